What follows belongs to an exercise in optimizing a design on an open flow for small area and few clock cycles; a production flow would make more cautious choices. Where RTL was checked, it was by simulation tests only, not by an equivalence proof against the original. Runs are listed by start time; runs that overlapped did not see each other's results, and the first one shown may already differ from the original design. The series may have gaps, and a smaller design here may also do less where the tests do not look. For runs 3, 4 and 10, only the layout was checked, not whether the RTL still works. The clock cells of runs 16 to 23 come from the design's own scripts or RTL, not from TritonCTS. The clock port is modelled as an ideal driver, which makes a skipped or thinned clock tree look cheaper than it is; a real chip needs a root buffer or a tree.

File: flow/config.mk
export PLATFORM = sky130hd
export DESIGN_NAME = ad9958_master
export DESIGN_NICKNAME = ad9958_master
export VERILOG_FILES = /design/flow/design.v
export SDC_FILE = /design/flow/constraint.sdc
export NUM_CORES = 4
export LEC_CHECK = 0
export CAP_MARGIN = 20
export CORE_MARGIN = 2
export CORE_UTILIZATION = 40
export SLEW_MARGIN = 20
File: flow/constraint.sdc
create_clock -name core_clock -period 5.0 [get_ports {clock}]
set_input_delay 1.0000 -clock core_clock [delete_from_list [all_inputs] [get_ports {clock}]]
set_output_delay 1.0000 -clock core_clock [all_outputs]
set_load 0.01 [all_outputs]
File: flow/design.v
`timescale 1ns / 1ps
module ad9958_config_register(
							  output 	   vco_gain,
							  output [4:0] clock_multiplier,
							  output [1:0] dac_fscale_ch0,
							  output [1:0] dac_fscale_ch1
);
   assign vco_gain = 1'b1;
   assign clock_multiplier = 5'd10;
   assign dac_fscale_ch0 = 2'b01;
   assign dac_fscale_ch1 = 2'b01;
endmodule
`timescale 1ns / 1ps
module four_bit_spi(
					 input 			  clock,
					 input 			  reset_n,
					 input 			  trigger,
					 input 			  four_bit,
					 output reg 	  busy,
					 input [5:0] 	  bits_to_send,
					 input [63:0] 	  data_input,
					 output 		  cs,
					 output 		  sclk,
					 output reg [3:0] sdio
);
   parameter
	 STATE_IDLE = 0,
	 STATE_SEND = 1;
   reg [1:0] 						  state;
   reg [5:0] 						  bits_cntr;
   assign cs = 1'b0;
   reg 								  sclk_r;
   assign sclk = sclk_r;
   always @(posedge clock) begin
	  if(~reset_n) begin
		 state <= STATE_IDLE;
		 busy <= 0;
		 sclk_r <= 1'b1;
		 sdio <= 4'b0;
	  end else begin
		 case(state)
		   STATE_IDLE : begin
			  sclk_r <= 1'b1;
			  if(trigger & ~busy) begin
				 busy <= 1;
				 state <= STATE_SEND;
				 sclk_r <= 1'b0;
				 if(four_bit) begin
					sdio[0] <= data_input[bits_to_send-4];
					sdio[1] <= data_input[bits_to_send-3];
					sdio[2] <= data_input[bits_to_send-2];
					sdio[3] <= data_input[bits_to_send-1];
					bits_cntr <= bits_to_send - 4;
				 end else begin
					sdio[0] <= data_input[bits_to_send-1];
					sdio[1] <= 0;
					sdio[2] <= 0;
					sdio[3] <= 0;
					bits_cntr <= bits_to_send - 1;
				 end
			  end else begin
				 busy <= 0;
			  end
		   end
		   STATE_SEND : begin
			  busy <= 1;
			  if(~sclk_r) begin
				 sclk_r <= 1'b1;
			  end else if(bits_cntr == 0) begin
				 state <= STATE_IDLE;
			  end else begin
				 sclk_r <= 1'b0;
				 if(four_bit) begin
					sdio[0] <= data_input[bits_cntr-4];
					sdio[1] <= data_input[bits_cntr-3];
					sdio[2] <= data_input[bits_cntr-2];
					sdio[3] <= data_input[bits_cntr-1];
					bits_cntr <= bits_cntr - 4;
				 end else begin
					sdio[0] <= data_input[bits_cntr-1];
					sdio[1] <= 0;
					sdio[2] <= 0;
					sdio[3] <= 0;
					bits_cntr <= bits_cntr - 1;
				 end
			  end
		   end
		   default : begin
			  state <= STATE_IDLE;
		   end
		 endcase  
	  end  
   end  
endmodule  
`timescale 1ns / 1ps
module ad9958_core(
				   input 			 clock,
				   input 			 reset_n,
				   input [32-1:0] 	 ftw_ch0,
				   input [32-1:0] 	 ftw_ch1,
				   input [10-1:0] 	 asf_ch0,
				   input [10-1:0] 	 asf_ch1,
				   input 			 vco_gain,
				   input [4:0] 		 clock_multiplier,
				   input [1:0] 		 dac_fscale_ch0,
				   input [1:0] 		 dac_fscale_ch1,
				   input 			 busy,
				   output reg 		 trigger,
				   output reg 		 four_bit,
				   output reg [5:0]  bits_to_send,
				   output reg [63:0] data_input,
				   output reg 		 master_reset,
				   output reg 		 io_update
				   );
   parameter
	 MSB_FIRST = 0,
	 LSB_FIRST = 1;
   parameter
	 ASF_EN = 13'b1000000000000;
   parameter
	 CH0_ENABLE = 8'b01000000,
	 CH1_ENABLE = 8'b10000000;
   parameter
	 IO_MODE = 3'b110;
   parameter
	 STATE_MASTER_RESET = 0,
	 STATE_IO_UPDATE = 1,
	 STATE_INSTRUCTION_WRITE = 2,
	 STATE_CSR_CONFIG = 3,
	 STATE_FR1_CONFIG = 4,
	 STATE_FR2_CONFIG = 5,
	 STATE_CFR_CONFIG = 6,
	 STATE_FTW_CONFIG = 7,
	 STATE_ASF_CONFIG = 8,
	 STATE_WAIT = 9;
   parameter
	 NONE_SELECTED = 0,
	 CH0_SELECTED = 1,
	 CH1_SELECTED = 2,
	 BOTH_SELECTED = 3;
   parameter
	 TUNE_FREQ = 0,
	 TUNE_AMPL = 1;
   reg 								 init_done;
   reg [1:0] 						 channel_select;
   reg 								 io_mode_set;
   reg [3:0] 						 state;
   reg [3:0] 						 next_state;
   reg [7:0] 						 reg_address;
   reg [1:0] 						 tune_target;
   reg [32-1:0] 					 ftw_ch0_buf;
   reg [32-1:0] 					 ftw_ch1_buf;
   reg [32-1:0] 					 asf_ch0_buf;
   reg [32-1:0] 					 asf_ch1_buf;
   always @(posedge clock) begin
	  if(reset_n && state == STATE_IO_UPDATE) begin
		 ftw_ch0_buf <= ftw_ch0;
		 ftw_ch1_buf <= ftw_ch1;
		 asf_ch0_buf <= asf_ch0;
		 asf_ch1_buf <= asf_ch1;
	  end
   end
   always @(posedge clock) begin
	  if(~reset_n) begin
		 init_done <= 0;
		 master_reset <= 0;
		 io_update <= 0;
		 trigger <= 0;
		 state <= STATE_MASTER_RESET;
		 io_mode_set <= 0;
	  end else begin
		 case(state)
		   STATE_MASTER_RESET : begin
			  four_bit <= 0;
			  master_reset <= 0;
			  state <= STATE_INSTRUCTION_WRITE;
			  next_state <= STATE_CSR_CONFIG;
			  channel_select <= BOTH_SELECTED;
			  reg_address <= 8'h00;
			  tune_target <= TUNE_FREQ;
		   end
		   STATE_IO_UPDATE : begin
			  io_update <= 1;
			  state <= STATE_WAIT;
			  next_state <= STATE_INSTRUCTION_WRITE;
			  channel_select <= CH0_SELECTED;
		   end  
		   STATE_INSTRUCTION_WRITE : begin
			  state <= STATE_WAIT;
			  master_reset <= 0;
			  trigger <= 1;
			  data_input <= reg_address | 8'h00;
			  bits_to_send <= 8;
			  if(io_mode_set) begin
				 four_bit <= 1;
			  end else begin
				 four_bit <= 0;
			  end
			  case(reg_address)
				8'h00 : begin
				   next_state <= STATE_CSR_CONFIG;
				end
				8'h01 : begin
				   next_state <= STATE_FR1_CONFIG;
				end
				8'h02 : begin
				   next_state <= STATE_FR2_CONFIG;
				end
				8'h03 : begin
				   next_state <= STATE_CFR_CONFIG;
				end
				8'h04 : begin
				   next_state <= STATE_FTW_CONFIG;
				end
				8'h06 : begin
				   next_state <= STATE_ASF_CONFIG;
				end
				default : begin
				   next_state <= STATE_INSTRUCTION_WRITE;
				end
			  endcase  
		   end  
		   STATE_CSR_CONFIG : begin
			  state <= STATE_WAIT;
			  trigger <= 1;
			  bits_to_send <= 8;
			  case (channel_select)
				CH0_SELECTED : begin
					next_state <= STATE_INSTRUCTION_WRITE;
				   data_input <= CH0_ENABLE | MSB_FIRST | IO_MODE;
				   case(tune_target)
					 TUNE_FREQ : begin
						reg_address <= 8'h04;
					 end
					 TUNE_AMPL :begin
						reg_address <= 8'h06;
					 end
				   endcase
				end
				CH1_SELECTED : begin
					next_state <= STATE_INSTRUCTION_WRITE;
				   data_input <= CH1_ENABLE | MSB_FIRST | IO_MODE;
				   case(tune_target)
					 TUNE_FREQ : begin
						reg_address <= 8'h04;
					 end
					 TUNE_AMPL :begin
						reg_address <= 8'h06;
					 end
				   endcase
				end
				BOTH_SELECTED : begin
					next_state <= STATE_IO_UPDATE;
				   io_mode_set <= 1;
					data_input <= CH0_ENABLE | CH1_ENABLE | MSB_FIRST | IO_MODE;
				   reg_address <= 8'h01;
				end
				default : begin  
				   data_input <= MSB_FIRST | IO_MODE;
				   reg_address <= 8'h01;
				end
			  endcase  
		   end  
		   STATE_FR1_CONFIG : begin
			  state <= STATE_WAIT;
			  next_state <= STATE_IO_UPDATE;
			  reg_address <= 8'h03;
			  trigger <= 1;
			  bits_to_send <= 24;
			  data_input <= (vco_gain << 23) | (clock_multiplier << 18);
		   end
		   STATE_FR2_CONFIG : begin
			  state <= STATE_WAIT;
			  next_state <= STATE_IO_UPDATE;
			  reg_address <= 8'h00;
		   end
		   STATE_CFR_CONFIG : begin
			  state <= STATE_WAIT;
			  next_state <= STATE_IO_UPDATE;
			  init_done <= 1;
			  trigger <= 1;
			  bits_to_send <= 24;
			  data_input <= (dac_fscale_ch0 << 8);
			  reg_address <= 8'h00;
		   end  
		   STATE_FTW_CONFIG : begin
			  state <= STATE_WAIT;
			  next_state <= STATE_INSTRUCTION_WRITE;
			  trigger <= 1;
			  bits_to_send <= 32;
			  case(channel_select)
				CH0_SELECTED : begin
				   channel_select <= CH1_SELECTED;
				   data_input <= ftw_ch0_buf;
				   next_state <= STATE_INSTRUCTION_WRITE;
				   tune_target <= TUNE_FREQ;
				end
				CH1_SELECTED : begin
				   channel_select <= CH0_SELECTED;
				   data_input <= ftw_ch1_buf;
				   next_state <= STATE_IO_UPDATE;
				   tune_target <= TUNE_AMPL;
				end
				default : begin
				end
			  endcase  
			  reg_address <= 8'h00;
		   end  
		   STATE_ASF_CONFIG : begin
			  state <= STATE_WAIT;
			  trigger <= 1;
			  bits_to_send <= 16;
			  case (channel_select)
				CH0_SELECTED : begin
				   channel_select <= CH1_SELECTED;
				   next_state <= STATE_INSTRUCTION_WRITE;
				   data_input <= ASF_EN | asf_ch0_buf;
				   tune_target <= TUNE_AMPL;
				end
				CH1_SELECTED : begin
				   channel_select <= CH0_SELECTED;
				   next_state <= STATE_IO_UPDATE;
				   data_input <= ASF_EN | asf_ch1_buf;
				   tune_target <= TUNE_FREQ;
				end
				default : begin
				   channel_select <= CH0_SELECTED;
				end
			  endcase  
			  reg_address <= 8'h00;
		   end  
		   STATE_WAIT : begin
			  master_reset <= 0;
			  io_update <= 0;
			  trigger <= 0;
			  if(~ (busy | trigger)) begin
				 state <= next_state;
			  end
		   end
		   default : begin
		   end
		 endcase  
	  end  
   end  
endmodule  
`timescale 1ns / 1ps
module ad9958_master(
					 input 			  clock,
					 input 			  reset_n,
					 output 		  cs,
					 output 		  sclk,
					 output [3:0] 	  sdio,
					 output 		  master_reset,
					 output 		  io_update,
					 input [32-1:0] ftw_ch0,
					 input [32-1:0] ftw_ch1,
					 input [10-1:0] asf_ch0,
					 input [10-1:0] asf_ch1
);
   wire [5:0]			bits_to_send;			 
   wire					busy;					 
   wire [4:0]			clock_multiplier;		 
   wire [1:0]			dac_fscale_ch0;			 
   wire [1:0]			dac_fscale_ch1;			 
   wire [63:0]			data_input;				 
   wire					four_bit;				 
   wire					trigger;				 
   wire					vco_gain;				 
   ad9958_core ad9958_core_inst( 
								.trigger		(trigger),
								.four_bit		(four_bit),
								.bits_to_send	(bits_to_send[5:0]),
								.data_input		(data_input[63:0]),
								.master_reset	(master_reset),
								.io_update		(io_update),
								.clock			(clock),
								.reset_n		(reset_n),
								.ftw_ch0		(ftw_ch0[32-1:0]),
								.ftw_ch1		(ftw_ch1[32-1:0]),
								.asf_ch0		(asf_ch0[10-1:0]),
								.asf_ch1		(asf_ch1[10-1:0]),
								.vco_gain		(vco_gain),
								.clock_multiplier(clock_multiplier[4:0]),
								.dac_fscale_ch0	(dac_fscale_ch0[1:0]),
								.dac_fscale_ch1	(dac_fscale_ch1[1:0]),
								.busy			(busy));
   four_bit_spi spi_master( 
						   .busy				(busy),
						   .cs					(cs),
						   .sclk				(sclk),
						   .sdio				(sdio[3:0]),
						   .clock				(clock),
						   .reset_n				(reset_n),
						   .trigger				(trigger),
						   .four_bit			(four_bit),
						   .bits_to_send		(bits_to_send[5:0]),
						   .data_input			(data_input[63:0]));
   ad9958_config_register config_register( 
										  .vco_gain				(vco_gain),
										  .clock_multiplier		(clock_multiplier[4:0]),
										  .dac_fscale_ch0		(dac_fscale_ch0[1:0]),
										  .dac_fscale_ch1		(dac_fscale_ch1[1:0]));
endmodule
File: flow/run.sh
#!/bin/bash
# synth_recipe.tcl (not shown) runs the flow's synth.tcl, then flattens the netlist and writes it again
# the make line also repeats each setting of config.mk as NAME=value (left out here)
make -C /OpenROAD-flow-scripts/flow DESIGN_CONFIG=/design/flow/config.mk WORK_HOME=/design/flow/orfs CLKGATE_MAP_FILE= SYNTH_SCRIPT=/design/flow/synth_recipe.tcl finish
==> results.cfg, run 1 <==
[worst_setup_path]
r2r_cells = 8
start_kind = register
worstReg2RegEnd = spi_master.sdio[3]$_SDFFE_PN0P_
crit_end = spi_master.sdio[3]$_SDFFE_PN0P_
reg2reg_from = spi_master.bits_cntr[2]$_SDFFCE_PN1P_
crit_path_end_kind = register
reg2reg_slack_ps = 1830
cp_max_fo = 15
critPathKind = reg2reg
crit_path_start = spi_master.bits_cntr[2]$_SDFFCE_PN1P_
worst_ep_required_time_ps = 5290
crit_arrival_ps = 3460

[synthesis]
syn_inst = 648
muxShareOfSynthArea_pct = 13.8
synthArstFlopShare_pct = 0
synth_top_family_by_area = multiplexers
synth-seq-area-share_pct = 55.2
yosysWarnings = 2
synth-compound-area-share_pct = 12.1
synthAdderAreaFrac_pct = 2.06
syn_area_um2 = 7900
synth-simple-area-share_pct = 11.2
synth_cell_types = 70
syn_area_per_cell_um2 = 12.2
synth_top_flop_cell = edfxtp_1
synth_xor_area_share_pct = 1.77
ys_ff_latch = 150
synth-edff-count = 136

[cells_and_area]
final_common_cell = edfxtp_1
layout_common_cells = edfxtp_1 (136), clkdlybuf4s50_1 (91), nor2_1 (55)
final_layout_size_suffix_gt1_share_pct = 11.8
nets = 830
post-route-util_pct = 49.6
area_delta_synth_final_pct = 21.8
diodes = 0

[detailed_routing]
ant_nets = 0
avgRoutedWirePerCell_um = 18.7
viasPerCell = 5.56
drc = 0
dr_total_vias = 5615
first_pass_iters = 5
wirelength_um = 18900
drt_iter0_drc = 497

[clock_tree]
cts_buffers = 17
cts_resized = 0
h-tree-depth = 4
worstSkewPairLatency_ps = 420
cts.path.max_buffers = 2
clk_pin_slew_ps = 60
cts_tree = yes
post_cts_buffers = 0
cts_sinks = 150
ctsHoldBuffers = 0
root_buffer = clkbuf_16

[grt]
antenna_found_initial = 0
grt_pass1_vias = 5582
grt_pass1_wl_um = 30000
grt_max_degree = 47
gr-total-overflow = 0
grt_usage_pct = 18.9

[floorplan]
start_util_pct = 40.7
io_pins = 94
die-height_um = 145
die_w_um = 145
core_area_um2 = 19400
row_count = 51
dieArea_um2 = 20900

[sta]
rsz0062_at_grt = false
clock-skew-final_ps = 14.8
fin_crit_ps = 3170
maxSlewHeadroom_pct = 36.9
finalMaxSlewViolations = 0
tightest_slew_ps = 943
fmax_mhz = 316
setup_tns_ps = 0
finalSetupViolations = 0
finalHoldViolCount = 0
finalCritPeriodShare_pct = 63.4
timing.final.ws_setup_ps = 1830

[place]
pre_cts_slack_ps = 1410
place.gp.congestion = 0.924
port-buffer-count = 91
dpl.hpwl_um = 13800

[status]
status = finished clean

[min_path]
min_path_type = reg2reg

[job]
maxCapViolCount = 0
## critical path, cell delays in order, from the launching register on
cell,delay [ps]
edfxtp_1,940
inv_1,310
ha_1,300
a21boi_1,440
mux2_2,400
a22oi_1,150
a32oi_1,160
nor3_1,240
o41ai_2,90
## metrics by stage
step / area [um2] / hold slack, ps / instances
2_1_floorplan: 7920 / 450 / 649
3_3_place_gp: 9080 / 460 / 977
3_5_place_dp: 9080 / 444 / 977
4_1_cts: 9620 / 466 / 1009
5_1_grt: 9620 / 482 / 1009
6_report: 9620 / 465 / 1009
## area by class of cell
class                      count  area, um2
fill                        1753       9780
sequential                   150       4360
multi-input combinational    432       3250
timing repair buffer         107       1040
clock buffer                  17        425
tap                          265        332
clock inverter                15        116
inverter                      23       86.3
## sequential cells by signal, indices dropped and copies added (netlist names)
signal                           count
ad9958_core_inst.data_input         32
ad9958_core_inst.ftw_ch0_buf        32
ad9958_core_inst.ftw_ch1_buf        32
ad9958_core_inst.asf_ch0_buf        10
ad9958_core_inst.asf_ch1_buf        10
spi_master.bits_cntr                 6
ad9958_core_inst.next_state          4
ad9958_core_inst.state               4
spi_master.sdio                      4
ad9958_core_inst.bits_to_send        3
ad9958_core_inst.reg_address         3
ad9958_core_inst.channel_select      2
ad9958_core_inst.four_bit            1
ad9958_core_inst.io_mode_set         1
ad9958_core_inst.io_update           1
ad9958_core_inst.trigger             1
ad9958_core_inst.tune_target         1
spi_master.busy                      1
spi_master.sclk_r                    1
spi_master.state                     1
## worst min path at each step
| stage | startpoint | slack, ps | to | depth (start not counted) |
|---|---|---|---|---|
| 2_1_floorplan | ad9958_core_inst.io_mode_set$_SDFFE_PN0P_ | 450 | ad9958_core_inst.io_mode_set$_SDFFE_PN0P_ | 2 |
| 3_3_place_gp | spi_master.sdio[3]$_SDFFE_PN0P_ | 460 | spi_master.sdio[3]$_SDFFE_PN0P_ | 2 |
| 3_5_place_dp | spi_master.sdio[1]$_SDFFE_PN0P_ | 440 | spi_master.sdio[1]$_SDFFE_PN0P_ | 2 |
| 4_1_cts | spi_master.sdio[1]$_SDFFE_PN0P_ | 470 | spi_master.sdio[1]$_SDFFE_PN0P_ | 2 |
| 5_1_grt | spi_master.sdio[1]$_SDFFE_PN0P_ | 480 | spi_master.sdio[1]$_SDFFE_PN0P_ | 2 |
| 6_report | spi_master.sdio[1]$_SDFFE_PN0P_ | 470 | spi_master.sdio[1]$_SDFFE_PN0P_ | 2 |
## metal layers
layer | GRT usage [%] | vias to the layer above | part of all wire [%] | routed length, um
li1 | - | 2630 | - | -
met1 | 26.3 | 2714 | 45 | 8420
met2 | 29.0 | 238 | 47 | 8770
met3 | 4.57 | 33 | 7.1 | 1330
met4 | 6.44 | 0 | 1.8 | 336
met5 | 0 | - | 0 | 0
## logic make-up after synthesis
logic type      after synthesis
other cells                   1
simple gates                185
buf+inv                      67
mux                          79
flops                       150
compound gates              140
xor+xnor                     13
fa+ha+maj                    13
## synth_stat cells, drive strengths merged, types with 8 or more instances
cell | n | share of area, %
ha | 13 | 2.1
inv | 22 | 1.0
nor3 | 11 | 0.70
dfxtp | 14 | 3.5
nand2b | 8 | 0.63
nor2b | 11 | 0.87
nor2 | 57 | 2.8
o21ai | 28 | 1.8
a21oi | 28 | 1.8
nand2 | 55 | 2.6
a221oi | 11 | 1.2
mux4 | 22 | 6.5
edfxtp | 136 | 52
mux2i | 52 | 6.6
a21boi | 8 | 0.76
nand3 | 17 | 1.1
buf | 24 | 1.8
clkbuf | 20 | 0.95
o22ai | 12 | 0.95
Testbench counts, summed over its fixed seeds: cycles 20,244.
Power of run 1 is not shown: the default activity estimate is doubtful for this run.
==> inputs of run 2 (changes only) <==
==> flow/design.v (replaced) <==
`timescale 1ns / 1ps
module ad9958_master(
    input         clock,
    input         reset_n,
    output        cs,
    output        sclk,
    output [3:0]  sdio,
    output        master_reset,
    output        io_update,
    input  [31:0] ftw_ch0,
    input  [31:0] ftw_ch1,
    input  [9:0]  asf_ch0,
    input  [9:0]  asf_ch1
);
   assign cs = 1'b0;
   assign master_reset = 1'b0;
   reg        sclk_r;
   reg        iou_r;
   reg [3:0]  n;
   reg [1:0]  st;
   reg        ch;
   reg        amp;
   reg [63:0] buf_r;
   wire last     = &n;
   wire need_iou = (st != 2'd0) ? ~(st == 2'd1 & ch) : ch;
   wire to_iou   = sclk_r & ~iou_r & last & need_iou;
   wire load_amp = (st == 2'd0) & ~amp;
   always @(posedge clock) begin
      if (~reset_n) begin
         sclk_r <= 1'b1;
         iou_r  <= 1'b0;
         n      <= 4'd15;
         st     <= 2'd1;
         ch     <= 1'b1;
      end else begin
         iou_r <= to_iou;
         if (~sclk_r) begin
            sclk_r <= 1'b1;
         end else if (~to_iou) begin
            sclk_r <= 1'b0;
            if (last & (st != 2'd1 | ~ch)) begin
               case (st)
                 2'd1: begin st <= 2'd2; n <= 4'd8; end
                 2'd2: begin st <= 2'd3; n <= 4'd8; end
                 2'd3: begin st <= 2'd0; n <= 4'd2; ch <= 1'b0; amp <= 1'b0; end
                 default: begin
                    n  <= 4'd2;
                    ch <= ~ch;
                    if (ch) amp <= ~amp;
                 end
               endcase
            end else begin
               if (st == 2'd1) ch <= 1'b0;
               n <= (st == 2'd0 & amp & n == 4'd7) ? 4'd12 : n + 4'd1;
            end
         end
      end
   end
   always @(posedge clock) begin
      if (to_iou) begin
         buf_r[63:48] <= ftw_ch0[31:16];
         buf_r[31:16] <= ftw_ch1[31:16];
         if (load_amp) begin
            buf_r[47:32] <= {4'h1, 2'b00, asf_ch0};
            buf_r[15:0]  <= {4'h1, 2'b00, asf_ch1};
         end else begin
            buf_r[47:32] <= ftw_ch0[15:0];
            buf_r[15:0]  <= ftw_ch1[15:0];
         end
      end
   end
   wire [3:0] slot = {ch, n[2:0]};
   wire [3:0] data_nib = buf_r[{~slot, 2'b00} +: 4];
   reg [3:0] hdr_nib;
   always @(*) begin
      case (n[2:0])
        3'd4:    hdr_nib = ch ? 4'h8 : 4'h4;
        3'd5:    hdr_nib = 4'h6;
        3'd7:    hdr_nib = amp ? 4'h6 : 4'h4;
        default: hdr_nib = 4'h0;
      endcase
   end
   reg [3:0] sdio_c;
   always @(*) begin
      case (st)
        2'd1: sdio_c = {3'b000, (n == 4'd8) | (n == 4'd9) | (n == 4'd13) | (n == 4'd14)};
        2'd2: sdio_c = (n[2:0] == 3'd1) ? 4'h1 : (n[2:0] == 3'd2) ? 4'hA :
                       (n[2:0] == 3'd3) ? 4'h8 : 4'h0;
        2'd3: sdio_c = (n[2:0] == 3'd1) ? 4'h3 : (n[2:0] == 3'd5) ? 4'h1 : 4'h0;
        default: sdio_c = n[3] ? data_nib : hdr_nib;
      endcase
   end
   assign sclk = sclk_r;
   assign sdio = sdio_c;
   assign io_update = iou_r;
endmodule
==> results.cfg, run 2 <==
[worst_setup_path]
worst_ep_required_time_ps = 4000
critPathKind = reg2out
path_cells = buf_4, clkinv_1, ha_1, mux2_1, o21ai_0, a21oi_1, or3_1, clkdlybuf4s50_1
slowest_stage = clkdlybuf4s50_1
cp_num_cells = 8
critPathBufInv = 3
crit_family = buffers and inverters
start_kind = register
worstReg2RegEnd = buf_r[46]$_SDFFCE_PP0P_
crit_path_end_kind = output port
reg2reg_from = st[1]$_SDFFE_PN0P_
r2r_cells = 6
worst_path_largest_cell_delay_ps = 500
reg2reg_slack_ps = 2400
crit_arrival_ps = 2870
cp_max_fo = 16

[job]
maxCapViolCount = 0

[clock_tree]
cts_resized = 0
cts_sinks = 74
root_buffer = clkbuf_8
post_cts_buffers = 0
cts_tree = yes
h-tree-depth = 3
cts_buffers = 9
ctsHoldBuffers = 0
cts.path.max_buffers = 2
clk_pin_slew_ps = 70
worstSkewPairLatency_ps = 340

[synthesis]
synth-seq-area-share_pct = 58.3
synth_top_flop_cell = edfxtp_1
syn_area_per_cell_um2 = 14.5
syn_area_um2 = 3660
synth_top_area_share_pct = 53.3
synthArstFlopShare_pct = 0
synth_area_leader_cell = edfxtp_1
synth_area_leaders = edfxtp_1 (53%), mux4_2 (6.8%), mux2_2 (6.2%), dfxtp_1 (4.9%), ha_1 (4.1%)
synth_cell_types = 46
syn_inst = 252
yosysMostFrequentCell = edfxtp_1
synth_common_cells = edfxtp_1 (65), mux2_2 (20), nand2_1 (20)
ys_ff_latch = 74
synth-edff-count = 65
yosysWarnings = 1

[sta]
fmax_mhz = 258
finalHoldViolCount = 0
fin_crit_ps = 3870
tightest_slew_ps = 788
finalCritPeriodShare_pct = 77.4
setup_tns_ps = 0
rsz0062_at_grt = false
maxSlewHeadroom_pct = 47.5
finalMaxSlewViolations = 0
clock-skew-final_ps = 10.7
timing.final.ws_setup_ps = 1130
finalSetupViolations = 0

[floorplan]
core_area_um2 = 8810
die_w_um = 99.7
io_pins = 94
start_util_pct = 41.6
dieArea_um2 = 9930
die-height_um = 99.7
row_count = 34

[place]
place.gp.congestion = 0.857
dp.cells = 444
port-buffer-count = 91
dpl.hpwl_um = 5400
pre_cts_slack_ps = 1470

[cells_and_area]
final_common_cell = clkdlybuf4s50_1
final_layout_size_suffix_gt1_share_pct = 16.2
nets = 445
top_register = buf_r
largest_register_ffs = 64
fillers = 741
diodes = 0
top_regs = buf_r: 64 flops, n: 4 flops, st: 2 flops
area_delta_synth_final_pct = 32.6
final_cell_count_no_fill = 459
layout_common_cells = clkdlybuf4s50_1 (91), edfxtp_1 (65), nand2_1 (20), mux2_2 (20), nor2b_1 (16)

[detailed_routing]
first_pass_iters = 4
viasPerCell = 5.19
drt_iter0_drc = 92
wirelength_um = 7390
avgRoutedWirePerCell_um = 16.1
dr_total_vias = 2382
ant_nets = 0
drc = 0

[grt]
grt_max_degree = 65
antenna_found_initial = 0
grt_usage_pct = 16.5
gr-total-overflow = 0
grt_pass1_vias = 2511
grt_pass1_wl_um = 12500

[status]
status = finished clean

[min_path]
min_path_type = reg2reg
min_to = amp$_SDFFCE_PP0P_
hp-start = amp$_SDFFCE_PP0P_
hold_depth = 1
run 2: cell types whose count changed after synthesis, moves of 9 or more:
cell and delta:
o22ai_1 -12, a221oi_1 -10, o21ai_0 -18, mux2i_1 -47, a21oi_1 -19, clkbuf_1 -18
nand3_1 -11, edfxtp_1 -71, mux2_2 +16, nand2_1 -34, nor3_1 -9, nor2_1 -53
run 2: per-stage QoR:
step                      cell area [um2]  hold slack (ps)  utilization (%)
after detailed placement             4670              626             53.0
after global routing                 4850              687             55.1
after CTS                            4850              652             55.1
final                                4850              651             55.1
after floorplan                      3660              558                -
after global placement               4670              603             53.0
run 2: logic make-up (layout without fill, tap and decap cells):
logic type | Yosys count | count (layout) | share of synthesized area [%]
compound gates | 37 | 37 | 7.35
xor+xnor | 1 | 1 | 0.239
fa+ha+maj | 12 | 12 | 4.10
buf+inv | 27 | 125 | 3.83
flops | 74 | 74 | 58.3
mux | 41 | 41 | 17.5
other cells | 1 | 2 | 0.102
simple gates | 59 | 59 | 8.65
run 2: area by class of cell:
cell class	count	area (um2)	area share, %
Sequential cell	74	2130	43.9
Tap cell	108	135	2.78
Multi-Input combinational cell	152	1400	28.9
Clock buffer	10	128	2.63
Inverter	14	52.6	1.08
Clock inverter	5	56.3	1.16
Timing Repair Buffer	96	948	19.5
run 2: how the worst max path moves through the flow:
stage                  startpoint                 end  slack (ps)
3_3_place_gp    n[0]$_SDFFE_PN1P_             sdio[0]        1500
4_1_cts         n[0]$_SDFFE_PN1P_             sdio[0]        1090
3_5_place_dp    n[0]$_SDFFE_PN1P_             sdio[0]        1470
6_report        n[0]$_SDFFE_PN1P_             sdio[0]        1130
5_1_grt         n[0]$_SDFFE_PN1P_             sdio[0]         910
2_1_floorplan  st[1]$_SDFFE_PN0P_  buf_r[0]$_DFFE_PP_         560
run 2: metal layers:
layer	track usage [%]	vias to the layer above	part of all wire (%)
li1	-	1153	-
met1	21.6	1157	45
met2	26.6	65	48
met3	4.08	7	4.9
met4	6.43	0	1.4
met5	0	-	0
Testbench counts for the RTL of run 2, summed over its fixed seeds: cycles 12,162.
Power of run 2 is not shown: the default activity estimate is doubtful for this run.
==> inputs of run 3 (changes only) <==
--- a/flow/design.v
+++ b/flow/design.v
@@ -71,4 +71,23 @@
    end
-   wire [3:0] slot = {ch, n[2:0]};
-   wire [3:0] data_nib = buf_r[{~slot, 2'b00} +: 4];
+   reg [3:0] data_nib;
+   always @(*) begin
+      case ({ch, n[2:0]})
+        4'd0:  data_nib = buf_r[63:60];
+        4'd1:  data_nib = buf_r[59:56];
+        4'd2:  data_nib = buf_r[55:52];
+        4'd3:  data_nib = buf_r[51:48];
+        4'd4:  data_nib = buf_r[47:44];
+        4'd5:  data_nib = buf_r[43:40];
+        4'd6:  data_nib = buf_r[39:36];
+        4'd7:  data_nib = buf_r[35:32];
+        4'd8:  data_nib = buf_r[31:28];
+        4'd9:  data_nib = buf_r[27:24];
+        4'd10: data_nib = buf_r[23:20];
+        4'd11: data_nib = buf_r[19:16];
+        4'd12: data_nib = buf_r[15:12];
+        4'd13: data_nib = buf_r[11:8];
+        4'd14: data_nib = buf_r[7:4];
+        default: data_nib = buf_r[3:0];
+      endcase
+   end
    reg [3:0] hdr_nib;
==> flow/flow/run.sh (new file) <==
#!/bin/bash
# Standard layout, with plain buf_1 cells as the port buffers.
set -euo pipefail
bash standard.sh "BUFFER_PORTS_ARGS=-buffer_cell sky130_fd_sc_hd__buf_1" finish > flow_make.log 2>&1
==> flow/standard.sh (new file) <==
#!/bin/bash
# synth_recipe.tcl (not shown) runs the flow's synth.tcl, then flattens the netlist and writes it again
# the make line also repeats each setting of config.mk as NAME=value (left out here)
make -C /OpenROAD-flow-scripts/flow DESIGN_CONFIG=/design/flow/config.mk WORK_HOME=/design/flow/orfs CLKGATE_MAP_FILE= SYNTH_SCRIPT=/design/flow/synth_recipe.tcl "${@:-finish}"
removed: flow/run.sh
==> results.cfg, run 3 <==
[worst_setup_path]
crit_path_end_kind = output port
worst_path_largest_cell_delay_ps = 780
slowest_stage = ha_1
critPathKind = reg2out
path_cells = ha_1, a22o_1, a221oi_2, mux4_2, o2bb2ai_1, buf_1
start_kind = register
cp_max_fo = 23
worst_ep_required_time_ps = 4000
crit_arrival_ps = 2810

[clock_tree]
cts_buffers = 9
root_buffer = clkbuf_8
ctsHoldBuffers = 0
cts_sinks = 74
post_cts_buffers = 0
cts_tree = yes
cts.path.max_buffers = 2
h-tree-depth = 3
clk_pin_slew_ps = 80
cts_resized = 0
worstSkewPairLatency_ps = 350

[sta]
fmax_mhz = 263
maxSlewHeadroom_pct = 42.0
setup_tns_ps = 0
tightest_slew_ps = 870
fin_crit_ps = 3810
finalSetupViolations = 0
finalCritPeriodShare_pct = 76.1
finalHoldViolCount = 0
finalMaxSlewViolations = 0
rsz0062_at_grt = false
timing.final.ws_setup_ps = 1190
clock-skew-final_ps = 8.87

[synthesis]
syn_inst = 275
synth_area_leader_cell = edfxtp_1
synth_area_leaders = edfxtp_1 (53%), mux2_2 (7.0%), dfxtp_1 (4.9%), ha_1 (4.1%), nor2b_1 (2.2%)
synth-seq-area-share_pct = 58.0
ys_ff_latch = 74
syn_area_um2 = 3680
synth_top_area_share_pct = 53.1
yosysMostFrequentCell = edfxtp_1
syn_area_per_cell_um2 = 13.4
synth_top_flop_cell = edfxtp_1
synthArstFlopShare_pct = 0
synth_common_cells = edfxtp_1 (65), mux2_2 (23), nand2_1 (20)
synth_cell_types = 59
synth-edff-count = 65
yosysWarnings = 1

[detailed_routing]
dr_total_vias = 2518
avgRoutedWirePerCell_um = 16.1
viasPerCell = 5.29
drc = 0
wirelength_um = 7670
ant_nets = 0
first_pass_iters = 4
drt_iter0_drc = 183

[floorplan]
die_w_um = 99.9
die-height_um = 99.9
core_area_um2 = 8810
start_util_pct = 41.8
dieArea_um2 = 9980
io_pins = 94
row_count = 34

[cells_and_area]
top_register = buf_r
diodes = 0
area_delta_synth_final_pct = 15.3
final_cell_count_no_fill = 476
largest_register_ffs = 64
final_common_cell = buf_1
top_regs = buf_r: 64 flops, n: 4 flops, st: 2 flops
fillers = 798
layout_common_cells = buf_1 (91), edfxtp_1 (65), mux2_2 (23)
nets = 461
final_layout_size_suffix_gt1_share_pct = 15.8

[min_path]
min_path_type = reg2reg

[place]
pre_cts_slack_ps = 1600
place.gp.congestion = 0.825
dp.cells = 460
port-buffer-count = 91
dpl.hpwl_um = 5450

[grt]
grt_max_degree = 43
grt_pass1_vias = 2544
grt_pass1_wl_um = 12500
antenna_found_initial = 0
gr-total-overflow = 0
grt_usage_pct = 16.1

[status]
status = finished clean

[job]
maxCapViolCount = 0
## run 3: stage by stage
step           hold slack (ps)  cell area [um2]  util [%]
2_1_floorplan              520             3680         -
3_3_place_gp               534             4060      46.1
3_5_place_dp               546             4060      46.1
4_1_cts                    559             4240      48.2
5_1_grt                    571             4240      48.2
6_report                   556             4240      48.2
## run 3: final timing paths
| check | from | depth (start not counted) | slack (ps) | end |
|---|---|---|---|---|
| worst min register to register | sclk_r$_SDFF_PN1_ | 1 | 560 | iou_r$_SDFF_PN0_ |
| worst min-delay path | sclk_r$_SDFF_PN1_ | 1 | 560 | iou_r$_SDFF_PN0_ |
| worst max register to register | n[0]$_SDFFE_PN1P_ | 5 | 1840 | buf_r[58]$_DFFE_PP_ |
| worst max-delay path | n[0]$_SDFFE_PN1P_ | 6 | 1190 | sdio[2] |
## run 3: layer usage
metal  vias to the layer above  part of all wire, %  global-route usage [%]
li1                       1233                    -                       -
met1                      1178                   45                    22.6
met2                        96                   47                    24.5
met3                        11                  6.6                    3.90
met4                         0                  1.4                    5.90
met5                         -                    0                       0
## run 3: logic make-up (layout without fill, tap and decap cells)
family / count (synthesis) / count (layout) / synth area share (%)
flip-flops: 74 / 74 / 58.0
AO/OA/AOI/OAI: 69 / 69 / 15.1
AND/OR/NAND/NOR: 66 / 66 / 9.66
multiplexers: 28 / 28 / 8.88
buffers and inverters: 25 / 117 / 4.15
adder cells (fa/ha/maj): 12 / 12 / 4.08
other: 1 / 2 / 0.102
## run 3: worst max-delay path: cells and delay by family (launching register included)
family                   cells  cell delay [ps]
adder cells (fa/ha/maj)      1              780
buffers and inverters        1              180
multiplexers                 1              510
AO/OA/AOI/OAI                3              490
flip-flops                   1              480
## run 3: cell type report
| type | instances | area [um2] | area share, % |
|---|---|---|---|
| repair buffers | 94 | 364 | 8.59 |
| flip-flops and latches | 74 | 2130 | 50.3 |
| well taps | 108 | 135 | 3.19 |
| multi-input cells | 177 | 1400 | 33.0 |
| inverters | 7 | 26.3 | 0.620 |
| clock buffers | 9 | 124 | 2.92 |
| clock inverters | 7 | 58.8 | 1.39 |
Power of run 3 is not shown: the default activity estimate is doubtful for this run.
==> inputs of run 4 (changes only) <==
==> flow/flow/run.sh (replaced) <==
#!/bin/bash
# Standard layout, with plain buf_1 cells as the port buffers and no dummy clock loads.
set -euo pipefail
bash standard.sh "BUFFER_PORTS_ARGS=-buffer_cell sky130_fd_sc_hd__buf_1" \
  "CTS_ARGS=-sink_clustering_enable -repair_clock_nets -dont_use_dummy_load" \
  finish > flow_make.log 2>&1
==> results.cfg, run 4 <==
[min_path]
hp-start = sclk_r$_SDFF_PN1_
min_to = iou_r$_SDFF_PN0_
min_path_type = reg2reg
hold_depth = 1

[cells_and_area]
layout_common_cells = buf_1 (91), edfxtp_1 (65), mux2_2 (23)
largest_register_ffs = 64
final_common_cell = buf_1
fin_area_um2 = 4180
top_register = buf_r
fillers = 802
diodes = 0
multiInputGateArea_um2 = 1400
regArea_um2 = 2130
top_regs = buf_r: 64 flops, n: 4 flops, st: 2 flops
area_delta_synth_final_pct = 13.7
final_layout_size_suffix_gt1_share_pct = 14.1
nets = 461

[sta]
fin_crit_ps = 3760
finalCritPeriodShare_pct = 75.3
rsz0062_at_grt = false
tightest_slew_ps = 867
maxSlewHeadroom_pct = 42.2
setup_tns_ps = 0
finalSetupViolations = 0
finalMaxSlewViolations = 0
clock-skew-final_ps = 24.0
fmax_mhz = 266
finalHoldViolCount = 0

[floorplan]
dieArea_um2 = 9980
core_area_um2 = 8810
io_pins = 94
die-height_um = 99.9
row_count = 34
die_w_um = 99.9
start_util_pct = 41.8

[grt]
grt_use_met1_pct = 22.4
grt_pass1_wl_um = 12300
antenna_found_initial = 0
grtUsageMet2_pct = 24.1
top_usage_layer = met2
grt_max_degree = 43
grt_pass1_vias = 2533
grtUsageMet3_pct = 4.32
grt_usage_pct = 16.0
gr-total-overflow = 0

[worst_setup_path]
crit_arrival_ps = 2760
crit_path_end_kind = output port
critPathKind = reg2out
r2r_cells = 5
start_kind = register
critPathBufInv = 1
worst_ep_required_time_ps = 4000
path_cells = ha_1, a22o_1, a221oi_2, mux4_2, o2bb2ai_1, buf_1
worst_path_largest_cell_delay_ps = 780
cp_max_fo = 23
worstReg2RegEnd = buf_r[58]$_DFFE_PP_
reg2reg_slack_ps = 1860
crit_family = adder cells
reg2reg_from = n[0]$_SDFFE_PN1P_
slowest_stage = ha_1

[clock_tree]
worstSkewPairLatency_ps = 350
h-tree-depth = 3
post_cts_buffers = 0
cts_resized = 0
root_buffer = clkbuf_8
ctsHoldBuffers = 0
clk_pin_slew_ps = 60
cts_buffers = 9
cts_sinks = 74
cts.path.max_buffers = 2
cts_tree = yes

[synthesis]
synthArstFlopShare_pct = 0
synth_common_cells = edfxtp_1 (65), mux2_2 (23), nand2_1 (20)
yosysWarnings = 1
ys_ff_latch = 74
synth-simple-area-share_pct = 9.66
syn_inst = 275
syn_area_per_cell_um2 = 13.4
synth_top_family_by_area = compound AO/OA/AOI/OAI gates
synth_area_leader_cell = edfxtp_1
syn_area_um2 = 3680
synth_top_area_share_pct = 53.1
synth-seq-area-share_pct = 58.0
synth-compound-area-share_pct = 15.1
yosysMostFrequentCell = edfxtp_1
synth_cell_types = 59
synth-edff-count = 65
synth_xor_area_share_pct = 0
synth_top_flop_cell = edfxtp_1
synthAdderAreaFrac_pct = 4.08
synth_area_leaders = edfxtp_1 (53%), mux2_2 (7.0%), dfxtp_1 (4.9%), ha_1 (4.1%), nor2b_1 (2.2%)
muxShareOfSynthArea_pct = 8.88

[place]
post_dp_cell_area_um2 = 4060
port-buffer-count = 91
place.gp.congestion = 0.825
dpl.hpwl_um = 5450

[detailed_routing]
avgRoutedWirePerCell_um = 16.2
drc = 0
dr_total_vias = 2457
wirelength_um = 7590
first_pass_iters = 4
ant_nets = 0
viasPerCell = 5.24
drt_iter0_drc = 160

[status]
status = finished clean

[job]
maxCapViolCount = 0
==> run 4: cell counts after synthesis <==
No cell type changed its count.
==> run 4: area by class of cell <==
type                            instances  share of cell area [%]
Clock buffer                            9                    2.96
Multi-Input combinational cell        177                    33.5
Inverter                                7                   0.628
Sequential cell                        74                    51.0
Tap cell                              108                    3.23
Timing Repair Buffer                   94                    8.71
==> run 4: worst max path at each step <==
| stage | startpoint | to | cells past startpoint |
|---|---|---|---|
| after floorplan | n[0]$_SDFFE_PN1P_ | buf_r[0]$_DFFE_PP_ | 4 |
| after global placement | n[0]$_SDFFE_PN1P_ | sdio[2] | 6 |
| after detailed placement | n[0]$_SDFFE_PN1P_ | sdio[2] | 6 |
| after CTS | n[0]$_SDFFE_PN1P_ | sdio[2] | 6 |
| after global routing | n[0]$_SDFFE_PN1P_ | sdio[3] | 6 |
| final | n[0]$_SDFFE_PN1P_ | sdio[2] | 6 |
==> run 4: per-layer routing <==
| layer | part of all wire [%] | vias to the layer above |
|---|---|---|
| met5 | 0 | - |
| met4 | 1.0 | 0 |
| met3 | 4.7 | 8 |
| met2 | 47 | 68 |
| met1 | 47 | 1154 |
| li1 | - | 1227 |
==> run 4: through the flow <==
step           utilization [%]  setup slack [ps]  std cells  hold WS (ps)
6_report                  47.5              1240        469           552
3_3_place_gp              46.1              1700        460           534
5_1_grt                   47.5              1070        469           568
2_1_floorplan                -              1850        276           520
3_5_place_dp              46.1              1600        460           546
4_1_cts                   47.5              1220        469           556
==> run 4: cells by family after synthesis <==
| group | Yosys count |
|---|---|
| adder cells (fa/ha/maj) | 12 |
| multiplexers | 28 |
| AND/OR/NAND/NOR | 66 |
| other | 1 |
| flip-flops | 74 |
| buffers and inverters | 25 |
| AO/OA/AOI/OAI | 69 |
==> run 4: worst register-to-register path, cell delays in order, from the launching register on <==
cell and delay [ps]:
dfxtp_1 470, ha_1 750, nand3_4 180, nor4_1 250
and2_2 550, buf_4 550
Power of run 4 is not shown: the default activity estimate is doubtful for this run.
==> inputs of run 5 (changes only) <==
--- a/flow/design.v
+++ b/flow/design.v
@@ -1 +1,24 @@
+`timescale 1ns / 1ps
+module ad9958_buffer(
+    input         clock,
+    input         load,
+    input         load_amp,
+    input  [31:0] ftw_ch0,
+    input  [31:0] ftw_ch1,
+    input  [9:0]  asf_ch0,
+    input  [9:0]  asf_ch1,
+    input  [3:0]  slot,
+    output [3:0]  nibble
+);
+   reg [63:0] buf_r;
+   always @(posedge clock) begin
+      if (load) begin
+         buf_r[63:42] <= ftw_ch0[31:10];
+         buf_r[31:10] <= ftw_ch1[31:10];
+         buf_r[41:32] <= load_amp ? asf_ch0 : ftw_ch0[9:0];
+         buf_r[9:0]   <= load_amp ? asf_ch1 : ftw_ch1[9:0];
+      end
+   end
+   assign nibble = buf_r[{~slot, 2'b00} +: 4];
+endmodule
 `timescale 1ns / 1ps
@@ -22,3 +45,2 @@
    reg        amp;
-   reg [63:0] buf_r;
    wire last     = &n;
@@ -26,3 +48,2 @@
    wire to_iou   = sclk_r & ~iou_r & last & need_iou;
-   wire load_amp = (st == 2'd0) & ~amp;
    always @(posedge clock) begin
@@ -58,45 +79,7 @@
    end
-   always @(posedge clock) begin
-      if (to_iou) begin
-         buf_r[63:48] <= ftw_ch0[31:16];
-         buf_r[31:16] <= ftw_ch1[31:16];
-         if (load_amp) begin
-            buf_r[47:32] <= {4'h1, 2'b00, asf_ch0};
-            buf_r[15:0]  <= {4'h1, 2'b00, asf_ch1};
-         end else begin
-            buf_r[47:32] <= ftw_ch0[15:0];
-            buf_r[15:0]  <= ftw_ch1[15:0];
-         end
-      end
-   end
-   reg [3:0] data_nib;
-   always @(*) begin
-      case ({ch, n[2:0]})
-        4'd0:  data_nib = buf_r[63:60];
-        4'd1:  data_nib = buf_r[59:56];
-        4'd2:  data_nib = buf_r[55:52];
-        4'd3:  data_nib = buf_r[51:48];
-        4'd4:  data_nib = buf_r[47:44];
-        4'd5:  data_nib = buf_r[43:40];
-        4'd6:  data_nib = buf_r[39:36];
-        4'd7:  data_nib = buf_r[35:32];
-        4'd8:  data_nib = buf_r[31:28];
-        4'd9:  data_nib = buf_r[27:24];
-        4'd10: data_nib = buf_r[23:20];
-        4'd11: data_nib = buf_r[19:16];
-        4'd12: data_nib = buf_r[15:12];
-        4'd13: data_nib = buf_r[11:8];
-        4'd14: data_nib = buf_r[7:4];
-        default: data_nib = buf_r[3:0];
-      endcase
-   end
-   reg [3:0] hdr_nib;
-   always @(*) begin
-      case (n[2:0])
-        3'd4:    hdr_nib = ch ? 4'h8 : 4'h4;
-        3'd5:    hdr_nib = 4'h6;
-        3'd7:    hdr_nib = amp ? 4'h6 : 4'h4;
-        default: hdr_nib = 4'h0;
-      endcase
-   end
+   wire [3:0] data_nib;
+   ad9958_buffer data_buf(
+      .clock(clock), .load(to_iou), .load_amp((st == 2'd0) & ~amp),
+      .ftw_ch0(ftw_ch0), .ftw_ch1(ftw_ch1), .asf_ch0(asf_ch0), .asf_ch1(asf_ch1),
+      .slot({ch, n[2:0]}), .nibble(data_nib));
    reg [3:0] sdio_c;
@@ -108,3 +91,11 @@
         2'd3: sdio_c = (n[2:0] == 3'd1) ? 4'h3 : (n[2:0] == 3'd5) ? 4'h1 : 4'h0;
-        default: sdio_c = n[3] ? data_nib : hdr_nib;
+        default:
+          case (n)
+            4'd4:  sdio_c = ch ? 4'h8 : 4'h4;
+            4'd5:  sdio_c = 4'h6;
+            4'd7:  sdio_c = amp ? 4'h6 : 4'h4;
+            4'd12: sdio_c = amp ? 4'h1 : data_nib;
+            4'd13: sdio_c = amp ? {2'b00, data_nib[1:0]} : data_nib;
+            default: sdio_c = n[3] ? data_nib : 4'h0;
+          endcase
       endcase
==> flow/flow/run.sh (replaced) <==
#!/bin/bash
# Standard layout with three changes: synthesis maps logic with an
# area-oriented ABC script and without the adder step (flow/synth.tcl,
# flow/area.abc), the port
# buffers are plain buf_1 cells, and clock tree
# synthesis adds no dummy loads.
set -euo pipefail
here=$(pwd)
bash standard.sh "SYNTH_SCRIPT=$here/flow/synth.tcl" \
  "ADDER_MAP_FILE=" \
  "CTS_ARGS=-sink_clustering_enable -repair_clock_nets -dont_use_dummy_load" \
  "BUFFER_PORTS_ARGS=-buffer_cell sky130_fd_sc_hd__buf_1" \
  finish > flow_make.log 2>&1
==> flow/flow/area.abc (new file) <==
strash
dc2
dch -f
amap
==> flow/flow/synth.tcl (new file) <==
set ::area_abc_script [file join [file dirname [file normalize [info script]]] area.abc]
proc synth {args} { yosys synth -nofsm -noshare {*}$args }
proc abc {args} {
  set i [lsearch -exact $args -script]
  if { $i >= 0 } { lset args [expr { $i + 1 }] $::area_abc_script }
  puts "abc script: $::area_abc_script"
  yosys abc {*}$args
}
source $::env(SCRIPTS_DIR)/synth.tcl
# left out here: clear keep_hierarchy, flatten, clean up, hide names made inside functions, write 1_2_yosys.v
==> results.cfg, run 5 <==
[detailed_routing]
ant_nets = 0
first_pass_iters = 5
wl_met1_um = 3230
wl_met2_um = 3580
wirelength_um = 7480
drt_iter0_drc = 182
drc = 0
viasPerCell = 5.47
avgRoutedWirePerCell_um = 16.6
met3_length_um = 569
dr_total_vias = 2460
dr.max_layer_used = met4

[clock_tree]
cts_resized = 0
cts_buffers = 9
h-tree-depth = 3
cts.path.max_buffers = 2
clk_pin_slew_ps = 70
root_buffer = clkbuf_8
ctsHoldBuffers = 0
worstSkewPairLatency_ps = 340
cts_tree = yes
cts_sinks = 74
post_cts_buffers = 0

[place]
dpl.hpwl_um = 5510
place.gp.congestion = 0.855
pre_cts_slack_ps = 1450
port-buffer-count = 91

[worst_setup_path]
start_kind = register
cp_max_fo = 12
crit_arrival_ps = 2950
crit_path_end_kind = output port
critPathKind = reg2out
worst_ep_required_time_ps = 4000

[sta]
fmax_mhz = 253
clock-skew-final_ps = 20.1
finalCritPeriodShare_pct = 78.9
finalHoldViolCount = 0
setup_tns_ps = 0
timing.final.ws_setup_ps = 1050
finalSetupViolations = 0
maxSlewHeadroom_pct = 56.3
finalMaxSlewViolations = 0
rsz0062_at_grt = false
fin_crit_ps = 3950
timing.hold.ws_ps = 527
tightest_slew_ps = 654

[floorplan]
dieArea_um2 = 8540
die-height_um = 92.4
row_count = 32
start_util_pct = 40.9
die_w_um = 92.4
core_area_um2 = 7650
io_pins = 94

[synthesis]
synth_top_area_share_pct = 62.4
ys_ff_latch = 74
yosysMostFrequentCell = edfxtp_1
yosysWarnings = 2
syn_area_um2 = 3130
syn_inst = 242
synth_cell_types = 31
synth_area_leader_cell = edfxtp_1
synth_area_leaders = edfxtp_1 (62%), a22o_1 (5.9%), dfxtp_1 (5.8%), a222oi_1 (4.5%), nor2_1 (2.9%)
synth-seq-area-share_pct = 68.2
synth_common_cells = edfxtp_1 (65), nor2_1 (24), clkinv_1 (22)
synth_top_flop_cell = edfxtp_1
synthArstFlopShare_pct = 0
synth-edff-count = 65
syn_area_per_cell_um2 = 12.9

[grt]
grt_max_degree = 36
grt_usage_pct = 18.3
grt_pass1_vias = 2399
grt_pass1_wl_um = 11800
antenna_found_initial = 0
gr-total-overflow = 0

[cells_and_area]
top_regs = data_buf.buf_r: 64 flops, n: 4 flops, st: 2 flops
diodes = 0
final_layout_size_suffix_gt1_share_pct = 4.89
top_register = data_buf.buf_r
area_delta_synth_final_pct = 20.8
largest_register_ffs = 64
nets = 436
final_common_cell = buf_1
layout_common_cells = buf_1 (91), edfxtp_1 (65), nor2_1 (24)

[status]
status = finished clean

[job]
maxCapViolCount = 0

[min_path]
min_path_type = reg2reg
==> run 5: cell count changes in the layout (fill, tap and decap cells not counted), sizes merged, moves of 11 or more <==
cell,change
a222oi,+11
a22o,+17
clkinv,+22
ha,-12
mux2,-24
nor2,+17
nor2b,-11
==> run 5: path summary, 6_finish.rpt <==
kind                   endpoint               start  slack (ps)  depth (start not counted)
max reg2reg     ch$_SDFFE_PN1P_   n[0]$_SDFFE_PN1P_        2110                         14
min reg2reg  st[1]$_SDFFE_PN0P_  st[0]$_SDFFE_PN1P_         530                          2
min          st[1]$_SDFFE_PN0P_  st[0]$_SDFFE_PN1P_         530                          2
max                     sdio[2]   n[0]$_SDFFE_PN1P_        1050                          9
==> run 5: worst max-delay path: stages (launching register included) <==
cell and delay (ps):
dfxtp_1 400, clkinv_1 170, nor2_1 450, buf_4 290, a222oi_1 130, a32oi_1 290, o22ai_1 140, o2111a_1 250
nor3_1 300, buf_1 190
==> run 5: layout make-up <==
class,instances,area [um2]
clock buffer,9,124
fill,703,3870
inverter,22,82.6
multi-input combinational,145,917
sequential,74,2130
tap,102,128
timing repair buffer,98,394
==> run 5: cell families (layout without fill, tap and decap cells) <==
kind of cell / Yosys count / count (layout) / share of synthesized area [%]
AOI/OAI and AO/OA: 79 / 79 / 19.8
and+or+nand+nor: 64 / 64 / 8.80
other: 1 / 2 / 0.120
DFF: 74 / 74 / 68.2
buffers and inverters: 24 / 129 / 3.12
==> run 5: stage by stage <==
| stage | area [um2] | utilization, % | std cells |
|---|---|---|---|
| 2_1_floorplan | 3150 | - | 243 |
| 3_3_place_gp | 3650 | 47.8 | 441 |
| 3_5_place_dp | 3650 | 47.8 | 441 |
| 4_1_cts | 3780 | 49.4 | 450 |
| 5_1_grt | 3780 | 49.4 | 450 |
| 6_report | 3780 | 49.4 | 450 |
==> run 5: metal layers <==
metal	track usage, %	vias up
met1	24.1	1145
met2	29.3	116
li1	-	1192
met5	0	-
met3	3.91	7
met4	7.84	0
Testbench counts for the RTL of run 5, summed over its fixed seeds: cycles 12,162.
Power of run 5 is not shown: the default activity estimate is doubtful for this run.
==> inputs of run 6 (changes only) <==
--- a/flow/design.v
+++ b/flow/design.v
@@ -40,3 +40,2 @@
    reg        sclk_r;
-   reg        iou_r;
    reg [3:0]  n;
@@ -46,4 +45,6 @@
    wire last     = &n;
-   wire need_iou = (st != 2'd0) ? ~(st == 2'd1 & ch) : ch;
-   wire to_iou   = sclk_r & ~iou_r & last & need_iou;
+   wire need_iou = ch | st[1];
+   wire to_iou   = sclk_r & last & need_iou;
+   wire restart  = (n[3:1] == 3'd0) | (last & ~need_iou);
+   wire [3:0] start = (st == 2'd0) ? 4'd2 : 4'd8;
    always @(posedge clock) begin
@@ -51,27 +52,23 @@
          sclk_r <= 1'b1;
-         iou_r  <= 1'b0;
-         n      <= 4'd15;
+         n      <= 4'd1;
          st     <= 2'd1;
-         ch     <= 1'b1;
+         ch     <= 1'b0;
+      end else if (~sclk_r) begin
+         sclk_r <= 1'b1;
       end else begin
-         iou_r <= to_iou;
-         if (~sclk_r) begin
-            sclk_r <= 1'b1;
-         end else if (~to_iou) begin
-            sclk_r <= 1'b0;
-            if (last & (st != 2'd1 | ~ch)) begin
-               case (st)
-                 2'd1: begin st <= 2'd2; n <= 4'd8; end
-                 2'd2: begin st <= 2'd3; n <= 4'd8; end
-                 2'd3: begin st <= 2'd0; n <= 4'd2; ch <= 1'b0; amp <= 1'b0; end
-                 default: begin
-                    n  <= 4'd2;
-                    ch <= ~ch;
-                    if (ch) amp <= ~amp;
-                 end
-               endcase
-            end else begin
-               if (st == 2'd1) ch <= 1'b0;
-               n <= (st == 2'd0 & amp & n == 4'd7) ? 4'd12 : n + 4'd1;
-            end
+         sclk_r <= to_iou;
+         if (restart)
+            n <= start;
+         else if (st == 2'd0 & amp & n == 4'd7)
+            n <= 4'd12;
+         else
+            n <= n + 4'd1;
+         if (last) begin
+            ch <= ~ch;
+            if (st != 2'd0 & (st != 2'd1 | ch))
+               st <= st + 2'd1;
+            if (st == 2'd3)
+               amp <= 1'b0;
+            else if (ch)
+               amp <= ~amp;
          end
@@ -87,3 +84,3 @@
       case (st)
-        2'd1: sdio_c = {3'b000, (n == 4'd8) | (n == 4'd9) | (n == 4'd13) | (n == 4'd14)};
+        2'd1: sdio_c = {3'b000, ch & ((n == 4'd8) | (n == 4'd9) | (n == 4'd13) | (n == 4'd14))};
         2'd2: sdio_c = (n[2:0] == 3'd1) ? 4'h1 : (n[2:0] == 3'd2) ? 4'hA :
@@ -104,3 +101,3 @@
    assign sdio = sdio_c;
-   assign io_update = iou_r;
+   assign io_update = sclk_r & (n == 4'd0);
 endmodule
==> flow/flow/area.abc (replaced) <==
strash
dc2
dc2
dch -f
amap
==> results.cfg, run 6 <==
[worst_setup_path]
crit_path_end_kind = output port
critPathBufInv = 3
worst_path_largest_cell_delay_ps = 480
crit_arrival_ps = 2840
worst_ep_required_time_ps = 4000
reg2reg_slack_ps = 1840
crit_family = compound AO/OA/AOI/OAI gates
cp_max_fo = 12
slowest_stage = nor2_1
critPathKind = reg2out
path_cells = clkinv_1, nor2_1, buf_4, a222oi_1, a221oi_1, a31o_1, a31oi_1, o22ai_1, buf_1
start_kind = register

[grt]
gr-total-overflow = 0
grt_max_degree = 43
antenna_found_initial = 0
grt_pass1_wl_um = 12000
grt_usage_pct = 18.7
grt_pass1_vias = 2372

[synthesis]
ys_ff_latch = 73
syn_area_per_cell_um2 = 13.5
yosysMostFrequentCell = edfxtp_1
synth_area_leaders = edfxtp_1 (64%), o22a_1 (5.8%), dfxtp_1 (5.3%), a222oi_1 (3.6%), a21oi_1 (2.6%)
synth_common_cells = edfxtp_1 (65), nor2_1 (20), o22a_1 (20)
synthArstFlopShare_pct = 0
syn_area_um2 = 3030
synth-seq-area-share_pct = 69.7
syn_inst = 224
yosysWarnings = 2
synth-edff-count = 65
synth_cell_types = 28
synth_area_leader_cell = edfxtp_1
synth_top_area_share_pct = 64.4
synth_top_flop_cell = edfxtp_1

[clock_tree]
cts_tree = yes
clk_pin_slew_ps = 60
h-tree-depth = 3
root_buffer = clkbuf_8
post_cts_buffers = 0
worstSkewPairLatency_ps = 340
cts_sinks = 73
cts.path.max_buffers = 2
ctsHoldBuffers = 0
cts_resized = 0
cts_buffers = 9

[cells_and_area]
largest_register_ffs = 64
final_cell_count_no_fill = 428
area_delta_synth_final_pct = 21.3
nets = 417
top_regs = data_buf.buf_r: 64 flops, n: 4 flops, st: 2 flops
layout_common_cells = buf_1 (91), edfxtp_1 (65), nor2_1 (20), o22a_1 (20), a21oi_1 (15)
final_common_cell = buf_1
diodes = 0
top_register = data_buf.buf_r
final_layout_size_suffix_gt1_share_pct = 4.86
fillers = 675

[floorplan]
core_area_um2 = 7290
io_pins = 94
die-height_um = 91.1
dieArea_um2 = 8290
die_w_um = 91.1
row_count = 31
start_util_pct = 41.6

[sta]
finalHoldViolCount = 0
fmax_mhz = 261
finalSetupViolations = 0
setup_tns_ps = 0
clock-skew-final_ps = 17.6
finalCritPeriodShare_pct = 76.8
rsz0062_at_grt = false
maxSlewHeadroom_pct = 43.8
fin_crit_ps = 3840
tightest_slew_ps = 841
finalMaxSlewViolations = 0

[detailed_routing]
avgRoutedWirePerCell_um = 17.0
wirelength_um = 7290
met3_length_um = 547
dr_total_vias = 2377
viasPerCell = 5.55
dr.max_layer_used = met4
drc = 0
wl_met1_um = 3280
drt_iter0_drc = 169
first_pass_iters = 5
wl_met2_um = 3400
ant_nets = 0

[place]
dp.cells = 419
dpl.hpwl_um = 5150
port-buffer-count = 91
place.gp.congestion = 0.960

[job]
maxCapViolCount = 0

[min_path]
min_path_type = reg2reg

[status]
status = finished clean
-- run 6: metrics by stage --
step                      setup slack, ps  hold WS, ps  util, %  cell area [um2]
after floorplan                       954          510        -             3040
after global placement               1650          547     48.7             3550
after detailed placement             1570          583     48.7             3550
after CTS                            1180          591     50.4             3680
after global routing                  825          618     50.4             3680
final                                1160          595     50.4             3680
-- run 6: cells by family (layout without fill, tap and decap cells) --
| group | count (synthesis) | count (layout) | synth area share [%] |
|---|---|---|---|
| compound gates | 80 | 80 | 20.3 |
| buf+inv | 16 | 120 | 2.23 |
| flops | 73 | 73 | 69.7 |
| other cells | 1 | 2 | 0.124 |
| simple gates | 54 | 54 | 7.72 |
-- run 6: final timing paths --
path	start	end	cells after the start
min reg2reg	sclk_r$_SDFF_PN1_	n[0]$_SDFFE_PN1P_	1
max	n[1]$_SDFFE_PN0P_	sdio[1]	9
min	sclk_r$_SDFF_PN1_	n[0]$_SDFFE_PN1P_	1
max reg2reg	n[1]$_SDFFE_PN0P_	data_buf.buf_r[7]$_DFFE_PP_	7
-- run 6: layout make-up --
| type | instances | area (um2) | area share [%] |
|---|---|---|---|
| tap | 99 | 124 | 3.37 |
| timing repair buffer | 97 | 399 | 10.9 |
| sequential | 73 | 2110 | 57.4 |
| inverter | 14 | 52.6 | 1.43 |
| clock buffer | 9 | 124 | 3.37 |
| multi-input combinational | 136 | 867 | 23.6 |
-- run 6: routing by layer --
layer | track usage, % | vias up
met5 | 0 | -
met4 | 5.81 | 0
met3 | 5.64 | 6
met2 | 28.6 | 118
met1 | 25.8 | 1118
li1 | - | 1135
Testbench counts for the RTL of run 6, summed over its fixed seeds: cycles 12,162.
Power of run 6 is not shown: the default activity estimate is doubtful for this run.
==> inputs of run 7 (changes only) <==
--- a/flow/config.mk
+++ b/flow/config.mk
@@ -10,2 +10,3 @@
 export CORE_UTILIZATION = 40
+export CTS_BUF_LIST = sky130_fd_sc_hd__clkbuf_16
 export SLEW_MARGIN = 20
==> results.cfg, run 7 <==
[floorplan]
start_util_pct = 41.6
die-height_um = 91.1
io_pins = 94
die_w_um = 91.1
dieArea_um2 = 8290
row_count = 31
core_area_um2 = 7290

[worst_setup_path]
worst_path_largest_cell_delay_ps = 480
crit_arrival_ps = 2840
cp_max_fo = 12
crit_path_end_kind = output port
start_kind = register
worst_ep_required_time_ps = 4000
critPathKind = reg2out
slowest_stage = nor2_1
path_cells = clkinv_1, nor2_1, buf_4, a222oi_1, a221oi_1, a31o_1, a31oi_1, o22ai_1, buf_1

[clock_tree]
cts_sinks = 73
root_buffer = clkbuf_8
clk_pin_slew_ps = 60
ctsHoldBuffers = 0
h-tree-depth = 3
cts_resized = 0
worstSkewPairLatency_ps = 340
cts.path.max_buffers = 2
cts_tree = yes
post_cts_buffers = 0
cts_buffers = 9

[place]
post_dp_cell_area_um2 = 3550
dpl.hpwl_um = 5150
port-buffer-count = 91
place.gp.congestion = 0.960

[sta]
rsz0062_at_grt = false
tightest_slew_ps = 841
finalSetupViolations = 0
finalCritPeriodShare_pct = 76.8
fin_crit_ps = 3840
finalHoldViolCount = 0
clock-skew-final_ps = 17.6
finalMaxSlewViolations = 0
timing.hold.ws_ps = 595
fmax_mhz = 261
setup_tns_ps = 0
maxSlewHeadroom_pct = 43.8

[synthesis]
synth_cell_types = 28
synth-edff-count = 65
synth_common_cells = edfxtp_1 (65), nor2_1 (20), o22a_1 (20)
ys_ff_latch = 73
synthArstFlopShare_pct = 0
yosysWarnings = 2
synth_top_flop_cell = edfxtp_1
syn_area_um2 = 3030
yosysMostFrequentCell = edfxtp_1
syn_inst = 224
synth_area_leaders = edfxtp_1 (64%), o22a_1 (5.8%), dfxtp_1 (5.3%), a222oi_1 (3.6%), a21oi_1 (2.6%)
synth_top_area_share_pct = 64.4
synth_area_leader_cell = edfxtp_1
synth-seq-area-share_pct = 69.7
syn_area_per_cell_um2 = 13.5

[cells_and_area]
top_register = data_buf.buf_r
layout_common_cells = buf_1 (91), edfxtp_1 (65), nor2_1 (20), o22a_1 (20), a21oi_1 (15)
final_common_cell = buf_1
area_delta_synth_final_pct = 21.3
diodes = 0
nets = 417
fin_area_um2 = 3680
final_layout_size_suffix_gt1_share_pct = 4.86
top_regs = data_buf.buf_r: 64 flops, n: 4 flops, st: 2 flops
largest_register_ffs = 64

[grt]
gr-total-overflow = 0
grt_max_degree = 43
antenna_found_initial = 0
grt_pass1_wl_um = 12000
grt_pass1_vias = 2372
grt_usage_pct = 18.7

[detailed_routing]
dr_total_vias = 2377
ant_nets = 0
first_pass_iters = 5
wl_met1_um = 3280
wl_met2_um = 3400
wirelength_um = 7290
drt_iter0_drc = 169
met3_length_um = 547
avgRoutedWirePerCell_um = 17.0
viasPerCell = 5.55
dr.max_layer_used = met4
drc = 0

[min_path]
min_path_type = reg2reg

[status]
status = finished clean

[job]
maxCapViolCount = 0
run 7: cell counts in the layout (fill, tap and decap cells not counted):
No cell type changed its count.
run 7: per-stage QoR:
step                      setup slack [ps]  std cells  utilization (%)
after floorplan                        954        225                -
after global placement                1650        419             48.7
after detailed placement              1570        419             48.7
after CTS                             1180        428             50.4
after global routing                   825        428             50.4
final                                 1160        428             50.4
run 7: logic make-up (layout without fill, tap and decap cells):
kind of cell / after synthesis / in the layout / synth area share, %
buf+inv: 16 / 120 / 2.23
flops: 73 / 73 / 69.7
other cells: 1 / 2 / 0.124
compound gates: 80 / 80 / 20.3
simple gates: 54 / 54 / 7.72
run 7: final timing paths:
kind | slack (ps) | end | start | cells after the start
max reg2reg | 1840 | data_buf.buf_r[7]$_DFFE_PP_ | n[1]$_SDFFE_PN0P_ | 7
max | 1160 | sdio[1] | n[1]$_SDFFE_PN0P_ | 9
min reg2reg | 590 | n[0]$_SDFFE_PN1P_ | sclk_r$_SDFF_PN1_ | 1
min | 590 | n[0]$_SDFFE_PN1P_ | sclk_r$_SDFF_PN1_ | 1
run 7: routing by layer:
layer  GRT usage [%]  up-vias
li1                -     1135
met1            25.8     1118
met2            28.6      118
met3            5.64        6
met4            5.81        0
met5               0        -
run 7: worst max-delay path, delay by kind of cell, from the launching register on:
| kind | cells | cell delay [ps] |
|---|---|---|
| DFF | 1 | 450 |
| and+or+nand+nor | 1 | 480 |
| AOI/OAI and AO/OA | 5 | 880 |
| buffers and inverters | 3 | 700 |
run 7: area by class of cell:
class	instances	area (um2)
Clock buffer	9	124
Fill cell	675	3610
Inverter	14	52.6
Multi-Input combinational cell	136	867
Sequential cell	73	2110
Tap cell	99	124
Timing Repair Buffer	97	399
Power of run 7 is not shown: the default activity estimate is doubtful for this run.
==> inputs of run 8 (changes only) <==
--- a/flow/flow/run.sh
+++ b/flow/flow/run.sh
@@ -10,3 +10,3 @@
   "ADDER_MAP_FILE=" \
-  "CTS_ARGS=-sink_clustering_enable -repair_clock_nets -dont_use_dummy_load" \
+  "CTS_ARGS=-sink_clustering_enable -repair_clock_nets -dont_use_dummy_load -buf_list sky130_fd_sc_hd__clkbuf_16" \
   "BUFFER_PORTS_ARGS=-buffer_cell sky130_fd_sc_hd__buf_1" \
--- a/flow/config.mk
+++ b/flow/config.mk
@@ -10,3 +10,2 @@
 export CORE_UTILIZATION = 40
-export CTS_BUF_LIST = sky130_fd_sc_hd__clkbuf_16
 export SLEW_MARGIN = 20
==> results.cfg, run 8 <==
[status]
status = finished clean

[clock_tree]
cts_buffers = 9
post_cts_buffers = 0
worstSkewPairLatency_ps = 330
cts_sinks = 73
cts_resized = 0
clk_pin_slew_ps = 50
root_buffer = clkbuf_16
ctsHoldBuffers = 0
h-tree-depth = 3
cts_tree = yes
cts.path.max_buffers = 2

[worst_setup_path]
worst_ep_required_time_ps = 4000
path_cells = clkinv_1, nor2_1, buf_4, a222oi_1, a221oi_1, a31o_1, a31oi_1, o22ai_1, buf_1
crit_path_start = n[1]$_SDFFE_PN0P_
cp_num_cells = 9
reg2reg_from = n[1]$_SDFFE_PN0P_
crit_family = compound AO/OA/AOI/OAI gates
worst_path_largest_cell_delay_ps = 520
critPathBufInv = 3
start_kind = register
slowest_stage = nor2_1
r2r_cells = 7
worstReg2RegEnd = data_buf.buf_r[7]$_DFFE_PP_
reg2reg_slack_ps = 1780
crit_arrival_ps = 2910
crit_end = sdio[1]
crit_path_end_kind = output port
critPathKind = reg2out
cp_max_fo = 12

[cells_and_area]
final_layout_size_suffix_gt1_share_pct = 4.86
top_register = data_buf.buf_r
layout_common_cells = buf_1 (91), edfxtp_1 (65), nor2_1 (20), o22a_1 (20), a21oi_1 (15)
top_regs = data_buf.buf_r: 64 flops, n: 4 flops, st: 2 flops
diodes = 0
largest_register_ffs = 64
fillers = 666
final_common_cell = buf_1
area_delta_synth_final_pct = 24.7
nets = 417

[sta]
finalHoldViolCount = 0
setup_tns_ps = 0
finalCritPeriodShare_pct = 78.2
clock-skew-final_ps = 15.2
rsz0062_at_grt = false
finalSetupViolations = 0
fin_crit_ps = 3910
maxSlewHeadroom_pct = 43.8
tightest_slew_ps = 841
finalMaxSlewViolations = 0
fmax_mhz = 256

[detailed_routing]
avgRoutedWirePerCell_um = 17.3
wirelength_um = 7410
viasPerCell = 5.60
ant_nets = 0
dr_total_vias = 2395
first_pass_iters = 5
drt_iter0_drc = 201
drc = 0

[grt]
gr-total-overflow = 0
grt_max_degree = 43
grt_usage_pct = 19.0
antenna_found_initial = 0
grt_pass1_wl_um = 12100
grt_pass1_vias = 2368

[synthesis]
synthArstFlopShare_pct = 0
yosysWarnings = 2
synth_top_flop_cell = edfxtp_1
synth_cell_types = 28
ys_ff_latch = 73
syn_area_um2 = 3030
synth_common_cells = edfxtp_1 (65), nor2_1 (20), o22a_1 (20)
synth_top_area_share_pct = 64.4
synth_area_leader_cell = edfxtp_1
syn_inst = 224
synth_area_leaders = edfxtp_1 (64%), o22a_1 (5.8%), dfxtp_1 (5.3%), a222oi_1 (3.6%), a21oi_1 (2.6%)
synth-seq-area-share_pct = 69.7
synth-edff-count = 65
yosysMostFrequentCell = edfxtp_1
syn_area_per_cell_um2 = 13.5

[place]
port-buffer-count = 91
dpl.hpwl_um = 5150
place.gp.congestion = 0.960

[floorplan]
io_pins = 94
die_w_um = 91.1
dieArea_um2 = 8290
die-height_um = 91.1
start_util_pct = 41.6
core_area_um2 = 7290
row_count = 31

[job]
maxCapViolCount = 0

[min_path]
min_path_type = reg2reg
-- run 8: cell counts after synthesis --
Identical to the previous run, type by type.
-- run 8: layer usage --
| metal | GRT usage (%) | part of all wire [%] |
|---|---|---|
| met1 | 26.3 | 45 |
| met2 | 29.4 | 48 |
| met3 | 4.98 | 6.3 |
| met4 | 6.31 | 1.2 |
| met5 | 0 | 0 |
-- run 8: worst min path at each step --
stage | start | endpoint | depth (start not counted)
finish | sclk_r$_SDFF_PN1_ | n[0]$_SDFFE_PN1P_ | 1
detailed placement | st[0]$_SDFFE_PN1P_ | st[0]$_SDFFE_PN1P_ | 2
global route | sclk_r$_SDFF_PN1_ | n[0]$_SDFFE_PN1P_ | 1
global placement | st[0]$_SDFFE_PN1P_ | st[0]$_SDFFE_PN1P_ | 2
CTS | st[0]$_SDFFE_PN1P_ | st[0]$_SDFFE_PN1P_ | 2
floorplan | st[0]$_SDFFE_PN1P_ | st[0]$_SDFFE_PN1P_ | 2
-- run 8: kinds of logic after synthesis --
logic type | count (synthesis) | share of synthesized area (%)
compound gates | 80 | 20.3
flops | 73 | 69.7
simple gates | 54 | 7.72
buf+inv | 16 | 2.23
other cells | 1 | 0.124
-- run 8: metrics by stage --
stage | util [%] | hold slack [ps] | instance area, um2 | setup WS (ps) | std cells
3_3_place_gp | 48.7 | 547 | 3550 | 1650 | 419
5_1_grt | 51.8 | 616 | 3780 | 811 | 428
2_1_floorplan | - | 510 | 3040 | 954 | 225
6_report | 51.8 | 590 | 3780 | 1090 | 428
3_5_place_dp | 48.7 | 583 | 3550 | 1570 | 419
4_1_cts | 51.8 | 593 | 3780 | 1190 | 428
-- run 8: worst register-to-register path, cell delays in order, from the launching register on --
cell and delay [ps]:
dfxtp_1 450, clkinv_1 230, nor2_1 520, nand3_1 260, nor2_1 240, clkinv_1 190
a21oi_4 680, buf_12 320
-- run 8: layout make-up --
type / instances / area [um2] / area share, %
Sequential cell: 73 / 2110 / 55.9
Multi-Input combinational cell: 136 / 867 / 22.9
Timing Repair Buffer: 97 / 399 / 10.6
Clock buffer: 9 / 225 / 5.96
Tap cell: 99 / 124 / 3.28
Inverter: 14 / 52.6 / 1.39
Power of run 8 is not shown: the default activity estimate is doubtful for this run.
==> inputs of run 9 (changes only) <==
--- a/flow/flow/run.sh
+++ b/flow/flow/run.sh
@@ -10,3 +10,3 @@
   "ADDER_MAP_FILE=" \
-  "CTS_ARGS=-sink_clustering_enable -repair_clock_nets -dont_use_dummy_load -buf_list sky130_fd_sc_hd__clkbuf_16" \
+  "CTS_ARGS=-sink_clustering_enable -repair_clock_nets -dont_use_dummy_load -buf_list sky130_fd_sc_hd__clkbuf_8 -sink_clustering_size 40 -sink_clustering_max_diameter 200" \
   "BUFFER_PORTS_ARGS=-buffer_cell sky130_fd_sc_hd__buf_1" \
==> results.cfg, run 9 <==
[cells_and_area]
final_cell_count_no_fill = 428
layout_common_cells = buf_1 (91), edfxtp_1 (65), nor2_1 (20), o22a_1 (20), a21oi_1 (15)
fillers = 675
area_delta_synth_final_pct = 21.3
top_regs = data_buf.buf_r: 64 flops, n: 4 flops, st: 2 flops
diodes = 0
top_register = data_buf.buf_r
final_layout_size_suffix_gt1_share_pct = 4.86
nets = 417
fin_area_um2 = 3680
largest_register_ffs = 64
final_common_cell = buf_1

[grt]
grt_max_degree = 43
grt_usage_pct = 18.7
grt_pass1_vias = 2372
grt_pass1_wl_um = 12000
gr-total-overflow = 0
antenna_found_initial = 0

[synthesis]
syn_inst = 224
yosysMostFrequentCell = edfxtp_1
syn_area_um2 = 3030
synth-edff-count = 65
yosysWarnings = 2
synth-seq-area-share_pct = 69.7
synth_cell_types = 28
synth_area_leader_cell = edfxtp_1
synthArstFlopShare_pct = 0
syn_area_per_cell_um2 = 13.5
synth_area_leaders = edfxtp_1 (64%), o22a_1 (5.8%), dfxtp_1 (5.3%), a222oi_1 (3.6%), a21oi_1 (2.6%)
ys_ff_latch = 73
synth_common_cells = edfxtp_1 (65), nor2_1 (20), o22a_1 (20)
synth_top_area_share_pct = 64.4
synth_top_flop_cell = edfxtp_1

[worst_setup_path]
crit_path_end_kind = output port
worst_path_largest_cell_delay_ps = 480
critPathKind = reg2out
start_kind = register
worst_ep_required_time_ps = 4000
reg2reg_from = n[1]$_SDFFE_PN0P_
path_cells = clkinv_1, nor2_1, buf_4, a222oi_1, a221oi_1, a31o_1, a31oi_1, o22ai_1, buf_1
worstReg2RegEnd = data_buf.buf_r[7]$_DFFE_PP_
cp_max_fo = 12
crit_arrival_ps = 2840
slowest_stage = nor2_1
reg2reg_slack_ps = 1840
r2r_cells = 7

[clock_tree]
cts_resized = 0
cts_sinks = 73
post_cts_buffers = 0
cts_tree = yes
h-tree-depth = 3
ctsHoldBuffers = 0
cts.path.max_buffers = 2
clk_pin_slew_ps = 60
root_buffer = clkbuf_8
cts_buffers = 9
worstSkewPairLatency_ps = 340

[floorplan]
io_pins = 94
start_util_pct = 41.6
die-height_um = 91.1
dieArea_um2 = 8290
die_w_um = 91.1
core_area_um2 = 7290
row_count = 31

[min_path]
min_path_type = reg2reg
min_to = n[0]$_SDFFE_PN1P_
hold_depth = 1
hp-start = sclk_r$_SDFF_PN1_

[detailed_routing]
first_pass_iters = 5
drt_iter0_drc = 169
avgRoutedWirePerCell_um = 17.0
dr_total_vias = 2377
viasPerCell = 5.55
wirelength_um = 7290
ant_nets = 0
drc = 0

[sta]
clock-skew-final_ps = 17.6
tightest_slew_ps = 841
fmax_mhz = 261
finalMaxSlewViolations = 0
setup_tns_ps = 0
timing.hold.ws_ps = 595
finalSetupViolations = 0
finalCritPeriodShare_pct = 76.8
fin_crit_ps = 3840
rsz0062_at_grt = false
maxSlewHeadroom_pct = 43.8
finalHoldViolCount = 0

[place]
post_dp_cell_area_um2 = 3550
dp.cells = 419
place.gp.congestion = 0.960
dpl.hpwl_um = 5150
port-buffer-count = 91

[status]
status = finished clean

[job]
maxCapViolCount = 0
run 9: changes by cell type in the layout (fill, tap and decap cells not counted):
cell | previous run | this run
clkbuf_16 | 9 | 0
clkbuf_8 | 0 | 9
run 9: through the flow:
stage | worst slack [ps] | util [%]
floorplan | 954 | -
global placement | 1650 | 48.7
detailed placement | 1570 | 48.7
CTS | 1180 | 50.4
global route | 825 | 50.4
finish | 1160 | 50.4
run 9: critical path, delay by kind of cell, from the launching register on:
family	cells	cell delay, ps
AO/OA/AOI/OAI	5	880
buffers and inverters	3	700
AND/OR/NAND/NOR	1	480
flip-flops	1	450
run 9: routing by layer:
layer,GRT usage (%),routed length (um),vias to the layer above
met4,5.81,57,0
met1,25.8,3280,1118
met5,0,0,-
met3,5.64,547,6
met2,28.6,3400,118
li1,-,-,1135
run 9: how the worst max path moves through the flow:
stage	startpoint	end	slack (ps)	cells past startpoint
after global routing	n[1]$_SDFFE_PN0P_	sdio[1]	820	9
final	n[1]$_SDFFE_PN0P_	sdio[1]	1160	9
after detailed placement	n[1]$_SDFFE_PN0P_	sdio[3]	1570	10
after CTS	n[1]$_SDFFE_PN0P_	sdio[1]	1180	9
after floorplan	n[1]$_SDFFE_PN0P_	data_buf.buf_r[0]$_DFFE_PP_	950	6
after global placement	n[1]$_SDFFE_PN0P_	sdio[3]	1650	10
run 9: logic make-up after synthesis:
group | count (synthesis) | share of synthesized area, %
other cells | 1 | 0.124
flops | 73 | 69.7
compound gates | 80 | 20.3
simple gates | 54 | 7.72
buf+inv | 16 | 2.23
run 9: area by class of cell:
cell class	instances	area (um2)	area share [%]
Multi-Input combinational cell	136	867	23.6
Sequential cell	73	2110	57.4
Clock buffer	9	124	3.37
Timing Repair Buffer	97	399	10.9
Inverter	14	52.6	1.43
Tap cell	99	124	3.37
Power of run 9 is not shown: the default activity estimate is doubtful for this run.
==> inputs of run 10 (changes only) <==
--- a/flow/design.v
+++ b/flow/design.v
@@ -81,20 +81,22 @@
       .slot({ch, n[2:0]}), .nibble(data_nib));
-   reg [3:0] sdio_c;
-   always @(*) begin
-      case (st)
-        2'd1: sdio_c = {3'b000, ch & ((n == 4'd8) | (n == 4'd9) | (n == 4'd13) | (n == 4'd14))};
-        2'd2: sdio_c = (n[2:0] == 3'd1) ? 4'h1 : (n[2:0] == 3'd2) ? 4'hA :
-                       (n[2:0] == 3'd3) ? 4'h8 : 4'h0;
-        2'd3: sdio_c = (n[2:0] == 3'd1) ? 4'h3 : (n[2:0] == 3'd5) ? 4'h1 : 4'h0;
-        default:
-          case (n)
-            4'd4:  sdio_c = ch ? 4'h8 : 4'h4;
-            4'd5:  sdio_c = 4'h6;
-            4'd7:  sdio_c = amp ? 4'h6 : 4'h4;
-            4'd12: sdio_c = amp ? 4'h1 : data_nib;
-            4'd13: sdio_c = amp ? {2'b00, data_nib[1:0]} : data_nib;
-            default: sdio_c = n[3] ? data_nib : 4'h0;
-          endcase
-      endcase
-   end
+   wire       loop = (st == 2'd0);
+   wire [2:0] k    = n[2:0];
+   wire       hdr  = loop & ~n[3];
+   wire       dat  = loop & n[3];
+   wire       mark = amp & (k == 3'd4);
+   wire       top0 = amp & (k[2:1] == 2'b10);
+   wire [3:0] sdio_c;
+   assign sdio_c[3] = (dat & ~top0 & data_nib[3])
+                    | (hdr & ch & (k == 3'd4))
+                    | ((st == 2'd2) & (k[2:1] == 2'b01));
+   assign sdio_c[2] = (dat & ~top0 & data_nib[2])
+                    | (hdr & (((k == 3'd4) & ~ch) | (k == 3'd5) | (k == 3'd7)));
+   assign sdio_c[1] = (dat & ~mark & data_nib[1])
+                    | (hdr & ((k == 3'd5) | ((k == 3'd7) & amp)))
+                    | ((st == 2'd2) & (k == 3'd2))
+                    | ((st == 2'd3) & (k == 3'd1));
+   assign sdio_c[0] = (dat & (mark | data_nib[0]))
+                    | ((st == 2'd1) & ch & ((k[1:0] == 2'b00) ? ~k[2] : (k[1:0] == 2'b01) ? 1'b1 : (k[1:0] == 2'b10) ? k[2] : 1'b0) & ~(k == 3'd4))
+                    | ((st == 2'd2) & (k == 3'd1))
+                    | ((st == 2'd3) & ((k == 3'd1) | (k == 3'd5)));
    assign sclk = sclk_r;
--- a/flow/flow/run.sh
+++ b/flow/flow/run.sh
@@ -10,3 +10,3 @@
   "ADDER_MAP_FILE=" \
-  "CTS_ARGS=-sink_clustering_enable -repair_clock_nets -dont_use_dummy_load -buf_list sky130_fd_sc_hd__clkbuf_8 -sink_clustering_size 40 -sink_clustering_max_diameter 200" \
+  "CTS_ARGS=-sink_clustering_enable -repair_clock_nets -dont_use_dummy_load" \
   "BUFFER_PORTS_ARGS=-buffer_cell sky130_fd_sc_hd__buf_1" \
==> results.cfg, run 10 <==
[floorplan]
dieArea_um2 = 8370
row_count = 31
io_pins = 94
die-height_um = 91.5
core_area_um2 = 7330
start_util_pct = 41.8
die_w_um = 91.5

[cells_and_area]
area_delta_synth_final_pct = 20.8
final_common_cell = buf_1
layout_common_cells = buf_1 (91), edfxtp_1 (65), nor2_1 (24)
final_layout_size_suffix_gt1_share_pct = 4.80
final_cell_count_no_fill = 432
nets = 421
diodes = 0
top_register = data_buf.buf_r
largest_register_ffs = 64
top_regs = data_buf.buf_r: 64 flops, n: 4 flops, st: 2 flops

[sta]
setup_tns_ps = 0
finalSetupViolations = 0
fmax_mhz = 265
rsz0062_at_grt = false
fin_crit_ps = 3770
timing.hold.ws_ps = 562
finalCritPeriodShare_pct = 75.5
tightest_slew_ps = 666
finalHoldViolCount = 0
maxSlewHeadroom_pct = 55.6
finalMaxSlewViolations = 0
clock-skew-final_ps = 14.3
timing.final.ws_setup_ps = 1230

[clock_tree]
clk_pin_slew_ps = 60
ctsHoldBuffers = 0
cts.path.max_buffers = 2
root_buffer = clkbuf_8
cts_buffers = 9
worstSkewPairLatency_ps = 330
cts_sinks = 73
h-tree-depth = 3
cts_resized = 0
post_cts_buffers = 0
cts_tree = yes

[synthesis]
synth_area_leaders = edfxtp_1 (64%), o22a_1 (5.7%), dfxtp_1 (5.2%), nor2_1 (2.9%), a222oi_1 (2.3%)
synth-edff-count = 65
synthArstFlopShare_pct = 0
ys_ff_latch = 73
yosysMostFrequentCell = edfxtp_1
syn_area_um2 = 3060
syn_inst = 228
synth-seq-area-share_pct = 69.0
synth_cell_types = 37
syn_area_per_cell_um2 = 13.4
synth_common_cells = edfxtp_1 (65), nor2_1 (24), o22a_1 (20)
synth_top_area_share_pct = 63.8
synth_top_flop_cell = edfxtp_1
synth_area_leader_cell = edfxtp_1
yosysWarnings = 2

[worst_setup_path]
crit_arrival_ps = 2770
crit_path_end_kind = output port
cp_max_fo = 15
slowest_stage = dfxtp_1
path_common_cell = a221oi_1
worst_ep_required_time_ps = 4000
path_cells = clkinv_1, a221oi_1, a221oi_1, a31o_1, o21a_1, a311o_1, buf_1
critPathKind = reg2out
crit_family = compound AO/OA/AOI/OAI gates
critPathBufInv = 2
start_kind = register
worst_path_largest_cell_delay_ps = 620

[detailed_routing]
drc = 0
viasPerCell = 5.39
avgRoutedWirePerCell_um = 16.2
ant_nets = 0
drt_iter0_drc = 189
wirelength_um = 7010
dr_total_vias = 2329
first_pass_iters = 4

[grt]
grt_max_degree = 56
grt_pass1_vias = 2329
antenna_found_initial = 0
grt_usage_pct = 17.6
grt_pass1_wl_um = 11200
gr-total-overflow = 0

[job]
maxCapViolCount = 0

[place]
port-buffer-count = 91
dpl.hpwl_um = 4900
pre_cts_slack_ps = 1340
dp.cells = 423
place.gp.congestion = 0.945

[min_path]
min_path_type = reg2reg

[status]
status = finished clean
-- run 10: cell types whose count changed after synthesis, sizes merged, moves of 3 or more --
cell,before,now
a31oi,8,2
a222oi,11,7
clkinv,14,18
nor2,20,24
nand3,10,4
nand2,14,17
a21oi,16,12
a22o,0,3
-- run 10: worst min-delay path, cell delays in order, from the launching register on --
cell and delay (ps):
dfxtp_1 370, a21oi_1 80, nor2_1 70
-- run 10: layout make-up --
| type | instances | area [um2] |
|---|---|---|
| inverter | 18 | 67.6 |
| tap | 99 | 124 |
| timing repair buffer | 97 | 390 |
| clock buffer | 9 | 124 |
| sequential | 73 | 2110 |
| fill | 668 | 3630 |
| multi-input combinational | 136 | 882 |
-- run 10: logic make-up (layout without fill, tap and decap cells) --
group	after synthesis	in the layout	share of synthesized area (%)
other	1	2	0.122
AND/OR/NAND/NOR	55	55	7.56
buffers and inverters	20	124	2.70
flip-flops	73	73	69.0
AO/OA/AOI/OAI	79	79	20.6
-- run 10: path summary, 6_finish.rpt --
| check | startpoint | endpoint | slack, ps | cells past startpoint |
|---|---|---|---|---|
| max | n[2]$_SDFFE_PN0P_ | sdio[0] | 1230 | 7 |
| min | n[3]$_SDFFE_PN0P_ | n[3]$_SDFFE_PN0P_ | 560 | 2 |
| max reg2reg | n[2]$_SDFFE_PN0P_ | data_buf.buf_r[27]$_DFFE_PP_ | 1340 | 9 |
| min reg2reg | n[3]$_SDFFE_PN0P_ | n[3]$_SDFFE_PN0P_ | 560 | 2 |
-- run 10: metrics by stage --
| stage | util, % | cell area [um2] |
|---|---|---|
| after floorplan | - | 3070 |
| after global placement | 48.6 | 3560 |
| after detailed placement | 48.8 | 3580 |
| after CTS | 50.5 | 3700 |
| after global routing | 50.5 | 3700 |
| final | 50.5 | 3700 |
-- run 10: metal layers --
metal	part of all wire, %	global-route usage [%]	vias up
met5	0	0	-
met4	2.2	8.96	0
met3	6.5	3.65	18
met2	47	27.4	99
met1	44	23.3	1074
li1	-	-	1138
Power of run 10 is not shown: the default activity estimate is doubtful for this run.
==> inputs of run 11 (changes only) <==
--- a/flow/design.v
+++ b/flow/design.v
@@ -81,22 +81,20 @@
       .slot({ch, n[2:0]}), .nibble(data_nib));
-   wire       loop = (st == 2'd0);
-   wire [2:0] k    = n[2:0];
-   wire       hdr  = loop & ~n[3];
-   wire       dat  = loop & n[3];
-   wire       mark = amp & (k == 3'd4);
-   wire       top0 = amp & (k[2:1] == 2'b10);
-   wire [3:0] sdio_c;
-   assign sdio_c[3] = (dat & ~top0 & data_nib[3])
-                    | (hdr & ch & (k == 3'd4))
-                    | ((st == 2'd2) & (k[2:1] == 2'b01));
-   assign sdio_c[2] = (dat & ~top0 & data_nib[2])
-                    | (hdr & (((k == 3'd4) & ~ch) | (k == 3'd5) | (k == 3'd7)));
-   assign sdio_c[1] = (dat & ~mark & data_nib[1])
-                    | (hdr & ((k == 3'd5) | ((k == 3'd7) & amp)))
-                    | ((st == 2'd2) & (k == 3'd2))
-                    | ((st == 2'd3) & (k == 3'd1));
-   assign sdio_c[0] = (dat & (mark | data_nib[0]))
-                    | ((st == 2'd1) & ch & ((k[1:0] == 2'b00) ? ~k[2] : (k[1:0] == 2'b01) ? 1'b1 : (k[1:0] == 2'b10) ? k[2] : 1'b0) & ~(k == 3'd4))
-                    | ((st == 2'd2) & (k == 3'd1))
-                    | ((st == 2'd3) & ((k == 3'd1) | (k == 3'd5)));
+   reg [3:0] sdio_c;
+   always @(*) begin
+      case (st)
+        2'd1: sdio_c = {3'b000, ch & ((n == 4'd8) | (n == 4'd9) | (n == 4'd13) | (n == 4'd14))};
+        2'd2: sdio_c = (n[2:0] == 3'd1) ? 4'h1 : (n[2:0] == 3'd2) ? 4'hA :
+                       (n[2:0] == 3'd3) ? 4'h8 : 4'h0;
+        2'd3: sdio_c = (n[2:0] == 3'd1) ? 4'h3 : (n[2:0] == 3'd5) ? 4'h1 : 4'h0;
+        default:
+          case (n)
+            4'd4:  sdio_c = ch ? 4'h8 : 4'h4;
+            4'd5:  sdio_c = 4'h6;
+            4'd7:  sdio_c = amp ? 4'h6 : 4'h4;
+            4'd12: sdio_c = amp ? 4'h1 : data_nib;
+            4'd13: sdio_c = amp ? {2'b00, data_nib[1:0]} : data_nib;
+            default: sdio_c = n[3] ? data_nib : 4'h0;
+          endcase
+      endcase
+   end
    assign sclk = sclk_r;
--- a/flow/flow/run.sh
+++ b/flow/flow/run.sh
@@ -10,3 +10,3 @@
   "ADDER_MAP_FILE=" \
-  "CTS_ARGS=-sink_clustering_enable -repair_clock_nets -dont_use_dummy_load" \
+  "CTS_ARGS=-repair_clock_nets -dont_use_dummy_load" \
   "BUFFER_PORTS_ARGS=-buffer_cell sky130_fd_sc_hd__buf_1" \
==> results.cfg, run 11 <==
[status]
status = finished clean

[cells_and_area]
layout_common_cells = buf_1 (91), edfxtp_1 (65), nor2_1 (20), o22a_1 (20), a21oi_1 (15)
largest_register_ffs = 64
area_delta_synth_final_pct = 21.3
final_layout_size_suffix_gt1_share_pct = 4.86
top_regs = data_buf.buf_r: 64 flops, n: 4 flops, st: 2 flops
fillers = 675
diodes = 0
nets = 417
top_register = data_buf.buf_r
final_common_cell = buf_1

[sta]
finalHoldViolCount = 0
timing.final.ws_setup_ps = 1160
rsz0062_at_grt = false
finalSetupViolations = 0
fin_crit_ps = 3840
tightest_slew_ps = 841
fmax_mhz = 261
timing.hold.ws_ps = 595
maxSlewHeadroom_pct = 43.8
setup_tns_ps = 0
finalCritPeriodShare_pct = 76.8
clock-skew-final_ps = 17.6
finalMaxSlewViolations = 0

[synthesis]
synth_cell_types = 28
synth_top_flop_cell = edfxtp_1
synth_top_area_share_pct = 64.4
syn_area_um2 = 3030
synthArstFlopShare_pct = 0
yosysWarnings = 2
synth_area_leader_cell = edfxtp_1
synth-edff-count = 65
syn_inst = 224
synth_area_leaders = edfxtp_1 (64%), o22a_1 (5.8%), dfxtp_1 (5.3%), a222oi_1 (3.6%), a21oi_1 (2.6%)
synth-seq-area-share_pct = 69.7
syn_area_per_cell_um2 = 13.5
yosysMostFrequentCell = edfxtp_1
ys_ff_latch = 73
synth_common_cells = edfxtp_1 (65), nor2_1 (20), o22a_1 (20)

[place]
dpl.hpwl_um = 5150
port-buffer-count = 91
place.gp.congestion = 0.960
pre_cts_slack_ps = 1570

[clock_tree]
post_cts_buffers = 0
worstSkewPairLatency_ps = 340
cts_resized = 0
h-tree-depth = 3
root_buffer = clkbuf_8
cts_sinks = 73
ctsHoldBuffers = 0
cts.path.max_buffers = 2
cts_buffers = 9
cts_tree = yes
clk_pin_slew_ps = 60

[floorplan]
die_w_um = 91.1
dieArea_um2 = 8290
row_count = 31
io_pins = 94
core_area_um2 = 7290
die-height_um = 91.1
start_util_pct = 41.6

[worst_setup_path]
start_kind = register
crit_path_end_kind = output port
crit_arrival_ps = 2840
critPathKind = reg2out
cp_max_fo = 12
worst_ep_required_time_ps = 4000

[detailed_routing]
drc = 0
dr_total_vias = 2377
viasPerCell = 5.55
ant_nets = 0
avgRoutedWirePerCell_um = 17.0
wirelength_um = 7290
drt_iter0_drc = 169
first_pass_iters = 5

[grt]
antenna_found_initial = 0
grt_pass1_wl_um = 12000
grt_max_degree = 43
grt_pass1_vias = 2372
grt_usage_pct = 18.7
gr-total-overflow = 0

[job]
maxCapViolCount = 0

[min_path]
min_path_type = reg2reg
## run 11: changes by cell type after synthesis, moves of 2 or more
cell / before / now
nor2_1: 24 / 20
a21oi_1: 12 / 16
a222oi_1: 7 / 11
a22o_1: 3 / 0
a32oi_1: 0 / 2
a31oi_1: 2 / 8
a22oi_1: 5 / 3
clkinv_1: 18 / 14
a311oi_1: 2 / 0
nand3_1: 4 / 10
nand2_1: 17 / 14
## run 11: area by class of cell
cell class | count | area, um2 | share of cell area [%]
clock buffers | 9 | 124 | 3.37
inverters | 14 | 52.6 | 1.43
multi-input cells | 136 | 867 | 23.6
flip-flops and latches | 73 | 2110 | 57.4
well taps | 99 | 124 | 3.37
repair buffers | 97 | 399 | 10.9
## run 11: kinds of logic after synthesis
logic type	after synthesis	share of synthesized area, %
AND/OR/NAND/NOR	54	7.72
AO/OA/AOI/OAI	80	20.3
buffers and inverters	16	2.23
other	1	0.124
flip-flops	73	69.7
## run 11: metrics by stage
step / area, um2 / util, % / instances
floorplan: 3040 / - / 225
CTS: 3680 / 50.4 / 428
finish: 3680 / 50.4 / 428
global placement: 3550 / 48.7 / 419
global route: 3680 / 50.4 / 428
detailed placement: 3550 / 48.7 / 419
## run 11: critical path, cell delays in order (launching register included)
cell and delay, ps:
dfxtp_1 450, clkinv_1 220, nor2_1 480, buf_4 300
a222oi_1 110, a221oi_1 330, a31o_1 160, a31oi_1 80
o22ai_1 200, buf_1 180
## run 11: worst paths after layout
kind                                  to  slack, ps              start  cells past startpoint
max                              sdio[1]       1160  n[1]$_SDFFE_PN0P_                      9
min                    n[0]$_SDFFE_PN1P_        590  sclk_r$_SDFF_PN1_                      1
max reg2reg  data_buf.buf_r[7]$_DFFE_PP_       1840  n[1]$_SDFFE_PN0P_                      7
min reg2reg            n[0]$_SDFFE_PN1P_        590  sclk_r$_SDFF_PN1_                      1
## run 11: per-layer routing
metal	global-route usage (%)	vias up	wire length (um)
met5	0	-	0
met2	28.6	118	3400
li1	-	1135	-
met4	5.81	0	57
met1	25.8	1118	3280
met3	5.64	6	547
Testbench counts for the RTL of run 11, summed over its fixed seeds: cycles 12,162.
Power of run 11 is not shown: the default activity estimate is doubtful for this run.
==> inputs of run 12 (changes only) <==
--- a/flow/flow/run.sh
+++ b/flow/flow/run.sh
@@ -10,3 +10,3 @@
   "ADDER_MAP_FILE=" \
-  "CTS_ARGS=-repair_clock_nets -dont_use_dummy_load" \
+  "CTS_ARGS=-sink_clustering_enable -repair_clock_nets -dont_use_dummy_load" \
   "BUFFER_PORTS_ARGS=-buffer_cell sky130_fd_sc_hd__buf_1" \
--- a/flow/config.mk
+++ b/flow/config.mk
@@ -10,2 +10,3 @@
 export CORE_UTILIZATION = 40
+export GPL_TIMING_DRIVEN = 0
 export SLEW_MARGIN = 20
==> results.cfg, run 12 <==
[sta]
maxSlewHeadroom_pct = 32.8
rsz0062_at_grt = false
tightest_slew_ps = 1010
fin_crit_ps = 3940
setup_tns_ps = 0
finalHoldViolCount = 0
finalSetupViolations = 0
clock-skew-final_ps = 21.5
fmax_mhz = 254
finalCritPeriodShare_pct = 78.8
finalMaxSlewViolations = 0
timing.final.ws_setup_ps = 1060

[job]
maxCapViolCount = 0

[floorplan]
die-height_um = 91.1
start_util_pct = 41.6
dieArea_um2 = 8290
core_area_um2 = 7290
die_w_um = 91.1
io_pins = 94
row_count = 31

[detailed_routing]
first_pass_iters = 5
ant_nets = 0
avgRoutedWirePerCell_um = 17.0
drt_iter0_drc = 269
viasPerCell = 5.57
drc = 0
dr_total_vias = 2390
wirelength_um = 7310

[min_path]
min_path_type = reg2reg
hp-start = st[0]$_SDFFE_PN1P_

[cells_and_area]
layout_common_cells = buf_1 (91), edfxtp_1 (65), o22a_1 (20)
final_layout_size_suffix_gt1_share_pct = 6.67
largest_register_ffs = 64
nets = 418
final_common_cell = buf_1
top_register = data_buf.buf_r
diodes = 0
top_regs = data_buf.buf_r: 64 flops, n: 4 flops, st: 2 flops
area_delta_synth_final_pct = 23.5
fillers = 698
final_cell_count_no_fill = 429

[clock_tree]
cts.path.max_buffers = 2
cts_buffers = 9
cts_sinks = 73
h-tree-depth = 3
cts_resized = 0
cts_tree = yes
post_cts_buffers = 0
ctsHoldBuffers = 0
worstSkewPairLatency_ps = 340
root_buffer = clkbuf_8
clk_pin_slew_ps = 50

[worst_setup_path]
cp_max_fo = 13
crit_path_start = n[1]$_SDFFE_PN0P_
worst_ep_required_time_ps = 4000
critPathKind = reg2out
crit_path_end_kind = output port
crit_arrival_ps = 2940
reg2reg_from = n[1]$_SDFFE_PN0P_
start_kind = register

[place]
pre_cts_slack_ps = 1450
place.gp.congestion = 0.910
dp.cells = 420
dpl.hpwl_um = 4970
port-buffer-count = 91

[synthesis]
syn_area_um2 = 3030
yosysMostFrequentCell = edfxtp_1
muxShareOfSynthArea_pct = 0
synthAdderAreaFrac_pct = 0
synth_top_flop_cell = edfxtp_1
synth_top_family_by_area = compound AO/OA/AOI/OAI gates
ys_ff_latch = 73
synth-edff-count = 65
syn_area_per_cell_um2 = 13.5
synth_cell_types = 28
synth-seq-area-share_pct = 69.7
synth-simple-area-share_pct = 7.72
synth_common_cells = edfxtp_1 (65), nor2_1 (20), o22a_1 (20)
synth_area_leaders = edfxtp_1 (64%), o22a_1 (5.8%), dfxtp_1 (5.3%), a222oi_1 (3.6%), a21oi_1 (2.6%)
syn_inst = 224
yosysWarnings = 2
synth-compound-area-share_pct = 20.3
synthArstFlopShare_pct = 0
synth_top_area_share_pct = 64.4
synth_xor_area_share_pct = 0
synth_area_leader_cell = edfxtp_1

[status]
status = finished clean

[grt]
grt_pass1_wl_um = 11700
antenna_found_initial = 0
grt_max_degree = 27
gr-total-overflow = 0
grt_pass1_vias = 2281
grt_usage_pct = 18.4
[run 12: kinds of logic (layout without fill, tap and decap cells)]
| kind of cell | Yosys count | in the layout |
|---|---|---|
| AND/OR/NAND/NOR | 54 | 54 |
| other | 1 | 2 |
| buffers and inverters | 16 | 121 |
| AO/OA/AOI/OAI | 80 | 80 |
| flip-flops | 73 | 73 |
[run 12: layout make-up]
| type | count | area, um2 | area share (%) |
|---|---|---|---|
| clock buffer | 9 | 124 | 3.31 |
| tap | 99 | 124 | 3.31 |
| inverter | 14 | 52.6 | 1.40 |
| sequential | 73 | 2110 | 56.4 |
| timing repair buffer | 96 | 438 | 11.7 |
| buffer | 2 | 15.0 | 0.401 |
| multi-input combinational | 136 | 880 | 23.5 |
[run 12: path summary, 6_finish.rpt]
kind | end | slack (ps) | depth (start not counted)
hold reg to reg | st[0]$_SDFFE_PN1P_ | 570 | 2
setup / recovery | sdio[3] | 1060 | 10
setup reg to reg | data_buf.buf_r[44]$_DFFE_PP_ | 1750 | 8
hold / removal | st[0]$_SDFFE_PN1P_ | 570 | 2
[run 12: critical path, cell delays in order (launching register included)]
cell	delay [ps]
dfxtp_1	490
clkinv_1	290
nor2_2	440
buf_8	220
a222oi_1	130
a221oi_1	400
a31oi_1	80
nor2_1	110
a31oi_1	50
o22ai_1	210
buf_1	190
[run 12: metal layers]
metal,up-vias,global-route usage (%),share of wire (%),wire length (um)
met5,-,0,0,0
met4,0,7.07,1.8,131
met3,15,4.98,7.2,525
met2,112,27.7,46,3390
met1,1124,25.4,45,3270
li1,1139,-,-,-
[run 12: through the flow]
step | utilization, % | hold slack (ps) | cell area, um2
after CTS | 51.4 | 568 | 3740
after floorplan | - | 510 | 3040
final | 51.4 | 572 | 3740
after global placement | 48.1 | 544 | 3500
after detailed placement | 49.7 | 554 | 3620
after global routing | 51.4 | 612 | 3740
Power of run 12 is not shown: the default activity estimate is doubtful for this run.
==> inputs of run 13 (changes only) <==
--- a/flow/config.mk
+++ b/flow/config.mk
@@ -7,3 +7,3 @@
 export LEC_CHECK = 0
-export CAP_MARGIN = 20
+export CAP_MARGIN = 0
 export CORE_MARGIN = 2
@@ -11,2 +11,2 @@
 export GPL_TIMING_DRIVEN = 0
-export SLEW_MARGIN = 20
+export SLEW_MARGIN = 0
==> results.cfg, run 13 <==
[status]
status = finished clean

[clock_tree]
cts_buffers = 9
post_cts_buffers = 0
cts_resized = 0
worstSkewPairLatency_ps = 340
root_buffer = clkbuf_8
h-tree-depth = 3
cts_sinks = 73
clk_pin_slew_ps = 50
ctsHoldBuffers = 0
cts.path.max_buffers = 2
cts_tree = yes

[cells_and_area]
final_common_cell = buf_1
area_delta_synth_final_pct = 23.7
diodes = 0
nets = 419
layout_common_cells = buf_1 (91), edfxtp_1 (65), o22a_1 (20)
fillers = 705
largest_register_ffs = 64
top_register = data_buf.buf_r
top_regs = data_buf.buf_r: 64 flops, n: 4 flops, st: 2 flops
fin_area_um2 = 3750
final_layout_size_suffix_gt1_share_pct = 6.65

[worst_setup_path]
reg2reg_slack_ps = 1790
critPathKind = reg2out
start_kind = register
crit_path_end_kind = output port
path_common_cell = a31oi_1
cp_max_fo = 13
r2r_cells = 8
crit_arrival_ps = 2930
reg2reg_from = n[1]$_SDFFE_PN0P_
worstReg2RegEnd = data_buf.buf_r[37]$_DFFE_PP_
worst_path_largest_cell_delay_ps = 490
path_cells = clkinv_1, nor2_2, buf_8, a222oi_1, a221oi_1, a31oi_1, nor2_1, a31oi_1, o22ai_1, buf_1
slowest_stage = dfxtp_1
worst_ep_required_time_ps = 4000

[synthesis]
synth-seq-area-share_pct = 69.7
ys_ff_latch = 73
synthAdderAreaFrac_pct = 0
synth_top_flop_cell = edfxtp_1
synth_area_leaders = edfxtp_1 (64%), o22a_1 (5.8%), dfxtp_1 (5.3%), a222oi_1 (3.6%), a21oi_1 (2.6%)
muxShareOfSynthArea_pct = 0
synthArstFlopShare_pct = 0
synth_area_leader_cell = edfxtp_1
synth-compound-area-share_pct = 20.3
synth-simple-area-share_pct = 7.72
syn_area_um2 = 3030
syn_area_per_cell_um2 = 13.5
syn_inst = 224
yosysMostFrequentCell = edfxtp_1
synth_cell_types = 28
synth_common_cells = edfxtp_1 (65), nor2_1 (20), o22a_1 (20)
synth-edff-count = 65
synth_top_family_by_area = compound AO/OA/AOI/OAI gates
synth_xor_area_share_pct = 0
yosysWarnings = 2
synth_top_area_share_pct = 64.4

[grt]
top_usage_layer = met2
grt_pass1_vias = 2326
antenna_found_initial = 0
grt_max_degree = 28
grt_use_met1_pct = 25.1
grt_usage_pct = 18.5
gr-total-overflow = 0
grtUsageMet2_pct = 27.6
grtUsageMet3_pct = 5.15
grt_pass1_wl_um = 11900

[detailed_routing]
first_pass_iters = 5
ant_nets = 0
dr_total_vias = 2420
wirelength_um = 7300
drc = 0
viasPerCell = 5.63
avgRoutedWirePerCell_um = 17.0
drt_iter0_drc = 192

[sta]
clock-skew-final_ps = 20.1
finalMaxSlewViolations = 0
fmax_mhz = 254
rsz0062_at_grt = false
finalSetupViolations = 0
finalCritPeriodShare_pct = 78.7
tightest_slew_ps = 841
finalHoldViolCount = 0
maxSlewHeadroom_pct = 43.8
fin_crit_ps = 3930

[floorplan]
core_area_um2 = 7290
dieArea_um2 = 8290
die-height_um = 91.1
start_util_pct = 41.6
row_count = 31
die_w_um = 91.1
io_pins = 94

[place]
dpl.hpwl_um = 5030
port-buffer-count = 91
post_dp_cell_area_um2 = 3620
place.gp.congestion = 0.910

[min_path]
hp-start = st[0]$_SDFFE_PN1P_
hold_depth = 2
min_to = st[0]$_SDFFE_PN1P_
min_path_type = reg2reg

[job]
maxCapViolCount = 0
[run 13: worst max-delay path by stage]
stage	slack, ps	depth (start not counted)	from	to
after floorplan	950	6	n[1]$_SDFFE_PN0P_	data_buf.buf_r[0]$_DFFE_PP_
after global placement	-710	6	n[1]$_SDFFE_PN0P_	data_buf.buf_r[26]$_DFFE_PP_
after detailed placement	1250	8	n[1]$_SDFFE_PN0P_	sdio[3]
after CTS	880	8	n[1]$_SDFFE_PN0P_	sdio[3]
after global routing	880	10	n[1]$_SDFFE_PN0P_	sdio[3]
final	1070	10	n[1]$_SDFFE_PN0P_	sdio[3]
[run 13: critical path: cells and delay by family (launching register included)]
kind | cells | cell delay [ps]
buffers and inverters | 3 | 670
and+or+nand+nor | 2 | 550
AOI/OAI and AO/OA | 5 | 880
DFF | 1 | 490
[run 13: metrics by stage]
step / setup slack, ps / TNS (ps) / instances / hold WS (ps) / utilization, %
5_1_grt: 880 / 0 / 430 / 612 / 51.4
6_report: 1070 / 0 / 430 / 589 / 51.4
3_5_place_dp: 1250 / 0 / 421 / 570 / 49.7
2_1_floorplan: 954 / 0 / 225 / 510 / -
3_3_place_gp: -707 / -46430 / 415 / 544 / 48.1
4_1_cts: 879 / 0 / 430 / 583 / 51.4
[run 13: cells by family (layout without fill, tap and decap cells)]
logic type	Yosys count	count (layout)
AOI/OAI and AO/OA	80	80
and+or+nand+nor	54	54
other	1	2
buffers and inverters	16	122
DFF	73	73
[run 13: cell type report]
cell class              count  area, um2  area share [%]
inverters                  14       52.6            1.40
multi-input cells         136        877            23.4
repair buffers             97        445            11.9
clock buffers               9        124            3.30
well taps                  99        124            3.30
plain buffers               2       15.0           0.400
flip-flops and latches     73       2110            56.3
[run 13: layer usage]
metal	routed length (um)	share of wire, %
met5	0	0
met4	190	2.6
met3	527	7.2
met2	3360	46
met1	3220	44
Power of run 13 is not shown: the default activity estimate is doubtful for this run.
==> inputs of run 14 (changes only) <==
--- a/flow/config.mk
+++ b/flow/config.mk
@@ -7,6 +7,5 @@
 export LEC_CHECK = 0
-export CAP_MARGIN = 0
+export CAP_MARGIN = 20
 export CORE_MARGIN = 2
-export CORE_UTILIZATION = 40
-export GPL_TIMING_DRIVEN = 0
-export SLEW_MARGIN = 0
+export CORE_UTILIZATION = 60
+export SLEW_MARGIN = 20
==> results.cfg, run 14 <==
[sta]
rsz0062_at_grt = false
maxSlewHeadroom_pct = 44.9
finalHoldViolCount = 0
fin_crit_ps = 3730
setup_tns_ps = 0
tightest_slew_ps = 825
timing.final.ws_setup_ps = 1270
finalSetupViolations = 0
finalCritPeriodShare_pct = 74.5
clock-skew-final_ps = 22.3
fmax_mhz = 268
finalMaxSlewViolations = 0

[worst_setup_path]
crit_path_end_kind = output port
slowest_stage = dfxtp_1
path_cells = clkinv_1, nor2_1, buf_4, a222oi_1, a221oi_1, a31oi_1, nor2_1, a31oi_1, o22ai_1, buf_1
critPathKind = reg2out
worst_ep_required_time_ps = 4000
crit_arrival_ps = 2730
start_kind = register
cp_max_fo = 15
worst_path_largest_cell_delay_ps = 450

[place]
place.gp.congestion = 0.901
dpl.hpwl_um = 4800
port-buffer-count = 91
dp.cells = 387
pre_cts_slack_ps = 1700

[clock_tree]
root_buffer = clkbuf_8
worstSkewPairLatency_ps = 350
h-tree-depth = 3
clk_pin_slew_ps = 60
cts_resized = 0
cts.path.max_buffers = 2
cts_buffers = 9
ctsHoldBuffers = 0
post_cts_buffers = 0
cts_tree = yes
cts_sinks = 73

[cells_and_area]
area_delta_synth_final_pct = 20.0
largest_register_ffs = 64
final_cell_count_no_fill = 396
regArea_um2 = 2110
top_register = data_buf.buf_r
multiInputGateArea_um2 = 867
nets = 417
post-route-util_pct = 76.0
final_common_cell = buf_1
diodes = 0
top_regs = data_buf.buf_r: 64 flops, n: 4 flops, st: 2 flops
layout_common_cells = buf_1 (91), edfxtp_1 (65), nor2_1 (20), o22a_1 (20), a21oi_1 (15)
fillers = 323
final_layout_size_suffix_gt1_share_pct = 4.86

[grt]
grt_max_degree = 42
grt_usage_pct = 27.6
gr-total-overflow = 0
grt_pass1_vias = 2350
antenna_found_initial = 0
grt_pass1_wl_um = 11200

[synthesis]
synth_area_leaders = edfxtp_1 (64%), o22a_1 (5.8%), dfxtp_1 (5.3%), a222oi_1 (3.6%), a21oi_1 (2.6%)
yosysWarnings = 2
synth-compound-area-share_pct = 20.3
synth_common_cells = edfxtp_1 (65), nor2_1 (20), o22a_1 (20)
syn_inst = 224
synth_top_family_by_area = compound AO/OA/AOI/OAI gates
synth_xor_area_share_pct = 0
syn_area_per_cell_um2 = 13.5
synth_top_area_share_pct = 64.4
synth_cell_types = 28
synthAdderAreaFrac_pct = 0
synth-simple-area-share_pct = 7.72
syn_area_um2 = 3030
synth_top_flop_cell = edfxtp_1
synthArstFlopShare_pct = 0
ys_ff_latch = 73
synth_area_leader_cell = edfxtp_1
synth-seq-area-share_pct = 69.7
muxShareOfSynthArea_pct = 0
synth-edff-count = 65
yosysMostFrequentCell = edfxtp_1

[detailed_routing]
wirelength_um = 7060
ant_nets = 0
first_pass_iters = 6
avgRoutedWirePerCell_um = 17.8
viasPerCell = 6.25
dr_total_vias = 2475
drc = 0
drt_iter0_drc = 469

[floorplan]
die_w_um = 75.1
die-height_um = 75.1
start_util_pct = 63.3
io_pins = 94
row_count = 25
dieArea_um2 = 5640
core_area_um2 = 4790

[job]
maxCapViolCount = 0

[status]
status = finished clean

[min_path]
min_path_type = reg2reg
[run 14: cell types whose count changed in the layout (fill, tap and decap cells not counted)]
cell	delta
buf_12	+1
buf_16	-2
buf_4	+2
buf_6	-1
buf_8	-2
nor2_1	+4
nor2_2	-4
[run 14: final timing paths]
path,from,to,slack [ps],depth (start not counted)
setup / recovery,n[1]$_SDFFE_PN0P_,sdio[3],1270,10
hold / removal,st[0]$_SDFFE_PN1P_,st[0]$_SDFFE_PN1P_,580,2
setup reg to reg,n[1]$_SDFFE_PN0P_,data_buf.buf_r[2]$_DFFE_PP_,1980,7
hold reg to reg,st[0]$_SDFFE_PN1P_,st[0]$_SDFFE_PN1P_,580,2
[run 14: logic make-up after synthesis]
family          after synthesis
flops                        73
compound gates               80
simple gates                 54
other cells                   1
buf+inv                      16
[run 14: layer usage]
metal / vias to the layer above / routed length (um) / GRT usage [%]
met5: - / 0 / 0
met4: 0 / 171 / 14.9
met3: 22 / 675 / 8.30
met2: 170 / 3400 / 41.8
met1: 1143 / 2820 / 36.0
li1: 1140 / - / -
[run 14: critical path: cells and delay by family (launching register included)]
kind,cells,cell delay [ps]
AND/OR/NAND/NOR,2,460
AO/OA/AOI/OAI,5,760
buffers and inverters,3,690
flip-flops,1,450
[run 14: layout make-up]
cell class	instances	share of cell area (%)
Inverter	14	1.44
Timing Repair Buffer	97	11.0
Sequential cell	73	58.0
Tap cell	67	2.30
Clock buffer	9	3.40
Multi-Input combinational cell	136	23.8
[run 14: metrics by stage]
stage	hold slack [ps]	cell area (um2)
floorplan	510	3040
global placement	555	3510
detailed placement	570	3510
CTS	584	3640
global route	613	3640
finish	582	3640
Power of run 14 is not shown: the default activity estimate is doubtful for this run.
==> inputs of run 15 (changes only) <==
==> flow/flow/run.sh (replaced) <==
#!/bin/bash
# Standard layout with these changes: synthesis maps logic with
# area-oriented ABC scripts (the smallest result of flow/*.abc) and without
# the adder step (flow/synth.tcl); the port buffers are plain buf_1 cells;
# clock tree synthesis adds no dummy loads, and its leaf level is then
# rebuilt with fewer buffers (flow/cts_merge.tcl).
set -euo pipefail
here=$(pwd)
bash standard.sh "SYNTH_SCRIPT=$here/flow/synth.tcl" \
  "ADDER_MAP_FILE=" \
  "POST_CTS_TCL=$here/flow/cts_merge.tcl" \
  "CTS_ARGS=-sink_clustering_enable -repair_clock_nets -dont_use_dummy_load" \
  "BUFFER_PORTS_ARGS=-buffer_cell sky130_fd_sc_hd__buf_1" \
  finish > flow_make.log 2>&1
==> flow/flow/a1.abc (new file) <==
strash
dc2
dc2
dch -f
amap
==> flow/flow/a2.abc (new file) <==
strash
ifraig
dc2
dch -f
amap
==> flow/flow/a3.abc (new file) <==
strash
dc2
rewrite -z
refactor -z
dch -f
amap
==> flow/flow/a4.abc (new file) <==
strash
dc2
dc2
dch -f
amap
strash
dc2
dch -f
amap
==> flow/flow/a5.abc (new file) <==
strash
dc2
dch -f
amap -m
==> flow/flow/a6.abc (new file) <==
strash
&get -n
&fraig -x
&put
scorr
dc2
strash
&get -n
&dch -f
&nf -R 1000
&put
==> flow/flow/a7.abc (new file) <==
strash
dc2
dch -f
amap -F 1000 -A 100
==> flow/flow/a8.abc (new file) <==
strash
dch -f
amap
strash
dc2
dch -f
amap
==> flow/flow/cts_merge.tcl (new file) <==
set cts_leaf_masters {sky130_fd_sc_hd__clkbuf_4 sky130_fd_sc_hd__clkbuf_8 sky130_fd_sc_hd__clkbuf_16}
set cts_root_master sky130_fd_sc_hd__clkbuf_2
set cts_slew_target 0.105

proc cts_two_level {} {
  set block [ord::get_db_block]
  set clk [$block findNet clock]
  set root ""
  foreach it [$clk getITerms] { set root [$it getInst] }
  if { $root eq "" } { return {} }
  set n0 [[$root findITerm X] getNet]
  set leaves {}
  foreach it [$n0 getITerms] {
    if { [$it getInst] ne $root } { lappend leaves [$it getInst] }
  }
  return [list $root $n0 $leaves]
}

proc cts_rebuild { K leaf_master } {
  set block [ord::get_db_block]
  set db [ord::get_db]
  lassign [cts_two_level] root n0 leaves
  set sinks {}
  foreach l $leaves {
    set ln [[$l findITerm X] getNet]
    foreach it [$ln getITerms] {
      if { [$it getInst] eq $l } { continue }
      set loc [[$it getInst] getLocation]
      lappend sinks [list $it [lindex $loc 0] [lindex $loc 1]]
    }
  }
  foreach l $leaves {
    set ln [[$l findITerm X] getNet]
    foreach it [$ln getITerms] {
      if { [$it getInst] ne $l } { $it disconnect }
    }
    odb::dbInst_destroy $l
    odb::dbNet_destroy $ln
  }
  # k-means on sink locations, seeded along x
  set ns [llength $sinks]
  set byx [lsort -integer -index 1 $sinks]
  set cents {}
  for { set k 0 } { $k < $K } { incr k } {
    set s [lindex $byx [expr { int(($k + 0.5) * $ns / $K) }]]
    lappend cents [list [lindex $s 1] [lindex $s 2]]
  }
  for { set iter 0 } { $iter < 50 } { incr iter } {
    set assign {}
    foreach s $sinks {
      set best 0
      set bd 1e18
      for { set k 0 } { $k < $K } { incr k } {
        set c [lindex $cents $k]
        set d [expr { abs([lindex $s 1] - [lindex $c 0]) + abs([lindex $s 2] - [lindex $c 1]) }]
        if { $d < $bd } {
          set bd $d
          set best $k
        }
      }
      lappend assign $best
    }
    set newc {}
    for { set k 0 } { $k < $K } { incr k } {
      set sx 0
      set sy 0
      set c 0
      foreach s $sinks a $assign {
        if { $a == $k } {
          set sx [expr { $sx + [lindex $s 1] }]
          set sy [expr { $sy + [lindex $s 2] }]
          incr c
        }
      }
      if { $c > 0 } {
        lappend newc [list [expr { $sx / $c }] [expr { $sy / $c }]]
      } else {
        lappend newc [lindex $cents $k]
      }
    }
    set cents $newc
  }
  set master [$db findMaster $leaf_master]
  for { set k 0 } { $k < $K } { incr k } {
    set inst [odb::dbInst_create $block $master "clkbuf_leaf_merged_$k"]
    set net [odb::dbNet_create $block "clknet_leaf_merged_$k"]
    $net setSigType CLOCK
    set c [lindex $cents $k]
    $inst setLocation [expr { int([lindex $c 0]) }] [expr { int([lindex $c 1]) }]
    $inst setPlacementStatus PLACED
    [$inst findITerm A] connect $n0
    [$inst findITerm X] connect $net
    set lnet($k) $net
  }
  foreach s $sinks a $assign {
    [lindex $s 0] connect $lnet($a)
  }
  $root swapMaster [$db findMaster $::cts_root_master]
  detailed_placement
  estimate_parasitics -placement
  set worst 0
  foreach s $sinks {
    set it [lindex $s 0]
    set p [get_pins [[$it getInst] getName]/[[$it getMTerm] getName]]
    set w [get_property $p slew_max]
    if { $w > $worst } { set worst $w }
  }
  return $worst
}

lassign [cts_two_level] root n0 leaves
set nleaves [llength $leaves]
puts "cts_merge: root [$root getName], $nleaves leaf buffers"
# candidate leaf levels, smallest total area first; the first that meets
# the slew target is kept, else CTS's own leaf count of the largest buffer
set db [ord::get_db]
set cands {}
foreach m $cts_leaf_masters {
  set mm [$db findMaster $m]
  set a [expr { [$mm getWidth] * [$mm getHeight] }]
  for { set K 2 } { $K <= $nleaves } { incr K } {
    lappend cands [list [expr { $K * $a }] $K $m]
  }
}
set done 0
foreach c [lsort -integer -index 0 $cands] {
  lassign $c a K m
  set worst [cts_rebuild $K $m]
  puts "cts_merge: $K x $m, worst clock pin slew $worst"
  if { $worst <= $cts_slew_target } {
    set done 1
    break
  }
}
if { !$done } {
  set worst [cts_rebuild $nleaves [lindex $cts_leaf_masters end]]
  puts "cts_merge: fallback $nleaves x [lindex $cts_leaf_masters end], worst clock pin slew $worst"
}
check_placement -verbose
==> flow/flow/synth.tcl (replaced) <==
set ::area_abc_scripts [lsort [glob [file join [file dirname [file normalize [info script]]] *.abc]]]
proc synth {args} { yosys synth -nofsm -noshare {*}$args }
proc abc {args} {
  set i [lsearch -exact $args -script]
  set l [lindex $args [expr { [lsearch -exact $args -liberty] + 1 }]]
  set stat_file $::env(OBJECTS_DIR)/abc_area_stat.txt
  yosys design -save abc_input
  set best ""
  set best_area 0
  foreach s $::area_abc_scripts {
    yosys design -load abc_input
    lset args [expr { $i + 1 }] $s
    yosys abc {*}$args
    yosys tee -q -o $stat_file stat -liberty $l
    set f [open $stat_file r]
    set text [read $f]
    close $f
    regexp {Chip area for (?:top )?module '[^']*': ([0-9.]+)} $text -> area
    puts "abc script [file tail $s]: area $area"
    if { $best eq "" || $area < $best_area } {
      set best $s
      set best_area $area
    }
  }
  puts "abc script kept: [file tail $best] (area $best_area)"
  yosys design -load abc_input
  lset args [expr { $i + 1 }] $best
  yosys abc {*}$args
}
source $::env(SCRIPTS_DIR)/synth.tcl
# left out here: clear keep_hierarchy, flatten, clean up, hide names made inside functions, write 1_2_yosys.v
--- a/flow/config.mk
+++ b/flow/config.mk
@@ -9,3 +9,3 @@
 export CORE_MARGIN = 2
-export CORE_UTILIZATION = 60
+export CORE_UTILIZATION = 40
 export SLEW_MARGIN = 20
removed: flow/flow/area.abc
==> results.cfg, run 15 <==
[status]
status = stopped before the end
haltStage = 4_1_cts
firstError = Error: cts.tcl, 90 can't read "::cts_root_master": no such variable

[place]
dpl.hpwl_um = 4920
dp.cells = 413
place.gp.congestion = 0.913
port-buffer-count = 91

[floorplan]
row_count = 31
die-height_um = 90.9
start_util_pct = 41.5
die_w_um = 90.9
io_pins = 94

[synthesis]
synth_top_flop_cell = edfxtp_1
syn_area_um2 = 3020
synth-seq-area-share_pct = 69.9
syn_inst = 219
synth_cell_types = 28
synthArstFlopShare_pct = 0
synth_top_area_share_pct = 64.6
synth_area_leader_cell = edfxtp_1
ys_ff_latch = 73
synth_common_cells = edfxtp_1 (65), o22a_1 (20), nor2_1 (19)
yosysWarnings = 2
synth_area_leaders = edfxtp_1 (65%), o22a_1 (5.8%), dfxtp_1 (5.3%), a222oi_1 (4.3%), nor2_1 (2.4%)
synth-edff-count = 65
yosysMostFrequentCell = edfxtp_1
syn_area_per_cell_um2 = 13.8

[clock_tree]
cts_sinks = 73
run 15: cell types whose count changed after synthesis, sizes merged, moves of 3 or more:
cell	previous run	this run
nand3	10	5
a21oi	16	12
a31oi	8	5
clkinv	14	17
run 15: stage by stage:
step / instance area [um2] / util, % / setup slack (ps)
3_5_place_dp: 3520 / 48.3 / 1110
3_3_place_gp: 3520 / 48.2 / 1110
2_1_floorplan: 3030 / - / 1680
run 15: how the worst max path moves through the flow:
stage | start | endpoint | slack, ps | depth (start not counted)
detailed placement | n[1]$_SDFFE_PN0P_ | sdio[3] | 1110 | 10
global placement | n[1]$_SDFFE_PN0P_ | sdio[3] | 1110 | 10
floorplan | n[1]$_SDFFE_PN0P_ | sdio[3] | 1680 | 8
run 15: logic make-up after synthesis:
| kind of cell | Yosys count | share of synthesized area [%] |
|---|---|---|
| buf+inv | 19 | 2.61 |
| flops | 73 | 69.9 |
| other cells | 1 | 0.124 |
| simple gates | 46 | 6.46 |
| compound gates | 80 | 20.9 |
==> inputs of run 16 (changes only) <==
--- a/flow/design.v
+++ b/flow/design.v
@@ -41,3 +41,3 @@
    reg [3:0]  n;
-   reg [1:0]  st;
+   reg        boot;
    reg        ch;
@@ -45,6 +45,5 @@
    wire last     = &n;
-   wire need_iou = ch | st[1];
+   wire need_iou = ch | (boot & amp);
    wire to_iou   = sclk_r & last & need_iou;
    wire restart  = (n[3:1] == 3'd0) | (last & ~need_iou);
-   wire [3:0] start = (st == 2'd0) ? 4'd2 : 4'd8;
    always @(posedge clock) begin
@@ -53,4 +52,5 @@
          n      <= 4'd1;
-         st     <= 2'd1;
+         boot   <= 1'b1;
          ch     <= 1'b0;
+         amp    <= 1'b0;
       end else if (~sclk_r) begin
@@ -60,4 +60,4 @@
          if (restart)
-            n <= start;
-         else if (st == 2'd0 & amp & n == 4'd7)
+            n <= boot ? 4'd8 : 4'd2;
+         else if (~boot & amp & n == 4'd7)
             n <= 4'd12;
@@ -66,9 +66,5 @@
          if (last) begin
-            ch <= ~ch;
-            if (st != 2'd0 & (st != 2'd1 | ch))
-               st <= st + 2'd1;
-            if (st == 2'd3)
-               amp <= 1'b0;
-            else if (ch)
-               amp <= ~amp;
+            {amp, ch} <= {amp, ch} + 2'd1;
+            if (amp & ch)
+               boot <= 1'b0;
          end
@@ -78,3 +74,3 @@
    ad9958_buffer data_buf(
-      .clock(clock), .load(to_iou), .load_amp((st == 2'd0) & ~amp),
+      .clock(clock), .load(to_iou), .load_amp(~boot & ~amp),
       .ftw_ch0(ftw_ch0), .ftw_ch1(ftw_ch1), .asf_ch0(asf_ch0), .asf_ch1(asf_ch1),
@@ -83,17 +79,19 @@
    always @(*) begin
-      case (st)
-        2'd1: sdio_c = {3'b000, ch & ((n == 4'd8) | (n == 4'd9) | (n == 4'd13) | (n == 4'd14))};
-        2'd2: sdio_c = (n[2:0] == 3'd1) ? 4'h1 : (n[2:0] == 3'd2) ? 4'hA :
-                       (n[2:0] == 3'd3) ? 4'h8 : 4'h0;
-        2'd3: sdio_c = (n[2:0] == 3'd1) ? 4'h3 : (n[2:0] == 3'd5) ? 4'h1 : 4'h0;
-        default:
-          case (n)
-            4'd4:  sdio_c = ch ? 4'h8 : 4'h4;
-            4'd5:  sdio_c = 4'h6;
-            4'd7:  sdio_c = amp ? 4'h6 : 4'h4;
-            4'd12: sdio_c = amp ? 4'h1 : data_nib;
-            4'd13: sdio_c = amp ? {2'b00, data_nib[1:0]} : data_nib;
-            default: sdio_c = n[3] ? data_nib : 4'h0;
-          endcase
-      endcase
+      if (boot)
+         case ({amp, ch})
+           2'd0: sdio_c = 4'h0;
+           2'd1: sdio_c = {3'b000, (n == 4'd8) | (n == 4'd9) | (n == 4'd13) | (n == 4'd14)};
+           2'd2: sdio_c = (n[2:0] == 3'd1) ? 4'h1 : (n[2:0] == 3'd2) ? 4'hA :
+                          (n[2:0] == 3'd3) ? 4'h8 : 4'h0;
+           default: sdio_c = (n[2:0] == 3'd1) ? 4'h3 : (n[2:0] == 3'd5) ? 4'h1 : 4'h0;
+         endcase
+      else
+         case (n)
+           4'd4:  sdio_c = ch ? 4'h8 : 4'h4;
+           4'd5:  sdio_c = 4'h6;
+           4'd7:  sdio_c = amp ? 4'h6 : 4'h4;
+           4'd12: sdio_c = amp ? 4'h1 : data_nib;
+           4'd13: sdio_c = amp ? {2'b00, data_nib[1:0]} : data_nib;
+           default: sdio_c = n[3] ? data_nib : 4'h0;
+         endcase
    end
--- a/flow/flow/cts_merge.tcl
+++ b/flow/flow/cts_merge.tcl
@@ -1,4 +1,4 @@
-set cts_leaf_masters {sky130_fd_sc_hd__clkbuf_4 sky130_fd_sc_hd__clkbuf_8 sky130_fd_sc_hd__clkbuf_16}
-set cts_root_master sky130_fd_sc_hd__clkbuf_2
-set cts_slew_target 0.105
+set ::cts_leaf_masters {sky130_fd_sc_hd__clkbuf_4 sky130_fd_sc_hd__clkbuf_8 sky130_fd_sc_hd__clkbuf_16}
+set ::cts_root_master sky130_fd_sc_hd__clkbuf_2
+set ::cts_slew_target 0.105
 
@@ -117,3 +117,3 @@
 set cands {}
-foreach m $cts_leaf_masters {
+foreach m $::cts_leaf_masters {
   set mm [$db findMaster $m]
@@ -129,3 +129,3 @@
   puts "cts_merge: $K x $m, worst clock pin slew $worst"
-  if { $worst <= $cts_slew_target } {
+  if { $worst <= $::cts_slew_target } {
     set done 1
@@ -135,4 +135,4 @@
 if { !$done } {
-  set worst [cts_rebuild $nleaves [lindex $cts_leaf_masters end]]
-  puts "cts_merge: fallback $nleaves x [lindex $cts_leaf_masters end], worst clock pin slew $worst"
+  set worst [cts_rebuild $nleaves [lindex $::cts_leaf_masters end]]
+  puts "cts_merge: fallback $nleaves x [lindex $::cts_leaf_masters end], worst clock pin slew $worst"
 }
==> results.cfg, run 16 <==
[status]
status = finished clean

[min_path]
min_path_type = reg2reg

[sta]
finalSetupViolations = 0
setup_tns_ps = 0
tightest_slew_ps = 996
fmax_mhz = 264
fin_crit_ps = 3790
finalHoldViolCount = 0
timing.final.ws_setup_ps = 1210
finalMaxSlewViolations = 0
rsz0062_at_grt = false
finalCritPeriodShare_pct = 75.7
maxSlewHeadroom_pct = 33.4
clock-skew-final_ps = 30.8

[worst_setup_path]
cp_max_fo = 13
critPathKind = reg2out
crit_path_end_kind = output port
reg2reg_slack_ps = 1980
critPathBufInv = 3
worst_ep_required_time_ps = 4000
path_cells = clkinv_1, nor2_1, buf_4, a222oi_1, and3_1, a311oi_1, nor3_1, o32ai_1, buf_1
crit_family = buffers and inverters
crit_arrival_ps = 2790
slowest_stage = dfxtp_1
start_kind = register
worst_path_largest_cell_delay_ps = 400

[place]
port-buffer-count = 91
place.gp.congestion = 0.836
dp.cells = 408
dpl.hpwl_um = 4760
pre_cts_slack_ps = 1750

[detailed_routing]
drt_iter0_drc = 170
avgRoutedWirePerCell_um = 16.1
wirelength_um = 6700
viasPerCell = 5.47
drc = 0
first_pass_iters = 6
ant_nets = 0
dr_total_vias = 2268

[cells_and_area]
nets = 404
final_common_cell = buf_1
layout_common_cells = buf_1 (91), edfxtp_1 (64), a22o_1 (20)
top_register = data_buf.buf_r
largest_register_ffs = 64
fillers = 667
final_layout_size_suffix_gt1_share_pct = 4.43
top_regs = data_buf.buf_r: 64 flops, n: 4 flops
final_cell_count_no_fill = 415
area_delta_synth_final_pct = 20.4
diodes = 0

[synthesis]
synth_cell_types = 29
ys_ff_latch = 72
syn_area_per_cell_um2 = 14.0
syn_inst = 213
yosysMostFrequentCell = edfxtp_1
synth_area_leader_cell = edfxtp_1
syn_area_um2 = 2980
synthArstFlopShare_pct = 0
synth_top_area_share_pct = 64.5
synth-seq-area-share_pct = 69.9
yosysWarnings = 2
synth_area_leaders = edfxtp_1 (65%), a22o_1 (5.9%), dfxtp_1 (5.4%), a222oi_1 (3.0%), nor2_1 (2.3%)
synth_top_flop_cell = edfxtp_1
synth-edff-count = 64
synth_common_cells = edfxtp_1 (64), a22o_1 (20), nor2_1 (18)

[floorplan]
die-height_um = 90.3
row_count = 31
dieArea_um2 = 8150
start_util_pct = 41.3
io_pins = 94
core_area_um2 = 7210
die_w_um = 90.3

[grt]
antenna_found_initial = 0
gr-total-overflow = 0
grt_max_degree = 36
grt_pass1_vias = 2252
grt_pass1_wl_um = 10800
grt_usage_pct = 17.0

[clock_tree]
worstSkewPairLatency_ps = 500
cts_sinks = 72
clk_pin_slew_ps = 60

[job]
maxCapViolCount = 0
==> run 16: final cells by class, clock buffers not listed <==
cell class / instances / area [um2] / area share, %
multi-input combinational: 126 / 841 / 23.4
tap: 99 / 124 / 3.45
inverter: 14 / 52.6 / 1.47
sequential: 72 / 2080 / 58.1
buffer: 6 / 82.6 / 2.30
timing repair buffer: 97 / 399 / 11.1
==> run 16: stage by stage <==
stage / hold slack, ps / area, um2 / util, %
after floorplan: 503 / 2980 / -
after global placement: 541 / 3500 / 48.5
after detailed placement: 569 / 3500 / 48.5
after global routing: 620 / 3590 / 49.7
final: 574 / 3590 / 49.7
==> run 16: final timing paths <==
check        depth (start not counted)              start                     endpoint
max                                  9  n[1]$_SDFFE_PN0P_                      sdio[0]
min                                  1  sclk_r$_SDFF_PN1_            n[0]$_SDFFE_PN1P_
max reg2reg                          7  n[2]$_SDFFE_PN0P_  data_buf.buf_r[7]$_DFFE_PP_
min reg2reg                          1  sclk_r$_SDFF_PN1_            n[0]$_SDFFE_PN1P_
==> run 16: layer usage <==
| layer | wire (um) | track usage, % |
|---|---|---|
| met4 | 156 | 7.82 |
| met3 | 558 | 6.09 |
| met2 | 3000 | 24.4 |
| met1 | 2980 | 23.0 |
| met5 | 0 | 0 |
==> run 16: cells by family after synthesis <==
kind of cell | count (synthesis) | synth area share [%]
compound gates | 79 | 21.1
buf+inv | 16 | 2.27
flops | 72 | 69.9
other cells | 1 | 0.126
simple gates | 45 | 6.64
Testbench counts for the RTL of run 16, summed over its fixed seeds: cycles 12,162.
Power of run 16 is not shown: the default activity estimate is doubtful for this run.
==> inputs of run 17 (changes only) <==
--- a/flow/design.v
+++ b/flow/design.v
@@ -77,22 +77,24 @@
       .slot({ch, n[2:0]}), .nibble(data_nib));
-   reg [3:0] sdio_c;
-   always @(*) begin
-      if (boot)
-         case ({amp, ch})
-           2'd0: sdio_c = 4'h0;
-           2'd1: sdio_c = {3'b000, (n == 4'd8) | (n == 4'd9) | (n == 4'd13) | (n == 4'd14)};
-           2'd2: sdio_c = (n[2:0] == 3'd1) ? 4'h1 : (n[2:0] == 3'd2) ? 4'hA :
-                          (n[2:0] == 3'd3) ? 4'h8 : 4'h0;
-           default: sdio_c = (n[2:0] == 3'd1) ? 4'h3 : (n[2:0] == 3'd5) ? 4'h1 : 4'h0;
-         endcase
-      else
-         case (n)
-           4'd4:  sdio_c = ch ? 4'h8 : 4'h4;
-           4'd5:  sdio_c = 4'h6;
-           4'd7:  sdio_c = amp ? 4'h6 : 4'h4;
-           4'd12: sdio_c = amp ? 4'h1 : data_nib;
-           4'd13: sdio_c = amp ? {2'b00, data_nib[1:0]} : data_nib;
-           default: sdio_c = n[3] ? data_nib : 4'h0;
-         endcase
-   end
+   wire [2:0] k    = n[2:0];
+   wire       hdr  = ~boot & ~n[3];
+   wire       dat  = ~boot & n[3];
+   wire       s1   = boot & ~amp & ch;
+   wire       s2   = boot & amp & ~ch;
+   wire       s3   = boot & amp & ch;
+   wire       mark = amp & (k == 3'd4);
+   wire       top0 = amp & (k[2:1] == 2'b10);
+   wire [3:0] sdio_c;
+   assign sdio_c[3] = (dat & ~top0 & data_nib[3])
+                    | (hdr & ch & (k == 3'd4))
+                    | (s2 & (k[2:1] == 2'b01));
+   assign sdio_c[2] = (dat & ~top0 & data_nib[2])
+                    | (hdr & (((k == 3'd4) & ~ch) | (k == 3'd5) | (k == 3'd7)));
+   assign sdio_c[1] = (dat & ~mark & data_nib[1])
+                    | (hdr & ((k == 3'd5) | ((k == 3'd7) & amp)))
+                    | (s2 & (k == 3'd2))
+                    | (s3 & (k == 3'd1));
+   assign sdio_c[0] = (dat & (mark | data_nib[0]))
+                    | (s1 & ((k == 3'd0) | (k[1:0] == 2'b01) | (k == 3'd6)))
+                    | (s2 & (k == 3'd1))
+                    | (s3 & ((k == 3'd1) | (k == 3'd5)));
    assign sclk = sclk_r;
==> flow/flow/a10.abc (new file) <==
strash
ifraig
scorr
dc2
dc2
dch -f
amap
==> flow/flow/a11.abc (new file) <==
strash
dc2
resub -z
dc2
dch -f
amap
==> flow/flow/a12.abc (new file) <==
strash
dch -f
if -a -K 4
strash
dch -f
amap
==> flow/flow/a13.abc (new file) <==
strash
dc2
dch -f
&get -n
&nf -a -R 1000
&put
==> flow/flow/a14.abc (new file) <==
strash
dc2
dc2
dc2
dch -f
amap
==> flow/flow/a9.abc (new file) <==
strash
dc2
dch -f
amap
--- a/flow/flow/cts_merge.tcl
+++ b/flow/flow/cts_merge.tcl
@@ -2,3 +2,3 @@
 set ::cts_root_master sky130_fd_sc_hd__clkbuf_2
-set ::cts_slew_target 0.105
+set ::cts_slew_target 0.115
 
--- a/flow/flow/synth.tcl
+++ b/flow/flow/synth.tcl
@@ -18,3 +18,6 @@
     regexp {Chip area for (?:top )?module '[^']*': ([0-9.]+)} $text -> area
-    puts "abc script [file tail $s]: area $area"
+    # a script that leaves cells unmapped is not a candidate
+    set unmapped [regexp {\$(lut|_[A-Z]+_)} $text]
+    puts "abc script [file tail $s]: area $area unmapped $unmapped"
+    if { $unmapped } { continue }
     if { $best eq "" || $area < $best_area } {
==> results.cfg, run 17 <==
[synthesis]
ys_ff_latch = 72
synth_area_leaders = edfxtp_1 (65%), o22a_1 (5.9%), dfxtp_1 (5.4%), a222oi_1 (2.7%), nand2_1 (2.5%)
synth-seq-area-share_pct = 70.2
synthArstFlopShare_pct = 0
synth_cell_types = 27
syn_area_per_cell_um2 = 13.5
yosysWarnings = 2
synth_common_cells = edfxtp_1 (64), nand2_1 (20), o22a_1 (20)
yosysMostFrequentCell = edfxtp_1
synth_top_flop_cell = edfxtp_1
syn_inst = 219
synth_top_area_share_pct = 64.8
syn_area_um2 = 2970
synth_area_leader_cell = edfxtp_1
synth-edff-count = 64

[worst_setup_path]
worst_ep_required_time_ps = 4000
crit_arrival_ps = 2860
cp_max_fo = 12
start_kind = register
crit_path_end_kind = output port
critPathKind = reg2out

[floorplan]
start_util_pct = 41.1
dieArea_um2 = 8120
io_pins = 94
row_count = 31
core_area_um2 = 7210
die_w_um = 90.1
die-height_um = 90.1

[sta]
fin_crit_ps = 3860
finalSetupViolations = 0
fmax_mhz = 259
rsz0062_at_grt = false
tightest_slew_ps = 796
finalMaxSlewViolations = 0
setup_tns_ps = 0
maxSlewHeadroom_pct = 46.9
clock-skew-final_ps = 30.5
finalHoldViolCount = 0
finalCritPeriodShare_pct = 77.3

[min_path]
min_path_type = reg2reg

[clock_tree]
cts_sinks = 72
clk_pin_slew_ps = 100
worstSkewPairLatency_ps = 440

[place]
port-buffer-count = 91
dpl.hpwl_um = 4730
place.gp.congestion = 0.892

[cells_and_area]
final_layout_size_suffix_gt1_share_pct = 4.08
final_common_cell = buf_1
top_regs = data_buf.buf_r: 64 flops, n: 4 flops
largest_register_ffs = 64
top_register = data_buf.buf_r
diodes = 0
nets = 407
layout_common_cells = buf_1 (91), edfxtp_1 (64), o22a_1 (20), nand2_1 (20)
area_delta_synth_final_pct = 19.4

[grt]
grt_pass1_vias = 2207
antenna_found_initial = 0
grt_pass1_wl_um = 10900
grt_usage_pct = 17.3
gr-total-overflow = 0
grt_max_degree = 66

[detailed_routing]
drc = 0
wirelength_um = 6730
dr_total_vias = 2241
avgRoutedWirePerCell_um = 16.1
viasPerCell = 5.36
ant_nets = 0
drt_iter0_drc = 223
first_pass_iters = 4

[status]
status = finished clean

[job]
maxCapViolCount = 0
==> run 17: cell count changes in the layout (fill, tap and decap cells not counted), sizes merged, moves of 4 or more <==
cell | previous run | this run
a22o | 20 | 0
nand3 | 4 | 8
o31ai | 0 | 4
a22oi | 5 | 9
nand2 | 11 | 20
a31oi | 9 | 5
a221oi | 6 | 2
a21oi | 8 | 12
o22a | 2 | 20
==> run 17: path summary, 6_finish.rpt <==
| kind | start | endpoint | slack, ps | depth (start not counted) |
|---|---|---|---|---|
| worst max-delay path | n[0]$_SDFFE_PN1P_ | sdio[1] | 1140 | 8 |
| worst min-delay path | sclk_r$_SDFF_PN1_ | n[0]$_SDFFE_PN1P_ | 510 | 1 |
| worst max register to register | n[0]$_SDFFE_PN1P_ | data_buf.buf_r[42]$_DFFE_PP_ | 1930 | 7 |
| worst min register to register | sclk_r$_SDFF_PN1_ | n[0]$_SDFFE_PN1P_ | 510 | 1 |
==> run 17: final cells by class, clock buffers not listed <==
type	count	area [um2]
inverter	14	52.6
buffer	5	68.8
sequential	72	2080
fill	691	3670
multi-input combinational	132	836
timing repair buffer	95	372
tap	99	124
==> run 17: logic make-up (layout without fill, tap and decap cells) <==
logic type	Yosys count	in the layout	share of synthesized area, %
compound gates	76	76	19.7
flops	72	72	70.2
simple gates	54	54	7.72
buf+inv	16	115	2.28
other cells	1	2	0.126
==> run 17: stage by stage <==
stage	std cells	hold slack (ps)	utilization [%]	setup slack (ps)	area, um2
after global placement	412	529	48.0	1380	3460
after detailed placement	412	533	48.0	1230	3460
final	418	511	49.1	1140	3540
after global routing	418	516	49.1	888	3540
after floorplan	220	506	-	1130	2970
==> run 17: critical path: stages (launching register included) <==
cell	delay, ps
dfxtp_1	470
clkinv_1	160
nor2_1	460
buf_4	300
a222oi_1	130
a221oi_1	380
a211oi_1	90
o221ai_1	250
buf_1	180
==> run 17: layer usage <==
metal / routed length [um] / track usage [%]
met2: 3150 / 25.9
met5: 0 / 0
met3: 443 / 5.20
met4: 101 / 5.26
met1: 3030 / 24.3
Testbench counts for the RTL of run 17, summed over its fixed seeds: cycles 12,162.
Power of run 17 is not shown: the default activity estimate is doubtful for this run.
==> inputs of run 18 (changes only) <==
--- a/flow/config.mk
+++ b/flow/config.mk
@@ -7,5 +7,5 @@
 export LEC_CHECK = 0
-export CAP_MARGIN = 20
+export CAP_MARGIN = 0
 export CORE_MARGIN = 2
 export CORE_UTILIZATION = 40
-export SLEW_MARGIN = 20
+export SLEW_MARGIN = 0
==> results.cfg, run 18 <==
[worst_setup_path]
r2r_cells = 7
worst_ep_required_time_ps = 4000
crit_path_end_kind = output port
cp_max_fo = 18
crit_arrival_ps = 3240
start_kind = register
critPathKind = reg2out
reg2reg_slack_ps = 1480

[detailed_routing]
viasPerCell = 5.34
wirelength_um = 6730
ant_nets = 0
first_pass_iters = 5
drt_iter0_drc = 157
avgRoutedWirePerCell_um = 16.1
drc = 0
dr_total_vias = 2231

[sta]
finalSetupViolations = 0
finalMaxSlewViolations = 0
fin_crit_ps = 4240
rsz0062_at_grt = false
clock-skew-final_ps = 35.5
finalHoldViolCount = 0
setup_tns_ps = 0
maxSlewHeadroom_pct = 13.4
finalCritPeriodShare_pct = 84.8
tightest_slew_ps = 1290
fmax_mhz = 236

[synthesis]
yosysWarnings = 2
yosysMostFrequentCell = edfxtp_1
synth_top_area_share_pct = 64.8
synth_common_cells = edfxtp_1 (64), nand2_1 (20), o22a_1 (20)
syn_inst = 219
synth_top_flop_cell = edfxtp_1
synthArstFlopShare_pct = 0
synth_area_leader_cell = edfxtp_1
syn_area_per_cell_um2 = 13.5
synth_area_leaders = edfxtp_1 (65%), o22a_1 (5.9%), dfxtp_1 (5.4%), a222oi_1 (2.7%), nand2_1 (2.5%)
syn_area_um2 = 2970
synth-edff-count = 64
synth_cell_types = 27
ys_ff_latch = 72
synth-seq-area-share_pct = 70.2

[cells_and_area]
multiInputGateArea_um2 = 831
final_common_cell = buf_1
diodes = 0
top_regs = data_buf.buf_r: 64 flops, n: 4 flops
largest_register_ffs = 64
regArea_um2 = 2080
final_layout_size_suffix_gt1_share_pct = 3.45
layout_common_cells = buf_1 (91), edfxtp_1 (64), o22a_1 (20), nand2_1 (20), nor2_1 (16)
fillers = 681
top_register = data_buf.buf_r
area_delta_synth_final_pct = 19.2
nets = 407

[grt]
top_usage_layer = met2
grt_usage_pct = 17.3
grtUsageMet3_pct = 5.28
grtUsageMet2_pct = 26.1
grt_pass1_wl_um = 10900
grt_pass1_vias = 2214
antenna_found_initial = 0
grt_max_degree = 66
grt_use_met1_pct = 24.0
gr-total-overflow = 0

[floorplan]
dieArea_um2 = 8120
die-height_um = 90.1
io_pins = 94
row_count = 31
die_w_um = 90.1
start_util_pct = 41.1
core_area_um2 = 7210

[clock_tree]
cts_sinks = 72
clk_pin_slew_ps = 90
worstSkewPairLatency_ps = 460

[min_path]
min_path_type = reg2reg
hold_depth = 1

[place]
dpl.hpwl_um = 4750
port-buffer-count = 91
place.gp.congestion = 0.892

[status]
status = finished clean

[job]
maxCapViolCount = 0
-- run 18: cell counts after synthesis --
No cell type changed its count.
-- run 18: worst max-delay path, stage by stage, from the launching register on --
cell and delay [ps]:
dfxtp_1 390, clkinv_1 230, nor2_1 1030, a222oi_1 300
a221o_1 380, nand3_1 100, a21oi_1 80, o31ai_1 80
buf_1 190
-- run 18: logic make-up (layout without fill, tap and decap cells) --
logic type / Yosys count / in the layout / synth area share [%]
AO/OA/AOI/OAI: 76 / 76 / 19.7
buffers and inverters: 16 / 115 / 2.28
flip-flops: 72 / 72 / 70.2
other: 1 / 2 / 0.126
AND/OR/NAND/NOR: 54 / 54 / 7.72
-- run 18: final timing paths --
kind,end,from
setup / recovery,sdio[0],n[1]$_SDFFE_PN0P_
hold reg to reg,n[0]$_SDFFE_PN1P_,sclk_r$_SDFF_PN1_
setup reg to reg,data_buf.buf_r[19]$_DFFE_PP_,n[1]$_SDFFE_PN0P_
hold / removal,n[0]$_SDFFE_PN1P_,sclk_r$_SDFF_PN1_
-- run 18: metal layers --
layer  up-vias  wire, um  part of all wire (%)
li1       1090         -                     -
met4         0       102                   1.5
met1      1025      2920                    43
met3        11       512                   7.6
met2       105      3200                    47
met5         -         0                     0
-- run 18: layout make-up, clock buffers not listed --
class	instances	share of cell area (%)
Buffer	5	1.95
Inverter	14	1.49
Multi-Input combinational cell	132	23.5
Sequential cell	72	58.9
Tap cell	99	3.50
Timing Repair Buffer	95	10.5
-- run 18: per-stage QoR --
step / setup slack, ps / hold slack, ps / area [um2] / instances / util [%]
floorplan: 1130 / 506 / 2970 / 220 / -
global placement: 1380 / 529 / 3460 / 412 / 48.0
detailed placement: 1230 / 528 / 3460 / 412 / 48.0
global route: 462 / 543 / 3530 / 418 / 49.0
finish: 760 / 518 / 3530 / 418 / 49.0
Power of run 18 is not shown: the default activity estimate is doubtful for this run.
==> inputs of run 19 (changes only) <==
--- a/flow/config.mk
+++ b/flow/config.mk
@@ -7,5 +7,6 @@
 export LEC_CHECK = 0
-export CAP_MARGIN = 0
+export CAP_MARGIN = 20
 export CORE_MARGIN = 2
-export CORE_UTILIZATION = 40
-export SLEW_MARGIN = 0
+export CORE_UTILIZATION = 55
+export PLACE_DENSITY = 0.85
+export SLEW_MARGIN = 20
==> results.cfg, run 19 <==
[cells_and_area]
final_layout_size_suffix_gt1_share_pct = 5.25
largest_register_ffs = 64
nets = 412
final_common_cell = buf_1
top_register = data_buf.buf_r
area_delta_synth_final_pct = 18.3
final_cell_count_no_fill = 394
top_regs = data_buf.buf_r: 64 flops, n: 4 flops
layout_common_cells = buf_1 (91), edfxtp_1 (64), o22a_1 (20), nand2_1 (20), nor2_1 (15)
diodes = 0

[synthesis]
synth_area_leaders = edfxtp_1 (65%), o22a_1 (5.9%), dfxtp_1 (5.4%), a222oi_1 (2.7%), nand2_1 (2.5%)
synthArstFlopShare_pct = 0
synth_common_cells = edfxtp_1 (64), nand2_1 (20), o22a_1 (20)
syn_area_per_cell_um2 = 13.5
synth_area_leader_cell = edfxtp_1
synth_top_flop_cell = edfxtp_1
synth-seq-area-share_pct = 70.2
synth-edff-count = 64
yosysWarnings = 2
syn_area_um2 = 2970
ys_ff_latch = 72
syn_inst = 219
synth_top_area_share_pct = 64.8
synth_cell_types = 27
yosysMostFrequentCell = edfxtp_1

[worst_setup_path]
path_cells = clkinv_1, nor2_2, a222oi_1, a221oi_1, a211oi_1, o221ai_1, buf_1
crit_arrival_ps = 2890
crit_family = compound AO/OA/AOI/OAI gates
worst_path_largest_cell_delay_ps = 680
crit_path_end_kind = output port
start_kind = register
critPathKind = reg2out
slowest_stage = nor2_2
cp_max_fo = 17
critPathBufInv = 2
r2r_cells = 8
cp_num_cells = 7
worst_ep_required_time_ps = 4000

[place]
port-buffer-count = 91
place.gp.congestion = 0.912
dp.cells = 385
dpl.hpwl_um = 4900

[sta]
rsz0062_at_grt = false
setup_tns_ps = 0
finalMaxSlewViolations = 0
finalSetupViolations = 0
tightest_slew_ps = 974
fmax_mhz = 257
finalHoldViolCount = 0
fin_crit_ps = 3890
clock-skew-final_ps = 24.1
maxSlewHeadroom_pct = 34.9
finalCritPeriodShare_pct = 77.9

[status]
status = finished clean

[grt]
grt_usage_pct = 25.0
grt_pass1_vias = 2351
grt_pass1_wl_um = 11300
grt_max_degree = 31
gr-total-overflow = 0
antenna_found_initial = 0

[clock_tree]
cts_sinks = 72
clk_pin_slew_ps = 90
worstSkewPairLatency_ps = 480

[floorplan]
dieArea_um2 = 5990
core_area_um2 = 5140
start_util_pct = 57.7
die_w_um = 77.4
io_pins = 94
die-height_um = 77.4
row_count = 26

[min_path]
hold_depth = 1
min_path_type = reg2reg

[job]
maxCapViolCount = 0

[detailed_routing]
drt_iter0_drc = 290
first_pass_iters = 5
wirelength_um = 7140
dr_total_vias = 2372
ant_nets = 0
viasPerCell = 6.02
avgRoutedWirePerCell_um = 18.1
drc = 0
-- run 19: cell types whose count changed in the layout (fill, tap and decap cells not counted) --
cell | previous run | this run
buf_4 | 4 | 6
nor2_2 | 0 | 1
clkbuf_4 | 0 | 8
nor2_1 | 16 | 15
clkbuf_8 | 5 | 0
-- run 19: logic make-up after synthesis --
family          share of synthesized area, %
buf+inv                                 2.28
other cells                            0.126
simple gates                            7.72
flops                                   70.2
compound gates                          19.7
-- run 19: layout make-up, clock buffers not listed --
type,instances,area [um2]
plain buffers,8,60.1
multi-input cells,132,833
well taps,70,87.6
flip-flops and latches,72,2080
fillers,417,1630
repair buffers,97,387
inverters,14,52.6
-- run 19: routing by layer --
metal	share of wire (%)	vias to the layer above	global-route usage, %
li1	-	1108	-
met1	39	1110	31.8
met2	50	138	40.1
met3	7.7	16	5.47
met4	2.8	0	14.1
met5	0	-	0
-- run 19: metrics by stage --
| stage | instance area, um2 | setup WS [ps] | utilization (%) | hold WS (ps) |
|---|---|---|---|---|
| floorplan | 2970 | 1130 | - | 506 |
| global placement | 3440 | 1380 | 66.9 | 492 |
| global route | 3510 | 944 | 68.2 | 532 |
| detailed placement | 3440 | 1230 | 66.9 | 531 |
| finish | 3510 | 1110 | 68.2 | 532 |
-- run 19: path summary, 6_finish.rpt --
path / end / startpoint / slack, ps
max: sdio[1] / n[1]$_SDFFE_PN0P_ / 1110
min: n[0]$_SDFFE_PN1P_ / sclk_r$_SDFF_PN1_ / 530
max reg2reg: data_buf.buf_r[62]$_DFFE_PP_ / n[0]$_SDFFE_PN1P_ / 1510
min reg2reg: n[0]$_SDFFE_PN1P_ / sclk_r$_SDFF_PN1_ / 530
Power of run 19 is not shown: the default activity estimate is doubtful for this run.
==> inputs of run 20 (changes only) <==
--- a/flow/config.mk
+++ b/flow/config.mk
@@ -9,4 +9,4 @@
 export CORE_MARGIN = 2
-export CORE_UTILIZATION = 55
-export PLACE_DENSITY = 0.85
+export CORE_UTILIZATION = 40
+export PLACE_DENSITY = 0.75
 export SLEW_MARGIN = 20
==> results.cfg, run 20 <==
[sta]
finalHoldViolCount = 0
fin_crit_ps = 3850
setup_tns_ps = 0
fmax_mhz = 260
maxSlewHeadroom_pct = 40.8
finalMaxSlewViolations = 0
rsz0062_at_grt = false
finalCritPeriodShare_pct = 77.0
finalSetupViolations = 0
tightest_slew_ps = 887
clock-skew-final_ps = 8.20

[detailed_routing]
first_pass_iters = 4
wirelength_um = 7100
ant_nets = 0
avgRoutedWirePerCell_um = 16.9
drt_iter0_drc = 137
dr_total_vias = 2283
viasPerCell = 5.45
drc = 0

[synthesis]
synth-edff-count = 64
synth_top_area_share_pct = 64.8
synth_cell_types = 27
syn_area_per_cell_um2 = 13.5
synth_top_flop_cell = edfxtp_1
yosysWarnings = 2
synth_area_leader_cell = edfxtp_1
ys_ff_latch = 72
synth_common_cells = edfxtp_1 (64), nand2_1 (20), o22a_1 (20)
synth-compound-area-share_pct = 19.7
synth-seq-area-share_pct = 70.2
synthArstFlopShare_pct = 0
synthAdderAreaFrac_pct = 0
synth_area_leaders = edfxtp_1 (65%), o22a_1 (5.9%), dfxtp_1 (5.4%), a222oi_1 (2.7%), nand2_1 (2.5%)
synth-simple-area-share_pct = 7.72
yosysMostFrequentCell = edfxtp_1
synth_xor_area_share_pct = 0
muxShareOfSynthArea_pct = 0
syn_area_um2 = 2970
synth_top_family_by_area = compound AO/OA/AOI/OAI gates
syn_inst = 219

[cells_and_area]
top_register = data_buf.buf_r
multiInputGateArea_um2 = 833
top_regs = data_buf.buf_r: 64 flops, n: 4 flops
final_common_cell = buf_1
nets = 408
final_cell_count_no_fill = 419
area_delta_synth_final_pct = 20.0
diodes = 0
regArea_um2 = 2080
layout_common_cells = buf_1 (91), edfxtp_1 (64), o22a_1 (20), nand2_1 (20), nor2_1 (15)
largest_register_ffs = 64
fillers = 682
final_layout_size_suffix_gt1_share_pct = 4.06

[worst_setup_path]
start_kind = register
worstReg2RegEnd = data_buf.buf_r[11]$_DFFE_PP_
crit_arrival_ps = 2850
critPathBufInv = 2
reg2reg_from = n[0]$_SDFFE_PN1P_
cp_max_fo = 17
reg2reg_slack_ps = 2060
worst_ep_required_time_ps = 4000
critPathKind = reg2out
path_cells = clkinv_1, nor2_2, a222oi_1, a221oi_1, a211oi_1, o221ai_1, buf_1
r2r_cells = 8
slowest_stage = nor2_2
cp_num_cells = 7
worst_path_largest_cell_delay_ps = 670
crit_family = compound AO/OA/AOI/OAI gates
crit_path_end_kind = output port

[min_path]
hp-start = sclk_r$_SDFF_PN1_
min_to = n[0]$_SDFFE_PN1P_
hold_depth = 1
min_path_type = reg2reg

[floorplan]
dieArea_um2 = 8120
die-height_um = 90.1
die_w_um = 90.1
io_pins = 94
row_count = 31
start_util_pct = 41.1
core_area_um2 = 7210

[place]
dp.cells = 413
place.gp.congestion = 0.917
port-buffer-count = 91
dpl.hpwl_um = 5050

[clock_tree]
cts_sinks = 72
worstSkewPairLatency_ps = 440
clk_pin_slew_ps = 90

[grt]
gr-total-overflow = 0
antenna_found_initial = 0
grt_usage_pct = 18.2
grt_max_degree = 40
grt_pass1_vias = 2290
grt_pass1_wl_um = 11500

[status]
status = finished clean

[job]
maxCapViolCount = 0
==> run 20: cell types whose count changed in the layout (fill, tap and decap cells not counted) <==
| cell | change |
|---|---|
| clkbuf_8 | +5 |
| buf_12 | +1 |
| buf_4 | -2 |
| clkbuf_4 | -8 |
==> run 20: worst max-delay path by stage <==
stage                            from                          end  slack [ps]
floorplan           n[1]$_SDFFE_PN0P_  data_buf.buf_r[0]$_DFFE_PP_        1130
global placement    n[1]$_SDFFE_PN0P_                      sdio[1]        1330
detailed placement  n[1]$_SDFFE_PN0P_                      sdio[1]        1630
global route        n[1]$_SDFFE_PN0P_                      sdio[1]         830
finish              n[1]$_SDFFE_PN0P_                      sdio[1]        1150
==> run 20: layout make-up, clock buffers not listed <==
cell class                      instances  share of cell area, %
Sequential cell                        72                   58.5
Multi-Input combinational cell        132                   23.4
Timing Repair Buffer                   96                   11.0
Tap cell                               99                   3.48
Buffer                                  5                   1.93
Inverter                               14                   1.48
==> run 20: metal layers <==
layer	vias up	part of all wire (%)	GRT usage [%]
met4	0	0.58	5.00
met2	94	49	28.6
li1	1091	-	-
met5	-	0	0
met1	1092	43	24.3
met3	6	7.8	6.04
==> run 20: cell families (layout without fill, tap and decap cells) <==
group,Yosys count,after routing
simple gates,54,54
flops,72,72
compound gates,76,76
other cells,1,2
buf+inv,16,116
==> run 20: through the flow <==
| stage | setup WS (ps) | util (%) | instance area, um2 | hold WS, ps |
|---|---|---|---|---|
| floorplan | 1130 | - | 2970 | 506 |
| global placement | 1330 | 48.2 | 3480 | 490 |
| detailed placement | 1630 | 48.3 | 3480 | 543 |
| global route | 827 | 49.3 | 3560 | 597 |
| finish | 1150 | 49.3 | 3560 | 543 |
Power of run 20 is not shown: the default activity estimate is doubtful for this run.
==> inputs of run 21 (changes only) <==
==> flow/flow/b1.abc (new file) <==
strash
&get -n
&st
&synch2
&if -K 6 -a
&put
strash
dch -f
amap
==> flow/flow/b2.abc (new file) <==
strash
&get -n
&b
&put
dch -f
amap
==> flow/flow/b3.abc (new file) <==
strash
dc2
&get -n
&dc2
&put
dch -f
amap
==> flow/flow/b4.abc (new file) <==
strash
&get -n
&st
&syn2
&put
dch -f
amap
==> flow/flow/b5.abc (new file) <==
strash
dch -f
amap
strash
dch -f
amap
strash
dch -f
amap
==> flow/flow/b6.abc (new file) <==
strash
refactor -N 12
rewrite
balance
dch -f
amap
==> flow/flow/b8.abc (new file) <==
strash
dch -f
amap
strash
dch -f
amap
strash
dch -f
amap
strash
dch -f
amap
strash
dch -f
amap
==> flow/flow/b9.abc (new file) <==
strash
dc2
dch -f
amap
strash
dc2
dch -f
amap
strash
dc2
dch -f
amap
--- a/flow/flow/synth.tcl
+++ b/flow/flow/synth.tcl
@@ -12,3 +12,6 @@
     lset args [expr { $i + 1 }] $s
-    yosys abc {*}$args
+    if { [catch { yosys abc {*}$args } err] } {
+      puts "abc script [file tail $s]: failed"
+      continue
+    }
     yosys tee -q -o $stat_file stat -liberty $l
--- a/flow/config.mk
+++ b/flow/config.mk
@@ -10,3 +10,2 @@
 export CORE_UTILIZATION = 40
-export PLACE_DENSITY = 0.75
 export SLEW_MARGIN = 20
==> results.cfg, run 21 <==
[synthesis]
syn_inst = 212
synth_top_flop_cell = edfxtp_1
yosysMostFrequentCell = edfxtp_1
synth_top_area_share_pct = 65.0
synthArstFlopShare_pct = 0
syn_area_per_cell_um2 = 13.9
synth-seq-area-share_pct = 70.4
yosysWarnings = 2
synth-edff-count = 64
synth_cell_types = 30
synth_area_leaders = edfxtp_1 (65%), o22a_1 (6.2%), dfxtp_1 (5.4%), a222oi_1 (4.4%), nor2_1 (2.3%)
synth_common_cells = edfxtp_1 (64), o22a_1 (21), nor2_1 (18)
syn_area_um2 = 2960
ys_ff_latch = 72
synth_area_leader_cell = edfxtp_1

[sta]
finalMaxSlewViolations = 0
fin_crit_ps = 3980
clock-skew-final_ps = 26.9
tightest_slew_ps = 750
maxSlewHeadroom_pct = 49.8
finalSetupViolations = 0
finalHoldViolCount = 0
fmax_mhz = 251
finalCritPeriodShare_pct = 79.6
rsz0062_at_grt = false
setup_tns_ps = 0

[grt]
grt_usage_pct = 17.6
gr-total-overflow = 0
grt_pass1_vias = 2125
grt_pass1_wl_um = 10700
antenna_found_initial = 0
grt_max_degree = 41

[clock_tree]
cts_sinks = 72
clk_pin_slew_ps = 90
worstSkewPairLatency_ps = 490

[worst_setup_path]
cp_max_fo = 9
crit_family = compound AO/OA/AOI/OAI gates
path_cells = clkinv_1, nor2_1, buf_4, a222oi_1, a32o_1, o21ai_0, a31oi_1, o221ai_1, buf_1
crit_arrival_ps = 2980
critPathBufInv = 3
worst_ep_required_time_ps = 4000
critPathKind = reg2out
slowest_stage = nor2_1
worst_path_largest_cell_delay_ps = 620
start_kind = register
crit_path_end_kind = output port

[floorplan]
core_area_um2 = 7210
dieArea_um2 = 8100
row_count = 31
die-height_um = 90.0
start_util_pct = 41.0
die_w_um = 90.0
io_pins = 94

[status]
status = finished clean

[cells_and_area]
final_layout_size_suffix_gt1_share_pct = 5.05
final_common_cell = buf_1
layout_common_cells = buf_1 (91), edfxtp_1 (64), o22a_1 (21)
top_regs = data_buf.buf_r: 64 flops, n: 4 flops
area_delta_synth_final_pct = 19.3
top_register = data_buf.buf_r
largest_register_ffs = 64
diodes = 0
nets = 405

[job]
maxCapViolCount = 0

[detailed_routing]
avgRoutedWirePerCell_um = 15.9
dr_total_vias = 2233
first_pass_iters = 6
drt_iter0_drc = 126
viasPerCell = 5.37
ant_nets = 0
drc = 0
wirelength_um = 6600

[place]
place.gp.congestion = 0.911
port-buffer-count = 91
dpl.hpwl_um = 4660

[min_path]
min_path_type = reg2reg
[run 21: cell types whose count changed after synthesis, moves of 3 or more]
cell      previous run  this run
a32oi_1              1         4
a21oi_1             12         7
a22oi_1              9         2
nand2_1             20        16
a222oi_1             8        13
[run 21: metal layers]
layer	vias to the layer above	routed length, um	track usage, %
met4	0	108	7.82
li1	1094	-	-
met1	1013	2890	24.7
met5	-	0	0
met2	116	3000	24.9
met3	10	605	6.04
[run 21: per-stage QoR]
| step | worst slack [ps] | hold slack [ps] | utilization [%] | cells | area (um2) |
|---|---|---|---|---|---|
| floorplan | 737 | 516 | - | 213 | 2960 |
| global placement | 1670 | 540 | 48.0 | 407 | 3460 |
| detailed placement | 1550 | 533 | 48.0 | 407 | 3460 |
| global route | 704 | 588 | 48.9 | 416 | 3530 |
| finish | 1020 | 535 | 48.9 | 416 | 3530 |
[run 21: cell families (layout without fill, tap and decap cells)]
family                 after synthesis  after routing  share of synthesized area [%]
flip-flops                          72             72                           70.4
AO/OA/AOI/OAI                       70             70                           19.4
AND/OR/NAND/NOR                     54             54                           7.91
buffers and inverters               15            119                           2.16
other                                1              2                          0.127
[run 21: worst paths after layout]
path	end	cells after the start	slack, ps	start
min reg2reg	n[0]$_SDFFE_PN1P_	1	530	sclk_r$_SDFF_PN1_
min	n[0]$_SDFFE_PN1P_	1	530	sclk_r$_SDFF_PN1_
max	sdio[0]	9	1020	n[1]$_SDFFE_PN0P_
max reg2reg	data_buf.buf_r[34]$_DFFE_PP_	5	2130	n[1]$_SDFFE_PN0P_
[run 21: area by class of cell, clock buffers not listed]
cell class | count | area (um2)
repair buffers | 97 | 387
plain buffers | 8 | 60.1
flip-flops and latches | 72 | 2080
multi-input cells | 126 | 822
well taps | 99 | 124
fillers | 673 | 3690
inverters | 13 | 48.8
Power of run 21 is not shown: the default activity estimate is doubtful for this run.
==> inputs of run 22 (changes only) <==
--- a/flow/design.v
+++ b/flow/design.v
@@ -74,3 +74,3 @@
    ad9958_buffer data_buf(
-      .clock(clock), .load(to_iou), .load_amp(~boot & ~amp),
+      .clock(clock), .load(to_iou), .load_amp(~amp),
       .ftw_ch0(ftw_ch0), .ftw_ch1(ftw_ch1), .asf_ch0(asf_ch0), .asf_ch1(asf_ch1),
==> results.cfg, run 22 <==
[status]
status = finished clean

[detailed_routing]
viasPerCell = 5.32
drt_iter0_drc = 210
drc = 0
wirelength_um = 6790
avgRoutedWirePerCell_um = 16.7
ant_nets = 0
first_pass_iters = 4
dr_total_vias = 2158

[floorplan]
start_util_pct = 40.9
row_count = 31
die-height_um = 89.7
io_pins = 94
die_w_um = 89.7
dieArea_um2 = 8040
core_area_um2 = 7180

[synthesis]
synth-simple-area-share_pct = 6.52
synth_top_area_share_pct = 65.5
synth_xor_area_share_pct = 0
yosysWarnings = 2
synth_top_flop_cell = edfxtp_1
syn_area_per_cell_um2 = 14.4
synth_common_cells = edfxtp_1 (64), o22a_1 (20), nor2_1 (17)
synth-compound-area-share_pct = 20.5
synth_area_leader_cell = edfxtp_1
muxShareOfSynthArea_pct = 0
ys_ff_latch = 72
syn_area_um2 = 2940
synthAdderAreaFrac_pct = 0
synth_top_family_by_area = compound AO/OA/AOI/OAI gates
synth_cell_types = 32
synthArstFlopShare_pct = 0
synth-seq-area-share_pct = 70.9
synth-edff-count = 64
syn_inst = 204
yosysMostFrequentCell = edfxtp_1
synth_area_leaders = edfxtp_1 (65%), o22a_1 (6.0%), dfxtp_1 (5.5%), a222oi_1 (3.8%), nor2_1 (2.2%)

[place]
dpl.hpwl_um = 4610
port-buffer-count = 91
pre_cts_slack_ps = 1720
place.gp.congestion = 0.851

[min_path]
min_path_type = reg2reg
hold_depth = 2
hp-start = boot$_SDFFE_PN1P_

[worst_setup_path]
worst_path_largest_cell_delay_ps = 460
r2r_cells = 6
worst_ep_required_time_ps = 4000
path_cells = clkinv_1, nor2_1, buf_4, a222oi_1, a221oi_1, a31oi_1, o21ai_0, buf_1
crit_arrival_ps = 2780
crit_path_end_kind = output port
cp_max_fo = 14
crit_path_start = n[0]$_SDFFE_PN1P_
start_kind = register
reg2reg_slack_ps = 1960
critPathKind = reg2out
crit_end = sdio[3]
worstReg2RegEnd = data_buf.buf_r[53]$_DFFE_PP_
reg2reg_from = n[0]$_SDFFE_PN1P_
slowest_stage = dfxtp_1

[grt]
grt_pass1_wl_um = 10700
antenna_found_initial = 0
gr-total-overflow = 0
grt_usage_pct = 18.3
grt_max_degree = 48
grt_pass1_vias = 2109

[sta]
finalCritPeriodShare_pct = 75.6
finalMaxSlewViolations = 0
fin_crit_ps = 3780
setup_tns_ps = 0
finalHoldViolCount = 0
fmax_mhz = 265
tightest_slew_ps = 600
finalSetupViolations = 0
rsz0062_at_grt = false
clock-skew-final_ps = 18.0
maxSlewHeadroom_pct = 60.0
timing.final.ws_setup_ps = 1220

[cells_and_area]
post-route-util_pct = 49.1
diodes = 0
final_layout_size_suffix_gt1_share_pct = 4.56
final_common_cell = buf_1
layout_common_cells = buf_1 (91), edfxtp_1 (64), o22a_1 (20)
top_regs = data_buf.buf_r: 64 flops, n: 4 flops
area_delta_synth_final_pct = 20.0
top_register = data_buf.buf_r
nets = 395
largest_register_ffs = 64

[clock_tree]
clk_pin_slew_ps = 80
worstSkewPairLatency_ps = 460
cts_sinks = 72

[job]
maxCapViolCount = 0
[run 22: worst min-delay path by stage]
stage / to
after floorplan: boot$_SDFFE_PN1P_
after global placement: boot$_SDFFE_PN1P_
after detailed placement: boot$_SDFFE_PN1P_
after global routing: boot$_SDFFE_PN1P_
final: boot$_SDFFE_PN1P_
[run 22: metrics by stage]
step	instances	area [um2]	hold slack, ps
global placement	400	3450	559
finish	406	3520	563
detailed placement	400	3450	550
floorplan	205	2940	505
global route	406	3520	606
[run 22: layer usage]
metal | vias up | global-route usage (%) | part of all wire (%)
li1 | 1062 | - | -
met1 | 997 | 24.8 | 43
met2 | 97 | 28.2 | 48
met3 | 2 | 5.76 | 8.5
met4 | 0 | 5.70 | 0.62
met5 | - | 0 | 0
[run 22: kinds of logic (layout without fill, tap and decap cells)]
group	after synthesis	after routing
buffers and inverters	13	115
other	1	2
AO/OA/AOI/OAI	74	74
flip-flops	72	72
AND/OR/NAND/NOR	44	44
[run 22: area by class of cell, clock buffers not listed]
class                      count  area, um2
buffer                         5       68.8
inverter                      11       41.3
tap                           99        124
fill                         651       3650
sequential                    72       2080
timing repair buffer          98        394
multi-input combinational    120        808
[run 22: critical path: cells and delay by family, from the launching register on]
family | cells | cell delay (ps)
simple gates | 1 | 350
compound gates | 4 | 860
flops | 1 | 460
buf+inv | 3 | 660
Testbench counts for the RTL of run 22, summed over its fixed seeds: cycles 12,162.
Power of run 22 is not shown: the default activity estimate is doubtful for this run.
==> inputs of run 23 (changes only) <==
--- a/flow/design.v
+++ b/flow/design.v
@@ -44,6 +44,6 @@
    reg        amp;
-   wire last     = &n;
+   wire last     = (n == 4'd0);
    wire need_iou = ch | (boot & amp);
    wire to_iou   = sclk_r & last & need_iou;
-   wire restart  = (n[3:1] == 3'd0) | (last & ~need_iou);
+   wire restart  = (n[3:1] == 3'b111) | (last & ~need_iou);
    always @(posedge clock) begin
@@ -51,3 +51,3 @@
          sclk_r <= 1'b1;
-         n      <= 4'd1;
+         n      <= 4'd14;
          boot   <= 1'b1;
@@ -60,7 +60,7 @@
          if (restart)
-            n <= boot ? 4'd8 : 4'd2;
-         else if (~boot & amp & n == 4'd7)
-            n <= 4'd12;
+            n <= boot ? 4'd7 : 4'd13;
+         else if (~boot & amp & n == 4'd8)
+            n <= 4'd3;
          else
-            n <= n + 4'd1;
+            n <= n - 4'd1;
          if (last) begin
@@ -76,6 +76,6 @@
       .ftw_ch0(ftw_ch0), .ftw_ch1(ftw_ch1), .asf_ch0(asf_ch0), .asf_ch1(asf_ch1),
-      .slot({ch, n[2:0]}), .nibble(data_nib));
-   wire [2:0] k    = n[2:0];
-   wire       hdr  = ~boot & ~n[3];
-   wire       dat  = ~boot & n[3];
+      .slot({ch, ~n[2:0]}), .nibble(data_nib));
+   wire [2:0] j    = ~n[2:0];
+   wire       hdr  = ~boot & n[3];
+   wire       dat  = ~boot & ~n[3];
    wire       s1   = boot & ~amp & ch;
@@ -83,21 +83,21 @@
    wire       s3   = boot & amp & ch;
-   wire       mark = amp & (k == 3'd4);
-   wire       top0 = amp & (k[2:1] == 2'b10);
+   wire       mark = amp & (j == 3'd4);
+   wire       top0 = amp & (j[2:1] == 2'b10);
    wire [3:0] sdio_c;
    assign sdio_c[3] = (dat & ~top0 & data_nib[3])
-                    | (hdr & ch & (k == 3'd4))
-                    | (s2 & (k[2:1] == 2'b01));
+                    | (hdr & ch & (j == 3'd4))
+                    | (s2 & (j[2:1] == 2'b01));
    assign sdio_c[2] = (dat & ~top0 & data_nib[2])
-                    | (hdr & (((k == 3'd4) & ~ch) | (k == 3'd5) | (k == 3'd7)));
+                    | (hdr & (((j == 3'd4) & ~ch) | (j == 3'd5) | (j == 3'd7)));
    assign sdio_c[1] = (dat & ~mark & data_nib[1])
-                    | (hdr & ((k == 3'd5) | ((k == 3'd7) & amp)))
-                    | (s2 & (k == 3'd2))
-                    | (s3 & (k == 3'd1));
+                    | (hdr & ((j == 3'd5) | ((j == 3'd7) & amp)))
+                    | (s2 & (j == 3'd2))
+                    | (s3 & (j == 3'd1));
    assign sdio_c[0] = (dat & (mark | data_nib[0]))
-                    | (s1 & ((k == 3'd0) | (k[1:0] == 2'b01) | (k == 3'd6)))
-                    | (s2 & (k == 3'd1))
-                    | (s3 & ((k == 3'd1) | (k == 3'd5)));
+                    | (s1 & ((j == 3'd0) | (j[1:0] == 2'b01) | (j == 3'd6)))
+                    | (s2 & (j == 3'd1))
+                    | (s3 & ((j == 3'd1) | (j == 3'd5)));
    assign sclk = sclk_r;
    assign sdio = sdio_c;
-   assign io_update = sclk_r & (n == 4'd0);
+   assign io_update = sclk_r & (n == 4'd15);
 endmodule
==> results.cfg, run 23 <==
[status]
status = finished clean

[detailed_routing]
first_pass_iters = 8
dr_total_vias = 2237
avgRoutedWirePerCell_um = 17.1
drc = 0
wirelength_um = 6990
ant_nets = 0
drt_iter0_drc = 256
viasPerCell = 5.47

[worst_setup_path]
worstReg2RegEnd = data_buf.buf_r[62]$_DFFE_PP_
start_kind = register
reg2reg_slack_ps = 1660
reg2reg_from = amp$_SDFFE_PN0P_
worst_ep_required_time_ps = 4000
critPathKind = reg2out
r2r_cells = 5
crit_arrival_ps = 3110
cp_max_fo = 22
crit_path_start = amp$_SDFFE_PN0P_
crit_end = sdio[0]
crit_path_end_kind = output port

[sta]
fin_crit_ps = 4110
finalMaxSlewViolations = 0
fmax_mhz = 243
clock-skew-final_ps = 32.5
finalSetupViolations = 0
tightest_slew_ps = 893
maxSlewHeadroom_pct = 40.4
finalHoldViolCount = 0
finalCritPeriodShare_pct = 82.2
rsz0062_at_grt = false
setup_tns_ps = 0

[floorplan]
dieArea_um2 = 8040
row_count = 31
io_pins = 94
start_util_pct = 40.9
die-height_um = 89.7
die_w_um = 89.7
core_area_um2 = 7180

[clock_tree]
cts_sinks = 72
worstSkewPairLatency_ps = 520
clk_pin_slew_ps = 110

[grt]
grt_use_met1_pct = 23.2
grtUsageMet2_pct = 29.6
top_usage_layer = met2
grt_pass1_wl_um = 10600
grt_pass1_vias = 2127
gr-total-overflow = 0
antenna_found_initial = 0
grt_usage_pct = 18.4
grt_max_degree = 25
grtUsageMet3_pct = 6.03

[place]
port-buffer-count = 91
place.gp.congestion = 0.959
dpl.hpwl_um = 4800

[synthesis]
muxShareOfSynthArea_pct = 0
synth_area_leader_cell = edfxtp_1
synthArstFlopShare_pct = 0
synth-simple-area-share_pct = 5.97
synth-seq-area-share_pct = 70.9
yosysWarnings = 2
synth_common_cells = edfxtp_1 (64), a22o_1 (21), nor2_1 (16)
synth-compound-area-share_pct = 20.5
yosysMostFrequentCell = edfxtp_1
synth_top_family_by_area = compound AO/OA/AOI/OAI gates
synthAdderAreaFrac_pct = 0
synth_top_flop_cell = edfxtp_1
synth_xor_area_share_pct = 0
syn_inst = 204
synth_cell_types = 28
synth_area_leaders = edfxtp_1 (65%), a22o_1 (6.3%), dfxtp_1 (5.5%), a222oi_1 (5.1%), nor2_1 (2.0%)
ys_ff_latch = 72
synth_top_area_share_pct = 65.5
syn_area_um2 = 2940
syn_area_per_cell_um2 = 14.4
synth-edff-count = 64

[cells_and_area]
final_common_cell = buf_1
diodes = 0
final_layout_size_suffix_gt1_share_pct = 5.48
layout_common_cells = buf_1 (91), edfxtp_1 (64), a22o_1 (21)
top_register = data_buf.buf_r
nets = 398
top_regs = data_buf.buf_r: 64 flops, n: 4 flops
area_delta_synth_final_pct = 19.7
largest_register_ffs = 64

[job]
maxCapViolCount = 0

[min_path]
min_path_type = reg2reg
hp-start = sclk_r$_SDFF_PN1_
==> run 23: worst min-delay path by stage <==
stage	to	slack (ps)	depth (start not counted)
global route	n[0]$_SDFFE_PN0P_	550	1
detailed placement	n[0]$_SDFFE_PN0P_	490	1
global placement	n[0]$_SDFFE_PN0P_	500	1
finish	n[0]$_SDFFE_PN0P_	500	1
floorplan	n[0]$_SDFFE_PN0P_	490	1
==> run 23: stage by stage <==
stage,util (%),area (um2),hold WS (ps),setup WS [ps],instances
after floorplan,-,2940,491,175,205
after global placement,48.1,3450,496,1480,400
after detailed placement,48.1,3450,485,1450,400
after global routing,49.0,3510,547,584,409
final,49.0,3510,502,890,409
==> run 23: cell families after synthesis <==
logic type      count (synthesis)
compound gates                 74
flops                          72
simple gates                   40
buf+inv                        17
other cells                     1
==> run 23: layer usage <==
metal  vias up  wire (um)
li1       1073          -
met1      1046       2960
met2       105       3390
met3        13        502
met4         0        140
met5         -          0
==> run 23: layout make-up, clock buffers not listed <==
cell class | count | area, um2
Fill cell | 658 | 3660
Buffer | 8 | 60.1
Inverter | 15 | 56.3
Multi-Input combinational cell | 116 | 793
Tap cell | 99 | 124
Sequential cell | 72 | 2080
Timing Repair Buffer | 98 | 394
==> run 23: critical path: stages, from the launching register on <==
cell	delay, ps
dfxtp_1	920
clkinv_1	590
nor4_1	530
o311ai_0	220
o2111ai_1	140
buf_1	180
Testbench counts for the RTL of run 23, summed over its fixed seeds: cycles 12,162.
Power of run 23 is not shown: the default activity estimate is doubtful for this run.

## what the ideal ports hide
How much do the figures lean on ideal ports? The routed layouts below were timed once more, with nothing changed but the port constraints.
Step 1 (the two cells are an assumption about what drives the block):
set clk [get_ports {clock}]
set_driving_cell -lib_cell sky130_fd_sc_hd__clkbuf_16 $clk
set_driving_cell -lib_cell sky130_fd_sc_hd__buf_2 [delete_from_list [all_inputs] $clk]
Step 2 also shifts input and output timing later by t, the mid clock arrival at the registers, as if the neighbouring blocks saw the same clock.
Slacks: ideal / step 1 / step 2; pairs: ideal / step 1.
| run | t (ns) | slack for setup (ns) | worst data-port slew with drivers (ns) |
|---|---|---|---|
| run 1 | 0.454 | 1.831 / 1.831 / 1.406 | 0.04 |
| run 2 | 0.364 | 1.128 / 1.097 / 1.461 | 0.05 |
| run 3 | 0.384 | 1.195 / 1.163 / 1.547 | 0.04 |
| run 4 | 0.368 | 1.235 / 1.203 / 1.572 | 0.04 |
| run 5 | 0.366 | 1.055 / 1.024 / 1.390 | 0.03 |
| run 6 | 0.362 | 1.161 / 1.132 / 1.494 | 0.03 |
| run 7 | 0.362 | 1.161 / 1.132 / 1.494 | 0.03 |
| run 8 | 0.358 | 1.091 / 1.055 / 1.413 | 0.03 |
| run 9 | 0.362 | 1.161 / 1.132 / 1.494 | 0.03 |
| run 10 | 0.357 | 1.226 / 1.195 / 1.340 | 0.03 |
| run 11 | 0.362 | 1.161 / 1.132 / 1.494 | 0.03 |
| run 12 | 0.362 | 1.058 / 1.029 / 1.391 | 0.05 |
| run 13 | 0.360 | 1.066 / 1.037 / 1.397 | 0.05 |
| run 14 | 0.372 | 1.275 / 1.244 / 1.616 | 0.04 |
| run 16 | 0.502 | 1.215 / 1.188 / 1.690 | 0.04 |
| run 17 | 0.450 | 1.137 / 1.111 / 1.561 | 0.04 |
| run 18 | 0.466 | 0.760 / 0.734 / 1.200 | 0.03 |
| run 19 | 0.489 | 1.107 / 1.081 / 1.507 | 0.04 |
| run 20 | 0.467 | 1.150 / 1.123 / 1.590 | 0.04 |
| run 21 | 0.506 | 1.021 / 0.993 / 1.500 | 0.04 |
| run 22 | 0.475 | 1.220 / 1.193 / 1.668 | 0.03 |
| run 23 | 0.536 | 0.890 / 0.863 / 1.399 | 0.04 |
After both steps setup and hold are still met in every run listed. The setup slack of run 1, which loses most, moves by 0.000 ns with the drivers and by -0.425 ns with both steps.
